From an optimization exercise on the open Yosys and OpenROAD flow, aimed at small area, a short achievable clock period and few clock cycles; shortcuts taken in it are not production practice.
At most, simulation tests tie the RTL to the original design; equivalence was not proved.
Runs are listed by start time; runs that overlapped did not see each other's results, and the first one shown may already differ from the original design.
Some runs may be left out. An edit can pass the tests and still lose a function that they never use.
For runs 2 to 7 and 9, only the layout was checked, not whether the RTL still works.

$ cat flow/constraint.sdc
create_clock -name core_clock -period 11.0 [get_ports {clock}]
set_input_delay 2.2000 -clock core_clock [delete_from_list [all_inputs] [get_ports {clock}]]
set_output_delay 2.2000 -clock core_clock [all_outputs]
set_load 0.01 [all_outputs]
$ cat flow/run.sh
#!/bin/bash
# synth_recipe.tcl (not shown) runs the flow's synth.tcl, then flattens the netlist and writes it again
# the make line also repeats each setting of config.mk as NAME=value (left out here)
make -C /OpenROAD-flow-scripts/flow DESIGN_CONFIG=/design/flow/config.mk WORK_HOME=/design/flow/orfs CLKGATE_MAP_FILE= SYNTH_SCRIPT=/design/flow/synth_recipe.tcl finish
$ cat flow/design.v
module dff
#(
	parameter DATA_WIDTH = 32
)
(
    input   						clock,
	input   	[DATA_WIDTH - 1:0] 	d	 ,
	output reg  [DATA_WIDTH - 1:0] 	q
);
always@(posedge clock) begin                      
	q <= d;
end
endmodule
module dff_ar
#(
	parameter DATA_WIDTH = 32, 
	parameter RESET_VALUE = 'b0
)
(
    input   						clock,
    input   						reset,
	input   	[DATA_WIDTH - 1:0] 	d	 ,
	output reg 	[DATA_WIDTH - 1:0] 	q
);
always@(posedge clock or posedge reset) begin
	if(reset) begin
		q <= RESET_VALUE;
	end
	else begin                                   
		q <= d;
	end
end
endmodule
module dff_en
#(
	parameter DATA_WIDTH = 32
)
(
    input   						clock,
    input   						en	 ,	
	input   	[DATA_WIDTH - 1:0] 	d	 ,
	output reg 	[DATA_WIDTH - 1:0] 	q
);
always@(posedge clock) begin
	if(en) begin
		q <= d;
	end
	else begin                                   
		q <= q;
	end
end
endmodule
module lzd_2bits(
    input	[1	:0]	src,
	output			p  ,
	output			v
);
assign	p = ~src[1:1];
assign	v = src[0:0] | src[1:1];
endmodule
module lzdu_2bits
#(
	parameter DATA_WIDTH = 2
)
(
    input	[DATA_WIDTH - 2:0]	p0,
	input   [DATA_WIDTH - 2:0]	p1,
	input 						v0,
	input 						v1,
	output  [DATA_WIDTH - 1:0]  p ,
	output						v
);
assign p[DATA_WIDTH - 1:DATA_WIDTH - 1] = ~v1;
assign p[DATA_WIDTH - 2:0] = v1 ? p1 : p0;
assign v = v0 | v1;
endmodule
module lzd_4bits(
    input	[3	:0]	src,
	output	[1	:0]	p  ,
	output			v
);
wire p0, p1;
wire v0, v1;
lzd_2bits u0_lzd_2bits(
    .src(src[1:0]	),
	.p  (p0			),
	.v  (v0			)
);
lzd_2bits u1_lzd_2bits(
    .src(src[3:2]	),
	.p  (p1			),
	.v  (v1			)
);
lzdu_2bits #(2) u_lzdu_2bits(
    .p0(p0	),
	.p1(p1	),
	.v0(v0	),
	.v1(v1	),
	.p (p	),
	.v (v	)
);
endmodule
module lzd_8bits(
    input   [7	:0]	src,
	output  [2	:0]	p  ,
	output			v
);
wire	[1	:0]	p0, p1;
wire			v0, v1;
lzd_4bits u0_lzd_4bits(
    .src(src[3:0]	),
	.p  (p0			),
	.v  (v0			)
);
lzd_4bits u1_lzd_4bits(
    .src(src[7:4]	),
	.p  (p1			),
	.v  (v1			)
);
lzdu_2bits #(3) u_lzdu_2bits(
    .p0(p0	),
	.p1(p1	),
	.v0(v0	),
	.v1(v1	),
	.p (p	),
	.v (v	)
);
endmodule
module lzd_16bits(
    input   [15	:0]	src,
	output  [3 	:0]	p  ,
	output			v
);
wire	[2	:0]	p0, p1;
wire			v0, v1;
lzd_8bits u0_lzd_8bits(
    .src(src[7:0]	),
	.p  (p0			),
	.v  (v0			)
);
lzd_8bits u1_lzd_8bits(
    .src(src[15:8]	),
	.p  (p1			),
	.v  (v1			)
);
lzdu_2bits #(4) u_lzdu_2bits(
    .p0(p0	),
	.p1(p1	),
	.v0(v0	),
	.v1(v1	),
	.p (p	),
	.v (v	)
);
endmodule
module lzd_32bits(
    input	[31	:0]	src,
	output  [4	:0]	p  ,
	output  	    v
);
wire	[3	:0]	p0, p1;
wire			v0, v1;
lzd_16bits u0_lzd_16bits(
    .src(src[15:0]	),
	.p  (p0			),
	.v  (v0			)
);
lzd_16bits u1_lzd_16bits(
    .src(src[31:16]	),
	.p  (p1			),
	.v  (v1			)
);
lzdu_2bits #(5) u_lzdu_2bits(
    .p0(p0	),
	.p1(p1	),
	.v0(v0	),
	.v1(v1	),
	.p (p	),
	.v (v	)
);
endmodule
module lzd_64bits(
    input	[63	:0]	src,
	output  [5	:0]	p  ,
	output			v
);
wire	[4	:0] p0, p1;
wire			v0, v1;
lzd_32bits u0_lzd_32bits(
    .src(src[31:0]	),
	.p  (p0			),
	.v  (v0			)
);
lzd_32bits u1_lzd_32bits(
    .src(src[63:32]	),
	.p  (p1			),
	.v  (v1			)
);
lzdu_2bits #(6) u_lzdu_2bits(
    .p0(p0	),
	.p1(p1	),
	.v0(v0	),
	.v1(v1	),
	.p (p	),
	.v (v	)
);
endmodule
module div_int
#(
	parameter DATA_WIDTH = 32,
	localparam DATA_WIDTH_SUB = DATA_WIDTH - 1,
	localparam DATA_WIDTH_ADD = DATA_WIDTH + 1
)
(
    input						clock       ,
	input		    			reset       ,					 
    input		    			en    		,
    input    					opcode      ,
    input   [DATA_WIDTH_SUB:0]	dividend    ,
    input   [DATA_WIDTH_SUB:0]	divisor     ,		    
    output  					valid_out   ,
	output  					almost_valid,
    output  [DATA_WIDTH_SUB:0]  quotient	,
    output  [DATA_WIDTH_SUB:0]  remainder
);
localparam CYCLE_WIDTH = $clog2(DATA_WIDTH) + 1;
localparam CYCLE_WIDTH_SUB = CYCLE_WIDTH - 1;
localparam FINISH_CYCLE = DATA_WIDTH_ADD;
localparam IDEL = 1'b0;
localparam RUN = 1'b1;
wire						state;
reg							state_next;
wire	[CYCLE_WIDTH_SUB:0] cycle;
reg		[CYCLE_WIDTH_SUB:0] cycle_next;
always@(*) begin
	case(state)
		IDEL: begin
			state_next = en ? RUN : IDEL;
			cycle_next = en ? cycle + 'b1 : 'b0;
		end
		RUN: begin
			state_next = cycle == FINISH_CYCLE ? IDEL : RUN;
			cycle_next = cycle == FINISH_CYCLE ? 'b0 : cycle + 'b1;
		end
	endcase
end
dff_ar #(1			) state_dff(.clock(clock), .reset(reset), .d(state_next), .q(state));
dff_ar #(CYCLE_WIDTH) cycle_dff(.clock(clock), .reset(reset), .d(cycle_next), .q(cycle));
localparam REG_WIDTH = DATA_WIDTH * 2 + 1;
localparam REG_WIDTH_SUB = REG_WIDTH - 1;
wire	[REG_WIDTH_SUB	:0]	dividend_true;
wire	[DATA_WIDTH		:0]	divisor_true;
wire	[DATA_WIDTH		:0]	divisor_negative;
assign dividend_true = opcode ? {{DATA_WIDTH_ADD{dividend[31:31]}}, dividend} : {{DATA_WIDTH_ADD{1'b0}}, dividend};
assign divisor_true = opcode ? {divisor[DATA_WIDTH_SUB:DATA_WIDTH_SUB], divisor} : {1'b0, divisor};
assign divisor_negative = ~divisor_true + 'b1;
wire	[REG_WIDTH_SUB	:0]	result;
wire	[REG_WIDTH_SUB	:0]	result_shifted;
wire	[REG_WIDTH_SUB	:0]	result_next;
wire	[DATA_WIDTH		:0]	r_adder_src0;
wire	[DATA_WIDTH		:0]	r_adder_src1;
wire	[DATA_WIDTH		:0]	r_adder_result;
wire						q;
assign result_shifted = {result[REG_WIDTH_SUB - 1:0], 1'b0};
assign r_adder_src0 = result_shifted[REG_WIDTH_SUB:DATA_WIDTH];
assign r_adder_src1 = result[REG_WIDTH_SUB:REG_WIDTH_SUB] == divisor_true[DATA_WIDTH:DATA_WIDTH] ? divisor_negative : divisor_true;
assign r_adder_result = r_adder_src0 + r_adder_src1;
assign q = result[REG_WIDTH_SUB:REG_WIDTH_SUB] == divisor_true[DATA_WIDTH:DATA_WIDTH] ? 'b1 : 'b0;
assign result_next = state == IDEL ? dividend_true : {r_adder_result, result_shifted[DATA_WIDTH_SUB:1], q};
dff #(REG_WIDTH) result_dff(.clock(clock), .d(result_next), .q(result));
wire	almost_valid_next;
assign almost_valid_next = cycle == DATA_WIDTH;
dff_ar #(1) almost_valid_dff(.clock(clock), .reset(reset), .d(almost_valid_next), .q(almost_valid));
wire						correction_en;
wire	[DATA_WIDTH_SUB	:0]	quotient_correction;
wire	[DATA_WIDTH		:0]	remainder_correction;
assign correction_en = cycle == DATA_WIDTH;
dff_en #(DATA_WIDTH		) quotient_correction_dff_en(.clock(clock), .en(correction_en), .d(result_next[DATA_WIDTH_SUB:0]		), .q(quotient_correction	));
dff_en #(DATA_WIDTH_ADD) remainder_correction_dff_en(.clock(clock), .en(correction_en), .d(result_next[REG_WIDTH_SUB:DATA_WIDTH]), .q(remainder_correction	));
wire						valid_out_next;
wire						need_correct;
wire						add_correct;
wire	[DATA_WIDTH_SUB:0]	quotient_complement;
wire	[DATA_WIDTH_SUB:0]	quotient_addend;
wire	[DATA_WIDTH_SUB:0]	quotient_corrected;
wire	[DATA_WIDTH_SUB:0]	remainder_addend;
wire	[DATA_WIDTH_SUB:0]	remainder_corrected;
assign valid_out_next = cycle == FINISH_CYCLE;
assign need_correct = remainder_correction[DATA_WIDTH:DATA_WIDTH] != dividend_true[REG_WIDTH - 1:REG_WIDTH - 1];
assign add_correct = remainder_correction[DATA_WIDTH:DATA_WIDTH] != divisor_true[DATA_WIDTH:DATA_WIDTH];
assign quotient_addend = add_correct ? -'b1 : 'b1;
assign quotient_complement = {quotient_correction[DATA_WIDTH_SUB - 1:0], 1'b1};
assign quotient_corrected = need_correct ? quotient_complement + quotient_addend : quotient_complement;
assign remainder_addend = add_correct ? divisor_true[DATA_WIDTH_SUB:0] : divisor_negative[DATA_WIDTH_SUB:0];
assign remainder_corrected = need_correct ? remainder_correction[DATA_WIDTH_SUB:0] + remainder_addend : remainder_correction[DATA_WIDTH_SUB:0];
dff_ar #(1) valid_out_dff_ar(.clock(clock), .reset(reset), .d(valid_out_next), .q(valid_out));
dff #(DATA_WIDTH) quotient_dff	(.clock(clock), .d(quotient_corrected	), .q(quotient	));
dff #(DATA_WIDTH) remainder_dff	(.clock(clock), .d(remainder_corrected	), .q(remainder	));
endmodule
module div_fp64(
	input  		    clock    ,
	input  		    reset    ,
	input   	    valid_in ,
	input	[2 	:0]	rm       ,
	input   [63	:0]	dividend ,
	input   [63	:0]	divisor  ,
	output  		valid_out,
	output  [63	:0]	quotient ,
	output			nv	     ,
	output			dz	     ,
	output			of		 ,
	output			uf	     ,
	output			nx		 
);
wire			dividend_sign;
wire			divisor_sign;
wire	[10	:0]	dividend_exp;
wire	[10	:0] divisor_exp;
wire	[51	:0] dividend_man;
wire	[51	:0] divisor_man;
assign dividend_sign = dividend[63:63];
assign divisor_sign = divisor[63:63];
assign dividend_exp = dividend[62:52];
assign divisor_exp = divisor[62:52];
assign dividend_man = dividend[51:0];
assign divisor_man = divisor[51:0];
wire dividend_normal;
wire divisor_normal;
wire dividend_subnormal;
wire divisor_subnormal;
wire dividend_zero;	
wire divisor_zero;	
wire dividend_infinity;
wire divisor_infinity;
wire dividend_snan;
wire divisor_snan;
wire dividend_qnan;
wire divisor_qnan;	
assign dividend_normal = dividend_exp != 11'b0 && dividend_exp != 11'b111_1111_1111;
assign divisor_normal = divisor_exp != 11'b0 && divisor_exp != 11'b111_1111_1111;
assign dividend_subnormal = dividend_exp == 11'b0 && dividend_man != 52'b0;
assign divisor_subnormal = divisor_exp == 11'b0 && divisor_man != 52'b0;
assign dividend_zero = dividend_exp == 11'b0 && dividend_man == 52'b0;
assign divisor_zero = divisor_exp == 11'b0 && divisor_man == 52'b0;
assign dividend_infinity = dividend_exp == 11'b111_1111_1111 && dividend_man == 52'b0;
assign divisor_infinity = divisor_exp == 11'b111_1111_1111 && divisor_man == 52'b0;
assign dividend_snan = dividend_exp == 11'b111_1111_1111 && !dividend_man[51:51] && dividend_man[50:0] != 51'b0;
assign divisor_snan = divisor_exp == 11'b111_1111_1111 && !divisor_man[51:51] && divisor_man[50:0] != 51'b0;
assign dividend_qnan = dividend_exp == 11'b111_1111_1111 && dividend_man[51:51];
assign divisor_qnan = divisor_exp == 11'b111_1111_1111 && divisor_man[51:51];
wire 			zero;	
wire 			infinity;
wire 			snan;
wire 			qnan;
wire	[50	:0]	nan_load;
wire 			nv_d0;
wire 			dz_d0;
assign zero = dividend_zero && (divisor_normal || divisor_subnormal || divisor_infinity) || 
			  (dividend_normal || dividend_subnormal) && divisor_infinity;
assign infinity = dividend_infinity && (divisor_normal || divisor_subnormal || divisor_zero);
assign snan = dividend_snan || divisor_snan;
assign qnan = dividend_qnan || divisor_qnan || dividend_zero && divisor_zero || dividend_infinity && divisor_infinity;
assign nan_load = dividend_snan || dividend_qnan ? dividend_man[50:0] : 
				  divisor_snan || divisor_qnan ? divisor_man[50:0] : 51'b1;
assign nv_d0 = dividend_zero && divisor_zero || dividend_infinity && divisor_infinity || 
			   dividend_snan || divisor_snan || dividend_qnan || divisor_qnan;
assign dz_d0 = (dividend_normal || dividend_subnormal) && divisor_zero;
wire sign;
assign sign = dividend_sign ^ divisor_sign;
wire	[11	:0]	dividend_exp_true;
wire	[11	:0]	divisor_exp_true;
wire	[11	:0]	divisor_exp_negative;
wire	[11	:0]	exp_temp;
wire	[12	:0]	exp_temp_wide;
wire	[5	:0]	dividend_lz;
wire			dividend_lz_v;
wire	[5	:0]	divisor_lz;
wire			divisor_lz_v;
assign dividend_exp_true = dividend_normal ? {1'b0, dividend_exp} + 12'b1100_0000_0001 : 12'b1100_0000_0010;
assign divisor_exp_true = divisor_normal ? {1'b0, divisor_exp} + 12'b1100_0000_0001 : 12'b1100_0000_0010;
assign divisor_exp_negative = ~divisor_exp_true + 'b1;
assign exp_temp_wide = {dividend_exp_true[11:11], dividend_exp_true} - {7'b0, dividend_lz} + 
					   {divisor_exp_negative[11:11], divisor_exp_negative} + {7'b0, divisor_lz};
assign exp_temp = $signed(exp_temp_wide) < $signed(-13'sd2045) ? 12'h803 : 
				  $signed(exp_temp_wide) > $signed(13'sd2045) ? 12'h7fd : exp_temp_wide[11:0];
wire	[52	:0]	dividend_man_true;
wire	[52	:0]	divisor_man_true;
assign dividend_man_true = {dividend_normal, dividend_man} << dividend_lz;
assign divisor_man_true = {divisor_normal, divisor_man} << divisor_lz;
lzd_64bits u0_lzd_64bits(
    .src({dividend_normal, dividend_man, 11'b0}),
	.p  (dividend_lz							),
	.v  (dividend_lz_v							)
);
lzd_64bits u3_lzd_64bits(
    .src({divisor_normal, divisor_man, 11'b0}	),
	.p  (divisor_lz								),
	.v  (divisor_lz_v							)
);
wire 			man_div_finish;
wire 			almost_valid;
wire	[107:0]	man_temp_d1;
wire	[107:0]	man_rem_d1;
div_int #(108) u_div_int(
    .clock    	 (clock								),
	.reset    	 (reset								),					 
    .en       	 (valid_in							),
    .opcode   	 (1'b0								),
    .dividend 	 ({1'b0, dividend_man_true, 54'b0}	),
    .divisor  	 ({55'b0, divisor_man_true}			),		    
    .valid_out	 (man_div_finish					),
	.almost_valid(almost_valid						),
    .quotient 	 (man_temp_d1						),
    .remainder	 (man_rem_d1						)
);
wire			zero_d1;
wire			infinity_d1;
wire			snan_d1;
wire			qnan_d1;
wire	[50	:0] nan_load_d1;
wire			nv_d1;
wire			dz_d1;
wire			sign_d1;
wire	[11	:0] exp_temp_d1;
wire	[2	:0] rm_d1;
dff_en #(1	) zero_dff_en_d1	(.clock(clock), .en(almost_valid), .d(zero		), .q(zero_d1		));
dff_en #(1	) infinity_dff_en_d1(.clock(clock), .en(almost_valid), .d(infinity	), .q(infinity_d1	));
dff_en #(1	) snan_dff_en_d1	(.clock(clock), .en(almost_valid), .d(snan		), .q(snan_d1		));
dff_en #(1	) qnan_dff_en_d1	(.clock(clock), .en(almost_valid), .d(qnan		), .q(qnan_d1		));
dff_en #(1	) nv_dff_en_d1		(.clock(clock), .en(almost_valid), .d(nv_d0		), .q(nv_d1			));
dff_en #(1	) dz_dff_en_d1		(.clock(clock), .en(almost_valid), .d(dz_d0		), .q(dz_d1			));
dff_en #(1	) sign_dff_en_d1	(.clock(clock), .en(almost_valid), .d(sign		), .q(sign_d1		));
dff_en #(12	) exp_temp_dff_en_d1(.clock(clock), .en(almost_valid), .d(exp_temp	), .q(exp_temp_d1	));
dff_en #(3	) rm_dff_en_d1		(.clock(clock), .en(almost_valid), .d(rm		), .q(rm_d1			));
dff_en #(51	) nan_load_dff_en_d1(.clock(clock), .en(almost_valid), .d(nan_load	), .q(nan_load_d1	));
wire	[5	:0]	p1_d1;
wire			v1_d1;
lzd_64bits u1_lzd_64bits(
    .src({man_temp_d1[107:55], 11'b0}	),
	.p  (p1_d1							),
	.v  (v1_d1							)
);
wire	[5	:0]	p2_d1;
wire			v2_d1;
lzd_64bits u2_lzd_64bits(
    .src({man_temp_d1[54:0], 9'b0}	),
	.p  (p2_d1						),
	.v  (v2_d1						)
);
wire	[12	:0] lshift_max_d1;
wire	[12	:0] rshift_min_d1;
wire			shift_direction_d1;  
wire	[6	:0] lshift_bits_d1;
wire	[6	:0] lshift_true_d1;
wire	[9	:0] rshift_bits_d1;
wire	[9	:0] rshift_true_d1;
assign lshift_max_d1 = {exp_temp_d1[11:11], exp_temp_d1} + 'd1022;
assign rshift_min_d1 = $signed(-'d1021) + ~{exp_temp_d1[11:11], exp_temp_d1};	 
assign shift_direction_d1 = $signed(rshift_min_d1) > $signed('b0) || v1_d1;
assign lshift_bits_d1 = p2_d1;
assign rshift_bits_d1 = v1_d1 ? 'd53 - p1_d1 : 'b0;
assign lshift_true_d1 = $signed(lshift_bits_d1) < $signed(lshift_max_d1) ? lshift_bits_d1 : 
						lshift_max_d1[12:12] ? 'b0 : lshift_max_d1[6:0];
assign rshift_true_d1 = $signed(rshift_bits_d1) > $signed(rshift_min_d1) ? rshift_bits_d1 : 
						rshift_min_d1[12:12] ? 'b0 : rshift_min_d1[9:0];
wire	[107:0]	man_lshifted_d1;
wire	[107:0]	man_rshifted_d1;
wire	[54	:0]	man_normalized_d1;
wire	[107:0]	dis_bits_d1;
wire	[11	:0]	exp_lshifted_d1;
wire	[11	:0]	exp_rshifted_d1;
wire	[11	:0]	exp_normalized_d1;
assign man_lshifted_d1 = man_temp_d1 << lshift_true_d1;
assign {man_rshifted_d1, dis_bits_d1} = rshift_true_d1 < 'd108 ? {man_temp_d1, 108'b0} >> rshift_true_d1 : {108'b0, man_temp_d1};
assign man_normalized_d1[54:1] = shift_direction_d1 ? man_rshifted_d1[54:1] : man_lshifted_d1[54:1];
assign man_normalized_d1[0:0] = (shift_direction_d1 ? |{man_rshifted_d1[0:0], dis_bits_d1} : |man_lshifted_d1[0:0]) | (|man_rem_d1);
assign exp_lshifted_d1 = exp_temp_d1 + ~{5'b0, lshift_true_d1} + 'b1;
assign exp_rshifted_d1 = exp_temp_d1 + {2'b0, rshift_true_d1};
assign exp_normalized_d1 = shift_direction_d1 ? exp_rshifted_d1 : exp_lshifted_d1;
wire			zero_d2;
wire			infinity_d2;
wire			snan_d2;
wire			qnan_d2;
wire			nv_d2;
wire			dz_d2;
wire			sign_d2;
wire	[11	:0] exp_temp_d2;
wire	[54	:0] man_temp_d2;
wire	[2	:0] rm_d2;
wire	[50	:0] nan_load_d2;
wire			valid_out_d2;
dff #(1	) zero_dff_d2		(.clock(clock), .d(zero_d1			), .q(zero_d2		));
dff #(1	) infinity_dff_d2	(.clock(clock), .d(infinity_d1		), .q(infinity_d2	));
dff #(1	) snan_dff_d2		(.clock(clock), .d(snan_d1			), .q(snan_d2		));
dff #(1	) qnan_dff_d2		(.clock(clock), .d(qnan_d1			), .q(qnan_d2		));
dff #(1	) nv_dff_d2			(.clock(clock), .d(nv_d1			), .q(nv_d2			));
dff #(1	) dz_dff_d2			(.clock(clock), .d(dz_d1			), .q(dz_d2			));
dff #(1	) sign_dff_d2		(.clock(clock), .d(sign_d1			), .q(sign_d2		));
dff #(12) exp_temp_dff_d2	(.clock(clock), .d(exp_normalized_d1), .q(exp_temp_d2	));
dff #(55) man_temp_dff_d2	(.clock(clock), .d(man_normalized_d1), .q(man_temp_d2	));
dff #(3	) rm_dff_d2			(.clock(clock), .d(rm_d1			), .q(rm_d2			));
dff #(51) nan_load_dff_d2	(.clock(clock), .d(nan_load_d1		), .q(nan_load_d2	));
dff_ar #(1) valid_out_dff_ar_d2(.clock(clock), .reset(reset), .d(man_div_finish), .q(valid_out_d2));
wire	[52	:0] man_round1_d2;
wire	[52	:0]	man_round0_d2;
reg		[52	:0]	man_rounded_d2;
assign man_round1_d2 = man_temp_d2[54:2] + 'b1;
assign man_round0_d2 = man_temp_d2[54:2];
always@(*) begin
	case(rm_d2)
		3'b000: begin
			case(man_temp_d2[1:0])
				2'b00: begin
					man_rounded_d2 = man_round0_d2;
				end
				2'b01: begin
					man_rounded_d2 = man_round0_d2;
				end
				2'b10: begin
					man_rounded_d2 = man_temp_d2[2:2] ? man_round1_d2 : man_round0_d2;
				end
				2'b11: begin
					man_rounded_d2 = man_round1_d2;
				end
			endcase
		end
		3'b001: begin
			man_rounded_d2 = man_round0_d2;
		end
		3'b010: begin
			man_rounded_d2 = sign_d2 ? (|man_temp_d2[1:0] ? man_round1_d2 : man_round0_d2) : man_round0_d2;
		end
		3'b011: begin
			man_rounded_d2 = sign_d2 ? man_round0_d2 : (|man_temp_d2[1:0] ? man_round1_d2 : man_round0_d2);
		end
		3'b100: begin
			man_rounded_d2 = man_temp_d2[1:1] ? man_round1_d2 : man_round0_d2;
		end
		default: begin
			man_rounded_d2 = 'b0;
		end
	endcase
end
wire	[11	:0]	exp_bias_d2;
assign exp_bias_d2 = man_rounded_d2[52:52] ? exp_temp_d2 + 'd1023 : 'b0;
wire			special;
wire			of_d2;
wire			uf_d2;
wire			nx_d2;
wire	[10	:0]	exp_d2;
wire	[51	:0]	man_d2;
assign special = zero_d2 || infinity_d2 || snan_d2 || qnan_d2 || dz_d2;
assign of_d2 = ~special && $signed(exp_temp_d2) > $signed('d1023);
assign uf_d2 = ~special && exp_bias_d2 == 'b0 && |man_temp_d2[1:0];
assign nx_d2 = of_d2 || ~special && |man_temp_d2[1:0];
assign exp_d2 = zero_d2 ? 'b0 : 
				infinity_d2 || snan_d2 || qnan_d2 || of_d2 || dz_d2 ? 'b111_1111_1111 : exp_bias_d2[10:0];
assign man_d2 = zero_d2 ? 'b0 :  
				infinity_d2 ? 'b0 :
				snan_d2 ? {1'b0, nan_load_d2} :
				qnan_d2 ? {1'b1, nan_load_d2} :
				of_d2 || dz_d2 ? 'b0 : man_rounded_d2[51:0];
dff_ar #(1) valid_out_dff_ar_d3(.clock(clock), .reset(reset), .d(valid_out_d2), .q(valid_out));
dff #(64) result_dff_d3	(.clock(clock), .d({sign_d2, exp_d2, man_d2}), .q(quotient	));
dff #(1	) nv_dff_d3		(.clock(clock), .d(nv_d2					), .q(nv		));
dff #(1	) dz_dff_d3		(.clock(clock), .d(dz_d2					), .q(dz		));
dff #(1	) of_dff_d3		(.clock(clock), .d(of_d2					), .q(of		));
dff #(1	) uf_dff_d3		(.clock(clock), .d(uf_d2					), .q(uf		));
dff #(1	) nx_dff_d3		(.clock(clock), .d(nx_d2					), .q(nx		));
endmodule
$ cat flow/config.mk
export PLATFORM = sky130hd
export DESIGN_NAME = div_fp64
export DESIGN_NICKNAME = div_fp64
export VERILOG_FILES = /design/flow/design.v
export SDC_FILE = /design/flow/constraint.sdc
export NUM_CORES = 8
export LEC_CHECK = 0
export CAP_MARGIN = 20
export CORE_MARGIN = 2
export CORE_UTILIZATION = 40
export SETUP_SLACK_MARGIN = 0.2
export SLEW_MARGIN = 20
==> impl_metrics.tcl, run 1 <==
set metrics [dict create \
    status "no timing/DRC/antenna violations" \
    slowest_stage "or4_1" \
    clock_skew_ps 54.89 \
    synth_xor_area_share_pct 5.461 \
    grt_max_degree 197 \
    clockBufferDepth 3 \
    cp-start-kind "primary input" \
    timing.final.ws_setup_ps 501.4 \
    clk_pin_slew_ps 60 \
    synth_async_sr_flop_share_pct 1.395 \
    routed_wl_microns 336000 \
    fp.dieArea_sq_mm 0.1956 \
    cp-end-kind "flop" \
    grtUsageTotal_pct 32.66 \
    htreeDepth 3 \
    pre_cts_ws_ps -1156 \
    port_buffers 203 \
    slew_viol_final 0 \
    post-route-period-util_pct 95.44 \
    drc 0 \
    die_h_microns 442.2 \
    via_per_inst 6.074 \
    synth_edf_count 289 \
    drt_pass1_iterations 6 \
    ys_ff_latch 932 \
    whs_ps 328.6 \
    wl_per_cell_microns 25.86 \
    yosysSeqAreaShare_pct 28.14 \
    area_delta_synth_final_pct 21.99 \
    gp_congestion 1.058 \
    post-place-cells 12760 \
    multi_input_area_sq_mm 0.05251 \
    drtAntennaViolNets 0 \
    ys_warn_count 18 \
    grt_pass1_wl_microns 489100 \
    vias 78920 \
    synthMuxAreaShare_pct 11.55 \
    synthSimpleGateAreaFrac_pct 17.82 \
    synth_ff_type "dfxtp_1" \
    crit_path_frequent_cell "buf_4" \
    synth-compound-area-share_pct 25.21 \
    stdcell_count 12990 \
    clock_latency_ps 770 \
    cts_hold_buf 0 \
    worstMarginPinSlew_ps 1180 \
    synth_top_family_by_area "compound AO/OA/AOI/OAI gates" \
    finalHoldViolCount 0 \
    synth-adder-area-share_pct 7.062 \
    ios 204 \
    fin_nets 10920 \
    post-route-min-period_ps 10500 \
    reg2reg_depth 32 \
    root_buffer "clkbuf_16" \
    core_area_sq_mm 0.1906 \
    fillers 18520 \
    avgSynthCellArea_sq_um 8.148 \
    place_hpwl_microns 267400 \
    tritoncts "yes" \
    cp_data_required_time_ps 11470 \
    seqCellArea_sq_mm 0.02163 \
    syn_inst 9428 \
    synth_area_leaders "dfxtp_1 16%, edfxtp_1 11%, mux2i_1 7.4%, ha_1 6.6%, a21oi_1 5.5%" \
    rsz0062_at_grt "yes" \
    cp_max_fo 7 \
    max-slew-margin-rel_pct 20.53 \
    max_stage_delay_ps 530 \
    hp-class "reg -> reg" \
    hold_path_depth 0 \
    dr.first_iter.drc_count 8026 \
    yosys.area.top_type_share_pct 16.42 \
    worstPathArrival_ps 10970 \
    initial_utilization_pct 40.31 \
    setup_viol 0 \
    die_w_microns 442.2 \
    fmax_mhz 95.25 \
    numClockSinks 932 \
    drive_gt1_share_pct 19.05 \
    synth_top_cell_by_area "dfxtp_1" \
    netlist_area_sq_mm 0.07682 \
    cts_buffers 104 \
    cap_viol_max_count 0 \
    num_rows 160 \
    overflow 0 \
    antenna_found_initial 25 \
    synthDistinctLibCells 114 \
    setup.worst_path.class "in -> reg" \
    grt_pass1_vias 75140 \
]
[worst max-delay path, delay by kind of cell]
family | cells | cell delay [ps]
AOI/OAI and AO/OA | 20 | 3680
xor gates and xnor gates | 2 | 320
adders and majority gates | 1 | 280
buffers and inverters | 10 | 2040
muxes | 2 | 420
and+or+nand+nor | 8 | 1990
[placed cells by master (no fill, tap or decap), drive strengths merged, types with 122 or more instances in the layout]
cell type,instances
inv,245
o22ai,157
xor2,166
dfxtp,630
ha,404
nor2,824
mux2,267
nand3,241
o21ai,553
edfxtp,289
xnor2,313
nor3,178
a21oi,856
buf,1272
mux2i,572
a211oi,164
and2,193
clkdlybuf4s50,200
nand4,122
clkbuf,141
a21o,323
nand2,806
[kinds of logic (layout without fill, tap and decap cells)]
logic type / count (synthesis) / in the layout
buf+inv: 885 / 1910
xor+xnor: 479 / 479
mux: 845 / 845
other cells: 2 / 31
fa+ha+maj: 424 / 424
compound gates: 2981 / 2981
simple gates: 2880 / 2880
flops: 932 / 932
[final timing paths]
check	startpoint	slack [ps]	to
setup reg to reg	u_div_int.quotient_dff.q[80]$_DFF_P_	1230	man_temp_dff_d2.q[0]$_DFF_P_
hold / removal	nv_dff_d2.q$_DFF_P_	330	nv_dff_d3.q$_DFF_P_
hold reg to reg	nv_dff_d2.q$_DFF_P_	330	nv_dff_d3.q$_DFF_P_
min in group asynchronous	reset	1870	u_div_int.cycle_dff.q[5]$_DFF_PP0_
setup / recovery	divisor[27]	500	u_div_int.remainder_correction_dff_en.q[108]$_DFFE_PP_
max in group asynchronous	reset	8630	u_div_int.almost_valid_dff.q$_DFF_PP0_
[registers in the layout, indices dropped and copies added, names as in the netlist, 8 cells and up]
name,flops
u_div_int.result_dff.q,217
u_div_int.remainder_correction_dff_en.q,109
u_div_int.quotient_dff.q,108
u_div_int.remainder_dff.q,108
u_div_int.quotient_correction_dff_en.q,107
result_dff_d3.q,64
man_temp_dff_d2.q,55
nan_load_dff_d2.q,51
nan_load_dff_en_d1.q,51
exp_temp_dff_d2.q,12
exp_temp_dff_en_d1.q,12
u_div_int.cycle_dff.q,8
[stage by stage]
| stage | util, % | instance area [sq um] | TNS [ps] |
|---|---|---|---|
| floorplan | - | 76920 | 0 |
| global placement | 46.79 | 89170 | -44640 |
| detailed placement | 46.79 | 89170 | -41910 |
| CTS | 48.74 | 92880 | 0 |
| global route | 49.17 | 93700 | 0 |
| finish | 49.17 | 93710 | 0 |
[layout make-up]
| cell class | instances | area share, % |
|---|---|---|
| Antenna cell | 23 | 0.06142 |
| Clock buffer | 138 | 3.156 |
| Clock inverter | 58 | 0.6329 |
| Inverter | 236 | 0.9519 |
| Multi-Input combinational cell | 7617 | 56.03 |
| Sequential cell | 932 | 23.08 |
| Tap cell | 2511 | 3.353 |
| Timing Repair Buffer | 1478 | 12.73 |
[per-layer routing]
metal  up-vias  global-route usage [%]  share of wire, %
met5         -                       0             0.010
li1      36880                       -                 -
met4         6                   16.42               5.5
met1     38120                   43.69                43
met2      3296                   51.61                45
met3       619                   4.231               6.7
[synth_stat cells, types with 96 or more instances]
cell type,n
and2_1,189
o22ai_1,157
ha_1,404
and3_1,96
mux2i_1,571
dfxtp_1,630
inv_1,223
clkbuf_1,478
xnor2_1,313
a31oi_1,121
a211oi_1,156
o21bai_1,96
a21oi_1,849
o21ai_0,534
xor2_1,166
a21o_1,323
nand2_1,806
nor2_1,823
nor3_1,177
edfxtp_1,289
mux2_2,266
nand4_1,122
nand3_1,239
nor4_1,107
[repair_timing]
item	4_1_cts	5_1_grt
buffers inserted	3	12
pin swaps	3	35
gates cloned	0	3
gates resized for setup	33	127
setup endpoints to repair	34	78
Testbench counts, summed over its fixed seeds: cycles 1,344,008.
Power of run 1 is not shown: the default activity estimate is doubtful for this run.
==> inputs of run 2 (changes only) <==
==> flow/design.v (replaced) <==
module div_fp64(
	input         clock,
	input         reset,
	input         valid_in,
	input  [2:0]  rm,
	input  [63:0] dividend,
	input  [63:0] divisor,
	output        valid_out,
	output [63:0] quotient,
	output        nv,
	output        dz,
	output        of,
	output        uf,
	output        nx
);
localparam S_IDLE  = 3'd0;
localparam S_NORM  = 3'd1;
localparam S_ITER  = 3'd2;
localparam S_SHIFT = 3'd3;
localparam S_FINAL = 3'd4;
wire [10:0] ea = dividend[62:52];
wire [10:0] eb = divisor[62:52];
wire [51:0] fa = dividend[51:0];
wire [51:0] fb = divisor[51:0];
wire a_ez = ~|ea;
wire b_ez = ~|eb;
wire a_eo = &ea;
wire b_eo = &eb;
wire a_fz = ~|fa;
wire b_fz = ~|fb;
wire a_zero = a_ez & a_fz;
wire b_zero = b_ez & b_fz;
wire a_inf  = a_eo & a_fz;
wire b_inf  = b_eo & b_fz;
wire a_nan  = a_eo & ~a_fz;
wire b_nan  = b_eo & ~b_fz;
wire a_snan = a_nan & ~fa[51];
wire b_snan = b_nan & ~fb[51];
wire zero_res = (a_zero & ~b_zero & ~b_nan) | (~a_eo & b_inf);
wire inf_res  = (a_inf & ~b_eo) | (~a_eo & ~a_zero & b_zero);
wire nan_res  = a_nan | b_nan | (a_zero & b_zero) | (a_inf & b_inf);
wire special  = zero_res | inf_res | nan_res;
wire sign     = dividend[63] ^ divisor[63];
wire [52:0] xa = {~a_ez, fa};
wire [52:0] xb = {~b_ez, fb};
wire [12:0] e0 = {2'b0, ea[10:1], ea[0] | a_ez} - {2'b0, eb[10:1], eb[0] | b_ez} + 13'd1077;
reg  [2:0]  state;
reg         vout;
reg  [54:0] R;       
reg  [52:0] D;       
reg  [63:0] Q;       
reg  [12:0] E;       
reg         zf;      
reg         st;      
reg         after_iter;
reg         nv_r, dz_r, of_r, uf_r, nx_r;
wire        c1 = R[54];                          
wire [53:0] s1 = R[53:0] + (c1 ? {1'b0, D} : ~{1'b0, D}) + {53'b0, ~c1};
wire        c2 = s1[53];
wire [53:0] a2 = {s1[52:0], 1'b0};
wire [53:0] s2 = a2 + (c2 ? {1'b0, D} : ~{1'b0, D}) + {53'b0, ~c2};
wire        b1 = ~s1[53];
wire        b2 = ~s2[53];
wire [55:0] q_it  = {Q[53:0], b1, b2};
wire        stop  = Q[52] | Q[51];
wire [12:0] e_m2  = E - 13'd2;
wire [12:0] e_p1  = E + 13'd1;
wire        r_zero = ~|R;
wire        s1_zero = ~|s1;
wire        rb   = Q[0];
wire        lsb  = Q[1];
wire        exact = zf | (after_iter & r_zero);
wire        stk  = st | ~exact;
wire        inx  = rb | stk;
reg         up;
always @(*) begin
	case (rm)
		3'd0: up = rb & (stk | lsb);
		3'd1: up = 1'b0;
		3'd2: up = sign & inx;
		3'd3: up = ~sign & inx;
		3'd4: up = rb;
		default: up = 1'b0;
	endcase
end
wire [10:0] ef   = Q[53] ? E[10:0] : 11'd0;
wire [62:0] sum  = {ef, Q[52:1]} + {62'b0, up};
wire        ovf  = (~E[12] & (E[11] | (&E[10:0]))) | (&sum[62:52]);
wire        unf  = ~|sum[62:52];
wire [50:0] payload = a_nan ? fa[50:0] : (b_nan ? fb[50:0] : 51'd1);
wire [63:0] res_special = {sign, (zero_res ? 11'd0 : 11'h7ff),
                           (nan_res ? {~(a_snan | b_snan), payload} : 52'd0)};
wire [63:0] res_normal  = ovf ? {sign, 11'h7ff, 52'd0} : {sign, sum};
wire        spec_now = zero_res | inf_res | nan_res;
always @(posedge clock or posedge reset) begin
	if (reset) begin
		state <= S_IDLE;
		vout  <= 1'b0;
	end else begin
		vout <= (state == S_FINAL);
		case (state)
			S_IDLE:  if (valid_in) state <= special ? S_FINAL : (xb[52] ? S_ITER : S_NORM);
			S_NORM:  if (D[51]) state <= S_ITER;
			S_ITER:  if (stop) state <= (Q[52] | $signed(e_m2) < 1) ? S_SHIFT : S_FINAL;
			S_SHIFT: if (!($signed(e_p1) < 1) || $signed(E) < -64) state <= S_FINAL;
			default: state <= S_IDLE;
		endcase
	end
end
always @(posedge clock) begin
	after_iter <= (state == S_ITER);
	R <= (state == S_ITER) ? {s2, 1'b0} : {2'b0, xa};
	case (state)
		S_IDLE: begin
			D  <= xb;
			Q  <= 64'd0;
			E  <= e0;
			zf <= 1'b0;
			st <= 1'b0;
		end
		S_NORM: begin
			D <= {D[51:0], 1'b0};
			E <= e_p1;
		end
		S_ITER: begin
			Q[55:0] <= q_it;
			E  <= e_m2;
			zf <= zf | s1_zero | r_zero;
		end
		S_SHIFT: begin
			zf <= exact;
			if ($signed(E) < -64) begin
				Q  <= 64'd0;
				E  <= 13'd1;
				st <= 1'b1;
			end else begin
				Q[55:0] <= {1'b0, Q[55:1]};
				E  <= e_p1;
				st <= st | Q[0];
			end
		end
		S_FINAL: begin
			Q    <= spec_now ? res_special : res_normal;
			nv_r <= nan_res;
			dz_r <= ~a_eo & ~a_zero & b_zero;
			of_r <= ~spec_now & ovf;
			uf_r <= ~spec_now & ~ovf & unf & inx;
			nx_r <= ~spec_now & (ovf | inx);
		end
		default: ;
	endcase
end
assign valid_out = vout;
assign quotient  = Q;
assign nv = nv_r;
assign dz = dz_r;
assign of = of_r;
assign uf = uf_r;
assign nx = nx_r;
endmodule
==> run 2 against run 1 <==
  * Non-clock buffer count decreased by 1259
  * Clock-buffer cell count decreased by 118
  * Sequential share of layout area increased by 1.0 points
  * Still clean on timing, DRC and antenna
  * Synthesized cell count decreased by 75%
  * Final area decreased by 76%
  * Via count decreased by 76%
  * Setup slack improved by 2700 ps
  * Highest routed layer unchanged
  * Final cell count decreased by 76%
  * First-iteration DRC count decreased by 73%
  * Global-route usage decreased by 3.4 points
==> impl_metrics.tcl, run 2 <==
set metrics [dict create \
    pre_cts_ws_ps 2939 \
    finalHoldViolCount 0 \
    max-slew-margin-rel_pct 29.25 \
    top_register "Q" \
    largest_reg_flops 64 \
    post-cts-setup-buffer-count 0 \
    grt_pass1_vias 18370 \
    clock_latency_ps 480 \
    cap_viol_max_count 0 \
    cp-end-kind "flop" \
    min_to "Q[54]$_DFFE_PP_" \
    overflow 0 \
    tritoncts "yes" \
    final.setup.tns_ps 0 \
    worstPathArrival_ps 8140 \
    grtUsageTotal_pct 29.29 \
    root_buffer "clkbuf_16" \
    post-place-cells 3033 \
    busiest_layer "met2" \
    grtUsageMet3_pct 3.187 \
    setup_viol 0 \
    fp.dieArea_sq_mm 0.04951 \
    numClockSinks 197 \
    synth_common_cells "208 x nand2_1, 190 x xnor2_1, 189 x a21oi_1" \
    dr.first_iter.drc_count 2162 \
    syn_inst 2326 \
    cts_buffers 17 \
    wl_per_cell_microns 24.29 \
    fmax_mhz 127.5 \
    synth_async_sr_flop_share_pct 2.030 \
    layout_commonest_cell "nand2_1" \
    ios 204 \
    fin_nets 2697 \
    top_regs "Q: 64 flops, R: 55 flops, D: 53 flops" \
    netlist_area_sq_mm 0.01910 \
    die_h_microns 222.5 \
    r2r_slack_ps 3160 \
    hp-class "reg -> reg" \
    clock_skew_ps 15.83 \
    worstMarginPinSlew_ps 1045 \
    cp_data_required_time_ps 11300 \
    routed_wl_microns 74440 \
    cp-start-kind "flop" \
    synth_area_leaders "edfxtp_1 22%, xnor2_1 8.7%, ha_1 8.1%, dfxtp_1 5.9%, a21oi_1 5.0%" \
    grt_max_degree 84 \
    rsz0062_at_grt "no" \
    ys_ff_latch 197 \
    place_hpwl_microns 58600 \
    avgSynthCellArea_sq_um 8.210 \
    post-route-min-period_ps 7844 \
    fillers 4679 \
    synth_ff_type "edfxtp_1" \
    htreeDepth 4 \
    drt_pass1_iterations 6 \
    core_area_sq_mm 0.04745 \
    die_w_microns 222.5 \
    cp_max_fo 55 \
    setup.worst_path.class "reg -> reg" \
    synth_edf_count 137 \
    r2r_end "zf$_DFFE_PP_" \
    yosys.area.top_type_share_pct 21.54 \
    reg2reg_depth 25 \
    final_cell_mix "206 x nand2_1, 203 x clkdlybuf4s50_1, 190 x xnor2_1" \
    vias 19310 \
    r2r_start "R[54]$_SDFF_PN0_" \
    cts-resized-gates 0 \
    initial_utilization_pct 40.25 \
    port_buffers 203 \
    grt_pass1_wl_microns 112300 \
    yosysMostFrequentCell "nand2_1" \
    synth_top_cell_by_area "edfxtp_1" \
    min_from "Q[55]$_DFFE_PP_" \
    n_antenna_cell 0 \
    post-route-period-util_pct 71.31 \
    grt.met1_usage_pct 40.69 \
    clockBufferDepth 2 \
    status "no timing/DRC/antenna violations" \
    drc 0 \
    clk_pin_slew_ps 80 \
    cts_hold_buf 0 \
    use_met2_pct 47.97 \
    yosysSeqAreaShare_pct 27.94 \
    synthDistinctLibCells 85 \
    slew_viol_final 0 \
    area_delta_synth_final_pct 16.12 \
    drive_gt1_share_pct 5.429 \
    hold_path_depth 1 \
    via_per_inst 6.299 \
    antenna_found_initial 2 \
    drtAntennaViolNets 0 \
    ys_warn_count 1 \
    num_rows 80 \
    gp_congestion 0.9509 \
    timing.final.ws_setup_ps 3156 \
    stdcell_count 3065 \
]
run 2: changes by cell type after synthesis, moves of 281 or more:
cell and delta:
a21oi_1 -660, nor2_1 -641, nand2_1 -598, dfxtp_1 -574
mux2i_1 -566, o21ai_0 -376, clkbuf_1 -368, ha_1 -281
run 2: cell families (layout without fill, tap and decap cells):
kind of cell             after synthesis  count (layout)  synth area share, %
AND/OR/NAND/NOR                      784             784                20.41
multiplexers                          57              57                3.328
flip-flops                           197             197                27.94
AO/OA/AOI/OAI                        703             703                23.87
buffers and inverters                192             316                3.839
adder cells (fa/ha/maj)              126             126                8.373
XOR/XNOR                             267             267                12.25
run 2: critical path, stage by stage (launching register included):
cell and delay, ps:
dfxtp_4 990, and2b_4 300, nor2_1 50, fa_1 430
a21oi_2 180, o22ai_1 170, o211ai_1 390, a311oi_1 250
a21oi_1 360, o31a_1 250, o21ai_0 170, a21o_1 210
a21o_1 200, a21o_1 170, a21oi_1 180, xor2_1 210
ha_1 210, nand4b_1 130, or4_1 420, or4_1 400
or4_1 420, or4_1 500, nor4_2 160, nand4_1 200
or4_1 480, o41ai_2 210
run 2: final cells by class:
class / count / area, sq um / area share (%)
multi-input cells: 1937 / 13100 / 59.08
inverters: 65 / 244.0 / 1.100
clock buffers: 20 / 456.7 / 2.059
flip-flops and latches: 197 / 5339 / 24.08
well taps: 615 / 769.5 / 3.470
repair buffers: 219 / 2172 / 9.795
clock inverters: 12 / 93.84 / 0.4232
run 2: layer usage:
layer	part of all wire, %	vias up
met4	2.7	4
met2	47	830
met5	0.030	-
met3	6.5	99
li1	-	8974
met1	44	9398
run 2: worst max path at each step:
stage                       to  cells past startpoint             start  slack, ps
2_1_floorplan     zf$_DFFE_PP_                     27  R[54]$_SDFF_PN0_       4490
3_3_place_gp   Q[29]$_DFFE_PP_                     19      dividend[63]       2970
3_5_place_dp   Q[29]$_DFFE_PP_                     20      dividend[63]       2940
4_1_cts           zf$_DFFE_PP_                     25  R[54]$_SDFF_PN0_       3260
5_1_grt         Q[0]$_DFFE_PP_                     24  R[54]$_SDFF_PN0_       2810
6_report          zf$_DFFE_PP_                     25  R[54]$_SDFF_PN0_       3160
run 2: metrics by stage:
step                      cell area [sq um]  hold WS, ps  utilization (%)
final                                 22180        617.2            46.74
after global routing                  22180        652.2            46.74
after CTS                             22180        617.3            46.74
after detailed placement              21620        587.4            45.58
after global placement                21600        585.5            45.52
after floorplan                       19100        534.1                -
Power of run 2 is left out: the tool's default activity adds up to more than one toggle a clock period on the data nets, which glitch-free logic cannot reach.
==> inputs of run 3 (changes only) <==
--- a/flow/config.mk
+++ b/flow/config.mk
@@ -8,5 +8,5 @@
 export CAP_MARGIN = 20
 export CORE_MARGIN = 2
 export CORE_UTILIZATION = 40
-export SETUP_SLACK_MARGIN = 0.2
+export SETUP_SLACK_MARGIN = 5
 export SLEW_MARGIN = 20
==> run 3 against run 2 <==
  * Still clean
  * Critical path depth rose by 1
  * Final area rose by 8.6%
  * Non-clock buffer count grew 91
  * Synthesized cell count is the same
  * First-iteration DRC count increased by 11%
  * Sequential share of layout area is 1.9 points lower
  * Global-route usage grew 0.93 points
  * Die area stayed put
  * Core utilization rose by 4.0 points
  * Worst hold slack improved by 5.8 ps
  * Synthesized area is the same
  * Wire length up 5.6%
==> impl_metrics.tcl, run 3 <==
set metrics [dict create \
    place_hpwl_microns 58640 \
    die_w_microns 222.5 \
    root_buffer "clkbuf_16" \
    min_to "Q[53]$_DFFE_PP_" \
    max-slew-margin-rel_pct 29.46 \
    max_stage_delay_ps 540 \
    area_delta_synth_final_pct 26.15 \
    fp.dieArea_sq_mm 0.04951 \
    synthDistinctLibCells 85 \
    whs_ps 623.0 \
    top_register "Q" \
    cp_data_required_time_ps 11310 \
    grtUsageTotal_pct 30.22 \
    layout_commonest_cell "nand2_1" \
    reg2reg_depth 26 \
    core_area_sq_mm 0.04745 \
    top_regs "Q: 64 flops, R: 55 flops, D: 53 flops" \
    final.setup.tns_ps 0 \
    post-route-period-util_pct 60.34 \
    antenna_found_initial 3 \
    synth_edf_count 137 \
    post-route-min-period_ps 6637 \
    cp-startpoint "R[54]$_SDFF_PN0_" \
    tritoncts "yes" \
    rsz0062_at_grt "yes" \
    hp-class "reg -> reg" \
    via_per_inst 6.339 \
    numClockSinks 197 \
    synth_ff_type "edfxtp_1" \
    cp-start-kind "flop" \
    clockBufferDepth 2 \
    port_buffers 203 \
    routed_wl_microns 78620 \
    grt_pass1_wl_microns 115300 \
    synth_async_sr_flop_share_pct 2.030 \
    cts_buffers 17 \
    syn_inst 2326 \
    final_cell_mix "200 x nand2_1, 197 x clkdlybuf4s50_1, 182 x xnor2_1" \
    ys_warn_count 1 \
    hold_path_depth 1 \
    worstPathArrival_ps 6940 \
    overflow 0 \
    clk_pin_slew_ps 90 \
    synth_area_leaders "edfxtp_1 22%, xnor2_1 8.7%, ha_1 8.1%, dfxtp_1 5.9%, a21oi_1 5.0%" \
    yosysSeqAreaShare_pct 27.94 \
    netlist_area_sq_mm 0.01910 \
    gp_congestion 0.9728 \
    status "no timing/DRC/antenna violations" \
    initial_utilization_pct 40.25 \
    clock_latency_ps 490 \
    cp_max_fo 13 \
    slew_viol_final 0 \
    cap_viol_max_count 0 \
    drc 0 \
    r2r_end "zf$_DFFE_PP_" \
    worstMarginPinSlew_ps 1058 \
    fin_nets 2791 \
    ios 204 \
    slowest_stage "or4_4" \
    avgSynthCellArea_sq_um 8.210 \
    clock_skew_ps 21.82 \
    vias 20040 \
    num_rows 80 \
    setup.worst_path.class "reg -> reg" \
    ys_ff_latch 197 \
    min_from "Q[54]$_DFFE_PP_" \
    synth_top_cell_by_area "edfxtp_1" \
    setup_viol 0 \
    largest_reg_flops 64 \
    drive_gt1_share_pct 14.66 \
    yosysMostFrequentCell "nand2_1" \
    r2r_start "R[54]$_SDFF_PN0_" \
    dr.first_iter.drc_count 2390 \
    grt_max_degree 105 \
    drt_pass1_iterations 6 \
    cts_hold_buf 0 \
    yosys.area.top_type_share_pct 21.54 \
    grt_pass1_vias 19020 \
    synth_common_cells "208 x nand2_1, 190 x xnor2_1, 189 x a21oi_1" \
    die_h_microns 222.5 \
    cp-end-kind "flop" \
    htreeDepth 4 \
    finalHoldViolCount 0 \
    fillers 4493 \
    fmax_mhz 150.7 \
    wl_per_cell_microns 24.87 \
    r2r_slack_ps 4360 \
    drtAntennaViolNets 0 \
]
[run 3: cell counts after synthesis]
Identical to the previous run, type by type.
[run 3: worst max-delay path, delay by kind of cell (launching register included)]
| family | cells | cell delay [ps] |
|---|---|---|
| adders and majority gates | 2 | 610 |
| and+or+nand+nor | 10 | 3110 |
| buffers and inverters | 2 | 330 |
| AOI/OAI and AO/OA | 10 | 1710 |
| DFF | 1 | 360 |
| xor gates and xnor gates | 2 | 310 |
[run 3: how the worst max path moves through the flow]
stage,depth (start not counted),endpoint
after detailed placement,20,Q[44]$_DFFE_PP_
after CTS,28,zf$_DFFE_PP_
after global placement,20,Q[44]$_DFFE_PP_
final,26,zf$_DFFE_PP_
after global routing,26,zf$_DFFE_PP_
after floorplan,27,zf$_DFFE_PP_
[run 3: area by class of cell]
cell class	instances	area [sq um]	area share [%]
tap	615	769.5	3.194
inverter	65	244.0	1.013
sequential	197	5339	22.16
clock inverter	15	186.4	0.7738
clock buffer	17	425.4	1.766
timing repair buffer	310	3048	12.65
antenna	2	5.005	0.02077
multi-input combinational	1940	14070	58.42
[run 3: what timing repair did]
action,4_1_cts,5_1_grt
buffers inserted,54,33
pin swaps,41,46
setup endpoints to repair,114,93
gates resized for setup,123,131
cloned,3,5
[run 3: cells by family (layout without fill, tap and decap cells)]
kind of cell             after synthesis  in the layout  share of synthesized area, %
AO/OA/AOI/OAI                        703            703                         23.87
XOR/XNOR                             267            267                         12.25
adder cells (fa/ha/maj)              126            126                         8.373
buffers and inverters                192            407                         3.839
flip-flops                           197            197                         27.94
multiplexers                          57             57                         3.328
other                                  0              2                             0
AND/OR/NAND/NOR                      784            787                         20.41
[run 3: metal layers]
metal | routed length (microns) | vias up | global-route usage [%]
met1 | 33090 | 9736 | 40.52
met2 | 36300 | 974 | 48.55
met5 | 12 | - | 0
met3 | 5864 | 178 | 4.509
li1 | - | 9146 | -
met4 | 3352 | 2 | 12.71
[run 3: stage by stage]
step | area [sq um] | instances | setup WS (ps) | util, %
final | 24090 | 3161 | 4363 | 50.78
after global routing | 24090 | 3159 | 4148 | 50.77
after CTS | 23250 | 3121 | 4486 | 49.01
after detailed placement | 21600 | 3032 | 2795 | 45.53
after global placement | 21600 | 3032 | 2808 | 45.53
after floorplan | 19130 | 2326 | 4968 | -
Power of run 3 is left out for the same reason.
==> inputs of run 4 (changes only) <==
==> flow/design.v (replaced) <==
module div_fp64(
	input         clock,
	input         reset,
	input         valid_in,
	input  [2:0]  rm,
	input  [63:0] dividend,
	input  [63:0] divisor,
	output        valid_out,
	output [63:0] quotient,
	output        nv,
	output        dz,
	output        of,
	output        uf,
	output        nx
);
localparam S_IDLE  = 3'd0;
localparam S_NORM  = 3'd1;
localparam S_ITER  = 3'd2;
localparam S_POST  = 3'd3;
localparam S_SHIFT = 3'd4;
localparam S_FINAL = 3'd5;
wire [10:0] ea = dividend[62:52];
wire [10:0] eb = divisor[62:52];
wire [51:0] fa = dividend[51:0];
wire [51:0] fb = divisor[51:0];
wire a_ez = ~|ea;
wire b_ez = ~|eb;
wire a_eo = &ea;
wire b_eo = &eb;
wire a_fz = ~|fa;
wire b_fz = ~|fb;
wire a_zero = a_ez & a_fz;
wire b_zero = b_ez & b_fz;
wire a_inf  = a_eo & a_fz;
wire b_inf  = b_eo & b_fz;
wire a_nan  = a_eo & ~a_fz;
wire b_nan  = b_eo & ~b_fz;
wire a_snan = a_nan & ~fa[51];
wire b_snan = b_nan & ~fb[51];
wire zero_res = (a_zero & ~b_zero & ~b_nan) | (~a_eo & b_inf);
wire inf_res  = (a_inf & ~b_eo) | (~a_eo & ~a_zero & b_zero);
wire nan_res  = a_nan | b_nan | (a_zero & b_zero) | (a_inf & b_inf);
wire special  = zero_res | inf_res | nan_res;
wire sign     = dividend[63] ^ divisor[63];
wire [52:0] xa = {~a_ez, fa};
wire [52:0] xb = {~b_ez, fb};
wire [10:0] ea1 = {ea[10:1], ea[0] | a_ez};
wire [10:0] eb1 = {eb[10:1], eb[0] | b_ez};
reg  [2:0]  state;
reg         vout;
reg  [56:0] WS, WC;   
reg  [52:0] D;        
reg  [63:0] Q;        
reg  [12:0] E;
reg  [10:0] EB;
reg  [5:0]  cnt;
reg         st;       
reg         ng;       
reg         spec;
reg         r_near, r_away, r_up;
reg         nv_r, dz_r, of_r, uf_r, nx_r;
wire [6:0] y = WS[55:49] + WC[55:49];
reg  [2:0] qs;    
always @(*) begin : qsel
	reg signed [7:0] m2, m1, m0, mm1;
	reg signed [7:0] yy;
	yy = {y[6], y};
	case (D[51:49])
		3'd0: begin m2 = 12; m1 = 4; m0 = -4; mm1 = -13; end
		3'd1: begin m2 = 14; m1 = 4; m0 = -5; mm1 = -15; end
		3'd2: begin m2 = 15; m1 = 4; m0 = -5; mm1 = -16; end
		3'd3: begin m2 = 16; m1 = 4; m0 = -6; mm1 = -18; end
		3'd4: begin m2 = 18; m1 = 6; m0 = -6; mm1 = -20; end
		3'd5: begin m2 = 20; m1 = 6; m0 = -6; mm1 = -20; end
		3'd6: begin m2 = 20; m1 = 6; m0 = -6; mm1 = -22; end
		default: begin m2 = 24; m1 = 8; m0 = -8; mm1 = -24; end
	endcase
	if (yy >= m2)       qs = 3'b010;
	else if (yy >= m1)  qs = 3'b001;
	else if (yy >= m0)  qs = 3'b000;
	else if (yy >= mm1) qs = 3'b101;
	else                qs = 3'b110;
end
wire qneg = qs[2];
wire q2   = qs[1];
wire q1   = qs[0];
wire qpos = ~qneg & (q1 | q2);
wire [57:0] d4 = {3'b0, D, 2'b0};
wire [57:0] d8 = {2'b0, D, 3'b0};
wire [57:0] mop = (({58{q1}} & d4) | ({58{q2}} & d8)) ^ {58{qpos}};
wire [57:0] wa = {WS[55:0], 2'b0};
wire [57:0] wb = {WC[55:0], 2'b0};
wire [57:0] ws_n = wa ^ wb ^ mop;
wire [57:0] wc_n = {((wa & wb) | (wa & mop) | (wb & mop)), qpos};
wire [53:0] qdec = Q[53:0] - 54'd1;
wire [1:0]  qd   = {q2 | (q1 & qneg), q1};
wire [55:0] q_it = {(qneg ? qdec : Q[53:0]), qd};
wire        stop = ((cnt == 6'd27) & ~a_ez) | q_it[55] | q_it[54];
wire [56:0] wsum  = WS + WC;
wire        wneg  = wsum[56];
wire        wzero = ~|wsum;
wire        first = (cnt == 6'd0);
wire [12:0] e_b   = (state == S_ITER) ? (first ? {2'b11, ~EB} : 13'h1ffe) : 13'd0;
wire [12:0] e_n   = E + e_b + {12'd0, (state != S_ITER) | first};
wire        e_lo  = $signed(E) < -13'sd1075;      
wire        e_lo1 = $signed(E) < -13'sd1076;      
wire        deep  = $signed(E) < -13'sd1140;      
wire        shift_post = Q[55] | Q[54] | e_lo;
wire        borrow = ng & ~Q[0];
wire        rb   = Q[0] ^ ng;
wire        lsb  = Q[1] ^ borrow;
wire        stk  = st | ng;
wire        inx  = rb | stk;
wire        up   = r_near ? (rb & (stk | lsb | r_away)) : (r_up & inx);
wire        inc  = up & ~borrow;
wire        dec  = ~up & borrow;
wire [10:0] ebias = E[10:0] + 11'd1076;
wire [10:0] ef   = Q[53] ? ebias : 11'd0;
wire [62:0] pk   = {ef, Q[52:1]};
reg  [62:0] ones, zeros;    
integer k;
always @(*) begin
	ones[0] = 1'b1;
	zeros[0] = 1'b1;
	for (k = 1; k < 63; k = k + 1) begin
		ones[k]  = ones[k-1] & pk[k-1];
		zeros[k] = zeros[k-1] & ~pk[k-1];
	end
end
wire [62:0] sum  = pk ^ ({63{inc}} & ones) ^ ({63{dec}} & zeros);
wire        e_ovf = $signed(E) > 13'sd970;
wire        ovf  = e_ovf | (inc & ones[52] & (ef == 11'h7fe));
wire        unf  = ((ef == 11'd0) & ~(inc & ones[52])) | ((ef == 11'd1) & dec & zeros[52]);
wire [50:0] payload = a_nan ? fa[50:0] : (b_nan ? fb[50:0] : 51'd1);
wire [63:0] res_special = {sign, (zero_res ? 11'd0 : 11'h7ff),
                           (nan_res ? {~(a_snan | b_snan), payload} : 52'd0)};
wire [63:0] res_normal  = ovf ? {sign, 11'h7ff, 52'd0} : {sign, sum};
always @(posedge clock or posedge reset) begin
	if (reset) begin
		state <= S_IDLE;
		vout  <= 1'b0;
	end else begin
		vout <= (state == S_FINAL);
		case (state)
			S_IDLE:  if (valid_in) state <= special ? S_FINAL : (xb[52] ? S_ITER : S_NORM);
			S_NORM:  if (D[51]) state <= S_ITER;
			S_ITER:  if (stop) state <= S_POST;
			S_POST:  state <= ((shift_post & (Q[55] | e_lo1)) | (~shift_post & e_lo)) ? S_SHIFT : S_FINAL;
			S_SHIFT: if (deep || !e_lo1 && !Q[55]) state <= S_FINAL;
			default: state <= S_IDLE;
		endcase
	end
end
always @(posedge clock) begin
	if (state == S_ITER) begin
		WS <= ws_n[56:0];
		WC <= wc_n[56:0];
	end else begin
		WS <= {4'b0, xa};
		WC <= 57'd0;
	end
	EB <= eb1;
	if (state == S_IDLE || state == S_NORM)
		D <= (state == S_IDLE) ? xb : {D[51:0], 1'b0};
	case (state)
		S_IDLE: begin
			Q      <= 64'd0;
			E      <= {2'b0, ea1};
			cnt    <= 6'd0;
			spec   <= special;
			r_near <= (rm == 3'd0) | (rm == 3'd4);
			r_away <= rm[2];
			r_up   <= ((rm == 3'd3) & ~sign) | ((rm == 3'd2) & sign);
		end
		S_NORM: begin
			E <= e_n;
		end
		S_ITER: begin
			Q[55:0] <= q_it;
			E   <= e_n;
			cnt <= cnt + 6'd1;
		end
		S_POST: begin
			if (shift_post) begin
				Q[55:0] <= {1'b0, Q[55:1]};
				E  <= e_n;
				st <= ~wzero | Q[0];
				ng <= wneg & ~Q[0];
			end else begin
				st <= ~wzero;
				ng <= wneg;
			end
		end
		S_SHIFT: begin
			if (deep) begin
				Q  <= 64'd0;
				E  <= -13'sd1075;
				st <= 1'b1;
				ng <= 1'b0;
			end else begin
				Q[55:0] <= {1'b0, Q[55:1]};
				E  <= e_n;
				st <= st | Q[0];
				ng <= ng & ~Q[0];
			end
		end
		S_FINAL: begin
			Q    <= spec ? res_special : res_normal;
			nv_r <= nan_res;
			dz_r <= ~a_eo & ~a_zero & b_zero;
			of_r <= ~spec & ovf;
			uf_r <= ~spec & ~ovf & unf & inx;
			nx_r <= ~spec & (ovf | inx);
		end
		default: ;
	endcase
end
assign valid_out = vout;
assign quotient  = Q;
assign nv = nv_r;
assign dz = dz_r;
assign of = of_r;
assign uf = uf_r;
assign nx = nx_r;
endmodule
--- a/flow/config.mk
+++ b/flow/config.mk
@@ -8,5 +8,5 @@
 export CAP_MARGIN = 20
 export CORE_MARGIN = 2
 export CORE_UTILIZATION = 40
-export SETUP_SLACK_MARGIN = 5
+export SETUP_SLACK_MARGIN = 0.2
 export SLEW_MARGIN = 20
==> run 4 against run 3 <==
  * Worst hold slack got worse by 15 ps
  * Highest routed layer is now met4
  * Final cell count rose by 7.2%
  * Flip-flop and latch count rose by 77
  * Final area rose by 5.3%
  * Non-clock buffer count fell by 81
  * First-iteration DRC count rose by 2.1%
  * Clock-buffer cell count rose by 39
  * Setup slack improved by 680 ps
  * Clock skew rose by 3.5 ps
  * Synthesized cell count rose by 9.7%
  * Still clean
==> impl_metrics.tcl, run 4 <==
set metrics [dict create \
    yosysMostFrequentCell "nand2_1" \
    cap_viol_max_count 0 \
    finalHoldViolCount 0 \
    max-slew-margin-rel_pct 24.55 \
    via_per_inst 6.175 \
    overflow 0 \
    synth_async_sr_flop_share_pct 1.460 \
    antenna_found_initial 10 \
    post-cts-setup-buffer-count 0 \
    drtAntennaViolNets 0 \
    syn_inst 2552 \
    cts_buffers 36 \
    grt_pass1_vias 19790 \
    drt_pass1_iterations 8 \
    post-route-period-util_pct 54.20 \
    final.setup.tns_ps 0 \
    dr.first_iter.drc_count 2439 \
    num_rows 85 \
    gp_congestion 1.015 \
    synth_area_leaders "edfxtp_1 20%, dfxtp_1 11%, ha_1 5.2%, fa_1 5.1%, a22oi_1 4.8%" \
    layout_commonest_cell "nand2_1" \
    max_stage_delay_ps 810 \
    synth_top_cell_by_area "edfxtp_1" \
    numClockSinks 274 \
    rsz0062_at_grt "no" \
    area_delta_synth_final_pct 16.73 \
    yosys.area.top_type_share_pct 20.31 \
    cp-start-kind "primary input" \
    grt.met1_usage_pct 42.29 \
    cts_hold_buf 0 \
    clk_pin_slew_ps 60 \
    grt_max_degree 100 \
    top_register "Q" \
    fmax_mhz 167.7 \
    grtUsageTotal_pct 29.49 \
    port_buffers 203 \
    use_met2_pct 44.93 \
    grtUsageMet3_pct 4.348 \
    cp-end-kind "flop" \
    worstMarginPinSlew_ps 1103 \
    clock_latency_ps 570 \
    die_h_microns 237.1 \
    die_w_microns 237.1 \
    ys_warn_count 1 \
    hp-class "reg -> reg" \
    avgSynthCellArea_sq_um 8.515 \
    netlist_area_sq_mm 0.02173 \
    busiest_layer "met2" \
    drive_gt1_share_pct 6.376 \
    fp.dieArea_sq_mm 0.05621 \
    cp_cell_sequence "clkdlybuf4s50_1, nor4_1, nand4_1, nor4_1, nor2_4, buf_4, nor2_4, buf_4, inv_1, o22ai_1, o22ai_1, a22oi_1, nand2_1" \
    synth_common_cells "219 x nand2_1, 210 x nor2_1, 177 x o21ai_0" \
    top_regs "Q: 64 flops, WS: 57 flops, WC: 55 flops" \
    tritoncts "yes" \
    wl_per_cell_microns 25.10 \
    routed_wl_microns 85030 \
    vias 20920 \
    htreeDepth 2 \
    cts-resized-gates 0 \
    final_cell_mix "217 x nand2_1, 207 x nor2_1, 203 x clkdlybuf4s50_1" \
    post-route-min-period_ps 5962 \
    cp_max_fo 52 \
    initial_utilization_pct 40.38 \
    slowest_stage "nor4_1" \
    worstPathArrival_ps 6280 \
    drc 0 \
    synthDistinctLibCells 98 \
    clock_skew_ps 25.36 \
    place_hpwl_microns 64970 \
    synth_ff_type "edfxtp_1" \
    largest_reg_flops 64 \
    fin_nets 2934 \
    post-route-util_pct 47.14 \
    setup.worst_path.class "in -> reg" \
    yosysSeqAreaShare_pct 32.11 \
    ys_ff_latch 274 \
    grt_pass1_wl_microns 126600 \
    cp_data_required_time_ps 11320 \
    ios 204 \
    clockBufferDepth 3 \
    setup_viol 0 \
    slew_viol_final 0 \
    root_buffer "clkbuf_16" \
    status "no timing/DRC/antenna violations" \
    core_area_sq_mm 0.05381 \
    synth_edf_count 147 \
]
run 4: cell count changes after synthesis, moves of 19 or more:
cell	change
dfxtp_1	+67
ha_1	-33
a21o_1	-38
fa_1	+52
xor2_1	+32
inv_1	+102
o21ai_0	+19
xnor2_1	-84
o22ai_1	+43
a22oi_1	+64
a21oi_1	-59
nand3_1	-19
nor2_1	+28
clkbuf_1	+24
run 4: path summary, 6_finish.rpt:
| kind | startpoint | endpoint | slack (ps) | depth (start not counted) |
|---|---|---|---|---|
| worst max-delay path | dividend[1] | Q[0]$_DFFE_PP_ | 5040 | 13 |
| worst min-delay path | D[34]$_DFFE_PP_ | D[35]$_DFFE_PP_ | 610 | 1 |
| worst max register to register | WS[49]$_DFF_P_ | WS[19]$_DFF_P_ | 5420 | 14 |
| worst min register to register | D[34]$_DFFE_PP_ | D[35]$_DFFE_PP_ | 610 | 1 |
| max in group asynchronous | reset | state[2]$_DFFE_PP0P_ | 8940 | 2 |
| min in group asynchronous | reset | vout$_DFF_PP0_ | 1870 | 2 |
run 4: per-stage QoR:
step           area, sq um  cells  worst slack (ps)  hold WS [ps]
3_5_place_dp         24240   3313              4493         603.4
6_report             25370   3388              5038         607.8
3_3_place_gp         24240   3313              4489         595.2
2_1_floorplan        21730   2552              5658         577.3
4_1_cts              25330   3378              5071         610.7
5_1_grt              25360   3387              4805         620.9
run 4: metal layers:
layer / share of wire, % / routed length (microns)
met2: 43 / 36980
met5: 0 / 0
met4: 3.8 / 3248
met1: 45 / 37940
met3: 8.1 / 6864
run 4: cell families (layout without fill, tap and decap cells):
kind of cell / count (synthesis) / count (layout) / synth area share [%]
AND/OR/NAND/NOR: 813 / 813 / 18.76
AO/OA/AOI/OAI: 712 / 712 / 21.14
buffers and inverters: 332 / 462 / 5.965
flip-flops: 274 / 274 / 32.11
XOR/XNOR: 215 / 215 / 8.665
adder cells (fa/ha/maj): 145 / 145 / 10.25
multiplexers: 61 / 61 / 3.115
other: 0 / 10 / 0
run 4: final cells by class:
class / instances / area, sq um
fill: 5249 / 28450
timing repair buffer: 229 / 2227
tap: 696 / 870.8
clock buffer: 56 / 1017
multi-input combinational: 1946 / 13550
antenna: 10 / 25.02
inverter: 168 / 630.6
sequential: 274 / 6977
clock inverter: 9 / 68.82
run 4: critical path, delay by kind of cell:
family | cells | cell delay [ps]
buffers and inverters | 4 | 1410
AOI/OAI and AO/OA | 3 | 520
and+or+nand+nor | 6 | 2110
Power of run 4 is not shown: the default activity estimate is doubtful for this run.
==> inputs of run 5 (changes only) <==
--- a/flow/config.mk
+++ b/flow/config.mk
@@ -8,5 +8,5 @@
 export CAP_MARGIN = 20
 export CORE_MARGIN = 2
 export CORE_UTILIZATION = 40
-export SETUP_SLACK_MARGIN = 0.2
+export SETUP_SLACK_MARGIN = 5
 export SLEW_MARGIN = 20
==> run 5 against run 4 <==
  * Via count increased by 0.18%
  * Final cell count unchanged
  * Critical endpoint is now Q[7]$_DFFE_PP_
  * Die area unchanged
  * Worst hold slack about the same
  * Largest cell class unchanged
  * Still clean on timing, DRC and antenna
  * Setup slack improved by 150 ps
  * Sequential share of layout area about the same
==> impl_metrics.tcl, run 5 <==
set metrics [dict create \
    status "no timing/DRC/antenna violations" \
    core_area_sq_mm 0.05381 \
    cts_buffers 36 \
    drt_pass1_iterations 6 \
    clock_skew_ps 25.80 \
    fillers 5248 \
    ios 204 \
    vias 20960 \
    met1_length_microns 37970 \
    stdcell_count 3388 \
    hp-class "reg -> reg" \
    yosysMostFrequentCell "nand2_1" \
    setup_viol 0 \
    cp_cell_sequence "clkdlybuf4s50_1, nor4_1, nand4_1, nor4_1, nor2_1, or3_1, nand2_1, buf_4, o22ai_1, a22oi_1, o21ai_0" \
    clock_latency_ps 570 \
    die_h_microns 237.1 \
    syn_inst 2552 \
    cp_max_fo 39 \
    port_buffers 203 \
    largest_reg_flops 64 \
    die_w_microns 237.1 \
    grt_pass1_vias 19790 \
    post-route-period-util_pct 52.84 \
    yosys.area.top_type_share_pct 20.31 \
    place_hpwl_microns 64970 \
    num_rows 85 \
    cap_viol_max_count 0 \
    grt_max_degree 100 \
    wl_met2_microns 37010 \
    antenna_found_initial 10 \
    numClockSinks 274 \
    layout_commonest_cell "nand2_1" \
    root_buffer "clkbuf_16" \
    worstPathArrival_ps 6090 \
    grt_pass1_wl_microns 126600 \
    top_regs "Q: 64 flops, WS: 57 flops, WC: 55 flops" \
    path_delay_family "simple AND/OR/NAND/NOR gates" \
    overflow 0 \
    max-slew-margin-rel_pct 24.50 \
    cp-end-kind "flop" \
    dr.first_iter.drc_count 2388 \
    ys_ff_latch 274 \
    post-place-cells 3313 \
    cp-start-kind "primary input" \
    max_stage_delay_ps 790 \
    fmax_mhz 172.0 \
    finalHoldViolCount 0 \
    final.setup.tns_ps 0 \
    synth_edf_count 147 \
    crit_path_frequent_cell "nor4_1" \
    clk_pin_slew_ps 60 \
    routed_wl_microns 85090 \
    initial_utilization_pct 40.38 \
    synthDistinctLibCells 98 \
    slowest_stage "nor4_1" \
    avgSynthCellArea_sq_um 8.515 \
    clockBufferDepth 3 \
    synth_ff_type "edfxtp_1" \
    htreeDepth 2 \
    drc 0 \
    final_cell_mix "217 x nand2_1, 207 x nor2_1, 203 x clkdlybuf4s50_1" \
    gp_congestion 1.015 \
    synth_async_sr_flop_share_pct 1.460 \
    yosysSeqAreaShare_pct 32.11 \
    netlist_area_sq_mm 0.02173 \
    fp.dieArea_sq_mm 0.05621 \
    path_buf_inv 2 \
    synth_top_cell_by_area "edfxtp_1" \
    top_register "Q" \
    tritoncts "yes" \
    ys_warn_count 1 \
    top_layer "met4" \
    drive_gt1_share_pct 6.413 \
    drtAntennaViolNets 0 \
    fin_nets 2934 \
    setup.worst_path.class "in -> reg" \
    post-route-min-period_ps 5812 \
    via_per_inst 6.186 \
    worstMarginPinSlew_ps 1104 \
    synth_area_leaders "edfxtp_1 20%, dfxtp_1 11%, ha_1 5.2%, fa_1 5.1%, a22oi_1 4.8%" \
    grtUsageTotal_pct 29.49 \
    slew_viol_final 0 \
    cp_data_required_time_ps 11280 \
    wl_per_cell_microns 25.12 \
    area_delta_synth_final_pct 16.76 \
    dr_wl_met3_microns 6853 \
    rsz0062_at_grt "no" \
    synth_common_cells "219 x nand2_1, 210 x nor2_1, 177 x o21ai_0" \
]
==> run 5: cells by family after synthesis <==
family / after synthesis / share of synthesized area (%)
simple gates: 813 / 18.76
compound gates: 712 / 21.14
buf+inv: 332 / 5.965
flops: 274 / 32.11
xor+xnor: 215 / 8.665
fa+ha+maj: 145 / 10.25
mux: 61 / 3.115
==> run 5: repair_timing <==
| item | 4_1_cts | 5_1_grt |
|---|---|---|
| setup buffers | 0 | 0 |
| setup endpoints to repair | 0 | 9 |
| hold buffers | 0 | 0 |
| gates resized for setup | 0 | 1 |
==> run 5: cell type report <==
cell class,instances,area [sq um],area share (%)
Timing Repair Buffer,229,2227,8.778
Clock inverter,9,68.82,0.2712
Multi-Input combinational cell,1946,13560,53.43
Sequential cell,274,6977,27.50
Tap cell,696,870.8,3.432
Clock buffer,56,1017,4.009
Antenna cell,10,25.02,0.09862
Inverter,168,630.6,2.485
==> run 5: worst paths after layout <==
kind                                  from              endpoint  slack [ps]  cells past startpoint
setup / recovery               divisor[17]        Q[7]$_DFFE_PP_        5190                     11
hold / removal             D[34]$_DFFE_PP_       D[35]$_DFFE_PP_         610                      1
setup reg to reg            WS[49]$_DFF_P_        WS[19]$_DFF_P_        5440                     14
hold reg to reg            D[34]$_DFFE_PP_       D[35]$_DFFE_PP_         610                      1
max in group asynchronous            reset  state[2]$_DFFE_PP0P_        8950                      2
min in group asynchronous            reset  state[1]$_DFFE_PP0P_        1870                      2
==> run 5: per-layer routing <==
layer	global-route usage, %	vias up
met3	4.348	173
met5	0	-
met2	44.93	1048
li1	-	9560
met4	10.92	0
met1	42.29	10180
==> run 5: worst reg2reg max path, stage by stage (launching register included) <==
cell      delay (ps)
dfxtp_1          320
ha_1             270
fa_1             480
a21o_1           190
a21oi_1          160
xnor2_1          330
ha_1             340
nor2b_1          130
o31ai_1          840
a21boi_4         730
buf_4            520
a22oi_1          210
xor2_1           190
fa_1             450
o21ai_0          290
==> run 5: per-stage QoR <==
stage,cell area [sq um],setup WS (ps),hold WS (ps),utilization [%]
5_1_grt,25370,5003,620.9,47.14
3_5_place_dp,24240,4493,603.4,45.05
6_report,25370,5188,607.3,47.15
2_1_floorplan,21730,5658,577.3,-
3_3_place_gp,24240,4489,595.2,45.05
4_1_cts,25330,5071,610.7,47.07
Power of run 5 is not shown: the default activity estimate is doubtful for this run.
==> inputs of run 6 (changes only) <==
==> flow/config.mk (replaced) <==
export PLATFORM = sky130hd
export DESIGN_NAME = div_fp64
export DESIGN_NICKNAME = div_fp64
export VERILOG_FILES = /design/flow/design.v
export SDC_FILE = /design/flow/constraint.sdc
export NUM_CORES = 8
export LEC_CHECK = 0
export CAP_MARGIN = 60
export CORE_MARGIN = 2
export CORE_UTILIZATION = 40
export SETUP_SLACK_MARGIN = 0.2
export SLEW_MARGIN = 60
==> run 6 against run 5 <==
  * Sequential share of layout area fell by 0.48 points
  * Core utilization increased by 0.85 points
  * Still clean on timing, DRC and antenna
  * Global-route usage is 0.17 points higher
  * Critical path type unchanged
  * Via count hardly changed
  * Register-to-register slack better by 640 ps
  * Non-clock buffer count rose by 11
  * Flip-flop and latch count stayed put
  * Wire length is 0.24% higher
  * Critical endpoint is now Q[19]$_DFFE_PP_
  * Synthesized area is the same
  * Worst hold slack better by 3.2 ps
==> impl_metrics.tcl, run 6 <==
set metrics [dict create \
    final.setup.tns_ps 0 \
    largest_reg_flops 64 \
    placed_cell_area_sq_mm 0.02452 \
    layout_commonest_cell "nand2_1" \
    grtUsageTotal_pct 29.66 \
    clock_latency_ps 560 \
    die_h_microns 237.1 \
    grt_max_degree 100 \
    place_hpwl_microns 65120 \
    cp-start-kind "primary input" \
    hold_path_depth 1 \
    slew_viol_final 0 \
    wl_per_cell_microns 25.11 \
    numClockSinks 274 \
    cp_data_required_time_ps 11280 \
    hp-class "reg -> reg" \
    vias 20970 \
    htreeDepth 2 \
    ios 204 \
    synth_edf_count 147 \
    core_area_sq_mm 0.05381 \
    final_cell_mix "217 x nand2_1, 203 x nor2_1, 203 x clkdlybuf4s50_1" \
    worstPathArrival_ps 5900 \
    synth_common_cells "219 x nand2_1, 210 x nor2_1, 177 x o21ai_0" \
    min_from "D[34]$_DFFE_PP_" \
    yosysMostFrequentCell "nand2_1" \
    overflow 0 \
    die_w_microns 237.1 \
    netlist_area_sq_mm 0.02173 \
    fp.dieArea_sq_mm 0.05621 \
    cp_max_fo 39 \
    worstMarginPinSlew_ps 628.3 \
    yosys.area.top_type_share_pct 20.31 \
    reg2reg_depth 18 \
    cts_buffers 36 \
    max-slew-margin-rel_pct 57.67 \
    drt_pass1_iterations 6 \
    cp-end-kind "flop" \
    initial_utilization_pct 40.38 \
    setup.worst_path.class "in -> reg" \
    fin_nets 2945 \
    top_regs "Q: 64 flops, WS: 57 flops, WC: 55 flops" \
    synth_top_cell_by_area "edfxtp_1" \
    ys_warn_count 1 \
    top_register "Q" \
    yosysSeqAreaShare_pct 32.11 \
    grt_pass1_wl_microns 127400 \
    whs_ps 610.5 \
    status "no timing/DRC/antenna violations" \
    r2r_start "state[0]$_DFFE_PP0P_" \
    fmax_mhz 178.1 \
    syn_inst 2552 \
    grt_pass1_vias 20060 \
    drc 0 \
    setup_viol 0 \
    drtAntennaViolNets 0 \
    synthDistinctLibCells 98 \
    post-route-min-period_ps 5616 \
    area_delta_synth_final_pct 18.87 \
    synth_ff_type "edfxtp_1" \
    synth_area_leaders "edfxtp_1 20%, dfxtp_1 11%, ha_1 5.2%, fa_1 5.1%, a22oi_1 4.8%" \
    clockBufferDepth 3 \
    avgSynthCellArea_sq_um 8.515 \
    via_per_inst 6.173 \
    num_rows 85 \
    post-cts-setup-buffer-count 0 \
    gp_congestion 1.015 \
    r2r_end "E[12]$_DFFE_PP_" \
    post-route-period-util_pct 51.05 \
    port_buffers 203 \
    min_to "D[35]$_DFFE_PP_" \
    drive_gt1_share_pct 8.315 \
    r2r_slack_ps 6080 \
    clk_pin_slew_ps 60 \
    routed_wl_microns 85300 \
    synth_async_sr_flop_share_pct 1.460 \
    cts_hold_buf 0 \
    ys_ff_latch 274 \
    fin_area_sq_mm 0.02583 \
    root_buffer "clkbuf_16" \
    tritoncts "yes" \
    clock_skew_ps 18.36 \
    antenna_found_initial 9 \
    rsz0062_at_grt "no" \
    dr.first_iter.drc_count 2739 \
    finalHoldViolCount 0 \
    cts-resized-gates 0 \
    cap_viol_max_count 0 \
]
[run 6: changes by cell type in the layout (fill, tap and decap cells not counted), moves of 4 or more]
| cell | before | now |
|---|---|---|
| nor2_2 | 1 | 5 |
| buf_6 | 0 | 5 |
| xnor2_2 | 1 | 5 |
| nor4_2 | 3 | 12 |
| nor2_1 | 207 | 203 |
| xnor2_1 | 105 | 101 |
| nor4_1 | 65 | 55 |
| clkbuf_1 | 17 | 8 |
| buf_4 | 26 | 21 |
[run 6: critical path, stage by stage]
cell and delay, ps:
clkdlybuf4s50_1 500, nor4_2 600, nand4_1 310, nor4_2 620, a21oi_1 140, or3_1 450
nand2_1 120, buf_4 460, o22ai_1 180, a22oi_1 150, o21ai_0 120
[run 6: worst max-delay path by stage]
stage | slack [ps] | cells past startpoint | startpoint | end
6_report | 5380 | 11 | dividend[1] | Q[19]$_DFFE_PP_
5_1_grt | 5350 | 11 | dividend[1] | Q[7]$_DFFE_PP_
4_1_cts | 5560 | 11 | divisor[39] | Q[19]$_DFFE_PP_
3_5_place_dp | 4980 | 11 | divisor[39] | Q[19]$_DFFE_PP_
3_3_place_gp | 4490 | 13 | dividend[1] | Q[0]$_DFFE_PP_
2_1_floorplan | 5660 | 3 | state[2]$_DFFE_PP0P_ | Q[0]$_DFFE_PP_
[run 6: final cells by class]
cell class	instances	area [sq um]
fill	5185	27980
multi-input combinational	1946	13780
sequential	274	6978
timing repair buffer	240	2391
clock buffer	50	1047
tap	696	870.8
inverter	168	630.6
clock inverter	16	121.4
antenna	7	17.52
[run 6: logic make-up (layout without fill, tap and decap cells)]
logic type,Yosys count,after routing,synth area share [%]
buf+inv,332,474,5.965
xor+xnor,215,215,8.665
compound gates,712,712,21.14
flops,274,274,32.11
simple gates,813,813,18.76
fa+ha+maj,145,145,10.25
mux,61,61,3.115
other cells,0,7,0
[run 6: per-layer routing]
metal / vias to the layer above / part of all wire (%) / global-route usage [%]
met2: 1047 / 44 / 44.89
met3: 161 / 8.7 / 4.756
met4: 0 / 3.7 / 11.51
li1: 9586 / - / -
met1: 10180 / 44 / 42.34
met5: - / 0 / 0
[run 6: through the flow]
step	worst slack [ps]	instances	util [%]
2_1_floorplan	5658	2552	-
3_3_place_gp	4489	3313	45.05
3_5_place_dp	4980	3319	45.57
4_1_cts	5563	3385	47.74
5_1_grt	5350	3397	48.00
6_report	5384	3397	48.00
Power of run 6 is not shown: the default activity estimate is doubtful for this run.
==> inputs of run 7 (changes only) <==
==> flow/design.v (replaced) <==
module div_fp64(
	input         clock,
	input         reset,
	input         valid_in,
	input  [2:0]  rm,
	input  [63:0] dividend,
	input  [63:0] divisor,
	output        valid_out,
	output [63:0] quotient,
	output        nv,
	output        dz,
	output        of,
	output        uf,
	output        nx
);
wire [10:0] ea = dividend[62:52];
wire [10:0] eb = divisor[62:52];
wire [51:0] fa = dividend[51:0];
wire [51:0] fb = divisor[51:0];
wire a_ez = ~|ea;
wire b_ez = ~|eb;
wire sign = dividend[63] ^ divisor[63];
wire [52:0] xa  = {~a_ez, fa};
wire [52:0] xb  = {~b_ez, fb};
wire [10:0] ea1 = {ea[10:1], ea[0] | a_ez};
wire [10:0] eb1 = {eb[10:1], eb[0] | b_ez};
reg  [3:0]  a_fnz, b_fnz;
reg         a_ezr, b_ezr, a_eor, b_eor, a_f51, b_f51;
always @(posedge clock) begin
	a_fnz <= {|fa[51:39], |fa[38:26], |fa[25:13], |fa[12:0]};
	b_fnz <= {|fb[51:39], |fb[38:26], |fb[25:13], |fb[12:0]};
	a_ezr <= a_ez;
	b_ezr <= b_ez;
	a_eor <= &ea;
	b_eor <= &eb;
	a_f51 <= fa[51];
	b_f51 <= fb[51];
end
wire a_fz   = ~|a_fnz;
wire b_fz   = ~|b_fnz;
wire a_zero = a_ezr & a_fz;
wire b_zero = b_ezr & b_fz;
wire a_inf  = a_eor & a_fz;
wire b_inf  = b_eor & b_fz;
wire a_nan  = a_eor & ~a_fz;
wire b_nan  = b_eor & ~b_fz;
wire a_snan = a_nan & ~a_f51;
wire b_snan = b_nan & ~b_f51;
wire zero_res = (a_zero & ~b_zero & ~b_nan) | (~a_eor & b_inf);
wire inf_res  = (a_inf & ~b_eor) | (~a_eor & ~a_zero & b_zero);
wire nan_res  = a_nan | b_nan | (a_zero & b_zero) | (a_inf & b_inf);
reg         c_spec, c_zero, c_nan, c_qb, c_pa, c_pb, c_dz, c_an;
reg         r_near, r_away, r_up;
always @(posedge clock) begin
	c_spec <= zero_res | inf_res | nan_res;
	c_zero <= zero_res;
	c_nan  <= nan_res;
	c_qb   <= ~(a_snan | b_snan);
	c_pa   <= a_nan;
	c_pb   <= ~a_nan & b_nan;
	c_dz   <= ~a_eor & ~a_zero & b_zero;
	c_an   <= ~a_ez;
	r_near <= (rm == 3'd0) | (rm == 3'd4);
	r_away <= rm[2];
	r_up   <= ((rm == 3'd3) & ~sign) | ((rm == 3'd2) & sign);
end
reg         s_idle, s_norm, s_iter, s_post, s_shift, s_final;
reg         vout;
reg         v2;       
reg  [56:0] WS, WC;   
reg  [6:0]  Y;        
reg  [52:0] D;        
reg  [7:0]  DS;       
reg  [55:0] Q;        
reg  [12:0] E;        
reg  [10:0] EB1;
reg  [12:0] EBK;
reg  [5:0]  cnt;
reg         first, second;
reg         st;       
reg  [7:0]  rz;       
reg         ng;       
reg         nv_r, dz_r, of_r, uf_r, nx_r;
wire abort = c_spec & v2;
reg [3:0] qt0;
always @(*) begin
	case (Y)
		7'd0: qt0 = 4'b0000;
		7'd1: qt0 = 4'b0000;
		7'd2: qt0 = 4'b0000;
		7'd3: qt0 = 4'b0000;
		7'd4: qt0 = 4'b0100;
		7'd5: qt0 = 4'b0100;
		7'd6: qt0 = 4'b0100;
		7'd7: qt0 = 4'b0100;
		7'd8: qt0 = 4'b0100;
		7'd9: qt0 = 4'b0100;
		7'd10: qt0 = 4'b0100;
		7'd11: qt0 = 4'b0100;
		7'd12: qt0 = 4'b1000;
		7'd13: qt0 = 4'b1000;
		7'd14: qt0 = 4'b1000;
		7'd15: qt0 = 4'b1000;
		7'd16: qt0 = 4'b1000;
		7'd17: qt0 = 4'b1000;
		7'd18: qt0 = 4'b1000;
		7'd19: qt0 = 4'b1000;
		7'd20: qt0 = 4'b1000;
		7'd21: qt0 = 4'b1000;
		7'd22: qt0 = 4'b1000;
		7'd23: qt0 = 4'b1000;
		7'd24: qt0 = 4'b1000;
		7'd25: qt0 = 4'b1000;
		7'd26: qt0 = 4'b1000;
		7'd27: qt0 = 4'b1000;
		7'd28: qt0 = 4'b1000;
		7'd29: qt0 = 4'b1000;
		7'd30: qt0 = 4'b1000;
		7'd31: qt0 = 4'b1000;
		7'd32: qt0 = 4'b1000;
		7'd33: qt0 = 4'b1000;
		7'd34: qt0 = 4'b1000;
		7'd35: qt0 = 4'b1000;
		7'd36: qt0 = 4'b1000;
		7'd37: qt0 = 4'b1000;
		7'd38: qt0 = 4'b1000;
		7'd39: qt0 = 4'b1000;
		7'd40: qt0 = 4'b1000;
		7'd41: qt0 = 4'b1000;
		7'd42: qt0 = 4'b1000;
		7'd43: qt0 = 4'b1000;
		7'd44: qt0 = 4'b1000;
		7'd45: qt0 = 4'b1000;
		7'd46: qt0 = 4'b1000;
		7'd47: qt0 = 4'b1000;
		7'd48: qt0 = 4'b1000;
		7'd49: qt0 = 4'b1000;
		7'd50: qt0 = 4'b1000;
		7'd51: qt0 = 4'b1000;
		7'd52: qt0 = 4'b1000;
		7'd53: qt0 = 4'b1000;
		7'd54: qt0 = 4'b1000;
		7'd55: qt0 = 4'b1000;
		7'd56: qt0 = 4'b1000;
		7'd57: qt0 = 4'b1000;
		7'd58: qt0 = 4'b1000;
		7'd59: qt0 = 4'b1000;
		7'd60: qt0 = 4'b1000;
		7'd61: qt0 = 4'b1000;
		7'd62: qt0 = 4'b1000;
		7'd63: qt0 = 4'b1000;
		7'd64: qt0 = 4'b0001;
		7'd65: qt0 = 4'b0001;
		7'd66: qt0 = 4'b0001;
		7'd67: qt0 = 4'b0001;
		7'd68: qt0 = 4'b0001;
		7'd69: qt0 = 4'b0001;
		7'd70: qt0 = 4'b0001;
		7'd71: qt0 = 4'b0001;
		7'd72: qt0 = 4'b0001;
		7'd73: qt0 = 4'b0001;
		7'd74: qt0 = 4'b0001;
		7'd75: qt0 = 4'b0001;
		7'd76: qt0 = 4'b0001;
		7'd77: qt0 = 4'b0001;
		7'd78: qt0 = 4'b0001;
		7'd79: qt0 = 4'b0001;
		7'd80: qt0 = 4'b0001;
		7'd81: qt0 = 4'b0001;
		7'd82: qt0 = 4'b0001;
		7'd83: qt0 = 4'b0001;
		7'd84: qt0 = 4'b0001;
		7'd85: qt0 = 4'b0001;
		7'd86: qt0 = 4'b0001;
		7'd87: qt0 = 4'b0001;
		7'd88: qt0 = 4'b0001;
		7'd89: qt0 = 4'b0001;
		7'd90: qt0 = 4'b0001;
		7'd91: qt0 = 4'b0001;
		7'd92: qt0 = 4'b0001;
		7'd93: qt0 = 4'b0001;
		7'd94: qt0 = 4'b0001;
		7'd95: qt0 = 4'b0001;
		7'd96: qt0 = 4'b0001;
		7'd97: qt0 = 4'b0001;
		7'd98: qt0 = 4'b0001;
		7'd99: qt0 = 4'b0001;
		7'd100: qt0 = 4'b0001;
		7'd101: qt0 = 4'b0001;
		7'd102: qt0 = 4'b0001;
		7'd103: qt0 = 4'b0001;
		7'd104: qt0 = 4'b0001;
		7'd105: qt0 = 4'b0001;
		7'd106: qt0 = 4'b0001;
		7'd107: qt0 = 4'b0001;
		7'd108: qt0 = 4'b0001;
		7'd109: qt0 = 4'b0001;
		7'd110: qt0 = 4'b0001;
		7'd111: qt0 = 4'b0001;
		7'd112: qt0 = 4'b0001;
		7'd113: qt0 = 4'b0001;
		7'd114: qt0 = 4'b0001;
		7'd115: qt0 = 4'b0010;
		7'd116: qt0 = 4'b0010;
		7'd117: qt0 = 4'b0010;
		7'd118: qt0 = 4'b0010;
		7'd119: qt0 = 4'b0010;
		7'd120: qt0 = 4'b0010;
		7'd121: qt0 = 4'b0010;
		7'd122: qt0 = 4'b0010;
		7'd123: qt0 = 4'b0010;
		7'd124: qt0 = 4'b0000;
		7'd125: qt0 = 4'b0000;
		7'd126: qt0 = 4'b0000;
		7'd127: qt0 = 4'b0000;
		default: qt0 = 4'b0000;
	endcase
end
reg [3:0] qt1;
always @(*) begin
	case (Y)
		7'd0: qt1 = 4'b0000;
		7'd1: qt1 = 4'b0000;
		7'd2: qt1 = 4'b0000;
		7'd3: qt1 = 4'b0000;
		7'd4: qt1 = 4'b0100;
		7'd5: qt1 = 4'b0100;
		7'd6: qt1 = 4'b0100;
		7'd7: qt1 = 4'b0100;
		7'd8: qt1 = 4'b0100;
		7'd9: qt1 = 4'b0100;
		7'd10: qt1 = 4'b0100;
		7'd11: qt1 = 4'b0100;
		7'd12: qt1 = 4'b0100;
		7'd13: qt1 = 4'b0100;
		7'd14: qt1 = 4'b1000;
		7'd15: qt1 = 4'b1000;
		7'd16: qt1 = 4'b1000;
		7'd17: qt1 = 4'b1000;
		7'd18: qt1 = 4'b1000;
		7'd19: qt1 = 4'b1000;
		7'd20: qt1 = 4'b1000;
		7'd21: qt1 = 4'b1000;
		7'd22: qt1 = 4'b1000;
		7'd23: qt1 = 4'b1000;
		7'd24: qt1 = 4'b1000;
		7'd25: qt1 = 4'b1000;
		7'd26: qt1 = 4'b1000;
		7'd27: qt1 = 4'b1000;
		7'd28: qt1 = 4'b1000;
		7'd29: qt1 = 4'b1000;
		7'd30: qt1 = 4'b1000;
		7'd31: qt1 = 4'b1000;
		7'd32: qt1 = 4'b1000;
		7'd33: qt1 = 4'b1000;
		7'd34: qt1 = 4'b1000;
		7'd35: qt1 = 4'b1000;
		7'd36: qt1 = 4'b1000;
		7'd37: qt1 = 4'b1000;
		7'd38: qt1 = 4'b1000;
		7'd39: qt1 = 4'b1000;
		7'd40: qt1 = 4'b1000;
		7'd41: qt1 = 4'b1000;
		7'd42: qt1 = 4'b1000;
		7'd43: qt1 = 4'b1000;
		7'd44: qt1 = 4'b1000;
		7'd45: qt1 = 4'b1000;
		7'd46: qt1 = 4'b1000;
		7'd47: qt1 = 4'b1000;
		7'd48: qt1 = 4'b1000;
		7'd49: qt1 = 4'b1000;
		7'd50: qt1 = 4'b1000;
		7'd51: qt1 = 4'b1000;
		7'd52: qt1 = 4'b1000;
		7'd53: qt1 = 4'b1000;
		7'd54: qt1 = 4'b1000;
		7'd55: qt1 = 4'b1000;
		7'd56: qt1 = 4'b1000;
		7'd57: qt1 = 4'b1000;
		7'd58: qt1 = 4'b1000;
		7'd59: qt1 = 4'b1000;
		7'd60: qt1 = 4'b1000;
		7'd61: qt1 = 4'b1000;
		7'd62: qt1 = 4'b1000;
		7'd63: qt1 = 4'b1000;
		7'd64: qt1 = 4'b0001;
		7'd65: qt1 = 4'b0001;
		7'd66: qt1 = 4'b0001;
		7'd67: qt1 = 4'b0001;
		7'd68: qt1 = 4'b0001;
		7'd69: qt1 = 4'b0001;
		7'd70: qt1 = 4'b0001;
		7'd71: qt1 = 4'b0001;
		7'd72: qt1 = 4'b0001;
		7'd73: qt1 = 4'b0001;
		7'd74: qt1 = 4'b0001;
		7'd75: qt1 = 4'b0001;
		7'd76: qt1 = 4'b0001;
		7'd77: qt1 = 4'b0001;
		7'd78: qt1 = 4'b0001;
		7'd79: qt1 = 4'b0001;
		7'd80: qt1 = 4'b0001;
		7'd81: qt1 = 4'b0001;
		7'd82: qt1 = 4'b0001;
		7'd83: qt1 = 4'b0001;
		7'd84: qt1 = 4'b0001;
		7'd85: qt1 = 4'b0001;
		7'd86: qt1 = 4'b0001;
		7'd87: qt1 = 4'b0001;
		7'd88: qt1 = 4'b0001;
		7'd89: qt1 = 4'b0001;
		7'd90: qt1 = 4'b0001;
		7'd91: qt1 = 4'b0001;
		7'd92: qt1 = 4'b0001;
		7'd93: qt1 = 4'b0001;
		7'd94: qt1 = 4'b0001;
		7'd95: qt1 = 4'b0001;
		7'd96: qt1 = 4'b0001;
		7'd97: qt1 = 4'b0001;
		7'd98: qt1 = 4'b0001;
		7'd99: qt1 = 4'b0001;
		7'd100: qt1 = 4'b0001;
		7'd101: qt1 = 4'b0001;
		7'd102: qt1 = 4'b0001;
		7'd103: qt1 = 4'b0001;
		7'd104: qt1 = 4'b0001;
		7'd105: qt1 = 4'b0001;
		7'd106: qt1 = 4'b0001;
		7'd107: qt1 = 4'b0001;
		7'd108: qt1 = 4'b0001;
		7'd109: qt1 = 4'b0001;
		7'd110: qt1 = 4'b0001;
		7'd111: qt1 = 4'b0001;
		7'd112: qt1 = 4'b0001;
		7'd113: qt1 = 4'b0010;
		7'd114: qt1 = 4'b0010;
		7'd115: qt1 = 4'b0010;
		7'd116: qt1 = 4'b0010;
		7'd117: qt1 = 4'b0010;
		7'd118: qt1 = 4'b0010;
		7'd119: qt1 = 4'b0010;
		7'd120: qt1 = 4'b0010;
		7'd121: qt1 = 4'b0010;
		7'd122: qt1 = 4'b0010;
		7'd123: qt1 = 4'b0000;
		7'd124: qt1 = 4'b0000;
		7'd125: qt1 = 4'b0000;
		7'd126: qt1 = 4'b0000;
		7'd127: qt1 = 4'b0000;
		default: qt1 = 4'b0000;
	endcase
end
reg [3:0] qt2;
always @(*) begin
	case (Y)
		7'd0: qt2 = 4'b0000;
		7'd1: qt2 = 4'b0000;
		7'd2: qt2 = 4'b0000;
		7'd3: qt2 = 4'b0000;
		7'd4: qt2 = 4'b0100;
		7'd5: qt2 = 4'b0100;
		7'd6: qt2 = 4'b0100;
		7'd7: qt2 = 4'b0100;
		7'd8: qt2 = 4'b0100;
		7'd9: qt2 = 4'b0100;
		7'd10: qt2 = 4'b0100;
		7'd11: qt2 = 4'b0100;
		7'd12: qt2 = 4'b0100;
		7'd13: qt2 = 4'b0100;
		7'd14: qt2 = 4'b0100;
		7'd15: qt2 = 4'b1000;
		7'd16: qt2 = 4'b1000;
		7'd17: qt2 = 4'b1000;
		7'd18: qt2 = 4'b1000;
		7'd19: qt2 = 4'b1000;
		7'd20: qt2 = 4'b1000;
		7'd21: qt2 = 4'b1000;
		7'd22: qt2 = 4'b1000;
		7'd23: qt2 = 4'b1000;
		7'd24: qt2 = 4'b1000;
		7'd25: qt2 = 4'b1000;
		7'd26: qt2 = 4'b1000;
		7'd27: qt2 = 4'b1000;
		7'd28: qt2 = 4'b1000;
		7'd29: qt2 = 4'b1000;
		7'd30: qt2 = 4'b1000;
		7'd31: qt2 = 4'b1000;
		7'd32: qt2 = 4'b1000;
		7'd33: qt2 = 4'b1000;
		7'd34: qt2 = 4'b1000;
		7'd35: qt2 = 4'b1000;
		7'd36: qt2 = 4'b1000;
		7'd37: qt2 = 4'b1000;
		7'd38: qt2 = 4'b1000;
		7'd39: qt2 = 4'b1000;
		7'd40: qt2 = 4'b1000;
		7'd41: qt2 = 4'b1000;
		7'd42: qt2 = 4'b1000;
		7'd43: qt2 = 4'b1000;
		7'd44: qt2 = 4'b1000;
		7'd45: qt2 = 4'b1000;
		7'd46: qt2 = 4'b1000;
		7'd47: qt2 = 4'b1000;
		7'd48: qt2 = 4'b1000;
		7'd49: qt2 = 4'b1000;
		7'd50: qt2 = 4'b1000;
		7'd51: qt2 = 4'b1000;
		7'd52: qt2 = 4'b1000;
		7'd53: qt2 = 4'b1000;
		7'd54: qt2 = 4'b1000;
		7'd55: qt2 = 4'b1000;
		7'd56: qt2 = 4'b1000;
		7'd57: qt2 = 4'b1000;
		7'd58: qt2 = 4'b1000;
		7'd59: qt2 = 4'b1000;
		7'd60: qt2 = 4'b1000;
		7'd61: qt2 = 4'b1000;
		7'd62: qt2 = 4'b1000;
		7'd63: qt2 = 4'b1000;
		7'd64: qt2 = 4'b0001;
		7'd65: qt2 = 4'b0001;
		7'd66: qt2 = 4'b0001;
		7'd67: qt2 = 4'b0001;
		7'd68: qt2 = 4'b0001;
		7'd69: qt2 = 4'b0001;
		7'd70: qt2 = 4'b0001;
		7'd71: qt2 = 4'b0001;
		7'd72: qt2 = 4'b0001;
		7'd73: qt2 = 4'b0001;
		7'd74: qt2 = 4'b0001;
		7'd75: qt2 = 4'b0001;
		7'd76: qt2 = 4'b0001;
		7'd77: qt2 = 4'b0001;
		7'd78: qt2 = 4'b0001;
		7'd79: qt2 = 4'b0001;
		7'd80: qt2 = 4'b0001;
		7'd81: qt2 = 4'b0001;
		7'd82: qt2 = 4'b0001;
		7'd83: qt2 = 4'b0001;
		7'd84: qt2 = 4'b0001;
		7'd85: qt2 = 4'b0001;
		7'd86: qt2 = 4'b0001;
		7'd87: qt2 = 4'b0001;
		7'd88: qt2 = 4'b0001;
		7'd89: qt2 = 4'b0001;
		7'd90: qt2 = 4'b0001;
		7'd91: qt2 = 4'b0001;
		7'd92: qt2 = 4'b0001;
		7'd93: qt2 = 4'b0001;
		7'd94: qt2 = 4'b0001;
		7'd95: qt2 = 4'b0001;
		7'd96: qt2 = 4'b0001;
		7'd97: qt2 = 4'b0001;
		7'd98: qt2 = 4'b0001;
		7'd99: qt2 = 4'b0001;
		7'd100: qt2 = 4'b0001;
		7'd101: qt2 = 4'b0001;
		7'd102: qt2 = 4'b0001;
		7'd103: qt2 = 4'b0001;
		7'd104: qt2 = 4'b0001;
		7'd105: qt2 = 4'b0001;
		7'd106: qt2 = 4'b0001;
		7'd107: qt2 = 4'b0001;
		7'd108: qt2 = 4'b0001;
		7'd109: qt2 = 4'b0001;
		7'd110: qt2 = 4'b0001;
		7'd111: qt2 = 4'b0001;
		7'd112: qt2 = 4'b0010;
		7'd113: qt2 = 4'b0010;
		7'd114: qt2 = 4'b0010;
		7'd115: qt2 = 4'b0010;
		7'd116: qt2 = 4'b0010;
		7'd117: qt2 = 4'b0010;
		7'd118: qt2 = 4'b0010;
		7'd119: qt2 = 4'b0010;
		7'd120: qt2 = 4'b0010;
		7'd121: qt2 = 4'b0010;
		7'd122: qt2 = 4'b0010;
		7'd123: qt2 = 4'b0000;
		7'd124: qt2 = 4'b0000;
		7'd125: qt2 = 4'b0000;
		7'd126: qt2 = 4'b0000;
		7'd127: qt2 = 4'b0000;
		default: qt2 = 4'b0000;
	endcase
end
reg [3:0] qt3;
always @(*) begin
	case (Y)
		7'd0: qt3 = 4'b0000;
		7'd1: qt3 = 4'b0000;
		7'd2: qt3 = 4'b0000;
		7'd3: qt3 = 4'b0000;
		7'd4: qt3 = 4'b0100;
		7'd5: qt3 = 4'b0100;
		7'd6: qt3 = 4'b0100;
		7'd7: qt3 = 4'b0100;
		7'd8: qt3 = 4'b0100;
		7'd9: qt3 = 4'b0100;
		7'd10: qt3 = 4'b0100;
		7'd11: qt3 = 4'b0100;
		7'd12: qt3 = 4'b0100;
		7'd13: qt3 = 4'b0100;
		7'd14: qt3 = 4'b0100;
		7'd15: qt3 = 4'b0100;
		7'd16: qt3 = 4'b1000;
		7'd17: qt3 = 4'b1000;
		7'd18: qt3 = 4'b1000;
		7'd19: qt3 = 4'b1000;
		7'd20: qt3 = 4'b1000;
		7'd21: qt3 = 4'b1000;
		7'd22: qt3 = 4'b1000;
		7'd23: qt3 = 4'b1000;
		7'd24: qt3 = 4'b1000;
		7'd25: qt3 = 4'b1000;
		7'd26: qt3 = 4'b1000;
		7'd27: qt3 = 4'b1000;
		7'd28: qt3 = 4'b1000;
		7'd29: qt3 = 4'b1000;
		7'd30: qt3 = 4'b1000;
		7'd31: qt3 = 4'b1000;
		7'd32: qt3 = 4'b1000;
		7'd33: qt3 = 4'b1000;
		7'd34: qt3 = 4'b1000;
		7'd35: qt3 = 4'b1000;
		7'd36: qt3 = 4'b1000;
		7'd37: qt3 = 4'b1000;
		7'd38: qt3 = 4'b1000;
		7'd39: qt3 = 4'b1000;
		7'd40: qt3 = 4'b1000;
		7'd41: qt3 = 4'b1000;
		7'd42: qt3 = 4'b1000;
		7'd43: qt3 = 4'b1000;
		7'd44: qt3 = 4'b1000;
		7'd45: qt3 = 4'b1000;
		7'd46: qt3 = 4'b1000;
		7'd47: qt3 = 4'b1000;
		7'd48: qt3 = 4'b1000;
		7'd49: qt3 = 4'b1000;
		7'd50: qt3 = 4'b1000;
		7'd51: qt3 = 4'b1000;
		7'd52: qt3 = 4'b1000;
		7'd53: qt3 = 4'b1000;
		7'd54: qt3 = 4'b1000;
		7'd55: qt3 = 4'b1000;
		7'd56: qt3 = 4'b1000;
		7'd57: qt3 = 4'b1000;
		7'd58: qt3 = 4'b1000;
		7'd59: qt3 = 4'b1000;
		7'd60: qt3 = 4'b1000;
		7'd61: qt3 = 4'b1000;
		7'd62: qt3 = 4'b1000;
		7'd63: qt3 = 4'b1000;
		7'd64: qt3 = 4'b0001;
		7'd65: qt3 = 4'b0001;
		7'd66: qt3 = 4'b0001;
		7'd67: qt3 = 4'b0001;
		7'd68: qt3 = 4'b0001;
		7'd69: qt3 = 4'b0001;
		7'd70: qt3 = 4'b0001;
		7'd71: qt3 = 4'b0001;
		7'd72: qt3 = 4'b0001;
		7'd73: qt3 = 4'b0001;
		7'd74: qt3 = 4'b0001;
		7'd75: qt3 = 4'b0001;
		7'd76: qt3 = 4'b0001;
		7'd77: qt3 = 4'b0001;
		7'd78: qt3 = 4'b0001;
		7'd79: qt3 = 4'b0001;
		7'd80: qt3 = 4'b0001;
		7'd81: qt3 = 4'b0001;
		7'd82: qt3 = 4'b0001;
		7'd83: qt3 = 4'b0001;
		7'd84: qt3 = 4'b0001;
		7'd85: qt3 = 4'b0001;
		7'd86: qt3 = 4'b0001;
		7'd87: qt3 = 4'b0001;
		7'd88: qt3 = 4'b0001;
		7'd89: qt3 = 4'b0001;
		7'd90: qt3 = 4'b0001;
		7'd91: qt3 = 4'b0001;
		7'd92: qt3 = 4'b0001;
		7'd93: qt3 = 4'b0001;
		7'd94: qt3 = 4'b0001;
		7'd95: qt3 = 4'b0001;
		7'd96: qt3 = 4'b0001;
		7'd97: qt3 = 4'b0001;
		7'd98: qt3 = 4'b0001;
		7'd99: qt3 = 4'b0001;
		7'd100: qt3 = 4'b0001;
		7'd101: qt3 = 4'b0001;
		7'd102: qt3 = 4'b0001;
		7'd103: qt3 = 4'b0001;
		7'd104: qt3 = 4'b0001;
		7'd105: qt3 = 4'b0001;
		7'd106: qt3 = 4'b0001;
		7'd107: qt3 = 4'b0001;
		7'd108: qt3 = 4'b0001;
		7'd109: qt3 = 4'b0001;
		7'd110: qt3 = 4'b0010;
		7'd111: qt3 = 4'b0010;
		7'd112: qt3 = 4'b0010;
		7'd113: qt3 = 4'b0010;
		7'd114: qt3 = 4'b0010;
		7'd115: qt3 = 4'b0010;
		7'd116: qt3 = 4'b0010;
		7'd117: qt3 = 4'b0010;
		7'd118: qt3 = 4'b0010;
		7'd119: qt3 = 4'b0010;
		7'd120: qt3 = 4'b0010;
		7'd121: qt3 = 4'b0010;
		7'd122: qt3 = 4'b0000;
		7'd123: qt3 = 4'b0000;
		7'd124: qt3 = 4'b0000;
		7'd125: qt3 = 4'b0000;
		7'd126: qt3 = 4'b0000;
		7'd127: qt3 = 4'b0000;
		default: qt3 = 4'b0000;
	endcase
end
reg [3:0] qt4;
always @(*) begin
	case (Y)
		7'd0: qt4 = 4'b0000;
		7'd1: qt4 = 4'b0000;
		7'd2: qt4 = 4'b0000;
		7'd3: qt4 = 4'b0000;
		7'd4: qt4 = 4'b0000;
		7'd5: qt4 = 4'b0000;
		7'd6: qt4 = 4'b0100;
		7'd7: qt4 = 4'b0100;
		7'd8: qt4 = 4'b0100;
		7'd9: qt4 = 4'b0100;
		7'd10: qt4 = 4'b0100;
		7'd11: qt4 = 4'b0100;
		7'd12: qt4 = 4'b0100;
		7'd13: qt4 = 4'b0100;
		7'd14: qt4 = 4'b0100;
		7'd15: qt4 = 4'b0100;
		7'd16: qt4 = 4'b0100;
		7'd17: qt4 = 4'b0100;
		7'd18: qt4 = 4'b1000;
		7'd19: qt4 = 4'b1000;
		7'd20: qt4 = 4'b1000;
		7'd21: qt4 = 4'b1000;
		7'd22: qt4 = 4'b1000;
		7'd23: qt4 = 4'b1000;
		7'd24: qt4 = 4'b1000;
		7'd25: qt4 = 4'b1000;
		7'd26: qt4 = 4'b1000;
		7'd27: qt4 = 4'b1000;
		7'd28: qt4 = 4'b1000;
		7'd29: qt4 = 4'b1000;
		7'd30: qt4 = 4'b1000;
		7'd31: qt4 = 4'b1000;
		7'd32: qt4 = 4'b1000;
		7'd33: qt4 = 4'b1000;
		7'd34: qt4 = 4'b1000;
		7'd35: qt4 = 4'b1000;
		7'd36: qt4 = 4'b1000;
		7'd37: qt4 = 4'b1000;
		7'd38: qt4 = 4'b1000;
		7'd39: qt4 = 4'b1000;
		7'd40: qt4 = 4'b1000;
		7'd41: qt4 = 4'b1000;
		7'd42: qt4 = 4'b1000;
		7'd43: qt4 = 4'b1000;
		7'd44: qt4 = 4'b1000;
		7'd45: qt4 = 4'b1000;
		7'd46: qt4 = 4'b1000;
		7'd47: qt4 = 4'b1000;
		7'd48: qt4 = 4'b1000;
		7'd49: qt4 = 4'b1000;
		7'd50: qt4 = 4'b1000;
		7'd51: qt4 = 4'b1000;
		7'd52: qt4 = 4'b1000;
		7'd53: qt4 = 4'b1000;
		7'd54: qt4 = 4'b1000;
		7'd55: qt4 = 4'b1000;
		7'd56: qt4 = 4'b1000;
		7'd57: qt4 = 4'b1000;
		7'd58: qt4 = 4'b1000;
		7'd59: qt4 = 4'b1000;
		7'd60: qt4 = 4'b1000;
		7'd61: qt4 = 4'b1000;
		7'd62: qt4 = 4'b1000;
		7'd63: qt4 = 4'b1000;
		7'd64: qt4 = 4'b0001;
		7'd65: qt4 = 4'b0001;
		7'd66: qt4 = 4'b0001;
		7'd67: qt4 = 4'b0001;
		7'd68: qt4 = 4'b0001;
		7'd69: qt4 = 4'b0001;
		7'd70: qt4 = 4'b0001;
		7'd71: qt4 = 4'b0001;
		7'd72: qt4 = 4'b0001;
		7'd73: qt4 = 4'b0001;
		7'd74: qt4 = 4'b0001;
		7'd75: qt4 = 4'b0001;
		7'd76: qt4 = 4'b0001;
		7'd77: qt4 = 4'b0001;
		7'd78: qt4 = 4'b0001;
		7'd79: qt4 = 4'b0001;
		7'd80: qt4 = 4'b0001;
		7'd81: qt4 = 4'b0001;
		7'd82: qt4 = 4'b0001;
		7'd83: qt4 = 4'b0001;
		7'd84: qt4 = 4'b0001;
		7'd85: qt4 = 4'b0001;
		7'd86: qt4 = 4'b0001;
		7'd87: qt4 = 4'b0001;
		7'd88: qt4 = 4'b0001;
		7'd89: qt4 = 4'b0001;
		7'd90: qt4 = 4'b0001;
		7'd91: qt4 = 4'b0001;
		7'd92: qt4 = 4'b0001;
		7'd93: qt4 = 4'b0001;
		7'd94: qt4 = 4'b0001;
		7'd95: qt4 = 4'b0001;
		7'd96: qt4 = 4'b0001;
		7'd97: qt4 = 4'b0001;
		7'd98: qt4 = 4'b0001;
		7'd99: qt4 = 4'b0001;
		7'd100: qt4 = 4'b0001;
		7'd101: qt4 = 4'b0001;
		7'd102: qt4 = 4'b0001;
		7'd103: qt4 = 4'b0001;
		7'd104: qt4 = 4'b0001;
		7'd105: qt4 = 4'b0001;
		7'd106: qt4 = 4'b0001;
		7'd107: qt4 = 4'b0001;
		7'd108: qt4 = 4'b0010;
		7'd109: qt4 = 4'b0010;
		7'd110: qt4 = 4'b0010;
		7'd111: qt4 = 4'b0010;
		7'd112: qt4 = 4'b0010;
		7'd113: qt4 = 4'b0010;
		7'd114: qt4 = 4'b0010;
		7'd115: qt4 = 4'b0010;
		7'd116: qt4 = 4'b0010;
		7'd117: qt4 = 4'b0010;
		7'd118: qt4 = 4'b0010;
		7'd119: qt4 = 4'b0010;
		7'd120: qt4 = 4'b0010;
		7'd121: qt4 = 4'b0010;
		7'd122: qt4 = 4'b0000;
		7'd123: qt4 = 4'b0000;
		7'd124: qt4 = 4'b0000;
		7'd125: qt4 = 4'b0000;
		7'd126: qt4 = 4'b0000;
		7'd127: qt4 = 4'b0000;
		default: qt4 = 4'b0000;
	endcase
end
reg [3:0] qt5;
always @(*) begin
	case (Y)
		7'd0: qt5 = 4'b0000;
		7'd1: qt5 = 4'b0000;
		7'd2: qt5 = 4'b0000;
		7'd3: qt5 = 4'b0000;
		7'd4: qt5 = 4'b0000;
		7'd5: qt5 = 4'b0000;
		7'd6: qt5 = 4'b0100;
		7'd7: qt5 = 4'b0100;
		7'd8: qt5 = 4'b0100;
		7'd9: qt5 = 4'b0100;
		7'd10: qt5 = 4'b0100;
		7'd11: qt5 = 4'b0100;
		7'd12: qt5 = 4'b0100;
		7'd13: qt5 = 4'b0100;
		7'd14: qt5 = 4'b0100;
		7'd15: qt5 = 4'b0100;
		7'd16: qt5 = 4'b0100;
		7'd17: qt5 = 4'b0100;
		7'd18: qt5 = 4'b0100;
		7'd19: qt5 = 4'b0100;
		7'd20: qt5 = 4'b1000;
		7'd21: qt5 = 4'b1000;
		7'd22: qt5 = 4'b1000;
		7'd23: qt5 = 4'b1000;
		7'd24: qt5 = 4'b1000;
		7'd25: qt5 = 4'b1000;
		7'd26: qt5 = 4'b1000;
		7'd27: qt5 = 4'b1000;
		7'd28: qt5 = 4'b1000;
		7'd29: qt5 = 4'b1000;
		7'd30: qt5 = 4'b1000;
		7'd31: qt5 = 4'b1000;
		7'd32: qt5 = 4'b1000;
		7'd33: qt5 = 4'b1000;
		7'd34: qt5 = 4'b1000;
		7'd35: qt5 = 4'b1000;
		7'd36: qt5 = 4'b1000;
		7'd37: qt5 = 4'b1000;
		7'd38: qt5 = 4'b1000;
		7'd39: qt5 = 4'b1000;
		7'd40: qt5 = 4'b1000;
		7'd41: qt5 = 4'b1000;
		7'd42: qt5 = 4'b1000;
		7'd43: qt5 = 4'b1000;
		7'd44: qt5 = 4'b1000;
		7'd45: qt5 = 4'b1000;
		7'd46: qt5 = 4'b1000;
		7'd47: qt5 = 4'b1000;
		7'd48: qt5 = 4'b1000;
		7'd49: qt5 = 4'b1000;
		7'd50: qt5 = 4'b1000;
		7'd51: qt5 = 4'b1000;
		7'd52: qt5 = 4'b1000;
		7'd53: qt5 = 4'b1000;
		7'd54: qt5 = 4'b1000;
		7'd55: qt5 = 4'b1000;
		7'd56: qt5 = 4'b1000;
		7'd57: qt5 = 4'b1000;
		7'd58: qt5 = 4'b1000;
		7'd59: qt5 = 4'b1000;
		7'd60: qt5 = 4'b1000;
		7'd61: qt5 = 4'b1000;
		7'd62: qt5 = 4'b1000;
		7'd63: qt5 = 4'b1000;
		7'd64: qt5 = 4'b0001;
		7'd65: qt5 = 4'b0001;
		7'd66: qt5 = 4'b0001;
		7'd67: qt5 = 4'b0001;
		7'd68: qt5 = 4'b0001;
		7'd69: qt5 = 4'b0001;
		7'd70: qt5 = 4'b0001;
		7'd71: qt5 = 4'b0001;
		7'd72: qt5 = 4'b0001;
		7'd73: qt5 = 4'b0001;
		7'd74: qt5 = 4'b0001;
		7'd75: qt5 = 4'b0001;
		7'd76: qt5 = 4'b0001;
		7'd77: qt5 = 4'b0001;
		7'd78: qt5 = 4'b0001;
		7'd79: qt5 = 4'b0001;
		7'd80: qt5 = 4'b0001;
		7'd81: qt5 = 4'b0001;
		7'd82: qt5 = 4'b0001;
		7'd83: qt5 = 4'b0001;
		7'd84: qt5 = 4'b0001;
		7'd85: qt5 = 4'b0001;
		7'd86: qt5 = 4'b0001;
		7'd87: qt5 = 4'b0001;
		7'd88: qt5 = 4'b0001;
		7'd89: qt5 = 4'b0001;
		7'd90: qt5 = 4'b0001;
		7'd91: qt5 = 4'b0001;
		7'd92: qt5 = 4'b0001;
		7'd93: qt5 = 4'b0001;
		7'd94: qt5 = 4'b0001;
		7'd95: qt5 = 4'b0001;
		7'd96: qt5 = 4'b0001;
		7'd97: qt5 = 4'b0001;
		7'd98: qt5 = 4'b0001;
		7'd99: qt5 = 4'b0001;
		7'd100: qt5 = 4'b0001;
		7'd101: qt5 = 4'b0001;
		7'd102: qt5 = 4'b0001;
		7'd103: qt5 = 4'b0001;
		7'd104: qt5 = 4'b0001;
		7'd105: qt5 = 4'b0001;
		7'd106: qt5 = 4'b0001;
		7'd107: qt5 = 4'b0001;
		7'd108: qt5 = 4'b0010;
		7'd109: qt5 = 4'b0010;
		7'd110: qt5 = 4'b0010;
		7'd111: qt5 = 4'b0010;
		7'd112: qt5 = 4'b0010;
		7'd113: qt5 = 4'b0010;
		7'd114: qt5 = 4'b0010;
		7'd115: qt5 = 4'b0010;
		7'd116: qt5 = 4'b0010;
		7'd117: qt5 = 4'b0010;
		7'd118: qt5 = 4'b0010;
		7'd119: qt5 = 4'b0010;
		7'd120: qt5 = 4'b0010;
		7'd121: qt5 = 4'b0010;
		7'd122: qt5 = 4'b0000;
		7'd123: qt5 = 4'b0000;
		7'd124: qt5 = 4'b0000;
		7'd125: qt5 = 4'b0000;
		7'd126: qt5 = 4'b0000;
		7'd127: qt5 = 4'b0000;
		default: qt5 = 4'b0000;
	endcase
end
reg [3:0] qt6;
always @(*) begin
	case (Y)
		7'd0: qt6 = 4'b0000;
		7'd1: qt6 = 4'b0000;
		7'd2: qt6 = 4'b0000;
		7'd3: qt6 = 4'b0000;
		7'd4: qt6 = 4'b0000;
		7'd5: qt6 = 4'b0000;
		7'd6: qt6 = 4'b0100;
		7'd7: qt6 = 4'b0100;
		7'd8: qt6 = 4'b0100;
		7'd9: qt6 = 4'b0100;
		7'd10: qt6 = 4'b0100;
		7'd11: qt6 = 4'b0100;
		7'd12: qt6 = 4'b0100;
		7'd13: qt6 = 4'b0100;
		7'd14: qt6 = 4'b0100;
		7'd15: qt6 = 4'b0100;
		7'd16: qt6 = 4'b0100;
		7'd17: qt6 = 4'b0100;
		7'd18: qt6 = 4'b0100;
		7'd19: qt6 = 4'b0100;
		7'd20: qt6 = 4'b1000;
		7'd21: qt6 = 4'b1000;
		7'd22: qt6 = 4'b1000;
		7'd23: qt6 = 4'b1000;
		7'd24: qt6 = 4'b1000;
		7'd25: qt6 = 4'b1000;
		7'd26: qt6 = 4'b1000;
		7'd27: qt6 = 4'b1000;
		7'd28: qt6 = 4'b1000;
		7'd29: qt6 = 4'b1000;
		7'd30: qt6 = 4'b1000;
		7'd31: qt6 = 4'b1000;
		7'd32: qt6 = 4'b1000;
		7'd33: qt6 = 4'b1000;
		7'd34: qt6 = 4'b1000;
		7'd35: qt6 = 4'b1000;
		7'd36: qt6 = 4'b1000;
		7'd37: qt6 = 4'b1000;
		7'd38: qt6 = 4'b1000;
		7'd39: qt6 = 4'b1000;
		7'd40: qt6 = 4'b1000;
		7'd41: qt6 = 4'b1000;
		7'd42: qt6 = 4'b1000;
		7'd43: qt6 = 4'b1000;
		7'd44: qt6 = 4'b1000;
		7'd45: qt6 = 4'b1000;
		7'd46: qt6 = 4'b1000;
		7'd47: qt6 = 4'b1000;
		7'd48: qt6 = 4'b1000;
		7'd49: qt6 = 4'b1000;
		7'd50: qt6 = 4'b1000;
		7'd51: qt6 = 4'b1000;
		7'd52: qt6 = 4'b1000;
		7'd53: qt6 = 4'b1000;
		7'd54: qt6 = 4'b1000;
		7'd55: qt6 = 4'b1000;
		7'd56: qt6 = 4'b1000;
		7'd57: qt6 = 4'b1000;
		7'd58: qt6 = 4'b1000;
		7'd59: qt6 = 4'b1000;
		7'd60: qt6 = 4'b1000;
		7'd61: qt6 = 4'b1000;
		7'd62: qt6 = 4'b1000;
		7'd63: qt6 = 4'b1000;
		7'd64: qt6 = 4'b0001;
		7'd65: qt6 = 4'b0001;
		7'd66: qt6 = 4'b0001;
		7'd67: qt6 = 4'b0001;
		7'd68: qt6 = 4'b0001;
		7'd69: qt6 = 4'b0001;
		7'd70: qt6 = 4'b0001;
		7'd71: qt6 = 4'b0001;
		7'd72: qt6 = 4'b0001;
		7'd73: qt6 = 4'b0001;
		7'd74: qt6 = 4'b0001;
		7'd75: qt6 = 4'b0001;
		7'd76: qt6 = 4'b0001;
		7'd77: qt6 = 4'b0001;
		7'd78: qt6 = 4'b0001;
		7'd79: qt6 = 4'b0001;
		7'd80: qt6 = 4'b0001;
		7'd81: qt6 = 4'b0001;
		7'd82: qt6 = 4'b0001;
		7'd83: qt6 = 4'b0001;
		7'd84: qt6 = 4'b0001;
		7'd85: qt6 = 4'b0001;
		7'd86: qt6 = 4'b0001;
		7'd87: qt6 = 4'b0001;
		7'd88: qt6 = 4'b0001;
		7'd89: qt6 = 4'b0001;
		7'd90: qt6 = 4'b0001;
		7'd91: qt6 = 4'b0001;
		7'd92: qt6 = 4'b0001;
		7'd93: qt6 = 4'b0001;
		7'd94: qt6 = 4'b0001;
		7'd95: qt6 = 4'b0001;
		7'd96: qt6 = 4'b0001;
		7'd97: qt6 = 4'b0001;
		7'd98: qt6 = 4'b0001;
		7'd99: qt6 = 4'b0001;
		7'd100: qt6 = 4'b0001;
		7'd101: qt6 = 4'b0001;
		7'd102: qt6 = 4'b0001;
		7'd103: qt6 = 4'b0001;
		7'd104: qt6 = 4'b0001;
		7'd105: qt6 = 4'b0001;
		7'd106: qt6 = 4'b0010;
		7'd107: qt6 = 4'b0010;
		7'd108: qt6 = 4'b0010;
		7'd109: qt6 = 4'b0010;
		7'd110: qt6 = 4'b0010;
		7'd111: qt6 = 4'b0010;
		7'd112: qt6 = 4'b0010;
		7'd113: qt6 = 4'b0010;
		7'd114: qt6 = 4'b0010;
		7'd115: qt6 = 4'b0010;
		7'd116: qt6 = 4'b0010;
		7'd117: qt6 = 4'b0010;
		7'd118: qt6 = 4'b0010;
		7'd119: qt6 = 4'b0010;
		7'd120: qt6 = 4'b0010;
		7'd121: qt6 = 4'b0010;
		7'd122: qt6 = 4'b0000;
		7'd123: qt6 = 4'b0000;
		7'd124: qt6 = 4'b0000;
		7'd125: qt6 = 4'b0000;
		7'd126: qt6 = 4'b0000;
		7'd127: qt6 = 4'b0000;
		default: qt6 = 4'b0000;
	endcase
end
reg [3:0] qt7;
always @(*) begin
	case (Y)
		7'd0: qt7 = 4'b0000;
		7'd1: qt7 = 4'b0000;
		7'd2: qt7 = 4'b0000;
		7'd3: qt7 = 4'b0000;
		7'd4: qt7 = 4'b0000;
		7'd5: qt7 = 4'b0000;
		7'd6: qt7 = 4'b0000;
		7'd7: qt7 = 4'b0000;
		7'd8: qt7 = 4'b0100;
		7'd9: qt7 = 4'b0100;
		7'd10: qt7 = 4'b0100;
		7'd11: qt7 = 4'b0100;
		7'd12: qt7 = 4'b0100;
		7'd13: qt7 = 4'b0100;
		7'd14: qt7 = 4'b0100;
		7'd15: qt7 = 4'b0100;
		7'd16: qt7 = 4'b0100;
		7'd17: qt7 = 4'b0100;
		7'd18: qt7 = 4'b0100;
		7'd19: qt7 = 4'b0100;
		7'd20: qt7 = 4'b0100;
		7'd21: qt7 = 4'b0100;
		7'd22: qt7 = 4'b0100;
		7'd23: qt7 = 4'b0100;
		7'd24: qt7 = 4'b1000;
		7'd25: qt7 = 4'b1000;
		7'd26: qt7 = 4'b1000;
		7'd27: qt7 = 4'b1000;
		7'd28: qt7 = 4'b1000;
		7'd29: qt7 = 4'b1000;
		7'd30: qt7 = 4'b1000;
		7'd31: qt7 = 4'b1000;
		7'd32: qt7 = 4'b1000;
		7'd33: qt7 = 4'b1000;
		7'd34: qt7 = 4'b1000;
		7'd35: qt7 = 4'b1000;
		7'd36: qt7 = 4'b1000;
		7'd37: qt7 = 4'b1000;
		7'd38: qt7 = 4'b1000;
		7'd39: qt7 = 4'b1000;
		7'd40: qt7 = 4'b1000;
		7'd41: qt7 = 4'b1000;
		7'd42: qt7 = 4'b1000;
		7'd43: qt7 = 4'b1000;
		7'd44: qt7 = 4'b1000;
		7'd45: qt7 = 4'b1000;
		7'd46: qt7 = 4'b1000;
		7'd47: qt7 = 4'b1000;
		7'd48: qt7 = 4'b1000;
		7'd49: qt7 = 4'b1000;
		7'd50: qt7 = 4'b1000;
		7'd51: qt7 = 4'b1000;
		7'd52: qt7 = 4'b1000;
		7'd53: qt7 = 4'b1000;
		7'd54: qt7 = 4'b1000;
		7'd55: qt7 = 4'b1000;
		7'd56: qt7 = 4'b1000;
		7'd57: qt7 = 4'b1000;
		7'd58: qt7 = 4'b1000;
		7'd59: qt7 = 4'b1000;
		7'd60: qt7 = 4'b1000;
		7'd61: qt7 = 4'b1000;
		7'd62: qt7 = 4'b1000;
		7'd63: qt7 = 4'b1000;
		7'd64: qt7 = 4'b0001;
		7'd65: qt7 = 4'b0001;
		7'd66: qt7 = 4'b0001;
		7'd67: qt7 = 4'b0001;
		7'd68: qt7 = 4'b0001;
		7'd69: qt7 = 4'b0001;
		7'd70: qt7 = 4'b0001;
		7'd71: qt7 = 4'b0001;
		7'd72: qt7 = 4'b0001;
		7'd73: qt7 = 4'b0001;
		7'd74: qt7 = 4'b0001;
		7'd75: qt7 = 4'b0001;
		7'd76: qt7 = 4'b0001;
		7'd77: qt7 = 4'b0001;
		7'd78: qt7 = 4'b0001;
		7'd79: qt7 = 4'b0001;
		7'd80: qt7 = 4'b0001;
		7'd81: qt7 = 4'b0001;
		7'd82: qt7 = 4'b0001;
		7'd83: qt7 = 4'b0001;
		7'd84: qt7 = 4'b0001;
		7'd85: qt7 = 4'b0001;
		7'd86: qt7 = 4'b0001;
		7'd87: qt7 = 4'b0001;
		7'd88: qt7 = 4'b0001;
		7'd89: qt7 = 4'b0001;
		7'd90: qt7 = 4'b0001;
		7'd91: qt7 = 4'b0001;
		7'd92: qt7 = 4'b0001;
		7'd93: qt7 = 4'b0001;
		7'd94: qt7 = 4'b0001;
		7'd95: qt7 = 4'b0001;
		7'd96: qt7 = 4'b0001;
		7'd97: qt7 = 4'b0001;
		7'd98: qt7 = 4'b0001;
		7'd99: qt7 = 4'b0001;
		7'd100: qt7 = 4'b0001;
		7'd101: qt7 = 4'b0001;
		7'd102: qt7 = 4'b0001;
		7'd103: qt7 = 4'b0001;
		7'd104: qt7 = 4'b0010;
		7'd105: qt7 = 4'b0010;
		7'd106: qt7 = 4'b0010;
		7'd107: qt7 = 4'b0010;
		7'd108: qt7 = 4'b0010;
		7'd109: qt7 = 4'b0010;
		7'd110: qt7 = 4'b0010;
		7'd111: qt7 = 4'b0010;
		7'd112: qt7 = 4'b0010;
		7'd113: qt7 = 4'b0010;
		7'd114: qt7 = 4'b0010;
		7'd115: qt7 = 4'b0010;
		7'd116: qt7 = 4'b0010;
		7'd117: qt7 = 4'b0010;
		7'd118: qt7 = 4'b0010;
		7'd119: qt7 = 4'b0010;
		7'd120: qt7 = 4'b0000;
		7'd121: qt7 = 4'b0000;
		7'd122: qt7 = 4'b0000;
		7'd123: qt7 = 4'b0000;
		7'd124: qt7 = 4'b0000;
		7'd125: qt7 = 4'b0000;
		7'd126: qt7 = 4'b0000;
		7'd127: qt7 = 4'b0000;
		default: qt7 = 4'b0000;
	endcase
end
wire [3:0] qs = ({4{DS[0]}} & qt0) | ({4{DS[1]}} & qt1) | ({4{DS[2]}} & qt2) | ({4{DS[3]}} & qt3) |
                ({4{DS[4]}} & qt4) | ({4{DS[5]}} & qt5) | ({4{DS[6]}} & qt6) | ({4{DS[7]}} & qt7);
wire qp2 = qs[3];    
wire qp1 = qs[2];
wire qn1 = qs[1];
wire qn2 = qs[0];
wire qpos = qp2 | qp1;
wire qneg = qn1 | qn2;
wire [57:0] d4 = {3'b0, D, 2'b0};
wire [57:0] d8 = {2'b0, D, 3'b0};
wire [57:0] mop = ({58{qp1}} & ~d4) | ({58{qp2}} & ~d8) | ({58{qn1}} & d4) | ({58{qn2}} & d8);
wire [57:0] wa = {WS[55:0], 2'b0};
wire [57:0] wb = {WC[55:0], 2'b0};
wire [57:0] ws_n = wa ^ wb ^ mop;
wire [57:0] wc_n = {((wa & wb) | (wa & mop) | (wb & mop)), qpos};
function [6:0] est;
	input [7:0] a, b, m;    
	reg   [6:0] s, c;
	begin
		s   = a[7:1] ^ b[7:1] ^ m[7:1];
		c   = (a[6:0] & b[6:0]) | (a[6:0] & m[6:0]) | (b[6:0] & m[6:0]);
		est = s + c;
	end
endfunction
wire [7:0] ea8 = wa[55:48];
wire [7:0] eb8 = wb[55:48];
wire [6:0] y_p2 = est(ea8, eb8, ~d8[55:48]);
wire [6:0] y_p1 = est(ea8, eb8, ~d4[55:48]);
wire [6:0] y_z  = est(ea8, eb8, 8'd0);
wire [6:0] y_m1 = est(ea8, eb8, d4[55:48]);
wire [6:0] y_m2 = est(ea8, eb8, d8[55:48]);
wire [6:0] y_n  = ({7{qp2}} & y_p2) | ({7{qp1}} & y_p1) | ({7{~qpos & ~qneg}} & y_z) |
                  ({7{qn1}} & y_m1) | ({7{qn2}} & y_m2);
wire [53:0] qdec = Q[53:0] - 54'd1;
wire [1:0]  qd   = {qp2 | qn2 | qn1, qp1 | qn1};
wire [55:0] q_it = {(qneg ? qdec : Q[53:0]), qd};
wire        stop = ((cnt == 6'd27) & c_an) | Q[53] | Q[52];
wire [56:0] wsum  = WS + WC;
wire        wneg  = wsum[56];
wire [7:0]  wnz   = {|wsum[56:50], |wsum[49:43], |wsum[42:36], |wsum[35:29],
                     |wsum[28:22], |wsum[21:15], |wsum[14:8], |wsum[7:0]};
wire        e_lo   = E[12] | (E == 13'd0);           
wire        e_lo1  = E[12];                          
wire        e_deep = E[12] & ~&E[11:6];              
wire        e_ovf  = ~E[12] & (E[11] | &E[10:0]);    
wire        shift_post = Q[55] | Q[54] | e_lo;
wire        sh_more    = s_post ? (shift_post & (Q[55] | e_lo1)) : (~e_deep & (e_lo1 | Q[55]));
reg  [12:0] e_inc, e_dec;
integer j;
always @(*) begin
	for (j = 0; j < 13; j = j + 1) begin
		e_inc[j] = E[j] ^ (&(E | ~((13'd1 << j) - 13'd1)));
		e_dec[j] = (j == 0) ? E[0] : (E[j] ^ ~|(E & ((13'd1 << j) - 13'd2)));
	end
end
wire [12:0] e_add = E + EBK;
reg  [12:0] e_nx;
always @(*) begin
	if (s_idle)
		e_nx = {2'b0, ea1};
	else if (s_iter)
		e_nx = second ? e_add : e_dec;
	else if (s_norm | (s_post & shift_post) | (s_shift & ~e_deep))
		e_nx = e_inc;
	else if (s_shift)
		e_nx = 13'd1;
	else
		e_nx = E;
end
wire        borrow = ng & ~Q[0];
wire        rb   = Q[0] ^ ng;
wire        lsb  = Q[1] ^ borrow;
wire        stk  = st | (|rz) | ng;
wire        inx  = rb | stk;
wire        up   = r_near ? (rb & (stk | lsb | r_away)) : (r_up & inx);
wire        inc  = up & ~borrow;
wire        dec  = ~up & borrow;
wire [10:0] ef   = Q[53] ? E[10:0] : 11'd0;
wire [62:0] pk   = {ef, Q[52:1]};
reg  [62:0] ones, zeros;    
integer k;
always @(*) begin
	ones[0] = 1'b1;
	zeros[0] = 1'b1;
	for (k = 1; k < 63; k = k + 1) begin
		ones[k]  = ones[k-1] & pk[k-1];
		zeros[k] = zeros[k-1] & ~pk[k-1];
	end
end
wire [62:0] sum  = pk ^ (({63{inc}} & ones) | ({63{dec}} & zeros));
wire        ovf  = e_ovf | (inc & ones[52] & (ef == 11'h7fe));
wire        unf  = ((ef == 11'd0) & ~(inc & ones[52])) | ((ef == 11'd1) & dec & zeros[52]);
wire [50:0] payload = ({51{c_pa}} & fa[50:0]) | ({51{c_pb}} & fb[50:0]) | {50'd0, ~c_pa & ~c_pb};
wire [63:0] res_special = {sign, {11{~c_zero}}, (c_nan ? {c_qb, payload} : 52'd0)};
wire [63:0] res_normal  = ovf ? {sign, 11'h7ff, 52'd0} : {sign, sum};
wire [63:0] res = c_spec ? res_special : res_normal;
always @(posedge clock or posedge reset) begin
	if (reset) begin
		s_idle  <= 1'b1;
		s_norm  <= 1'b0;
		s_iter  <= 1'b0;
		s_post  <= 1'b0;
		s_shift <= 1'b0;
		s_final <= 1'b0;
		vout    <= 1'b0;
	end else begin
		vout    <= s_final;
		s_idle  <= (s_idle & ~valid_in) | s_final;
		s_norm  <= (s_idle & valid_in & ~xb[52]) | (s_norm & ~abort & ~D[51]);
		s_iter  <= (s_idle & valid_in & xb[52]) | (s_norm & ~abort & D[51]) | (s_iter & ~abort & ~stop);
		s_post  <= s_iter & ~abort & stop;
		s_shift <= (s_post | s_shift) & sh_more;
		s_final <= ((s_norm | s_iter) & abort) | ((s_post | s_shift) & ~sh_more);
	end
end
always @(posedge clock) begin
	v2     <= ~s_idle;
	first  <= s_idle | s_norm;
	second <= s_iter & first;
	EB1    <= eb1;
	EBK    <= 13'd1076 - {2'b0, EB1};
	E      <= e_nx;
	nv_r   <= c_nan;
	dz_r   <= c_dz;
	of_r   <= ~c_spec & ovf;
	uf_r   <= ~c_spec & ~ovf & unf & inx;
	nx_r   <= ~c_spec & (ovf | inx);
	if (s_iter) begin
		WS <= ws_n[56:0];
		WC <= wc_n[56:0];
		Y  <= y_n;
	end else if (s_final) begin
		WS <= res[56:0];
		WC <= {50'd0, res[63:57]};
		Y  <= {3'b0, xa[52:49]};
	end else begin
		WS <= {4'b0, xa};
		WC <= 57'd0;
		Y  <= {3'b0, xa[52:49]};
	end
	if (s_idle) begin
		D  <= xb;
		DS <= 8'd1 << xb[51:49];
	end else if (s_norm) begin
		D  <= {D[51:0], 1'b0};
		DS <= 8'd1 << D[50:48];
	end
	if (s_idle) begin
		Q   <= 56'd0;
		cnt <= 6'd0;
	end
	if (s_iter) begin
		Q   <= q_it;
		cnt <= cnt + 6'd1;
	end
	if (s_post) begin
		rz <= wnz;
		if (shift_post) begin
			Q  <= {1'b0, Q[55:1]};
			st <= Q[0];
			ng <= wneg & ~Q[0];
		end else begin
			st <= 1'b0;
			ng <= wneg;
		end
	end
	if (s_shift) begin
		if (e_deep) begin
			Q  <= 56'd0;
			st <= 1'b1;
			ng <= 1'b0;
		end else begin
			Q  <= {1'b0, Q[55:1]};
			st <= st | Q[0];
			ng <= ng & ~Q[0];
		end
	end
end
assign valid_out = vout;
assign quotient  = {WC[6:0], WS};
assign nv = nv_r;
assign dz = dz_r;
assign of = of_r;
assign uf = uf_r;
assign nx = nx_r;
endmodule
--- a/flow/config.mk
+++ b/flow/config.mk
@@ -5,8 +5,8 @@
 export SDC_FILE = /design/flow/constraint.sdc
 export NUM_CORES = 8
 export LEC_CHECK = 0
-export CAP_MARGIN = 60
+export CAP_MARGIN = 20
 export CORE_MARGIN = 2
 export CORE_UTILIZATION = 40
 export SETUP_SLACK_MARGIN = 0.2
-export SLEW_MARGIN = 60
+export SLEW_MARGIN = 20
==> run 7 against run 6 <==
  * Flip-flop and latch count is 56 higher
  * Critical path depth is 3 higher
  * Final area is 16% higher
  * Die area is 19% higher
  * Worst hold slack worse by 280 ps
  * Still clean on timing, DRC and antenna
  * Final cell count is 22% higher
  * Core utilization is 1.6 points lower
  * Setup slack better by 1000 ps
==> impl_metrics.tcl, run 7 <==
set metrics [dict create \
    status "no timing/DRC/antenna violations" \
    final_cell_mix "322 x nor2_1, 256 x o21ai_0, 251 x nand2_1" \
    top_regs "WC: 57 flops, WS: 57 flops, Q: 56 flops" \
    reg2reg_depth 14 \
    wl_per_cell_microns 22.93 \
    grtUsageTotal_pct 27.58 \
    layout_commonest_cell "nor2_1" \
    die_h_microns 258.7 \
    finalHoldViolCount 0 \
    drc 0 \
    post-route-util_pct 46.38 \
    via_per_inst 6.025 \
    yosys.area.top_type_share_pct 18.13 \
    ios 204 \
    n_antenna_cell 0 \
    worstMarginPinSlew_ps 1216 \
    cts_hold_buf 0 \
    setup_viol 0 \
    r2r_slack_ps 6420 \
    setup.worst_path.class "reg -> reg" \
    synth_area_leaders "dfxtp_1 18%, edfxtp_1 10%, fa_1 7.1%, ha_1 5.7%, o21ai_0 5.0%" \
    htreeDepth 2 \
    min_to "dz_r$_DFF_P_" \
    clock_skew_ps 21.56 \
    synth_top_cell_by_area "dfxtp_1" \
    netlist_area_sq_mm 0.02595 \
    clock_latency_ps 590 \
    timing.final.ws_setup_ps 6425 \
    yosysSeqAreaShare_pct 28.99 \
    synth_edf_count 88 \
    synthDistinctLibCells 93 \
    cp-end-kind "flop" \
    pre_cts_ws_ps 6521 \
    post-route-period-util_pct 41.60 \
    drt_pass1_iterations 6 \
    max-slew-margin-rel_pct 18.19 \
    hp-class "reg -> reg" \
    gp_congestion 0.9793 \
    syn_inst 3206 \
    fin_nets 3603 \
    cts-resized-gates 0 \
    cp_data_required_time_ps 11460 \
    dr.first_iter.drc_count 2901 \
    slew_viol_final 0 \
    die_w_microns 258.7 \
    cts_buffers 41 \
    ys_warn_count 1 \
    seqCellArea_sq_mm 0.007536 \
    drtAntennaViolNets 0 \
    post-cts-setup-buffer-count 0 \
    cp_max_fo 7 \
    r2r_start "rz[5]$_DFFE_PP_" \
    numClockSinks 330 \
    synth_common_cells "323 x nor2_1, 257 x o21ai_0, 252 x nand2_1" \
    fmax_mhz 218.6 \
    place_hpwl_microns 70840 \
    min_from "c_dz$_DFF_P_" \
    initial_utilization_pct 40.33 \
    antenna_found_initial 2 \
    drive_gt1_share_pct 6.409 \
    hold_path_depth 0 \
    fillers 6266 \
    fp.dieArea_sq_mm 0.06693 \
    grt_pass1_vias 23790 \
    core_area_sq_mm 0.06435 \
    synth_async_sr_flop_share_pct 2.121 \
    overflow 0 \
    area_delta_synth_final_pct 14.99 \
    vias 24990 \
    grt_max_degree 85 \
    clockBufferDepth 3 \
    yosysMostFrequentCell "nor2_1" \
    port_buffers 203 \
    r2r_end "WC[0]$_DFF_P_" \
    root_buffer "clkbuf_16" \
    final.setup.tns_ps 0 \
    num_rows 93 \
    clk_pin_slew_ps 60 \
    rsz0062_at_grt "no" \
    ys_ff_latch 330 \
    avgSynthCellArea_sq_um 8.095 \
    grt_pass1_wl_microns 144500 \
    tritoncts "yes" \
    cp-start-kind "flop" \
    cap_viol_max_count 0 \
    routed_wl_microns 95100 \
    worstPathArrival_ps 5040 \
    post-route-min-period_ps 4575 \
    cp-startpoint "rz[5]$_DFFE_PP_" \
    multi_input_area_sq_mm 0.01668 \
    synth_ff_type "dfxtp_1" \
]
[run 7: cell count changes after synthesis, sizes merged, moves of 37 or more]
cell,delta
nor2,+113
dfxtp,+112
inv,+74
a22oi,-73
a211oi,+71
a21oi,+65
o21ai,+62
edfxtp,-59
clkbuf,+55
a221oi,+38
fa,+37
[run 7: metrics by stage]
stage / area, sq um / hold slack [ps] / cells
after floorplan: 25950 / 309.6 / 3206
after global placement: 28460 / 309.7 / 4071
after detailed placement: 28470 / 312.1 / 4071
after CTS: 29840 / 326.3 / 4147
after global routing: 29840 / 336.5 / 4147
final: 29840 / 326.6 / 4147
[run 7: layer usage]
metal | track usage [%] | part of all wire (%) | vias to the layer above | wire [microns]
met1 | 38.65 | 45 | 12140 | 42500
met4 | 8.237 | 3.0 | 2 | 2874
met2 | 43.84 | 45 | 1091 | 42790
met5 | 0 | 0.014 | - | 13
li1 | - | - | 11580 | -
met3 | 4.186 | 7.3 | 166 | 6924
[run 7: how the worst max path moves through the flow]
| stage | end | slack, ps | depth (start not counted) |
|---|---|---|---|
| after floorplan | WS[29]$_DFF_P_ | 7550 | 15 |
| after global placement | WS[33]$_DFF_P_ | 6580 | 15 |
| after detailed placement | WS[33]$_DFF_P_ | 6520 | 14 |
| after CTS | WS[33]$_DFF_P_ | 6520 | 14 |
| after global routing | WS[33]$_DFF_P_ | 6260 | 14 |
| final | WC[0]$_DFF_P_ | 6420 | 14 |
[run 7: logic make-up (layout without fill, tap and decap cells)]
family                   Yosys count  after routing  share of synthesized area (%)
flip-flops                       330            330                          28.99
multiplexers                      60             60                          2.550
AND/OR/NAND/NOR                 1004           1004                          18.58
adder cells (fa/ha/maj)          210            210                          12.79
AO/OA/AOI/OAI                    935            935                          23.35
XOR/XNOR                         201            201                          6.783
buffers and inverters            466            552                          6.957
[run 7: area by class of cell]
class	count	share of cell area (%)
flip-flops and latches	330	25.25
clock inverters	18	0.5241
multi-input cells	2410	55.90
well taps	855	3.585
clock buffers	58	4.075
repair buffers	236	7.639
inverters	240	3.027
[run 7: worst max-delay path, cell delays in order, from the launching register on]
cell and delay, ps:
edfxtp_1 350, or4_1 580, nor4_1 520, nand4b_1 170, o211a_1 180, inv_1 60, ha_1 180, nor3b_1 600
nand4_1 260, nor4_4 460, nand4b_1 410, nand2_1 160, mux2i_1 90, a221oi_1 340, o21ai_0 110
Power of run 7 is not shown: the default activity estimate is doubtful for this run.
==> inputs of run 8 (changes only) <==
==> flow/design.v (replaced) <==
module div_fp64(
	input         clock,
	input         reset,
	input         valid_in,
	input  [2:0]  rm,
	input  [63:0] dividend,
	input  [63:0] divisor,
	output        valid_out,
	output [63:0] quotient,
	output        nv,
	output        dz,
	output        of,
	output        uf,
	output        nx
);
wire [10:0] ea = dividend[62:52];
wire [10:0] eb = divisor[62:52];
wire [51:0] fa = dividend[51:0];
wire [51:0] fb = divisor[51:0];
wire a_ez = ~|ea;
wire b_ez = ~|eb;
wire a_eo = &ea;
wire b_eo = &eb;
wire a_fz = ~|fa;
wire b_fz = ~|fb;
wire a_zero = a_ez & a_fz;
wire b_zero = b_ez & b_fz;
wire a_inf  = a_eo & a_fz;
wire b_inf  = b_eo & b_fz;
wire a_nan  = a_eo & ~a_fz;
wire b_nan  = b_eo & ~b_fz;
wire a_snan = a_nan & ~fa[51];
wire b_snan = b_nan & ~fb[51];
wire zero_res = (a_zero & ~b_zero & ~b_nan) | (~a_eo & b_inf);
wire inf_res  = (a_inf & ~b_eo) | (~a_eo & ~a_zero & b_zero);
wire nan_res  = a_nan | b_nan | (a_zero & b_zero) | (a_inf & b_inf);
wire special  = zero_res | inf_res | nan_res;
wire sign     = dividend[63] ^ divisor[63];
wire [52:0] xa  = {~a_ez, fa};
wire [52:0] xb  = {~b_ez, fb};
wire [10:0] ea1 = {ea[10:1], ea[0] | a_ez};
wire [10:0] eb1 = {eb[10:1], eb[0] | b_ez};
reg         s_idle, s_norm, s_iter, s_post, s_shift, s_final;
reg         vout;
reg  [56:0] WS, WC;   
reg  [6:0]  Y;        
reg  [52:0] D;        
reg  [55:0] Q;        
reg  [12:0] E;        
reg         e_lo, e_lo1, e_deep, e_ovf;
reg  [10:0] EB;
reg  [5:0]  cnt;
reg         first;
reg         st;       
reg  [3:0]  rz;       
reg         ng;       
reg         c_spec, c_zero, c_nan, c_qb, c_pa, c_pb, c_nv, c_dz, c_an;
reg         r_near, r_away, r_up;
reg         nv_r, dz_r, of_r, uf_r, nx_r;
reg  [3:0] qs;    
always @(*) begin
	case ({D[51:49], Y})
		10'd0: qs = 4'b0000;
		10'd1: qs = 4'b0000;
		10'd2: qs = 4'b0000;
		10'd3: qs = 4'b0000;
		10'd4: qs = 4'b0100;
		10'd5: qs = 4'b0100;
		10'd6: qs = 4'b0100;
		10'd7: qs = 4'b0100;
		10'd8: qs = 4'b0100;
		10'd9: qs = 4'b0100;
		10'd10: qs = 4'b0100;
		10'd11: qs = 4'b0100;
		10'd12: qs = 4'b1000;
		10'd13: qs = 4'b1000;
		10'd14: qs = 4'b1000;
		10'd15: qs = 4'b1000;
		10'd16: qs = 4'b1000;
		10'd17: qs = 4'b1000;
		10'd18: qs = 4'b1000;
		10'd19: qs = 4'b1000;
		10'd20: qs = 4'b1000;
		10'd21: qs = 4'b1000;
		10'd22: qs = 4'b1000;
		10'd23: qs = 4'b1000;
		10'd24: qs = 4'b1000;
		10'd25: qs = 4'b1000;
		10'd26: qs = 4'b1000;
		10'd27: qs = 4'b1000;
		10'd28: qs = 4'b1000;
		10'd29: qs = 4'b1000;
		10'd30: qs = 4'b1000;
		10'd31: qs = 4'b1000;
		10'd32: qs = 4'b1000;
		10'd33: qs = 4'b1000;
		10'd34: qs = 4'b1000;
		10'd35: qs = 4'b1000;
		10'd36: qs = 4'b1000;
		10'd37: qs = 4'b1000;
		10'd38: qs = 4'b1000;
		10'd39: qs = 4'b1000;
		10'd40: qs = 4'b1000;
		10'd41: qs = 4'b1000;
		10'd42: qs = 4'b1000;
		10'd43: qs = 4'b1000;
		10'd44: qs = 4'b1000;
		10'd45: qs = 4'b1000;
		10'd46: qs = 4'b1000;
		10'd47: qs = 4'b1000;
		10'd48: qs = 4'b1000;
		10'd49: qs = 4'b1000;
		10'd50: qs = 4'b1000;
		10'd51: qs = 4'b1000;
		10'd52: qs = 4'b1000;
		10'd53: qs = 4'b1000;
		10'd54: qs = 4'b1000;
		10'd55: qs = 4'b1000;
		10'd56: qs = 4'b1000;
		10'd57: qs = 4'b1000;
		10'd58: qs = 4'b1000;
		10'd59: qs = 4'b1000;
		10'd60: qs = 4'b1000;
		10'd61: qs = 4'b1000;
		10'd62: qs = 4'b1000;
		10'd63: qs = 4'b1000;
		10'd64: qs = 4'b0001;
		10'd65: qs = 4'b0001;
		10'd66: qs = 4'b0001;
		10'd67: qs = 4'b0001;
		10'd68: qs = 4'b0001;
		10'd69: qs = 4'b0001;
		10'd70: qs = 4'b0001;
		10'd71: qs = 4'b0001;
		10'd72: qs = 4'b0001;
		10'd73: qs = 4'b0001;
		10'd74: qs = 4'b0001;
		10'd75: qs = 4'b0001;
		10'd76: qs = 4'b0001;
		10'd77: qs = 4'b0001;
		10'd78: qs = 4'b0001;
		10'd79: qs = 4'b0001;
		10'd80: qs = 4'b0001;
		10'd81: qs = 4'b0001;
		10'd82: qs = 4'b0001;
		10'd83: qs = 4'b0001;
		10'd84: qs = 4'b0001;
		10'd85: qs = 4'b0001;
		10'd86: qs = 4'b0001;
		10'd87: qs = 4'b0001;
		10'd88: qs = 4'b0001;
		10'd89: qs = 4'b0001;
		10'd90: qs = 4'b0001;
		10'd91: qs = 4'b0001;
		10'd92: qs = 4'b0001;
		10'd93: qs = 4'b0001;
		10'd94: qs = 4'b0001;
		10'd95: qs = 4'b0001;
		10'd96: qs = 4'b0001;
		10'd97: qs = 4'b0001;
		10'd98: qs = 4'b0001;
		10'd99: qs = 4'b0001;
		10'd100: qs = 4'b0001;
		10'd101: qs = 4'b0001;
		10'd102: qs = 4'b0001;
		10'd103: qs = 4'b0001;
		10'd104: qs = 4'b0001;
		10'd105: qs = 4'b0001;
		10'd106: qs = 4'b0001;
		10'd107: qs = 4'b0001;
		10'd108: qs = 4'b0001;
		10'd109: qs = 4'b0001;
		10'd110: qs = 4'b0001;
		10'd111: qs = 4'b0001;
		10'd112: qs = 4'b0001;
		10'd113: qs = 4'b0001;
		10'd114: qs = 4'b0001;
		10'd115: qs = 4'b0010;
		10'd116: qs = 4'b0010;
		10'd117: qs = 4'b0010;
		10'd118: qs = 4'b0010;
		10'd119: qs = 4'b0010;
		10'd120: qs = 4'b0010;
		10'd121: qs = 4'b0010;
		10'd122: qs = 4'b0010;
		10'd123: qs = 4'b0010;
		10'd124: qs = 4'b0000;
		10'd125: qs = 4'b0000;
		10'd126: qs = 4'b0000;
		10'd127: qs = 4'b0000;
		10'd128: qs = 4'b0000;
		10'd129: qs = 4'b0000;
		10'd130: qs = 4'b0000;
		10'd131: qs = 4'b0000;
		10'd132: qs = 4'b0100;
		10'd133: qs = 4'b0100;
		10'd134: qs = 4'b0100;
		10'd135: qs = 4'b0100;
		10'd136: qs = 4'b0100;
		10'd137: qs = 4'b0100;
		10'd138: qs = 4'b0100;
		10'd139: qs = 4'b0100;
		10'd140: qs = 4'b0100;
		10'd141: qs = 4'b0100;
		10'd142: qs = 4'b1000;
		10'd143: qs = 4'b1000;
		10'd144: qs = 4'b1000;
		10'd145: qs = 4'b1000;
		10'd146: qs = 4'b1000;
		10'd147: qs = 4'b1000;
		10'd148: qs = 4'b1000;
		10'd149: qs = 4'b1000;
		10'd150: qs = 4'b1000;
		10'd151: qs = 4'b1000;
		10'd152: qs = 4'b1000;
		10'd153: qs = 4'b1000;
		10'd154: qs = 4'b1000;
		10'd155: qs = 4'b1000;
		10'd156: qs = 4'b1000;
		10'd157: qs = 4'b1000;
		10'd158: qs = 4'b1000;
		10'd159: qs = 4'b1000;
		10'd160: qs = 4'b1000;
		10'd161: qs = 4'b1000;
		10'd162: qs = 4'b1000;
		10'd163: qs = 4'b1000;
		10'd164: qs = 4'b1000;
		10'd165: qs = 4'b1000;
		10'd166: qs = 4'b1000;
		10'd167: qs = 4'b1000;
		10'd168: qs = 4'b1000;
		10'd169: qs = 4'b1000;
		10'd170: qs = 4'b1000;
		10'd171: qs = 4'b1000;
		10'd172: qs = 4'b1000;
		10'd173: qs = 4'b1000;
		10'd174: qs = 4'b1000;
		10'd175: qs = 4'b1000;
		10'd176: qs = 4'b1000;
		10'd177: qs = 4'b1000;
		10'd178: qs = 4'b1000;
		10'd179: qs = 4'b1000;
		10'd180: qs = 4'b1000;
		10'd181: qs = 4'b1000;
		10'd182: qs = 4'b1000;
		10'd183: qs = 4'b1000;
		10'd184: qs = 4'b1000;
		10'd185: qs = 4'b1000;
		10'd186: qs = 4'b1000;
		10'd187: qs = 4'b1000;
		10'd188: qs = 4'b1000;
		10'd189: qs = 4'b1000;
		10'd190: qs = 4'b1000;
		10'd191: qs = 4'b1000;
		10'd192: qs = 4'b0001;
		10'd193: qs = 4'b0001;
		10'd194: qs = 4'b0001;
		10'd195: qs = 4'b0001;
		10'd196: qs = 4'b0001;
		10'd197: qs = 4'b0001;
		10'd198: qs = 4'b0001;
		10'd199: qs = 4'b0001;
		10'd200: qs = 4'b0001;
		10'd201: qs = 4'b0001;
		10'd202: qs = 4'b0001;
		10'd203: qs = 4'b0001;
		10'd204: qs = 4'b0001;
		10'd205: qs = 4'b0001;
		10'd206: qs = 4'b0001;
		10'd207: qs = 4'b0001;
		10'd208: qs = 4'b0001;
		10'd209: qs = 4'b0001;
		10'd210: qs = 4'b0001;
		10'd211: qs = 4'b0001;
		10'd212: qs = 4'b0001;
		10'd213: qs = 4'b0001;
		10'd214: qs = 4'b0001;
		10'd215: qs = 4'b0001;
		10'd216: qs = 4'b0001;
		10'd217: qs = 4'b0001;
		10'd218: qs = 4'b0001;
		10'd219: qs = 4'b0001;
		10'd220: qs = 4'b0001;
		10'd221: qs = 4'b0001;
		10'd222: qs = 4'b0001;
		10'd223: qs = 4'b0001;
		10'd224: qs = 4'b0001;
		10'd225: qs = 4'b0001;
		10'd226: qs = 4'b0001;
		10'd227: qs = 4'b0001;
		10'd228: qs = 4'b0001;
		10'd229: qs = 4'b0001;
		10'd230: qs = 4'b0001;
		10'd231: qs = 4'b0001;
		10'd232: qs = 4'b0001;
		10'd233: qs = 4'b0001;
		10'd234: qs = 4'b0001;
		10'd235: qs = 4'b0001;
		10'd236: qs = 4'b0001;
		10'd237: qs = 4'b0001;
		10'd238: qs = 4'b0001;
		10'd239: qs = 4'b0001;
		10'd240: qs = 4'b0001;
		10'd241: qs = 4'b0010;
		10'd242: qs = 4'b0010;
		10'd243: qs = 4'b0010;
		10'd244: qs = 4'b0010;
		10'd245: qs = 4'b0010;
		10'd246: qs = 4'b0010;
		10'd247: qs = 4'b0010;
		10'd248: qs = 4'b0010;
		10'd249: qs = 4'b0010;
		10'd250: qs = 4'b0010;
		10'd251: qs = 4'b0000;
		10'd252: qs = 4'b0000;
		10'd253: qs = 4'b0000;
		10'd254: qs = 4'b0000;
		10'd255: qs = 4'b0000;
		10'd256: qs = 4'b0000;
		10'd257: qs = 4'b0000;
		10'd258: qs = 4'b0000;
		10'd259: qs = 4'b0000;
		10'd260: qs = 4'b0100;
		10'd261: qs = 4'b0100;
		10'd262: qs = 4'b0100;
		10'd263: qs = 4'b0100;
		10'd264: qs = 4'b0100;
		10'd265: qs = 4'b0100;
		10'd266: qs = 4'b0100;
		10'd267: qs = 4'b0100;
		10'd268: qs = 4'b0100;
		10'd269: qs = 4'b0100;
		10'd270: qs = 4'b0100;
		10'd271: qs = 4'b1000;
		10'd272: qs = 4'b1000;
		10'd273: qs = 4'b1000;
		10'd274: qs = 4'b1000;
		10'd275: qs = 4'b1000;
		10'd276: qs = 4'b1000;
		10'd277: qs = 4'b1000;
		10'd278: qs = 4'b1000;
		10'd279: qs = 4'b1000;
		10'd280: qs = 4'b1000;
		10'd281: qs = 4'b1000;
		10'd282: qs = 4'b1000;
		10'd283: qs = 4'b1000;
		10'd284: qs = 4'b1000;
		10'd285: qs = 4'b1000;
		10'd286: qs = 4'b1000;
		10'd287: qs = 4'b1000;
		10'd288: qs = 4'b1000;
		10'd289: qs = 4'b1000;
		10'd290: qs = 4'b1000;
		10'd291: qs = 4'b1000;
		10'd292: qs = 4'b1000;
		10'd293: qs = 4'b1000;
		10'd294: qs = 4'b1000;
		10'd295: qs = 4'b1000;
		10'd296: qs = 4'b1000;
		10'd297: qs = 4'b1000;
		10'd298: qs = 4'b1000;
		10'd299: qs = 4'b1000;
		10'd300: qs = 4'b1000;
		10'd301: qs = 4'b1000;
		10'd302: qs = 4'b1000;
		10'd303: qs = 4'b1000;
		10'd304: qs = 4'b1000;
		10'd305: qs = 4'b1000;
		10'd306: qs = 4'b1000;
		10'd307: qs = 4'b1000;
		10'd308: qs = 4'b1000;
		10'd309: qs = 4'b1000;
		10'd310: qs = 4'b1000;
		10'd311: qs = 4'b1000;
		10'd312: qs = 4'b1000;
		10'd313: qs = 4'b1000;
		10'd314: qs = 4'b1000;
		10'd315: qs = 4'b1000;
		10'd316: qs = 4'b1000;
		10'd317: qs = 4'b1000;
		10'd318: qs = 4'b1000;
		10'd319: qs = 4'b1000;
		10'd320: qs = 4'b0001;
		10'd321: qs = 4'b0001;
		10'd322: qs = 4'b0001;
		10'd323: qs = 4'b0001;
		10'd324: qs = 4'b0001;
		10'd325: qs = 4'b0001;
		10'd326: qs = 4'b0001;
		10'd327: qs = 4'b0001;
		10'd328: qs = 4'b0001;
		10'd329: qs = 4'b0001;
		10'd330: qs = 4'b0001;
		10'd331: qs = 4'b0001;
		10'd332: qs = 4'b0001;
		10'd333: qs = 4'b0001;
		10'd334: qs = 4'b0001;
		10'd335: qs = 4'b0001;
		10'd336: qs = 4'b0001;
		10'd337: qs = 4'b0001;
		10'd338: qs = 4'b0001;
		10'd339: qs = 4'b0001;
		10'd340: qs = 4'b0001;
		10'd341: qs = 4'b0001;
		10'd342: qs = 4'b0001;
		10'd343: qs = 4'b0001;
		10'd344: qs = 4'b0001;
		10'd345: qs = 4'b0001;
		10'd346: qs = 4'b0001;
		10'd347: qs = 4'b0001;
		10'd348: qs = 4'b0001;
		10'd349: qs = 4'b0001;
		10'd350: qs = 4'b0001;
		10'd351: qs = 4'b0001;
		10'd352: qs = 4'b0001;
		10'd353: qs = 4'b0001;
		10'd354: qs = 4'b0001;
		10'd355: qs = 4'b0001;
		10'd356: qs = 4'b0001;
		10'd357: qs = 4'b0001;
		10'd358: qs = 4'b0001;
		10'd359: qs = 4'b0001;
		10'd360: qs = 4'b0001;
		10'd361: qs = 4'b0001;
		10'd362: qs = 4'b0001;
		10'd363: qs = 4'b0001;
		10'd364: qs = 4'b0001;
		10'd365: qs = 4'b0001;
		10'd366: qs = 4'b0001;
		10'd367: qs = 4'b0001;
		10'd368: qs = 4'b0010;
		10'd369: qs = 4'b0010;
		10'd370: qs = 4'b0010;
		10'd371: qs = 4'b0010;
		10'd372: qs = 4'b0010;
		10'd373: qs = 4'b0010;
		10'd374: qs = 4'b0010;
		10'd375: qs = 4'b0010;
		10'd376: qs = 4'b0010;
		10'd377: qs = 4'b0010;
		10'd378: qs = 4'b0010;
		10'd379: qs = 4'b0000;
		10'd380: qs = 4'b0000;
		10'd381: qs = 4'b0000;
		10'd382: qs = 4'b0000;
		10'd383: qs = 4'b0000;
		10'd384: qs = 4'b0000;
		10'd385: qs = 4'b0000;
		10'd386: qs = 4'b0000;
		10'd387: qs = 4'b0000;
		10'd388: qs = 4'b0100;
		10'd389: qs = 4'b0100;
		10'd390: qs = 4'b0100;
		10'd391: qs = 4'b0100;
		10'd392: qs = 4'b0100;
		10'd393: qs = 4'b0100;
		10'd394: qs = 4'b0100;
		10'd395: qs = 4'b0100;
		10'd396: qs = 4'b0100;
		10'd397: qs = 4'b0100;
		10'd398: qs = 4'b0100;
		10'd399: qs = 4'b0100;
		10'd400: qs = 4'b1000;
		10'd401: qs = 4'b1000;
		10'd402: qs = 4'b1000;
		10'd403: qs = 4'b1000;
		10'd404: qs = 4'b1000;
		10'd405: qs = 4'b1000;
		10'd406: qs = 4'b1000;
		10'd407: qs = 4'b1000;
		10'd408: qs = 4'b1000;
		10'd409: qs = 4'b1000;
		10'd410: qs = 4'b1000;
		10'd411: qs = 4'b1000;
		10'd412: qs = 4'b1000;
		10'd413: qs = 4'b1000;
		10'd414: qs = 4'b1000;
		10'd415: qs = 4'b1000;
		10'd416: qs = 4'b1000;
		10'd417: qs = 4'b1000;
		10'd418: qs = 4'b1000;
		10'd419: qs = 4'b1000;
		10'd420: qs = 4'b1000;
		10'd421: qs = 4'b1000;
		10'd422: qs = 4'b1000;
		10'd423: qs = 4'b1000;
		10'd424: qs = 4'b1000;
		10'd425: qs = 4'b1000;
		10'd426: qs = 4'b1000;
		10'd427: qs = 4'b1000;
		10'd428: qs = 4'b1000;
		10'd429: qs = 4'b1000;
		10'd430: qs = 4'b1000;
		10'd431: qs = 4'b1000;
		10'd432: qs = 4'b1000;
		10'd433: qs = 4'b1000;
		10'd434: qs = 4'b1000;
		10'd435: qs = 4'b1000;
		10'd436: qs = 4'b1000;
		10'd437: qs = 4'b1000;
		10'd438: qs = 4'b1000;
		10'd439: qs = 4'b1000;
		10'd440: qs = 4'b1000;
		10'd441: qs = 4'b1000;
		10'd442: qs = 4'b1000;
		10'd443: qs = 4'b1000;
		10'd444: qs = 4'b1000;
		10'd445: qs = 4'b1000;
		10'd446: qs = 4'b1000;
		10'd447: qs = 4'b1000;
		10'd448: qs = 4'b0001;
		10'd449: qs = 4'b0001;
		10'd450: qs = 4'b0001;
		10'd451: qs = 4'b0001;
		10'd452: qs = 4'b0001;
		10'd453: qs = 4'b0001;
		10'd454: qs = 4'b0001;
		10'd455: qs = 4'b0001;
		10'd456: qs = 4'b0001;
		10'd457: qs = 4'b0001;
		10'd458: qs = 4'b0001;
		10'd459: qs = 4'b0001;
		10'd460: qs = 4'b0001;
		10'd461: qs = 4'b0001;
		10'd462: qs = 4'b0001;
		10'd463: qs = 4'b0001;
		10'd464: qs = 4'b0001;
		10'd465: qs = 4'b0001;
		10'd466: qs = 4'b0001;
		10'd467: qs = 4'b0001;
		10'd468: qs = 4'b0001;
		10'd469: qs = 4'b0001;
		10'd470: qs = 4'b0001;
		10'd471: qs = 4'b0001;
		10'd472: qs = 4'b0001;
		10'd473: qs = 4'b0001;
		10'd474: qs = 4'b0001;
		10'd475: qs = 4'b0001;
		10'd476: qs = 4'b0001;
		10'd477: qs = 4'b0001;
		10'd478: qs = 4'b0001;
		10'd479: qs = 4'b0001;
		10'd480: qs = 4'b0001;
		10'd481: qs = 4'b0001;
		10'd482: qs = 4'b0001;
		10'd483: qs = 4'b0001;
		10'd484: qs = 4'b0001;
		10'd485: qs = 4'b0001;
		10'd486: qs = 4'b0001;
		10'd487: qs = 4'b0001;
		10'd488: qs = 4'b0001;
		10'd489: qs = 4'b0001;
		10'd490: qs = 4'b0001;
		10'd491: qs = 4'b0001;
		10'd492: qs = 4'b0001;
		10'd493: qs = 4'b0001;
		10'd494: qs = 4'b0010;
		10'd495: qs = 4'b0010;
		10'd496: qs = 4'b0010;
		10'd497: qs = 4'b0010;
		10'd498: qs = 4'b0010;
		10'd499: qs = 4'b0010;
		10'd500: qs = 4'b0010;
		10'd501: qs = 4'b0010;
		10'd502: qs = 4'b0010;
		10'd503: qs = 4'b0010;
		10'd504: qs = 4'b0010;
		10'd505: qs = 4'b0010;
		10'd506: qs = 4'b0000;
		10'd507: qs = 4'b0000;
		10'd508: qs = 4'b0000;
		10'd509: qs = 4'b0000;
		10'd510: qs = 4'b0000;
		10'd511: qs = 4'b0000;
		10'd512: qs = 4'b0000;
		10'd513: qs = 4'b0000;
		10'd514: qs = 4'b0000;
		10'd515: qs = 4'b0000;
		10'd516: qs = 4'b0000;
		10'd517: qs = 4'b0000;
		10'd518: qs = 4'b0100;
		10'd519: qs = 4'b0100;
		10'd520: qs = 4'b0100;
		10'd521: qs = 4'b0100;
		10'd522: qs = 4'b0100;
		10'd523: qs = 4'b0100;
		10'd524: qs = 4'b0100;
		10'd525: qs = 4'b0100;
		10'd526: qs = 4'b0100;
		10'd527: qs = 4'b0100;
		10'd528: qs = 4'b0100;
		10'd529: qs = 4'b0100;
		10'd530: qs = 4'b1000;
		10'd531: qs = 4'b1000;
		10'd532: qs = 4'b1000;
		10'd533: qs = 4'b1000;
		10'd534: qs = 4'b1000;
		10'd535: qs = 4'b1000;
		10'd536: qs = 4'b1000;
		10'd537: qs = 4'b1000;
		10'd538: qs = 4'b1000;
		10'd539: qs = 4'b1000;
		10'd540: qs = 4'b1000;
		10'd541: qs = 4'b1000;
		10'd542: qs = 4'b1000;
		10'd543: qs = 4'b1000;
		10'd544: qs = 4'b1000;
		10'd545: qs = 4'b1000;
		10'd546: qs = 4'b1000;
		10'd547: qs = 4'b1000;
		10'd548: qs = 4'b1000;
		10'd549: qs = 4'b1000;
		10'd550: qs = 4'b1000;
		10'd551: qs = 4'b1000;
		10'd552: qs = 4'b1000;
		10'd553: qs = 4'b1000;
		10'd554: qs = 4'b1000;
		10'd555: qs = 4'b1000;
		10'd556: qs = 4'b1000;
		10'd557: qs = 4'b1000;
		10'd558: qs = 4'b1000;
		10'd559: qs = 4'b1000;
		10'd560: qs = 4'b1000;
		10'd561: qs = 4'b1000;
		10'd562: qs = 4'b1000;
		10'd563: qs = 4'b1000;
		10'd564: qs = 4'b1000;
		10'd565: qs = 4'b1000;
		10'd566: qs = 4'b1000;
		10'd567: qs = 4'b1000;
		10'd568: qs = 4'b1000;
		10'd569: qs = 4'b1000;
		10'd570: qs = 4'b1000;
		10'd571: qs = 4'b1000;
		10'd572: qs = 4'b1000;
		10'd573: qs = 4'b1000;
		10'd574: qs = 4'b1000;
		10'd575: qs = 4'b1000;
		10'd576: qs = 4'b0001;
		10'd577: qs = 4'b0001;
		10'd578: qs = 4'b0001;
		10'd579: qs = 4'b0001;
		10'd580: qs = 4'b0001;
		10'd581: qs = 4'b0001;
		10'd582: qs = 4'b0001;
		10'd583: qs = 4'b0001;
		10'd584: qs = 4'b0001;
		10'd585: qs = 4'b0001;
		10'd586: qs = 4'b0001;
		10'd587: qs = 4'b0001;
		10'd588: qs = 4'b0001;
		10'd589: qs = 4'b0001;
		10'd590: qs = 4'b0001;
		10'd591: qs = 4'b0001;
		10'd592: qs = 4'b0001;
		10'd593: qs = 4'b0001;
		10'd594: qs = 4'b0001;
		10'd595: qs = 4'b0001;
		10'd596: qs = 4'b0001;
		10'd597: qs = 4'b0001;
		10'd598: qs = 4'b0001;
		10'd599: qs = 4'b0001;
		10'd600: qs = 4'b0001;
		10'd601: qs = 4'b0001;
		10'd602: qs = 4'b0001;
		10'd603: qs = 4'b0001;
		10'd604: qs = 4'b0001;
		10'd605: qs = 4'b0001;
		10'd606: qs = 4'b0001;
		10'd607: qs = 4'b0001;
		10'd608: qs = 4'b0001;
		10'd609: qs = 4'b0001;
		10'd610: qs = 4'b0001;
		10'd611: qs = 4'b0001;
		10'd612: qs = 4'b0001;
		10'd613: qs = 4'b0001;
		10'd614: qs = 4'b0001;
		10'd615: qs = 4'b0001;
		10'd616: qs = 4'b0001;
		10'd617: qs = 4'b0001;
		10'd618: qs = 4'b0001;
		10'd619: qs = 4'b0001;
		10'd620: qs = 4'b0010;
		10'd621: qs = 4'b0010;
		10'd622: qs = 4'b0010;
		10'd623: qs = 4'b0010;
		10'd624: qs = 4'b0010;
		10'd625: qs = 4'b0010;
		10'd626: qs = 4'b0010;
		10'd627: qs = 4'b0010;
		10'd628: qs = 4'b0010;
		10'd629: qs = 4'b0010;
		10'd630: qs = 4'b0010;
		10'd631: qs = 4'b0010;
		10'd632: qs = 4'b0010;
		10'd633: qs = 4'b0010;
		10'd634: qs = 4'b0000;
		10'd635: qs = 4'b0000;
		10'd636: qs = 4'b0000;
		10'd637: qs = 4'b0000;
		10'd638: qs = 4'b0000;
		10'd639: qs = 4'b0000;
		10'd640: qs = 4'b0000;
		10'd641: qs = 4'b0000;
		10'd642: qs = 4'b0000;
		10'd643: qs = 4'b0000;
		10'd644: qs = 4'b0000;
		10'd645: qs = 4'b0000;
		10'd646: qs = 4'b0100;
		10'd647: qs = 4'b0100;
		10'd648: qs = 4'b0100;
		10'd649: qs = 4'b0100;
		10'd650: qs = 4'b0100;
		10'd651: qs = 4'b0100;
		10'd652: qs = 4'b0100;
		10'd653: qs = 4'b0100;
		10'd654: qs = 4'b0100;
		10'd655: qs = 4'b0100;
		10'd656: qs = 4'b0100;
		10'd657: qs = 4'b0100;
		10'd658: qs = 4'b0100;
		10'd659: qs = 4'b0100;
		10'd660: qs = 4'b1000;
		10'd661: qs = 4'b1000;
		10'd662: qs = 4'b1000;
		10'd663: qs = 4'b1000;
		10'd664: qs = 4'b1000;
		10'd665: qs = 4'b1000;
		10'd666: qs = 4'b1000;
		10'd667: qs = 4'b1000;
		10'd668: qs = 4'b1000;
		10'd669: qs = 4'b1000;
		10'd670: qs = 4'b1000;
		10'd671: qs = 4'b1000;
		10'd672: qs = 4'b1000;
		10'd673: qs = 4'b1000;
		10'd674: qs = 4'b1000;
		10'd675: qs = 4'b1000;
		10'd676: qs = 4'b1000;
		10'd677: qs = 4'b1000;
		10'd678: qs = 4'b1000;
		10'd679: qs = 4'b1000;
		10'd680: qs = 4'b1000;
		10'd681: qs = 4'b1000;
		10'd682: qs = 4'b1000;
		10'd683: qs = 4'b1000;
		10'd684: qs = 4'b1000;
		10'd685: qs = 4'b1000;
		10'd686: qs = 4'b1000;
		10'd687: qs = 4'b1000;
		10'd688: qs = 4'b1000;
		10'd689: qs = 4'b1000;
		10'd690: qs = 4'b1000;
		10'd691: qs = 4'b1000;
		10'd692: qs = 4'b1000;
		10'd693: qs = 4'b1000;
		10'd694: qs = 4'b1000;
		10'd695: qs = 4'b1000;
		10'd696: qs = 4'b1000;
		10'd697: qs = 4'b1000;
		10'd698: qs = 4'b1000;
		10'd699: qs = 4'b1000;
		10'd700: qs = 4'b1000;
		10'd701: qs = 4'b1000;
		10'd702: qs = 4'b1000;
		10'd703: qs = 4'b1000;
		10'd704: qs = 4'b0001;
		10'd705: qs = 4'b0001;
		10'd706: qs = 4'b0001;
		10'd707: qs = 4'b0001;
		10'd708: qs = 4'b0001;
		10'd709: qs = 4'b0001;
		10'd710: qs = 4'b0001;
		10'd711: qs = 4'b0001;
		10'd712: qs = 4'b0001;
		10'd713: qs = 4'b0001;
		10'd714: qs = 4'b0001;
		10'd715: qs = 4'b0001;
		10'd716: qs = 4'b0001;
		10'd717: qs = 4'b0001;
		10'd718: qs = 4'b0001;
		10'd719: qs = 4'b0001;
		10'd720: qs = 4'b0001;
		10'd721: qs = 4'b0001;
		10'd722: qs = 4'b0001;
		10'd723: qs = 4'b0001;
		10'd724: qs = 4'b0001;
		10'd725: qs = 4'b0001;
		10'd726: qs = 4'b0001;
		10'd727: qs = 4'b0001;
		10'd728: qs = 4'b0001;
		10'd729: qs = 4'b0001;
		10'd730: qs = 4'b0001;
		10'd731: qs = 4'b0001;
		10'd732: qs = 4'b0001;
		10'd733: qs = 4'b0001;
		10'd734: qs = 4'b0001;
		10'd735: qs = 4'b0001;
		10'd736: qs = 4'b0001;
		10'd737: qs = 4'b0001;
		10'd738: qs = 4'b0001;
		10'd739: qs = 4'b0001;
		10'd740: qs = 4'b0001;
		10'd741: qs = 4'b0001;
		10'd742: qs = 4'b0001;
		10'd743: qs = 4'b0001;
		10'd744: qs = 4'b0001;
		10'd745: qs = 4'b0001;
		10'd746: qs = 4'b0001;
		10'd747: qs = 4'b0001;
		10'd748: qs = 4'b0010;
		10'd749: qs = 4'b0010;
		10'd750: qs = 4'b0010;
		10'd751: qs = 4'b0010;
		10'd752: qs = 4'b0010;
		10'd753: qs = 4'b0010;
		10'd754: qs = 4'b0010;
		10'd755: qs = 4'b0010;
		10'd756: qs = 4'b0010;
		10'd757: qs = 4'b0010;
		10'd758: qs = 4'b0010;
		10'd759: qs = 4'b0010;
		10'd760: qs = 4'b0010;
		10'd761: qs = 4'b0010;
		10'd762: qs = 4'b0000;
		10'd763: qs = 4'b0000;
		10'd764: qs = 4'b0000;
		10'd765: qs = 4'b0000;
		10'd766: qs = 4'b0000;
		10'd767: qs = 4'b0000;
		10'd768: qs = 4'b0000;
		10'd769: qs = 4'b0000;
		10'd770: qs = 4'b0000;
		10'd771: qs = 4'b0000;
		10'd772: qs = 4'b0000;
		10'd773: qs = 4'b0000;
		10'd774: qs = 4'b0100;
		10'd775: qs = 4'b0100;
		10'd776: qs = 4'b0100;
		10'd777: qs = 4'b0100;
		10'd778: qs = 4'b0100;
		10'd779: qs = 4'b0100;
		10'd780: qs = 4'b0100;
		10'd781: qs = 4'b0100;
		10'd782: qs = 4'b0100;
		10'd783: qs = 4'b0100;
		10'd784: qs = 4'b0100;
		10'd785: qs = 4'b0100;
		10'd786: qs = 4'b0100;
		10'd787: qs = 4'b0100;
		10'd788: qs = 4'b1000;
		10'd789: qs = 4'b1000;
		10'd790: qs = 4'b1000;
		10'd791: qs = 4'b1000;
		10'd792: qs = 4'b1000;
		10'd793: qs = 4'b1000;
		10'd794: qs = 4'b1000;
		10'd795: qs = 4'b1000;
		10'd796: qs = 4'b1000;
		10'd797: qs = 4'b1000;
		10'd798: qs = 4'b1000;
		10'd799: qs = 4'b1000;
		10'd800: qs = 4'b1000;
		10'd801: qs = 4'b1000;
		10'd802: qs = 4'b1000;
		10'd803: qs = 4'b1000;
		10'd804: qs = 4'b1000;
		10'd805: qs = 4'b1000;
		10'd806: qs = 4'b1000;
		10'd807: qs = 4'b1000;
		10'd808: qs = 4'b1000;
		10'd809: qs = 4'b1000;
		10'd810: qs = 4'b1000;
		10'd811: qs = 4'b1000;
		10'd812: qs = 4'b1000;
		10'd813: qs = 4'b1000;
		10'd814: qs = 4'b1000;
		10'd815: qs = 4'b1000;
		10'd816: qs = 4'b1000;
		10'd817: qs = 4'b1000;
		10'd818: qs = 4'b1000;
		10'd819: qs = 4'b1000;
		10'd820: qs = 4'b1000;
		10'd821: qs = 4'b1000;
		10'd822: qs = 4'b1000;
		10'd823: qs = 4'b1000;
		10'd824: qs = 4'b1000;
		10'd825: qs = 4'b1000;
		10'd826: qs = 4'b1000;
		10'd827: qs = 4'b1000;
		10'd828: qs = 4'b1000;
		10'd829: qs = 4'b1000;
		10'd830: qs = 4'b1000;
		10'd831: qs = 4'b1000;
		10'd832: qs = 4'b0001;
		10'd833: qs = 4'b0001;
		10'd834: qs = 4'b0001;
		10'd835: qs = 4'b0001;
		10'd836: qs = 4'b0001;
		10'd837: qs = 4'b0001;
		10'd838: qs = 4'b0001;
		10'd839: qs = 4'b0001;
		10'd840: qs = 4'b0001;
		10'd841: qs = 4'b0001;
		10'd842: qs = 4'b0001;
		10'd843: qs = 4'b0001;
		10'd844: qs = 4'b0001;
		10'd845: qs = 4'b0001;
		10'd846: qs = 4'b0001;
		10'd847: qs = 4'b0001;
		10'd848: qs = 4'b0001;
		10'd849: qs = 4'b0001;
		10'd850: qs = 4'b0001;
		10'd851: qs = 4'b0001;
		10'd852: qs = 4'b0001;
		10'd853: qs = 4'b0001;
		10'd854: qs = 4'b0001;
		10'd855: qs = 4'b0001;
		10'd856: qs = 4'b0001;
		10'd857: qs = 4'b0001;
		10'd858: qs = 4'b0001;
		10'd859: qs = 4'b0001;
		10'd860: qs = 4'b0001;
		10'd861: qs = 4'b0001;
		10'd862: qs = 4'b0001;
		10'd863: qs = 4'b0001;
		10'd864: qs = 4'b0001;
		10'd865: qs = 4'b0001;
		10'd866: qs = 4'b0001;
		10'd867: qs = 4'b0001;
		10'd868: qs = 4'b0001;
		10'd869: qs = 4'b0001;
		10'd870: qs = 4'b0001;
		10'd871: qs = 4'b0001;
		10'd872: qs = 4'b0001;
		10'd873: qs = 4'b0001;
		10'd874: qs = 4'b0010;
		10'd875: qs = 4'b0010;
		10'd876: qs = 4'b0010;
		10'd877: qs = 4'b0010;
		10'd878: qs = 4'b0010;
		10'd879: qs = 4'b0010;
		10'd880: qs = 4'b0010;
		10'd881: qs = 4'b0010;
		10'd882: qs = 4'b0010;
		10'd883: qs = 4'b0010;
		10'd884: qs = 4'b0010;
		10'd885: qs = 4'b0010;
		10'd886: qs = 4'b0010;
		10'd887: qs = 4'b0010;
		10'd888: qs = 4'b0010;
		10'd889: qs = 4'b0010;
		10'd890: qs = 4'b0000;
		10'd891: qs = 4'b0000;
		10'd892: qs = 4'b0000;
		10'd893: qs = 4'b0000;
		10'd894: qs = 4'b0000;
		10'd895: qs = 4'b0000;
		10'd896: qs = 4'b0000;
		10'd897: qs = 4'b0000;
		10'd898: qs = 4'b0000;
		10'd899: qs = 4'b0000;
		10'd900: qs = 4'b0000;
		10'd901: qs = 4'b0000;
		10'd902: qs = 4'b0000;
		10'd903: qs = 4'b0000;
		10'd904: qs = 4'b0100;
		10'd905: qs = 4'b0100;
		10'd906: qs = 4'b0100;
		10'd907: qs = 4'b0100;
		10'd908: qs = 4'b0100;
		10'd909: qs = 4'b0100;
		10'd910: qs = 4'b0100;
		10'd911: qs = 4'b0100;
		10'd912: qs = 4'b0100;
		10'd913: qs = 4'b0100;
		10'd914: qs = 4'b0100;
		10'd915: qs = 4'b0100;
		10'd916: qs = 4'b0100;
		10'd917: qs = 4'b0100;
		10'd918: qs = 4'b0100;
		10'd919: qs = 4'b0100;
		10'd920: qs = 4'b1000;
		10'd921: qs = 4'b1000;
		10'd922: qs = 4'b1000;
		10'd923: qs = 4'b1000;
		10'd924: qs = 4'b1000;
		10'd925: qs = 4'b1000;
		10'd926: qs = 4'b1000;
		10'd927: qs = 4'b1000;
		10'd928: qs = 4'b1000;
		10'd929: qs = 4'b1000;
		10'd930: qs = 4'b1000;
		10'd931: qs = 4'b1000;
		10'd932: qs = 4'b1000;
		10'd933: qs = 4'b1000;
		10'd934: qs = 4'b1000;
		10'd935: qs = 4'b1000;
		10'd936: qs = 4'b1000;
		10'd937: qs = 4'b1000;
		10'd938: qs = 4'b1000;
		10'd939: qs = 4'b1000;
		10'd940: qs = 4'b1000;
		10'd941: qs = 4'b1000;
		10'd942: qs = 4'b1000;
		10'd943: qs = 4'b1000;
		10'd944: qs = 4'b1000;
		10'd945: qs = 4'b1000;
		10'd946: qs = 4'b1000;
		10'd947: qs = 4'b1000;
		10'd948: qs = 4'b1000;
		10'd949: qs = 4'b1000;
		10'd950: qs = 4'b1000;
		10'd951: qs = 4'b1000;
		10'd952: qs = 4'b1000;
		10'd953: qs = 4'b1000;
		10'd954: qs = 4'b1000;
		10'd955: qs = 4'b1000;
		10'd956: qs = 4'b1000;
		10'd957: qs = 4'b1000;
		10'd958: qs = 4'b1000;
		10'd959: qs = 4'b1000;
		10'd960: qs = 4'b0001;
		10'd961: qs = 4'b0001;
		10'd962: qs = 4'b0001;
		10'd963: qs = 4'b0001;
		10'd964: qs = 4'b0001;
		10'd965: qs = 4'b0001;
		10'd966: qs = 4'b0001;
		10'd967: qs = 4'b0001;
		10'd968: qs = 4'b0001;
		10'd969: qs = 4'b0001;
		10'd970: qs = 4'b0001;
		10'd971: qs = 4'b0001;
		10'd972: qs = 4'b0001;
		10'd973: qs = 4'b0001;
		10'd974: qs = 4'b0001;
		10'd975: qs = 4'b0001;
		10'd976: qs = 4'b0001;
		10'd977: qs = 4'b0001;
		10'd978: qs = 4'b0001;
		10'd979: qs = 4'b0001;
		10'd980: qs = 4'b0001;
		10'd981: qs = 4'b0001;
		10'd982: qs = 4'b0001;
		10'd983: qs = 4'b0001;
		10'd984: qs = 4'b0001;
		10'd985: qs = 4'b0001;
		10'd986: qs = 4'b0001;
		10'd987: qs = 4'b0001;
		10'd988: qs = 4'b0001;
		10'd989: qs = 4'b0001;
		10'd990: qs = 4'b0001;
		10'd991: qs = 4'b0001;
		10'd992: qs = 4'b0001;
		10'd993: qs = 4'b0001;
		10'd994: qs = 4'b0001;
		10'd995: qs = 4'b0001;
		10'd996: qs = 4'b0001;
		10'd997: qs = 4'b0001;
		10'd998: qs = 4'b0001;
		10'd999: qs = 4'b0001;
		10'd1000: qs = 4'b0010;
		10'd1001: qs = 4'b0010;
		10'd1002: qs = 4'b0010;
		10'd1003: qs = 4'b0010;
		10'd1004: qs = 4'b0010;
		10'd1005: qs = 4'b0010;
		10'd1006: qs = 4'b0010;
		10'd1007: qs = 4'b0010;
		10'd1008: qs = 4'b0010;
		10'd1009: qs = 4'b0010;
		10'd1010: qs = 4'b0010;
		10'd1011: qs = 4'b0010;
		10'd1012: qs = 4'b0010;
		10'd1013: qs = 4'b0010;
		10'd1014: qs = 4'b0010;
		10'd1015: qs = 4'b0010;
		10'd1016: qs = 4'b0000;
		10'd1017: qs = 4'b0000;
		10'd1018: qs = 4'b0000;
		10'd1019: qs = 4'b0000;
		10'd1020: qs = 4'b0000;
		10'd1021: qs = 4'b0000;
		10'd1022: qs = 4'b0000;
		10'd1023: qs = 4'b0000;
		default: qs = 4'b0000;
	endcase
end
wire qp2 = qs[3];
wire qp1 = qs[2];
wire qn1 = qs[1];
wire qn2 = qs[0];
wire qpos = qp2 | qp1;
wire qneg = qn1 | qn2;
wire [57:0] d4 = {3'b0, D, 2'b0};
wire [57:0] d8 = {2'b0, D, 3'b0};
wire [57:0] mop = ({58{qp1}} & ~d4) | ({58{qp2}} & ~d8) | ({58{qn1}} & d4) | ({58{qn2}} & d8);
wire [57:0] wa = {WS[55:0], 2'b0};
wire [57:0] wb = {WC[55:0], 2'b0};
wire [57:0] ws_n = wa ^ wb ^ mop;
wire [57:0] wc_n = {((wa & wb) | (wa & mop) | (wb & mop)), qpos};
function [6:0] est;
	input [7:0] a, b, m;    
	reg   [6:0] s, c;
	begin
		s   = a[7:1] ^ b[7:1] ^ m[7:1];
		c   = (a[6:0] & b[6:0]) | (a[6:0] & m[6:0]) | (b[6:0] & m[6:0]);
		est = s + c;
	end
endfunction
wire [7:0] ea8 = wa[55:48];
wire [7:0] eb8 = wb[55:48];
wire [6:0] y_p2 = est(ea8, eb8, ~d8[55:48]);
wire [6:0] y_p1 = est(ea8, eb8, ~d4[55:48]);
wire [6:0] y_z  = est(ea8, eb8, 8'd0);
wire [6:0] y_m1 = est(ea8, eb8, d4[55:48]);
wire [6:0] y_m2 = est(ea8, eb8, d8[55:48]);
wire [6:0] y_n  = ({7{qp2}} & y_p2) | ({7{qp1}} & y_p1) | ({7{~qpos & ~qneg}} & y_z) |
                  ({7{qn1}} & y_m1) | ({7{qn2}} & y_m2);
wire [53:0] qdec = Q[53:0] - 54'd1;
wire [1:0]  qd   = {qp2 | qn2 | qn1, qp1 | qn1};
wire [55:0] q_it = {(qneg ? qdec : Q[53:0]), qd};
wire        stop = ((cnt == 6'd27) & c_an) | q_it[55] | q_it[54];
wire [56:0] wsum  = WS + WC;
wire        wneg  = wsum[56];
wire [3:0]  wnz   = {|wsum[56:43], |wsum[42:29], |wsum[28:15], |wsum[14:0]};
function lt_c;
	input [12:0] e;
	input [12:0] c;
	integer i;
	reg lt, eq;
	reg [12:0] u, v;
	begin
		u = e ^ 13'h1000;
		v = c ^ 13'h1000;
		lt = 1'b0;
		eq = 1'b1;
		for (i = 12; i >= 0; i = i - 1) begin
			lt = lt | (eq & ~u[i] & v[i]);
			eq = eq & (u[i] == v[i]);
		end
		lt_c = lt;
	end
endfunction
wire        shift_post = Q[55] | Q[54] | e_lo;
wire        sh_more    = s_post ? (shift_post & (Q[55] | e_lo1)) : (~e_deep & (e_lo1 | Q[55]));
reg         m_sub, m_dec;    
reg  [12:0] e_inc, e_dec;
integer j;
always @(*) begin
	for (j = 0; j < 13; j = j + 1) begin
		e_inc[j] = E[j] ^ (&(E | ~((13'd1 << j) - 13'd1)));
		e_dec[j] = (j == 0) ? E[0] : (E[j] ^ ~|(E & ((13'd1 << j) - 13'd2)));
	end
end
wire [12:0] e_sub = E - {2'b0, EB};
wire        m_inc = s_norm | (s_post & shift_post) | (s_shift & ~e_deep);
reg  [12:0] e_nx;      
always @(*) begin
	if (m_sub)
		e_nx = e_sub;
	else if (m_dec)
		e_nx = e_dec;
	else if (m_inc)
		e_nx = e_inc;
	else if (s_shift)
		e_nx = -13'sd1075;
	else
		e_nx = E;
end
wire        borrow = ng & ~Q[0];
wire        rb   = Q[0] ^ ng;
wire        lsb  = Q[1] ^ borrow;
wire        stk  = st | (|rz) | ng;
wire        inx  = rb | stk;
wire        up   = r_near ? (rb & (stk | lsb | r_away)) : (r_up & inx);
wire        inc  = up & ~borrow;
wire        dec  = ~up & borrow;
wire [10:0] ebias = E[10:0] + 11'd1076;
wire [10:0] ef   = Q[53] ? ebias : 11'd0;
wire [62:0] pk   = {ef, Q[52:1]};
reg  [62:0] ones, zeros;    
integer k;
always @(*) begin
	ones[0] = 1'b1;
	zeros[0] = 1'b1;
	for (k = 1; k < 63; k = k + 1) begin
		ones[k]  = ones[k-1] & pk[k-1];
		zeros[k] = zeros[k-1] & ~pk[k-1];
	end
end
wire [62:0] sum  = pk ^ ({63{inc}} & ones) ^ ({63{dec}} & zeros);
wire        ovf  = e_ovf | (inc & ones[52] & (ef == 11'h7fe));
wire        unf  = ((ef == 11'd0) & ~(inc & ones[52])) | ((ef == 11'd1) & dec & zeros[52]);
wire [50:0] payload = ({51{c_pa}} & fa[50:0]) | ({51{c_pb}} & fb[50:0]) | {50'd0, ~c_pa & ~c_pb};
wire [63:0] res_special = {sign, {11{~c_zero}}, (c_nan ? {c_qb, payload} : 52'd0)};
wire [63:0] res_normal  = ovf ? {sign, 11'h7ff, 52'd0} : {sign, sum};
wire [63:0] res = c_spec ? res_special : res_normal;
always @(posedge clock or posedge reset) begin
	if (reset) begin
		s_idle  <= 1'b1;
		s_norm  <= 1'b0;
		s_iter  <= 1'b0;
		s_post  <= 1'b0;
		s_shift <= 1'b0;
		s_final <= 1'b0;
		vout    <= 1'b0;
	end else begin
		vout    <= s_final;
		s_idle  <= (s_idle & ~valid_in) | s_final;
		s_norm  <= (s_idle & valid_in & ~xb[52]) | (s_norm & ~c_spec & ~D[51]);
		s_iter  <= (s_idle & valid_in & xb[52]) | (s_norm & ~c_spec & D[51]) | (s_iter & ~c_spec & ~stop);
		s_post  <= s_iter & ~c_spec & stop;
		s_shift <= (s_post | s_shift) & sh_more;
		s_final <= (s_norm & c_spec) | (s_iter & c_spec) | ((s_post | s_shift) & ~sh_more);
	end
end
always @(posedge clock) begin
	c_spec <= special;
	c_an   <= ~a_ez;
	c_zero <= zero_res;
	c_nan  <= nan_res;
	c_qb   <= ~(a_snan | b_snan);
	c_pa   <= a_nan;
	c_pb   <= ~a_nan & b_nan;
	c_nv   <= nan_res;
	c_dz   <= ~a_eo & ~a_zero & b_zero;
	r_near <= (rm == 3'd0) | (rm == 3'd4);
	r_away <= rm[2];
	r_up   <= ((rm == 3'd3) & ~sign) | ((rm == 3'd2) & sign);
	EB     <= eb1;
	first  <= s_idle | s_norm;
	m_sub  <= (s_idle & valid_in & xb[52]) | (s_norm & D[51]);
	m_dec  <= s_iter & ~stop;
	nv_r   <= c_nv;
	dz_r   <= c_dz;
	of_r   <= ~c_spec & ovf;
	uf_r   <= ~c_spec & ~ovf & unf & inx;
	nx_r   <= ~c_spec & (ovf | inx);
	E      <= s_idle ? {2'b0, ea1} : e_nx;
	e_lo   <= lt_c(e_nx, -13'sd1075);      
	e_lo1  <= lt_c(e_nx, -13'sd1076);      
	e_deep <= lt_c(e_nx, -13'sd1140);      
	e_ovf  <= ~lt_c(e_nx, 13'sd971);       
	if (s_iter) begin
		WS <= ws_n[56:0];
		WC <= wc_n[56:0];
		Y  <= y_n;
	end else if (s_final) begin
		WS <= res[56:0];
		WC <= {50'd0, res[63:57]};
		Y  <= {3'b0, xa[52:49]};
	end else begin
		WS <= {4'b0, xa};
		WC <= 57'd0;
		Y  <= {3'b0, xa[52:49]};
	end
	if (s_idle)
		D <= xb;
	else if (s_norm)
		D <= {D[51:0], 1'b0};
	if (s_idle) begin
		Q   <= 56'd0;
		cnt <= 6'd0;
	end
	if (s_iter) begin
		Q   <= q_it;
		cnt <= cnt + 6'd1;
	end
	if (s_post) begin
		rz <= wnz;
		if (shift_post) begin
			Q  <= {1'b0, Q[55:1]};
			st <= Q[0];
			ng <= wneg & ~Q[0];
		end else begin
			st <= 1'b0;
			ng <= wneg;
		end
	end
	if (s_shift) begin
		if (e_deep) begin
			Q  <= 56'd0;
			st <= 1'b1;
			ng <= 1'b0;
		end else begin
			Q  <= {1'b0, Q[55:1]};
			st <= st | Q[0];
			ng <= ng & ~Q[0];
		end
	end
end
assign valid_out = vout;
assign quotient  = {WC[6:0], WS};
assign nv = nv_r;
assign dz = dz_r;
assign of = of_r;
assign uf = uf_r;
assign nx = nx_r;
endmodule
==> run 8 against run 7 <==
  * Setup slack got worse by 110 ps
  * Clock skew grew 2.0 ps
  * Final area is 5.0% lower
  * Final cell count shrank 3.1%
  * Global-route usage increased by 1.4 points
  * Synthesized cell count shrank 2.0%
  * Flip-flop and latch count decreased by 35
  * Critical endpoint is now c_zero$_DFF_P_
  * Highest routed layer is now met4
==> impl_metrics.tcl, run 8 <==
set metrics [dict create \
    status "no timing/DRC/antenna violations" \
    stdcell_count 4018 \
    area_delta_synth_final_pct 14.27 \
    synth-compound-area-share_pct 24.17 \
    fmax_mhz 213.4 \
    drtAntennaViolNets 0 \
    rsz0062_at_grt "no" \
    setup.worst_path.class "in -> reg" \
    slew_viol_final 0 \
    yosysSeqAreaShare_pct 26.56 \
    top_regs "WC: 57 flops, WS: 57 flops, Q: 56 flops" \
    clockBufferDepth 3 \
    port_buffers 203 \
    grtUsageTotal_pct 28.96 \
    pre_cts_ws_ps 5712 \
    overflow 0 \
    tritoncts "yes" \
    post-route-period-util_pct 42.61 \
    timing.final.ws_setup_ps 6313 \
    vias 24300 \
    max-slew-margin-rel_pct 26.38 \
    cts_buffers 38 \
    clock_latency_ps 570 \
    synth_top_family_by_area "compound AO/OA/AOI/OAI gates" \
    synthSimpleGateAreaFrac_pct 19.00 \
    root_buffer "clkbuf_16" \
    worstMarginPinSlew_ps 1102 \
    grt_pass1_vias 23650 \
    post-place-cells 3948 \
    post-route-min-period_ps 4687 \
    initial_utilization_pct 40.37 \
    synth_xor_area_share_pct 7.023 \
    drt_pass1_iterations 7 \
    synth_area_leaders "dfxtp_1 18%, edfxtp_1 7.9%, fa_1 7.4%, nor2_1 6.0%, ha_1 5.7%" \
    dr.first_iter.drc_count 2295 \
    finalHoldViolCount 0 \
    fp.dieArea_sq_mm 0.06405 \
    cap_viol_max_count 0 \
    synth_common_cells "397 x nor2_1, 260 x a21oi_1, 234 x inv_1" \
    die_h_microns 253.1 \
    setup_viol 0 \
    max_stage_delay_ps 960 \
    num_rows 91 \
    cp_max_fo 4 \
    die_w_microns 253.1 \
    fin_nets 3538 \
    cp-start-kind "primary input" \
    syn_inst 3141 \
    synth_async_sr_flop_share_pct 2.373 \
    wl_per_cell_microns 23.59 \
    drc 0 \
    netlist_area_sq_mm 0.02482 \
    grt_pass1_wl_microns 143200 \
    yosys.area.top_type_share_pct 17.99 \
    cp-end-kind "flop" \
    r2r_slack_ps 6600 \
    final_cell_mix "395 x nor2_1, 260 x a21oi_1, 233 x inv_1" \
    slowest_stage "nor4_1" \
    htreeDepth 2 \
    clock_skew_ps 23.55 \
    synth_top_cell_by_area "dfxtp_1" \
    antenna_found_initial 1 \
    clk_pin_slew_ps 60 \
    grt_max_degree 61 \
    synth_ff_type "dfxtp_1" \
    cts_hold_buf 0 \
    avgSynthCellArea_sq_um 7.902 \
    ys_warn_count 1 \
    place_hpwl_microns 71330 \
    ios 204 \
    hp-class "reg -> reg" \
    routed_wl_microns 94770 \
    cp_cell_sequence "clkdlybuf4s50_1, nor4_1, buf_4, nand4_1, nor4_1, and2_1, a21oi_1, mux2i_1" \
    numClockSinks 295 \
    synth-adder-area-share_pct 13.21 \
    core_area_sq_mm 0.06148 \
    crit_path_frequent_cell "nor4_1" \
    final.setup.tns_ps 0 \
    via_per_inst 6.047 \
    layout_commonest_cell "nor2_1" \
    path_buf_inv 2 \
    synthMuxAreaShare_pct 2.828 \
    synthDistinctLibCells 89 \
    drive_gt1_share_pct 5.454 \
    ys_ff_latch 295 \
    cp_data_required_time_ps 11490 \
    synth_edf_count 65 \
    post-cts-setup-buffer-count 0 \
    worstPathArrival_ps 5180 \
    path_delay_family "simple AND/OR/NAND/NOR gates" \
    yosysMostFrequentCell "nor2_1" \
    gp_congestion 0.9751 \
    cts-resized-gates 0 \
]
==> run 8: changes by cell type in the layout (fill, tap and decap cells not counted), sizes merged, moves of 23 or more <==
cell	before	now
xor2	80	57
nor2	324	397
o22ai	47	14
nand2	254	163
edfxtp	88	65
a21oi	195	260
o21ai	258	215
a211oi	88	116
==> run 8: cells by family after synthesis <==
group                    Yosys count
flip-flops                       295
XOR/XNOR                         199
adder cells (fa/ha/maj)          207
multiplexers                      64
AO/OA/AOI/OAI                    940
AND/OR/NAND/NOR                  987
buffers and inverters            449
==> run 8: per-stage QoR <==
| stage | utilization (%) | area [sq um] | hold WS [ps] |
|---|---|---|---|
| 2_1_floorplan | - | 24820 | 309.6 |
| 3_5_place_dp | 44.26 | 27210 | 326.9 |
| 6_report | 46.13 | 28360 | 337.3 |
| 5_1_grt | 46.13 | 28360 | 352.9 |
| 4_1_cts | 46.12 | 28360 | 341.1 |
| 3_3_place_gp | 44.20 | 27180 | 319.5 |
==> run 8: worst register-to-register path: cells and delay by family (launching register included) <==
| family | cells | cell delay [ps] |
|---|---|---|
| compound gates | 5 | 1450 |
| fa+ha+maj | 1 | 520 |
| buf+inv | 2 | 1130 |
| flops | 1 | 810 |
| simple gates | 2 | 410 |
==> run 8: path summary, 6_finish.rpt <==
kind / start / to / cells after the start
max: dividend[6] / c_zero$_DFF_P_ / 8
min: c_dz$_DFF_P_ / dz_r$_DFF_P_ / 0
max reg2reg: D[49]$_DFFE_PP_ / WS[9]$_DFF_P_ / 10
min reg2reg: c_dz$_DFF_P_ / dz_r$_DFF_P_ / 0
max in group asynchronous: reset / s_iter$_DFF_PP0_ / 2
min in group asynchronous: reset / s_norm$_DFF_PP0_ / 2
==> run 8: layout make-up <==
| type | count | area, sq um |
|---|---|---|
| diodes | 1 | 2.502 |
| clock buffers | 51 | 1061 |
| clock inverters | 18 | 87.58 |
| fillers | 6080 | 33120 |
| inverters | 237 | 889.6 |
| multi-input cells | 2397 | 16480 |
| flip-flops and latches | 295 | 6603 |
| well taps | 790 | 988.4 |
| repair buffers | 229 | 2247 |
==> run 8: metal layers <==
layer / wire (microns) / GRT usage (%) / share of wire, % / vias to the layer above
met5: 0 / 0 / 0 / -
li1: - / - / - / 11330
met1: 39930 / 37.72 / 42 / 11840
met4: 3552 / 10.53 / 3.7 / 0
met3: 5983 / 3.670 / 6.3 / 163
met2: 45300 / 49.10 / 48 / 963
Testbench counts for the RTL of run 8, summed over its fixed seeds: cycles 379,545.
Power of run 8 is not shown: the default activity estimate is doubtful for this run.
==> inputs of run 9 (changes only) <==
--- a/flow/design.v
+++ b/flow/design.v
@@ -19,47 +19,71 @@
 wire [51:0] fb = divisor[51:0];
 wire a_ez = ~|ea;
 wire b_ez = ~|eb;
-wire a_eo = &ea;
-wire b_eo = &eb;
-wire a_fz = ~|fa;
-wire b_fz = ~|fb;
-wire a_zero = a_ez & a_fz;
-wire b_zero = b_ez & b_fz;
-wire a_inf  = a_eo & a_fz;
-wire b_inf  = b_eo & b_fz;
-wire a_nan  = a_eo & ~a_fz;
-wire b_nan  = b_eo & ~b_fz;
-wire a_snan = a_nan & ~fa[51];
-wire b_snan = b_nan & ~fb[51];
-wire zero_res = (a_zero & ~b_zero & ~b_nan) | (~a_eo & b_inf);
-wire inf_res  = (a_inf & ~b_eo) | (~a_eo & ~a_zero & b_zero);
-wire nan_res  = a_nan | b_nan | (a_zero & b_zero) | (a_inf & b_inf);
-wire special  = zero_res | inf_res | nan_res;
-wire sign     = dividend[63] ^ divisor[63];
+wire sign = dividend[63] ^ divisor[63];
 wire [52:0] xa  = {~a_ez, fa};
 wire [52:0] xb  = {~b_ez, fb};
 wire [10:0] ea1 = {ea[10:1], ea[0] | a_ez};
 wire [10:0] eb1 = {eb[10:1], eb[0] | b_ez};
+reg  [3:0]  a_fnz, b_fnz;
+reg         a_ezr, b_ezr, a_eor, b_eor, a_f51, b_f51;
+always @(posedge clock) begin
+	a_fnz <= {|fa[51:39], |fa[38:26], |fa[25:13], |fa[12:0]};
+	b_fnz <= {|fb[51:39], |fb[38:26], |fb[25:13], |fb[12:0]};
+	a_ezr <= a_ez;
+	b_ezr <= b_ez;
+	a_eor <= &ea;
+	b_eor <= &eb;
+	a_f51 <= fa[51];
+	b_f51 <= fb[51];
+end
+wire a_fz   = ~|a_fnz;
+wire b_fz   = ~|b_fnz;
+wire a_zero = a_ezr & a_fz;
+wire b_zero = b_ezr & b_fz;
+wire a_inf  = a_eor & a_fz;
+wire b_inf  = b_eor & b_fz;
+wire a_nan  = a_eor & ~a_fz;
+wire b_nan  = b_eor & ~b_fz;
+wire a_snan = a_nan & ~a_f51;
+wire b_snan = b_nan & ~b_f51;
+wire zero_res = (a_zero & ~b_zero & ~b_nan) | (~a_eor & b_inf);
+wire inf_res  = (a_inf & ~b_eor) | (~a_eor & ~a_zero & b_zero);
+wire nan_res  = a_nan | b_nan | (a_zero & b_zero) | (a_inf & b_inf);
+reg         c_spec, c_zero, c_nan, c_qb, c_pa, c_pb, c_dz, c_an;
+reg         r_near, r_away, r_up;
+always @(posedge clock) begin
+	c_spec <= zero_res | inf_res | nan_res;
+	c_zero <= zero_res;
+	c_nan  <= nan_res;
+	c_qb   <= ~(a_snan | b_snan);
+	c_pa   <= a_nan;
+	c_pb   <= ~a_nan & b_nan;
+	c_dz   <= ~a_eor & ~a_zero & b_zero;
+	c_an   <= ~a_ez;
+	r_near <= (rm == 3'd0) | (rm == 3'd4);
+	r_away <= rm[2];
+	r_up   <= ((rm == 3'd3) & ~sign) | ((rm == 3'd2) & sign);
+end
 reg         s_idle, s_norm, s_iter, s_post, s_shift, s_final;
 reg         vout;
+reg         v2;       
 reg  [56:0] WS, WC;   
 reg  [6:0]  Y;        
 reg  [52:0] D;        
-reg  [55:0] Q;        
+reg  [2:0]  DT;       
+reg  [56:0] Q;        
 reg  [12:0] E;        
-reg         e_lo, e_lo1, e_deep, e_ovf;
-reg  [10:0] EB;
+reg  [10:0] EB1;
+reg  [12:0] EBK;
 reg  [5:0]  cnt;
-reg         first;
+reg         first, second;
 reg         st;       
-reg  [3:0]  rz;       
-reg         ng;       
-reg         c_spec, c_zero, c_nan, c_qb, c_pa, c_pb, c_nv, c_dz, c_an;
-reg         r_near, r_away, r_up;
+reg  [7:0]  rz;       
 reg         nv_r, dz_r, of_r, uf_r, nx_r;
+wire abort = c_spec & v2;
 reg  [3:0] qs;    
 always @(*) begin
-	case ({D[51:49], Y})
+	case ({~DT, Y})
 		10'd0: qs = 4'b0000;
 		10'd1: qs = 4'b0000;
 		10'd2: qs = 4'b0000;
@@ -1087,7 +1111,7 @@
 		default: qs = 4'b0000;
 	endcase
 end
-wire qp2 = qs[3];
+wire qp2 = qs[3];    
 wire qp1 = qs[2];
 wire qn1 = qs[1];
 wire qn2 = qs[0];
@@ -1118,34 +1142,20 @@
 wire [6:0] y_m2 = est(ea8, eb8, d8[55:48]);
 wire [6:0] y_n  = ({7{qp2}} & y_p2) | ({7{qp1}} & y_p1) | ({7{~qpos & ~qneg}} & y_z) |
                   ({7{qn1}} & y_m1) | ({7{qn2}} & y_m2);
-wire [53:0] qdec = Q[53:0] - 54'd1;
+wire [56:0] qdec = Q - 57'd2;
 wire [1:0]  qd   = {qp2 | qn2 | qn1, qp1 | qn1};
-wire [55:0] q_it = {(qneg ? qdec : Q[53:0]), qd};
-wire        stop = ((cnt == 6'd27) & c_an) | q_it[55] | q_it[54];
+wire [56:0] q_it = {(qneg ? qdec[54:1] : Q[54:1]), qd, 1'b0};
+wire        stop = ((cnt == 6'd27) & c_an) | Q[54] | Q[53];
 wire [56:0] wsum  = WS + WC;
 wire        wneg  = wsum[56];
-wire [3:0]  wnz   = {|wsum[56:43], |wsum[42:29], |wsum[28:15], |wsum[14:0]};
-function lt_c;
-	input [12:0] e;
-	input [12:0] c;
-	integer i;
-	reg lt, eq;
-	reg [12:0] u, v;
-	begin
-		u = e ^ 13'h1000;
-		v = c ^ 13'h1000;
-		lt = 1'b0;
-		eq = 1'b1;
-		for (i = 12; i >= 0; i = i - 1) begin
-			lt = lt | (eq & ~u[i] & v[i]);
-			eq = eq & (u[i] == v[i]);
-		end
-		lt_c = lt;
-	end
-endfunction
-wire        shift_post = Q[55] | Q[54] | e_lo;
-wire        sh_more    = s_post ? (shift_post & (Q[55] | e_lo1)) : (~e_deep & (e_lo1 | Q[55]));
-reg         m_sub, m_dec;    
+wire [7:0]  wnz   = {|wsum[56:50], |wsum[49:43], |wsum[42:36], |wsum[35:29],
+                     |wsum[28:22], |wsum[21:15], |wsum[14:8], |wsum[7:0]};
+wire        e_lo   = E[12] | (E == 13'd0);           
+wire        e_lo1  = E[12];                          
+wire        e_deep = E[12] & ~&E[11:6];              
+wire        e_ovf  = ~E[12] & (E[11] | &E[10:0]);    
+wire        shift_post = Q[56] | Q[55] | e_lo;    
+wire        sh_more    = s_post ? (shift_post & (Q[56] | e_lo1)) : (~e_deep & (e_lo1 | Q[55]));
 reg  [12:0] e_inc, e_dec;
 integer j;
 always @(*) begin
@@ -1154,48 +1164,39 @@
 		e_dec[j] = (j == 0) ? E[0] : (E[j] ^ ~|(E & ((13'd1 << j) - 13'd2)));
 	end
 end
-wire [12:0] e_sub = E - {2'b0, EB};
-wire        m_inc = s_norm | (s_post & shift_post) | (s_shift & ~e_deep);
-reg  [12:0] e_nx;      
+wire [12:0] e_add = E + EBK;
+reg  [12:0] e_nx;
 always @(*) begin
-	if (m_sub)
-		e_nx = e_sub;
-	else if (m_dec)
-		e_nx = e_dec;
-	else if (m_inc)
+	if (s_idle)
+		e_nx = {2'b0, ea1};
+	else if (s_iter)
+		e_nx = second ? e_add : e_dec;
+	else if (s_norm | (s_post & shift_post) | (s_shift & ~e_deep))
 		e_nx = e_inc;
 	else if (s_shift)
-		e_nx = -13'sd1075;
+		e_nx = 13'd1;
 	else
 		e_nx = E;
 end
-wire        borrow = ng & ~Q[0];
-wire        rb   = Q[0] ^ ng;
-wire        lsb  = Q[1] ^ borrow;
-wire        stk  = st | (|rz) | ng;
+wire        rb   = Q[0];
+wire        lsb  = Q[1];
+wire        stk  = st | (|rz);
 wire        inx  = rb | stk;
-wire        up   = r_near ? (rb & (stk | lsb | r_away)) : (r_up & inx);
-wire        inc  = up & ~borrow;
-wire        dec  = ~up & borrow;
-wire [10:0] ebias = E[10:0] + 11'd1076;
-wire [10:0] ef   = Q[53] ? ebias : 11'd0;
+wire        inc  = r_near ? (rb & (stk | lsb | r_away)) : (r_up & inx);
+wire [10:0] ef   = Q[53] ? E[10:0] : 11'd0;
 wire [62:0] pk   = {ef, Q[52:1]};
-reg  [62:0] ones, zeros;    
+reg  [62:0] ones;    
 integer k;
 always @(*) begin
-	ones[0] = 1'b1;
-	zeros[0] = 1'b1;
-	for (k = 1; k < 63; k = k + 1) begin
-		ones[k]  = ones[k-1] & pk[k-1];
-		zeros[k] = zeros[k-1] & ~pk[k-1];
-	end
+	for (k = 0; k < 63; k = k + 1)
+		ones[k] = &(pk | ~((63'd1 << k) - 63'd1));
 end
-wire [62:0] sum  = pk ^ ({63{inc}} & ones) ^ ({63{dec}} & zeros);
+wire [62:0] sum  = inc ? (pk ^ ones) : pk;
 wire        ovf  = e_ovf | (inc & ones[52] & (ef == 11'h7fe));
-wire        unf  = ((ef == 11'd0) & ~(inc & ones[52])) | ((ef == 11'd1) & dec & zeros[52]);
+wire        unf  = (ef == 11'd0) & ~(inc & ones[52]);
 wire [50:0] payload = ({51{c_pa}} & fa[50:0]) | ({51{c_pb}} & fb[50:0]) | {50'd0, ~c_pa & ~c_pb};
 wire [63:0] res_special = {sign, {11{~c_zero}}, (c_nan ? {c_qb, payload} : 52'd0)};
-wire [63:0] res_normal  = ovf ? {sign, 11'h7ff, 52'd0} : {sign, sum};
+wire [63:0] res_normal  = e_ovf ? {sign, 11'h7ff, 52'd0} : {sign, sum};
 wire [63:0] res = c_spec ? res_special : res_normal;
 always @(posedge clock or posedge reset) begin
 	if (reset) begin
@@ -1209,40 +1210,25 @@
 	end else begin
 		vout    <= s_final;
 		s_idle  <= (s_idle & ~valid_in) | s_final;
-		s_norm  <= (s_idle & valid_in & ~xb[52]) | (s_norm & ~c_spec & ~D[51]);
-		s_iter  <= (s_idle & valid_in & xb[52]) | (s_norm & ~c_spec & D[51]) | (s_iter & ~c_spec & ~stop);
-		s_post  <= s_iter & ~c_spec & stop;
+		s_norm  <= (s_idle & valid_in & ~xb[52]) | (s_norm & ~abort & ~D[51]);
+		s_iter  <= (s_idle & valid_in & xb[52]) | (s_norm & ~abort & D[51]) | (s_iter & ~abort & ~stop);
+		s_post  <= s_iter & ~abort & stop;
 		s_shift <= (s_post | s_shift) & sh_more;
-		s_final <= (s_norm & c_spec) | (s_iter & c_spec) | ((s_post | s_shift) & ~sh_more);
+		s_final <= ((s_norm | s_iter) & abort) | ((s_post | s_shift) & ~sh_more);
 	end
 end
 always @(posedge clock) begin
-	c_spec <= special;
-	c_an   <= ~a_ez;
-	c_zero <= zero_res;
-	c_nan  <= nan_res;
-	c_qb   <= ~(a_snan | b_snan);
-	c_pa   <= a_nan;
-	c_pb   <= ~a_nan & b_nan;
-	c_nv   <= nan_res;
-	c_dz   <= ~a_eo & ~a_zero & b_zero;
-	r_near <= (rm == 3'd0) | (rm == 3'd4);
-	r_away <= rm[2];
-	r_up   <= ((rm == 3'd3) & ~sign) | ((rm == 3'd2) & sign);
-	EB     <= eb1;
+	v2     <= ~s_idle;
 	first  <= s_idle | s_norm;
-	m_sub  <= (s_idle & valid_in & xb[52]) | (s_norm & D[51]);
-	m_dec  <= s_iter & ~stop;
-	nv_r   <= c_nv;
+	second <= s_iter & first;
+	EB1    <= eb1;
+	EBK    <= 13'd1076 - {2'b0, EB1};
+	E      <= e_nx;
+	nv_r   <= c_nan;
 	dz_r   <= c_dz;
 	of_r   <= ~c_spec & ovf;
 	uf_r   <= ~c_spec & ~ovf & unf & inx;
 	nx_r   <= ~c_spec & (ovf | inx);
-	E      <= s_idle ? {2'b0, ea1} : e_nx;
-	e_lo   <= lt_c(e_nx, -13'sd1075);      
-	e_lo1  <= lt_c(e_nx, -13'sd1076);      
-	e_deep <= lt_c(e_nx, -13'sd1140);      
-	e_ovf  <= ~lt_c(e_nx, 13'sd971);       
 	if (s_iter) begin
 		WS <= ws_n[56:0];
 		WC <= wc_n[56:0];
@@ -1256,12 +1242,15 @@
 		WC <= 57'd0;
 		Y  <= {3'b0, xa[52:49]};
 	end
-	if (s_idle)
-		D <= xb;
-	else if (s_norm)
-		D <= {D[51:0], 1'b0};
 	if (s_idle) begin
-		Q   <= 56'd0;
+		D  <= xb;
+		DT <= ~xb[51:49];
+	end else if (s_norm) begin
+		D  <= {D[51:0], 1'b0};
+		DT <= ~D[50:48];
+	end
+	if (s_idle) begin
+		Q   <= 57'd0;
 		cnt <= 6'd0;
 	end
 	if (s_iter) begin
@@ -1271,23 +1260,20 @@
 	if (s_post) begin
 		rz <= wnz;
 		if (shift_post) begin
-			Q  <= {1'b0, Q[55:1]};
-			st <= Q[0];
-			ng <= wneg & ~Q[0];
+			Q  <= wneg ? {2'b0, qdec[56:2]} : {2'b0, Q[56:2]};
+			st <= wneg ? qdec[1] : Q[1];
 		end else begin
+			Q  <= wneg ? {1'b0, qdec[56:1]} : {1'b0, Q[56:1]};
 			st <= 1'b0;
-			ng <= wneg;
 		end
 	end
 	if (s_shift) begin
 		if (e_deep) begin
-			Q  <= 56'd0;
+			Q  <= 57'd0;
 			st <= 1'b1;
-			ng <= 1'b0;
 		end else begin
-			Q  <= {1'b0, Q[55:1]};
+			Q  <= {1'b0, Q[56:1]};
 			st <= st | Q[0];
-			ng <= ng & ~Q[0];
 		end
 	end
 end
==> run 9 against run 8 <==
  * Global-route usage is 0.15 points lower
  * Clock skew increased by 11 ps
  * Still clean
  * Wire length is 8.2% higher
  * Critical endpoint is now Q[13]$_DFFE_PP_
  * Clock-buffer cell count up 9
==> impl_metrics.tcl, run 9 <==
set metrics [dict create \
    area_delta_synth_final_pct 14.95 \
    reg2reg_depth 12 \
    clock_skew_ps 34.83 \
    num_rows 94 \
    path_buf_inv 2 \
    rsz0062_at_grt "no" \
    r2r_start "WS[46]$_DFF_P_" \
    cp.depth 12 \
    initial_utilization_pct 40.51 \
    antenna_found_initial 2 \
    dr.first_iter.drc_count 3171 \
    die_h_microns 262.5 \
    overflow 0 \
    cts_buffers 42 \
    clock_latency_ps 610 \
    tritoncts "yes" \
    post-route-period-util_pct 48.00 \
    clk_pin_slew_ps 60 \
    htreeDepth 2 \
    status "no timing/DRC/antenna violations" \
    cap_viol_max_count 0 \
    cp_cell_sequence "ha_1, inv_1, fa_1, o21ai_0, a221oi_1, o21ai_0, nor3_1, xor2_4, buf_4, or3_1, o221ai_1, o21bai_1" \
    fmax_mhz 189.4 \
    drtAntennaViolNets 0 \
    cp-startpoint "WS[46]$_DFF_P_" \
    r2r_slack_ps 5720 \
    synth_area_leaders "edfxtp_1 16%, dfxtp_1 13%, fa_1 6.9%, ha_1 5.8%, xnor2_1 4.9%" \
    syn_inst 3166 \
    drive_gt1_share_pct 6.013 \
    worstMarginPinSlew_ps 1142 \
    min_from "c_dz$_DFF_P_" \
    synth_edf_count 139 \
    yosys.area.top_type_share_pct 15.61 \
    place_hpwl_microns 76080 \
    synth_ff_type "dfxtp_1" \
    via_per_inst 6.238 \
    routed_wl_microns 102600 \
    clockBufferDepth 3 \
    ios 204 \
    layout_commonest_cell "nor2_1" \
    top_regs "Q: 57 flops, WC: 57 flops, WS: 57 flops" \
    grt_pass1_vias 24880 \
    ys_ff_latch 325 \
    yosysMostFrequentCell "nor2_1" \
    drc 0 \
    cp-endpoint "Q[13]$_DFFE_PP_" \
    finalHoldViolCount 0 \
    max-slew-margin-rel_pct 23.71 \
    setup_viol 0 \
    cp_max_fo 61 \
    grtUsageTotal_pct 28.81 \
    fp.dieArea_sq_mm 0.06891 \
    slowest_stage "nor3_1" \
    root_buffer "clkbuf_16" \
    synth_async_sr_flop_share_pct 2.154 \
    path_delay_family "simple AND/OR/NAND/NOR gates" \
    core_area_sq_mm 0.06598 \
    hp-class "reg -> reg" \
    setup.worst_path.class "reg -> reg" \
    fin_nets 3558 \
    yosysSeqAreaShare_pct 29.68 \
    drt_pass1_iterations 8 \
    synth_common_cells "264 x nor2_1, 243 x nand2_1, 224 x inv_1" \
    cp-end-kind "flop" \
    final_cell_mix "262 x nor2_1, 240 x nand2_1, 223 x inv_1" \
    ys_warn_count 1 \
    max_stage_delay_ps 960 \
    cts-resized-gates 0 \
    worstPathArrival_ps 5590 \
    cp_data_required_time_ps 11310 \
    port_buffers 203 \
    synthDistinctLibCells 82 \
    die_w_microns 262.5 \
    crit_path_frequent_cell "o21ai_0" \
    slew_viol_final 0 \
    post-cts-setup-buffer-count 0 \
    r2r_end "Q[13]$_DFFE_PP_" \
    post-route-min-period_ps 5280 \
    wl_per_cell_microns 24.96 \
    vias 25630 \
    avgSynthCellArea_sq_um 8.443 \
    cts_hold_buf 0 \
    cp-start-kind "flop" \
    numClockSinks 325 \
    grt_max_degree 65 \
    netlist_area_sq_mm 0.02673 \
    synth_top_cell_by_area "edfxtp_1" \
    final.setup.tns_ps 0 \
    grt_pass1_wl_microns 155200 \
    gp_congestion 0.9555 \
]
-- run 9: cell types whose count changed after synthesis, sizes merged, moves of 28 or more --
cell,delta
nor2,-133
a211oi,-99
o221ai,+97
nand2,+80
edfxtp,+74
xor2,+57
a21oi,-46
dfxtp,-44
clkbuf,+35
mux2i,+28
-- run 9: area by class of cell --
type | instances | area (sq um)
diodes | 2 | 5.005
clock buffers | 60 | 1211
clock inverters | 18 | 239.0
fillers | 6462 | 35250
inverters | 224 | 843.3
multi-input cells | 2382 | 17140
flip-flops and latches | 325 | 7941
well taps | 864 | 1081
repair buffers | 234 | 2265
-- run 9: layer usage --
metal / vias up / routed length [microns] / global-route usage, %
met5: - / 0 / 0
met4: 0 / 3917 / 10.16
met3: 237 / 9437 / 4.882
met2: 1438 / 47220 / 47.27
met1: 12370 / 42010 / 38.25
li1: 11590 / - / -
-- run 9: cell families (layout without fill, tap and decap cells) --
kind of cell	count (synthesis)	count (layout)	share of synthesized area [%]
AO/OA/AOI/OAI	884	884	21.98
XOR/XNOR	265	265	8.682
flip-flops	325	325	29.68
AND/OR/NAND/NOR	927	927	16.74
buffers and inverters	459	536	6.642
adder cells (fa/ha/maj)	215	215	12.65
other	0	2	0
multiplexers	91	91	3.632
-- run 9: worst reg2reg max path: stages, from the launching register on --
cell	delay (ps)
dfxtp_1	350
ha_1	230
inv_1	170
fa_1	370
o21ai_0	260
a221oi_1	380
o21ai_0	390
nor3_1	960
xor2_4	160
buf_4	620
or3_1	690
o221ai_1	220
o21bai_1	210
-- run 9: how the worst min path moves through the flow --
stage	endpoint	slack, ps	cells past startpoint
5_1_grt	dz_r$_DFF_P_	340	0
3_5_place_dp	dz_r$_DFF_P_	320	0
2_1_floorplan	dz_r$_DFF_P_	310	0
4_1_cts	dz_r$_DFF_P_	340	0
3_3_place_gp	dz_r$_DFF_P_	320	0
6_report	dz_r$_DFF_P_	330	0
-- run 9: stage by stage --
step	util (%)	setup WS (ps)	hold WS [ps]	std cells	instance area (sq um)
final	46.57	5720	333.6	4109	30730
after floorplan	-	7320	309.6	3166	26730
after global placement	44.34	5913	324.2	4029	29260
after detailed placement	44.36	5831	324.0	4029	29270
after CTS	46.56	5800	336.0	4107	30720
after global routing	46.57	5444	343.5	4108	30720
Power of run 9 is not shown: the default activity estimate is doubtful for this run.
==> inputs of run 10 (changes only) <==
==> flow/design.v: back to that of run 8 <==
==> flow/flow/run.sh (new file) <==
#!/bin/bash
set -euo pipefail
cd "$(dirname "$0")/.."
bash standard.sh synth > flow_synth.log 2>&1
bash standard.sh finish 'BUFFER_PORTS_ARGS=-buffer_cell sky130_fd_sc_hd__buf_1' SETUP_SLACK_MARGIN=7 > flow_layout.log 2>&1
==> flow/standard.sh (new file) <==
#!/bin/bash
# synth_recipe.tcl (not shown) runs the flow's synth.tcl, then flattens the netlist and writes it again
# the make line also repeats each setting of config.mk as NAME=value (left out here)
make -C /OpenROAD-flow-scripts/flow DESIGN_CONFIG=/design/flow/config.mk WORK_HOME=/design/flow/orfs CLKGATE_MAP_FILE= SYNTH_SCRIPT=/design/flow/synth_recipe.tcl "${@:-finish}"
removed: flow/run.sh
==> run 10 against run 9 <==
  * Core utilization shrank 1.9 points
  * Non-clock buffer count increased by 3
  * Critical path type unchanged
  * Wire length fell by 12%
  * Final cell count down 1.9%
  * Global-route usage shrank 1.1 points
  * Critical path depth is 2 lower
  * Clock skew shrank 1.6 ps
  * Flip-flop and latch count fell by 30
==> impl_metrics.tcl, run 10 <==
set metrics [dict create \
    slew_viol_final 0 \
    grt_pass1_wl_microns 137600 \
    grtUsageTotal_pct 27.71 \
    max_stage_delay_ps 640 \
    ys_warn_count 1 \
    place_hpwl_microns 66240 \
    routed_wl_microns 90090 \
    grt_pass1_vias 22620 \
    clock_latency_ps 590 \
    num_rows 91 \
    slowest_stage "or4_1" \
    area_delta_synth_final_pct 10.67 \
    synth_async_sr_flop_share_pct 2.373 \
    die_h_microns 253.1 \
    worstPathArrival_ps 4330 \
    wl_per_cell_microns 22.35 \
    worstMarginPinSlew_ps 1093 \
    fin_area_sq_mm 0.02747 \
    path_delay_family "simple AND/OR/NAND/NOR gates" \
    die_w_microns 253.1 \
    cts_buffers 40 \
    post-place-cells 3949 \
    gp_congestion 0.9321 \
    cp_data_required_time_ps 11450 \
    post-route-period-util_pct 35.34 \
    vias 24060 \
    synth_area_leaders "dfxtp_1 18%, edfxtp_1 7.9%, fa_1 7.4%, nor2_1 6.0%, ha_1 5.7%" \
    ios 204 \
    clockBufferDepth 3 \
    fmax_mhz 257.2 \
    yosys.area.top_type_share_pct 17.99 \
    drc 0 \
    yosysSeqAreaShare_pct 26.56 \
    initial_utilization_pct 40.37 \
    drt_pass1_iterations 6 \
    top_regs "WC: 57 flops, WS: 57 flops, Q: 56 flops" \
    avgSynthCellArea_sq_um 7.902 \
    synth_top_cell_by_area "dfxtp_1" \
    cap_viol_max_count 0 \
    status "no timing/DRC/antenna violations" \
    core_area_sq_mm 0.06148 \
    synth_ff_type "dfxtp_1" \
    cp_cell_sequence "or4_1, o32a_1, nor2_1, or4b_4, or2_1, o31ai_4, a22oi_1, xor2_1, o21ai_1, nand2_1" \
    netlist_area_sq_mm 0.02482 \
    ys_ff_latch 295 \
    root_buffer "clkbuf_16" \
    final.setup.tns_ps 0 \
    htreeDepth 2 \
    finalHoldViolCount 0 \
    placed_cell_area_sq_mm 0.02592 \
    layout_commonest_cell "nor2_1" \
    hp-class "reg -> reg" \
    setup.worst_path.class "reg -> reg" \
    cp-start-kind "flop" \
    setup_viol 0 \
    via_per_inst 5.970 \
    numClockSinks 295 \
    grt_max_degree 65 \
    n_antenna_cell 0 \
    syn_inst 3141 \
    synth_common_cells "397 x nor2_1, 260 x a21oi_1, 234 x inv_1" \
    cp_max_fo 8 \
    drtAntennaViolNets 0 \
    tritoncts "yes" \
    fp.dieArea_sq_mm 0.06405 \
    synth_edf_count 65 \
    post-route-min-period_ps 3887 \
    path_buf_inv 0 \
    fin_nets 3548 \
    yosysMostFrequentCell "nor2_1" \
    drive_gt1_share_pct 6.512 \
    final_cell_mix "395 x nor2_1, 259 x a21oi_1, 233 x inv_1" \
    antenna_found_initial 2 \
    port_buffers 203 \
    dr.first_iter.drc_count 2315 \
    clk_pin_slew_ps 60 \
    cp-end-kind "flop" \
    synthDistinctLibCells 89 \
    rsz0062_at_grt "yes" \
    whs_ps 424.7 \
    clock_skew_ps 33.24 \
    stdcell_count 4030 \
    overflow 0 \
    max-slew-margin-rel_pct 27.12 \
]
-- run 10: logic make-up (layout without fill, tap and decap cells) --
family	count (synthesis)	in the layout	synth area share (%)
compound gates	940	940	24.17
simple gates	987	987	19.00
xor+xnor	199	199	7.023
flops	295	295	26.56
buf+inv	449	548	7.209
mux	64	64	2.828
fa+ha+maj	207	207	13.21
-- run 10: final timing paths --
path | cells past startpoint | start | end | slack, ps
worst max register to register | 10 | rz[3]$_DFFE_PP_ | WC[0]$_DFF_P_ | 7110
min in group asynchronous | 2 | reset | vout$_DFF_PP0_ | 1540
worst min register to register | 0 | c_dz$_DFF_P_ | dz_r$_DFF_P_ | 420
worst max-delay path | 10 | rz[3]$_DFFE_PP_ | WC[0]$_DFF_P_ | 7110
worst min-delay path | 0 | c_dz$_DFF_P_ | dz_r$_DFF_P_ | 420
max in group asynchronous | 2 | reset | s_idle$_DFF_PP1_ | 9180
-- run 10: stage by stage --
| stage | util [%] | setup slack (ps) |
|---|---|---|
| detailed placement | 42.16 | 6319 |
| global route | 44.67 | 6990 |
| CTS | 44.41 | 7018 |
| global placement | 42.15 | 6380 |
| finish | 44.67 | 7113 |
| floorplan | - | 7500 |
-- run 10: cell type report --
| cell class | count | area (sq um) |
|---|---|---|
| Clock inverter | 25 | 262.8 |
| Fill cell | 6254 | 34020 |
| Tap cell | 790 | 988.4 |
| Multi-Input combinational cell | 2397 | 16600 |
| Clock buffer | 49 | 1097 |
| Inverter | 237 | 890.9 |
| Timing Repair Buffer | 237 | 1027 |
| Sequential cell | 295 | 6605 |
-- run 10: routing by layer --
layer	part of all wire (%)	routed length, microns	track usage (%)
met2	46	41720	44.85
met3	7.1	6386	4.030
met4	3.4	3027	9.349
met5	0.023	21	0
met1	43	38930	37.78
-- run 10: what timing repair did --
item	4_1_cts	5_1_grt
gates resized for setup	8	21
pin swaps	1	1
buffers inserted	0	7
hold buffers	0	0
endpoints found under the setup margin	19	72
-- run 10: worst reg2reg max path: stages, from the launching register on --
cell and delay (ps):
edfxtp_1 460, or4_1 640, o32a_1 350, nor2_1 310, or4b_4 580, or2_1 400, o31ai_4 210, a22oi_1 120
xor2_1 210, o21ai_1 370, nand2_1 100
Testbench counts for the RTL of run 10, summed over its fixed seeds: cycles 379,545.
Power of run 10 is not shown: the default activity estimate is doubtful for this run.
==> inputs of run 11 (changes only) <==
==> flow/flow/run.sh (replaced) <==
#!/bin/bash
set -euo pipefail
cd "$(dirname "$0")/.."
bash standard.sh synth > flow_synth.log 2>&1
bash standard.sh finish 'BUFFER_PORTS_ARGS=-buffer_cell sky130_fd_sc_hd__buf_1' SETUP_SLACK_MARGIN=7.5 > flow_layout.log 2>&1
==> run 11 against run 10 <==
  * Largest cell class unchanged
  * Fmax is 11% higher
  * Still clean
  * First-iteration DRC count is 4.9% higher
  * Global-route usage is 0.18 points higher
==> impl_metrics.tcl, run 11 <==
set metrics [dict create \
    grt_pass1_vias 22760 \
    cp-end-kind "primary output" \
    dr.first_iter.drc_count 2429 \
    hp-class "reg -> reg" \
    synth_common_cells "397 x nor2_1, 260 x a21oi_1, 234 x inv_1" \
    synth_top_cell_by_area "dfxtp_1" \
    clockBufferDepth 3 \
    worstPathArrival_ps 1290 \
    finalHoldViolCount 0 \
    cp_cell_sequence "buf_2" \
    dr_wl_met3_microns 6902 \
    synth_edf_count 65 \
    drtAntennaViolNets 0 \
    slew_viol_final 0 \
    path_buf_inv 1 \
    via_per_inst 5.972 \
    worstMarginPinSlew_ps 1122 \
    final.setup.tns_ps 0 \
    setup_viol 0 \
    synthDistinctLibCells 89 \
    timing.final.ws_setup_ps 7510 \
    gp_congestion 0.9321 \
    clock_latency_ps 600 \
    yosysSeqAreaShare_pct 26.56 \
    rsz0062_at_grt "yes" \
    initial_utilization_pct 40.37 \
    ys_ff_latch 295 \
    status "no timing/DRC/antenna violations" \
    yosys.area.top_type_share_pct 17.99 \
    syn_inst 3141 \
    place_hpwl_microns 66240 \
    fp.dieArea_sq_mm 0.06405 \
    port_buffers 203 \
    met1_length_microns 39320 \
    overflow 0 \
    grtUsageTotal_pct 27.90 \
    num_rows 91 \
    top_regs "WC: 57 flops, WS: 57 flops, Q: 56 flops" \
    clock_skew_ps 40.84 \
    drc 0 \
    cp_data_required_time_ps 8800 \
    max_stage_delay_ps 420 \
    antenna_found_initial 2 \
    grt_max_degree 65 \
    drive_gt1_share_pct 11.60 \
    top_layer "met5" \
    htreeDepth 2 \
    synth_ff_type "dfxtp_1" \
    cts_buffers 40 \
    area_delta_synth_final_pct 14.48 \
    routed_wl_microns 92010 \
    synth_async_sr_flop_share_pct 2.373 \
    tritoncts "yes" \
    netlist_area_sq_mm 0.02482 \
    cp_max_fo 3 \
    die_h_microns 253.1 \
    ios 204 \
    die_w_microns 253.1 \
    clk_pin_slew_ps 60 \
    grt_pass1_wl_microns 138600 \
    post-route-min-period_ps 3490 \
    wl_met2_microns 42230 \
    max-slew-margin-rel_pct 25.06 \
    root_buffer "clkbuf_16" \
    cap_viol_max_count 0 \
    setup.worst_path.class "reg -> out" \
    drt_pass1_iterations 8 \
    yosysMostFrequentCell "nor2_1" \
    vias 24280 \
    fin_nets 3584 \
    wl_per_cell_microns 22.63 \
    avgSynthCellArea_sq_um 7.902 \
    slowest_stage "dfxtp_1" \
    final_cell_mix "392 x nor2_1, 245 x a21oi_1, 229 x inv_1" \
    cp-start-kind "flop" \
    n_antenna_cell 0 \
    pre_cts_ws_ps 6319 \
    ys_warn_count 1 \
    numClockSinks 295 \
    layout_commonest_cell "nor2_1" \
    path_delay_family "flip-flops" \
    post-route-period-util_pct 31.72 \
    core_area_sq_mm 0.06148 \
    synth_area_leaders "dfxtp_1 18%, edfxtp_1 7.9%, fa_1 7.4%, nor2_1 6.0%, ha_1 5.7%" \
    fmax_mhz 286.6 \
]
run 11: path summary, 6_finish.rpt:
kind	startpoint	endpoint	slack [ps]	cells past startpoint
max in group asynchronous	reset	s_idle$_DFF_PP1_	9180	2
min in group asynchronous	reset	vout$_DFF_PP0_	1540	2
worst min register to register	c_dz$_DFF_P_	dz_r$_DFF_P_	430	0
worst max-delay path	WC[3]$_DFF_P_	quotient[60]	7510	1
worst min-delay path	c_dz$_DFF_P_	dz_r$_DFF_P_	430	0
worst max register to register	WS[0]$_DFF_P_	rz[3]$_DFFE_PP_	7530	12
run 11: worst reg2reg max path, cell delays in order, from the launching register on:
cell and delay [ps]:
dfxtp_2 350, ha_4 170, fa_2 400, a211oi_2 260, o21a_1 200, o21ai_4 90
o211a_1 300, or2_4 270, a21oi_4 210, buf_6 120, a41o_1 170, o2111ai_2 130
or4_1 510
run 11: cell type report:
cell class              instances  area [sq um]
fillers                      6147         33070
clock buffers                  49          1097
clock inverters                25         262.8
well taps                     790         988.4
multi-input cells            2397         17110
inverters                     237         895.9
repair buffers                273          1413
flip-flops and latches        295          6645
run 11: repair_timing:
item,CTS,global route
pin swaps,18,31
cloned,0,2
hold buffers,0,0
setup endpoints to repair,165,126
buffers inserted,19,22
gates resized for setup,81,131
run 11: kinds of logic (layout without fill, tap and decap cells):
group	Yosys count	count (layout)	synth area share, %
AND/OR/NAND/NOR	987	987	19.00
XOR/XNOR	199	199	7.023
AO/OA/AOI/OAI	940	940	24.17
multiplexers	64	64	2.828
flip-flops	295	295	26.56
adder cells (fa/ha/maj)	207	207	13.21
buffers and inverters	449	584	7.209
run 11: per-stage QoR:
step / hold slack (ps) / instances / area [sq um] / util (%)
2_1_floorplan: 309.6 / 3141 / 24820 / -
3_3_place_gp: 412.8 / 3949 / 25920 / 42.15
3_5_place_dp: 414.7 / 3949 / 25920 / 42.16
4_1_cts: 418.6 / 4042 / 27750 / 45.13
5_1_grt: 427.0 / 4066 / 28410 / 46.21
6_report: 427.0 / 4066 / 28410 / 46.21
run 11: per-layer routing:
| metal | GRT usage [%] | up-vias |
|---|---|---|
| li1 | - | 11450 |
| met1 | 38.07 | 11730 |
| met2 | 44.89 | 936 |
| met3 | 3.947 | 166 |
| met4 | 10.06 | 4 |
| met5 | 0 | - |
Power of run 11 is not shown: the default activity estimate is doubtful for this run.
==> inputs of run 12 (changes only) <==
--- a/flow/design.v
+++ b/flow/design.v
@@ -1121,10 +1121,24 @@
 wire [53:0] qdec = Q[53:0] - 54'd1;
 wire [1:0]  qd   = {qp2 | qn2 | qn1, qp1 | qn1};
 wire [55:0] q_it = {(qneg ? qdec : Q[53:0]), qd};
-wire        stop = ((cnt == 6'd27) & c_an) | q_it[55] | q_it[54];
-wire [56:0] wsum  = WS + WC;
-wire        wneg  = wsum[56];
-wire [3:0]  wnz   = {|wsum[56:43], |wsum[42:29], |wsum[28:15], |wsum[14:0]};
+wire        stop = ((cnt == 6'd27) & c_an) | q_it[55] | q_it[54] | (e_le3 & ~first);
+wire [56:0] rp = WS ^ WC;
+wire [56:0] rg = WS & WC;
+wire [56:0] rt = WS | WC;
+wire [56:0] zc = rp ^ {rt[55:0], 1'b0};
+reg  [63:0] tg, tp;
+integer lv, ix;
+always @(*) begin
+	tg = {8'd0, rg[55:0]};
+	tp = {8'hff, rt[55:0]};
+	for (lv = 1; lv < 64; lv = lv * 2)
+		for (ix = 0; ix < 64; ix = ix + 2 * lv) begin
+			tg[ix + 2*lv - 1] = tg[ix + 2*lv - 1] | (tp[ix + 2*lv - 1] & tg[ix + lv - 1]);
+			tp[ix + 2*lv - 1] = tp[ix + 2*lv - 1] & tp[ix + lv - 1];
+		end
+end
+wire        wneg  = rp[56] ^ tg[63];
+wire [3:0]  wnz   = {|zc[56:43], |zc[42:29], |zc[28:15], |zc[14:0]};
 function lt_c;
 	input [12:0] e;
 	input [12:0] c;
@@ -1169,6 +1183,11 @@
 	else
 		e_nx = E;
 end
+wire        eo_ovf = ~lt_c(e_nx, 13'sd1025);      
+wire        eo_unf = lt_c(e_nx, -13'sd1075);      
+wire        i_out  = c_spec | (m_sub & (eo_ovf | eo_unf));
+reg         x_ovf, x_unf;
+reg         e_le3;
 wire        borrow = ng & ~Q[0];
 wire        rb   = Q[0] ^ ng;
 wire        lsb  = Q[1] ^ borrow;
@@ -1196,7 +1215,9 @@
 wire [50:0] payload = ({51{c_pa}} & fa[50:0]) | ({51{c_pb}} & fb[50:0]) | {50'd0, ~c_pa & ~c_pb};
 wire [63:0] res_special = {sign, {11{~c_zero}}, (c_nan ? {c_qb, payload} : 52'd0)};
 wire [63:0] res_normal  = ovf ? {sign, 11'h7ff, 52'd0} : {sign, sum};
-wire [63:0] res = c_spec ? res_special : res_normal;
+wire [63:0] res_ovf = {sign, 11'h7ff, 52'd0};
+wire [63:0] res_unf = {sign, 11'd0, 51'd0, r_up};
+wire [63:0] res = c_spec ? res_special : (x_ovf ? res_ovf : (x_unf ? res_unf : res_normal));
 always @(posedge clock or posedge reset) begin
 	if (reset) begin
 		s_idle  <= 1'b1;
@@ -1210,10 +1231,10 @@
 		vout    <= s_final;
 		s_idle  <= (s_idle & ~valid_in) | s_final;
 		s_norm  <= (s_idle & valid_in & ~xb[52]) | (s_norm & ~c_spec & ~D[51]);
-		s_iter  <= (s_idle & valid_in & xb[52]) | (s_norm & ~c_spec & D[51]) | (s_iter & ~c_spec & ~stop);
-		s_post  <= s_iter & ~c_spec & stop;
+		s_iter  <= (s_idle & valid_in & xb[52]) | (s_norm & ~c_spec & D[51]) | (s_iter & ~i_out & ~stop);
+		s_post  <= s_iter & ~i_out & stop;
 		s_shift <= (s_post | s_shift) & sh_more;
-		s_final <= (s_norm & c_spec) | (s_iter & c_spec) | ((s_post | s_shift) & ~sh_more);
+		s_final <= (s_norm & c_spec) | (s_iter & i_out) | ((s_post | s_shift) & ~sh_more);
 	end
 end
 always @(posedge clock) begin
@@ -1235,11 +1256,14 @@
 	m_dec  <= s_iter & ~stop;
 	nv_r   <= c_nv;
 	dz_r   <= c_dz;
-	of_r   <= ~c_spec & ovf;
-	uf_r   <= ~c_spec & ~ovf & unf & inx;
-	nx_r   <= ~c_spec & (ovf | inx);
+	of_r   <= ~c_spec & (x_ovf | (~x_unf & ovf));
+	uf_r   <= ~c_spec & (x_unf | (~x_ovf & ~ovf & unf & inx));
+	nx_r   <= ~c_spec & (x_ovf | x_unf | ovf | inx);
+	x_ovf  <= s_iter & m_sub & eo_ovf;
+	x_unf  <= s_iter & m_sub & eo_unf;
 	E      <= s_idle ? {2'b0, ea1} : e_nx;
 	e_lo   <= lt_c(e_nx, -13'sd1075);      
+	e_le3  <= lt_c(e_nx, -13'sd1072);      
 	e_lo1  <= lt_c(e_nx, -13'sd1076);      
 	e_deep <= lt_c(e_nx, -13'sd1140);      
 	e_ovf  <= ~lt_c(e_nx, 13'sd971);       
==> run 12 against run 11 <==
  * Flip-flop and latch count grew 4
  * Synthesized area shrank 1.2%
  * Global-route usage grew 0.73 points
  * Register-to-register slack is essentially flat
  * Critical path depth grew 7
  * Sequential share of layout area grew 0.72 points
  * Via count shrank 1.2%
  * Synthesized cell count shrank 5.0%
  * Die area shrank 1.2%
  * Critical path type is now in -> reg
  * Critical endpoint is now c_dz$_DFF_P_
==> impl_metrics.tcl, run 12 <==
set metrics [dict create \
    reg2reg_depth 8 \
    pre_cts_ws_ps 6606 \
    avgSynthCellArea_sq_um 8.214 \
    yosysSeqAreaShare_pct 27.22 \
    cp_data_required_time_ps 11460 \
    timing.final.ws_setup_ps 7473 \
    ios 204 \
    finalHoldViolCount 0 \
    synth_async_sr_flop_share_pct 2.341 \
    clockBufferDepth 3 \
    core_area_sq_mm 0.06047 \
    vias 23990 \
    slew_viol_final 0 \
    fillers 5922 \
    fmax_mhz 283.5 \
    cts_hold_buf 0 \
    path_buf_inv 2 \
    drc 0 \
    synthDistinctLibCells 90 \
    grtUsageTotal_pct 28.63 \
    cp-end-kind "flop" \
    cp_cell_sequence "buf_1, nor4_2, nand4_1, nor4_4, and2_1, inv_1, nand2_1, nor2_1" \
    die_h_microns 251.5 \
    r2r_slack_ps 7530 \
    gp_congestion 0.9777 \
    place_hpwl_microns 68670 \
    min_to "nv_r$_DFF_P_" \
    initial_utilization_pct 40.53 \
    drt_pass1_iterations 6 \
    path_delay_family "simple AND/OR/NAND/NOR gates" \
    slowest_stage "nor4_2" \
    ys_ff_latch 299 \
    worstPathArrival_ps 3980 \
    rsz0062_at_grt "no" \
    max-slew-margin-rel_pct 28.87 \
    tritoncts "yes" \
    final_cell_mix "290 x nor2_1, 240 x inv_1, 205 x dfxtp_1" \
    syn_inst 2984 \
    worstMarginPinSlew_ps 1064 \
    num_rows 90 \
    r2r_start "Y[5]$_SDFF_PN0_" \
    synth_ff_type "dfxtp_1" \
    clock_latency_ps 560 \
    r2r_end "Y[1]$_DFF_P_" \
    synth_edf_count 65 \
    cp_max_fo 4 \
    netlist_area_sq_mm 0.02451 \
    max_stage_delay_ps 580 \
    clock_skew_ps 21.72 \
    dr.first_iter.drc_count 2697 \
    port_buffers 203 \
    area_delta_synth_final_pct 13.74 \
    grt_pass1_vias 22960 \
    cts_buffers 37 \
    post-route-min-period_ps 3527 \
    drtAntennaViolNets 0 \
    drive_gt1_share_pct 10.51 \
    min_from "c_nan$_DFF_P_" \
    synth_top_cell_by_area "dfxtp_1" \
    synth_common_cells "298 x nor2_1, 246 x inv_1, 227 x dfxtp_1" \
    cp-start-kind "primary input" \
    status "no timing/DRC/antenna violations" \
    cp-startpoint "dividend[12]" \
    fin_nets 3501 \
    yosys.area.top_type_share_pct 18.54 \
    hp-class "reg -> reg" \
    die_w_microns 251.5 \
    hold_path_depth 0 \
    grt_max_degree 79 \
    htreeDepth 2 \
    fp.dieArea_sq_mm 0.06327 \
    numClockSinks 299 \
    layout_commonest_cell "nor2_1" \
    synth_area_leaders "dfxtp_1 19%, ha_1 8.6%, edfxtp_1 8.0%, fa_1 7.2%, xnor2_1 5.5%" \
    cap_viol_max_count 0 \
    top_regs "WC: 57 flops, WS: 57 flops, Q: 56 flops" \
    routed_wl_microns 93620 \
    setup_viol 0 \
    wl_per_cell_microns 23.87 \
    grt_pass1_wl_microns 140200 \
    ys_warn_count 1 \
    root_buffer "clkbuf_16" \
    post-route-period-util_pct 32.07 \
    via_per_inst 6.116 \
    overflow 0 \
    setup.worst_path.class "in -> reg" \
    yosysMostFrequentCell "nor2_1" \
    antenna_found_initial 4 \
    final.setup.tns_ps 0 \
    clk_pin_slew_ps 60 \
]
[run 12: cell count changes in the layout (fill, tap and decap cells not counted), moves of 17 or more]
cell      delta
nor2_1     -102
a21oi_1     -82
ha_1        +70
nand2_1     +34
nor4_1      +25
a211oi_1    -22
a21o_1      -20
buf_4       +19
o221ai_1    +17
[run 12: kinds of logic after synthesis]
logic type / after synthesis / share of synthesized area (%)
AOI/OAI and AO/OA: 785 / 21.15
xor gates and xnor gates: 218 / 7.821
adders and majority gates: 257 / 15.82
buffers and inverters: 454 / 7.152
DFF: 299 / 27.22
muxes: 64 / 2.884
and+or+nand+nor: 907 / 17.95
[run 12: layer usage]
metal	vias up	track usage (%)	part of all wire, %
met5	-	0	0.041
met4	6	8.656	3.2
met3	197	5.643	9.7
met2	1252	44.26	44
met1	11650	40.24	43
li1	10890	-	-
[run 12: layout make-up]
cell class | instances | area [sq um] | area share [%]
inverter | 248 | 940.9 | 3.375
clock inverter | 8 | 71.32 | 0.2558
sequential | 299 | 6721 | 24.11
timing repair buffer | 291 | 1473 | 5.283
tap | 782 | 978.4 | 3.510
multi-input combinational | 2233 | 16540 | 59.35
antenna | 1 | 2.502 | 0.008977
clock buffer | 60 | 1145 | 4.107
[run 12: repair_timing]
action,in CTS,in global routing
setup endpoints to repair,159,87
gates cloned,1,1
gates resized for setup,54,62
pin swaps,9,20
setup buffers,23,30
hold endpoints to repair,0,0
[run 12: how the worst max path moves through the flow]
| stage | endpoint | cells past startpoint |
|---|---|---|
| after floorplan | c_dz$_DFF_P_ | 7 |
| after detailed placement | c_qb$_DFF_P_ | 6 |
| after CTS | WS[48]$_DFF_P_ | 9 |
| after global routing | s_iter$_DFF_PP0_ | 14 |
| final | c_dz$_DFF_P_ | 8 |
| after global placement | c_qb$_DFF_P_ | 6 |
[run 12: through the flow]
stage / std cells / hold slack (ps) / area (sq um) / util (%)
floorplan: 2984 / 309.6 / 24510 / -
global placement: 3797 / 472.3 / 25740 / 42.57
detailed placement: 3797 / 464.7 / 25740 / 42.57
CTS: 3889 / 477.2 / 27400 / 45.31
global route: 3921 / 496.4 / 27870 / 46.10
finish: 3922 / 492.3 / 27880 / 46.10
[run 12: worst register-to-register path, stage by stage (launching register included)]
cell	delay [ps]
dfxtp_1	600
a22oi_1	160
o21ai_0	350
a21oi_2	200
o21ai_0	420
o21a_1	610
and3_1	470
nand2b_1	100
a31oi_1	420
Testbench counts for the RTL of run 12, summed over its fixed seeds: cycles 289,191.
Power of run 12 is not shown: the default activity estimate is doubtful for this run.
==> inputs of run 13 (changes only) <==
--- a/flow/design.v
+++ b/flow/design.v
@@ -52,7 +52,6 @@
 reg  [5:0]  cnt;
 reg         first;
 reg         st;       
-reg  [3:0]  rz;       
 reg         ng;       
 reg         c_spec, c_zero, c_nan, c_qb, c_pa, c_pb, c_nv, c_dz, c_an;
 reg         r_near, r_away, r_up;
@@ -1100,45 +1099,37 @@
 wire [57:0] wb = {WC[55:0], 2'b0};
 wire [57:0] ws_n = wa ^ wb ^ mop;
 wire [57:0] wc_n = {((wa & wb) | (wa & mop) | (wb & mop)), qpos};
+wire [7:0] ea8 = wa[55:48];
+wire [7:0] eb8 = wb[55:48];
+wire [6:0] y_ab = ea8[7:1] + eb8[7:1];
 function [6:0] est;
+	input [6:0] s;
 	input [7:0] a, b, m;    
-	reg   [6:0] s, c;
 	begin
-		s   = a[7:1] ^ b[7:1] ^ m[7:1];
-		c   = (a[6:0] & b[6:0]) | (a[6:0] & m[6:0]) | (b[6:0] & m[6:0]);
-		est = s + c;
+		est = s + m[7:1] + {6'd0, (a[0] & b[0]) | (a[0] & m[0]) | (b[0] & m[0])};
 	end
 endfunction
-wire [7:0] ea8 = wa[55:48];
-wire [7:0] eb8 = wb[55:48];
-wire [6:0] y_p2 = est(ea8, eb8, ~d8[55:48]);
-wire [6:0] y_p1 = est(ea8, eb8, ~d4[55:48]);
-wire [6:0] y_z  = est(ea8, eb8, 8'd0);
-wire [6:0] y_m1 = est(ea8, eb8, d4[55:48]);
-wire [6:0] y_m2 = est(ea8, eb8, d8[55:48]);
+wire [6:0] y_p2 = est(y_ab, ea8, eb8, ~d8[55:48]);
+wire [6:0] y_p1 = est(y_ab, ea8, eb8, ~d4[55:48]);
+wire [6:0] y_z  = est(y_ab, ea8, eb8, 8'd0);
+wire [6:0] y_m1 = est(y_ab, ea8, eb8, d4[55:48]);
+wire [6:0] y_m2 = est(y_ab, ea8, eb8, d8[55:48]);
 wire [6:0] y_n  = ({7{qp2}} & y_p2) | ({7{qp1}} & y_p1) | ({7{~qpos & ~qneg}} & y_z) |
                   ({7{qn1}} & y_m1) | ({7{qn2}} & y_m2);
 wire [53:0] qdec = Q[53:0] - 54'd1;
 wire [1:0]  qd   = {qp2 | qn2 | qn1, qp1 | qn1};
 wire [55:0] q_it = {(qneg ? qdec : Q[53:0]), qd};
 wire        stop = ((cnt == 6'd27) & c_an) | q_it[55] | q_it[54] | (e_le3 & ~first);
-wire [56:0] rp = WS ^ WC;
-wire [56:0] rg = WS & WC;
-wire [56:0] rt = WS | WC;
-wire [56:0] zc = rp ^ {rt[55:0], 1'b0};
-reg  [63:0] tg, tp;
-integer lv, ix;
-always @(*) begin
-	tg = {8'd0, rg[55:0]};
-	tp = {8'hff, rt[55:0]};
-	for (lv = 1; lv < 64; lv = lv * 2)
-		for (ix = 0; ix < 64; ix = ix + 2 * lv) begin
-			tg[ix + 2*lv - 1] = tg[ix + 2*lv - 1] | (tp[ix + 2*lv - 1] & tg[ix + lv - 1]);
-			tp[ix + 2*lv - 1] = tp[ix + 2*lv - 1] & tp[ix + lv - 1];
-		end
-end
-wire        wneg  = rp[56] ^ tg[63];
-wire [3:0]  wnz   = {|zc[56:43], |zc[42:29], |zc[28:15], |zc[14:0]};
+function y_clear_f;
+	input [6:0] y;
+	y_clear_f = y[6] ? (y <= 7'h7d) : (y != 7'd0);
+endfunction
+reg         yc;
+wire        y_clear = yc;
+wire        xtra    = s_post & ~y_clear & ~lim;
+reg         lim;      
+wire        rem_nz  = y_clear;
+wire        rem_neg = y_clear & Y[6];
 function lt_c;
 	input [12:0] e;
 	input [12:0] c;
@@ -1169,7 +1160,7 @@
 	end
 end
 wire [12:0] e_sub = E - {2'b0, EB};
-wire        m_inc = s_norm | (s_post & shift_post) | (s_shift & ~e_deep);
+wire        m_inc = s_norm | (s_post & ~xtra & shift_post) | (s_shift & ~e_deep);
 reg  [12:0] e_nx;      
 always @(*) begin
 	if (m_sub)
@@ -1188,10 +1179,12 @@
 wire        i_out  = c_spec | (m_sub & (eo_ovf | eo_unf));
 reg         x_ovf, x_unf;
 reg         e_le3;
-wire        borrow = ng & ~Q[0];
-wire        rb   = Q[0] ^ ng;
+wire        fast = s_post & ~xtra & ~Q[55] & ~Q[54] & ~e_lo;
+wire        ngx  = fast ? rem_neg : ng;
+wire        borrow = ngx & ~Q[0];
+wire        rb   = Q[0] ^ ngx;
 wire        lsb  = Q[1] ^ borrow;
-wire        stk  = st | (|rz) | ng;
+wire        stk  = fast ? rem_nz : (st | ng);
 wire        inx  = rb | stk;
 wire        up   = r_near ? (rb & (stk | lsb | r_away)) : (r_up & inx);
 wire        inc  = up & ~borrow;
@@ -1199,25 +1192,27 @@
 wire [10:0] ebias = E[10:0] + 11'd1076;
 wire [10:0] ef   = Q[53] ? ebias : 11'd0;
 wire [62:0] pk   = {ef, Q[52:1]};
-reg  [62:0] ones, zeros;    
+reg  [62:0] ones;    
 integer k;
 always @(*) begin
 	ones[0] = 1'b1;
-	zeros[0] = 1'b1;
-	for (k = 1; k < 63; k = k + 1) begin
-		ones[k]  = ones[k-1] & pk[k-1];
-		zeros[k] = zeros[k-1] & ~pk[k-1];
-	end
+	for (k = 1; k < 63; k = k + 1)
+		ones[k] = ones[k-1] & pk[k-1];
 end
-wire [62:0] sum  = pk ^ ({63{inc}} & ones) ^ ({63{dec}} & zeros);
+wire        fz   = ~|Q[52:1];
+wire [10:0] ef_d = ef - {10'd0, fz};
+wire [62:0] sum  = dec ? {ef_d, qdec[52:1]} : (pk ^ ({63{inc}} & ones));
 wire        ovf  = e_ovf | (inc & ones[52] & (ef == 11'h7fe));
-wire        unf  = ((ef == 11'd0) & ~(inc & ones[52])) | ((ef == 11'd1) & dec & zeros[52]);
+wire        unf  = ((ef == 11'd0) & ~(inc & ones[52])) | ((ef == 11'd1) & dec & fz);
 wire [50:0] payload = ({51{c_pa}} & fa[50:0]) | ({51{c_pb}} & fb[50:0]) | {50'd0, ~c_pa & ~c_pb};
 wire [63:0] res_special = {sign, {11{~c_zero}}, (c_nan ? {c_qb, payload} : 52'd0)};
 wire [63:0] res_normal  = ovf ? {sign, 11'h7ff, 52'd0} : {sign, sum};
 wire [63:0] res_ovf = {sign, 11'h7ff, 52'd0};
 wire [63:0] res_unf = {sign, 11'd0, 51'd0, r_up};
 wire [63:0] res = c_spec ? res_special : (x_ovf ? res_ovf : (x_unf ? res_unf : res_normal));
+wire       yc_n = (qp2 & y_clear_f(y_p2)) | (qp1 & y_clear_f(y_p1)) | (~qpos & ~qneg & y_clear_f(y_z)) |
+                  (qn1 & y_clear_f(y_m1)) | (qn2 & y_clear_f(y_m2));
+wire [6:0] y_d = (s_iter | xtra) ? y_n : {3'b0, xa[52:49]};
 always @(posedge clock or posedge reset) begin
 	if (reset) begin
 		s_idle  <= 1'b1;
@@ -1228,13 +1223,13 @@
 		s_final <= 1'b0;
 		vout    <= 1'b0;
 	end else begin
-		vout    <= s_final;
-		s_idle  <= (s_idle & ~valid_in) | s_final;
+		vout    <= s_final | fast;
+		s_idle  <= (s_idle & ~valid_in) | s_final | fast;
 		s_norm  <= (s_idle & valid_in & ~xb[52]) | (s_norm & ~c_spec & ~D[51]);
 		s_iter  <= (s_idle & valid_in & xb[52]) | (s_norm & ~c_spec & D[51]) | (s_iter & ~i_out & ~stop);
-		s_post  <= s_iter & ~i_out & stop;
-		s_shift <= (s_post | s_shift) & sh_more;
-		s_final <= (s_norm & c_spec) | (s_iter & i_out) | ((s_post | s_shift) & ~sh_more);
+		s_post  <= (s_iter & ~i_out & stop) | xtra;
+		s_shift <= ((s_post & ~xtra & ~fast) | s_shift) & sh_more;
+		s_final <= (s_norm & c_spec) | (s_iter & i_out) | (((s_post & ~xtra & ~fast) | s_shift) & ~sh_more);
 	end
 end
 always @(posedge clock) begin
@@ -1267,18 +1262,17 @@
 	e_lo1  <= lt_c(e_nx, -13'sd1076);      
 	e_deep <= lt_c(e_nx, -13'sd1140);      
 	e_ovf  <= ~lt_c(e_nx, 13'sd971);       
-	if (s_iter) begin
+	Y  <= y_d;
+	yc <= (s_iter | xtra) ? yc_n : y_clear_f({3'b0, xa[52:49]});
+	if (s_iter | xtra) begin
 		WS <= ws_n[56:0];
 		WC <= wc_n[56:0];
-		Y  <= y_n;
-	end else if (s_final) begin
+	end else if (s_final | fast) begin
 		WS <= res[56:0];
 		WC <= {50'd0, res[63:57]};
-		Y  <= {3'b0, xa[52:49]};
 	end else begin
 		WS <= {4'b0, xa};
 		WC <= 57'd0;
-		Y  <= {3'b0, xa[52:49]};
 	end
 	if (s_idle)
 		D <= xb;
@@ -1290,17 +1284,21 @@
 	end
 	if (s_iter) begin
 		Q   <= q_it;
+		cnt <= stop ? 6'd0 : cnt + 6'd1;
+		lim <= 1'b0;
+	end
+	if (xtra) begin
 		cnt <= cnt + 6'd1;
+		lim <= (cnt == 6'd26);
 	end
-	if (s_post) begin
-		rz <= wnz;
+	if (s_post & ~xtra) begin
 		if (shift_post) begin
 			Q  <= {1'b0, Q[55:1]};
-			st <= Q[0];
-			ng <= wneg & ~Q[0];
+			st <= rem_nz | Q[0];
+			ng <= rem_neg & ~Q[0];
 		end else begin
-			st <= 1'b0;
-			ng <= wneg;
+			st <= rem_nz;
+			ng <= rem_neg;
 		end
 	end
 	if (s_shift) begin
==> flow/flow/run.sh (replaced) <==
#!/bin/bash
set -euo pipefail
cd "$(dirname "$0")/.."
bash standard.sh synth > flow_synth.log 2>&1
bash standard.sh finish 'BUFFER_PORTS_ARGS=-buffer_cell sky130_fd_sc_hd__buf_1' SETUP_SLACK_MARGIN=7.5 \
	CTS_CLUSTER_SIZE=20 CTS_CLUSTER_DIAMETER=100 > flow_layout.log 2>&1
==> run 13 against run 12 <==
  * Still clean
  * Flip-flop and latch count down 4
  * Critical path depth up 5
  * First-iteration DRC count is 22% lower
  * Clock-buffer cell count fell by 28
  * Non-clock buffer count increased by 22
  * Die area down 12%
  * Synthesized cell count decreased by 13%
  * Clock skew barely moved
  * Worst hold slack worse by 130 ps
  * Setup slack worse by 56 ps
==> impl_metrics.tcl, run 13 <==
set metrics [dict create \
    grtUsageMet3_pct 6.085 \
    die_w_microns 236.0 \
    gp_congestion 0.9386 \
    cp_max_fo 5 \
    wl_per_cell_microns 25.39 \
    slew_viol_final 0 \
    fp.dieArea_sq_mm 0.05568 \
    num_rows 85 \
    cp_data_required_time_ps 11420 \
    grtUsageTotal_pct 29.59 \
    cts_buffers 20 \
    setup.worst_path.class "reg -> reg" \
    hp-class "reg -> reg" \
    initial_utilization_pct 40.23 \
    synth_async_sr_flop_share_pct 2.373 \
    worstPathArrival_ps 4000 \
    largest_reg_flops 57 \
    crit_path_frequent_cell "ha_4" \
    fmax_mhz 279.1 \
    syn_inst 2605 \
    yosysSeqAreaShare_pct 30.49 \
    top_regs "WS: 57 flops, Q: 56 flops, WC: 55 flops" \
    post-route-period-util_pct 32.57 \
    die_h_microns 236.0 \
    antenna_found_initial 5 \
    fillers 5193 \
    root_buffer "clkbuf_16" \
    post-route-min-period_ps 3583 \
    dr.first_iter.drc_count 2108 \
    synthDistinctLibCells 95 \
    synth_top_cell_by_area "dfxtp_1" \
    clock_skew_ps 21.69 \
    via_per_inst 6.419 \
    tritoncts "yes" \
    clock_latency_ps 570 \
    setup_viol 0 \
    grt_max_degree 70 \
    worstMarginPinSlew_ps 1198 \
    ys_ff_latch 295 \
    routed_wl_microns 87130 \
    yosys.area.top_type_share_pct 21.02 \
    max-slew-margin-rel_pct 19.50 \
    avgSynthCellArea_sq_um 8.262 \
    port_buffers 203 \
    synth_ff_type "dfxtp_1" \
    grt_pass1_vias 20550 \
    drc 0 \
    overflow 0 \
    final.setup.tns_ps 0 \
    numClockSinks 295 \
    fin_nets 2978 \
    clk_pin_slew_ps 90 \
    synth_common_cells "229 x nor2_1, 226 x dfxtp_1, 195 x inv_1" \
    vias 22020 \
    use_met2_pct 46.16 \
    drt_pass1_iterations 6 \
    cp-end-kind "flop" \
    drive_gt1_share_pct 15.98 \
    top_register "WS" \
    netlist_area_sq_mm 0.02152 \
    cp_cell_sequence "ha_4, fa_2, xor2_4, buf_12, ha_4, buf_4, xor2_1, and3_1, nand3_1, or4_1, a32o_2, a31oi_4, a21oi_4" \
    rsz0062_at_grt "yes" \
    finalHoldViolCount 0 \
    ios 204 \
    busiest_layer "met2" \
    layout_commonest_cell "nor2_1" \
    status "no timing/DRC/antenna violations" \
    cap_viol_max_count 0 \
    path_delay_family "adder cells" \
    synth_edf_count 62 \
    synth_area_leaders "dfxtp_1 21%, edfxtp_1 8.7%, fa_1 5.8%, xnor2_1 5.2%, a221oi_1 4.1%" \
    grt_pass1_wl_microns 128800 \
    drtAntennaViolNets 0 \
    yosysMostFrequentCell "nor2_1" \
    place_hpwl_microns 59830 \
    cts_hold_buf 0 \
    cp-start-kind "flop" \
    max_stage_delay_ps 520 \
    slowest_stage "or4_1" \
    multi_input_area_sq_mm 0.01453 \
    core_area_sq_mm 0.05350 \
    path_buf_inv 2 \
    area_delta_synth_final_pct 17.41 \
    htreeDepth 1 \
    final_cell_mix "218 x nor2_1, 195 x dfxtp_1, 191 x buf_1" \
    grt.met1_usage_pct 41.19 \
    seqCellArea_sq_mm 0.006623 \
    clockBufferDepth 3 \
    ys_warn_count 1 \
]
==> run 13: final cells by class <==
type | instances | area share, %
multi-input combinational | 1894 | 57.50
sequential | 295 | 26.21
timing repair buffer | 313 | 7.358
tap | 696 | 3.446
inverter | 196 | 2.961
clock buffer | 32 | 2.322
clock inverter | 4 | 0.1980
antenna | 1 | 0.009902
==> run 13: final timing paths <==
check,from,end,slack [ps],cells after the start
min in group asynchronous,reset,s_final$_DFF_PP0_,1640,2
worst min-delay path,c_dz$_DFF_P_,dz_r$_DFF_P_,360,0
max in group asynchronous,reset,s_iter$_DFF_PP0_,8980,2
worst min register to register,c_dz$_DFF_P_,dz_r$_DFF_P_,360,0
worst max-delay path,WS[47]$_DFF_P_,yc$_DFF_P_,7420,13
worst max register to register,WS[47]$_DFF_P_,yc$_DFF_P_,7420,13
==> run 13: layer usage <==
| layer | share of wire (%) | routed length (microns) | vias to the layer above |
|---|---|---|---|
| met5 | 0.025 | 22 | - |
| met4 | 3.6 | 3107 | 4 |
| met3 | 10 | 9071 | 182 |
| met2 | 45 | 38850 | 1223 |
| met1 | 41 | 36070 | 10820 |
| li1 | - | - | 9797 |
==> run 13: through the flow <==
stage	cell area, sq um	util (%)	hold WS [ps]	std cells	setup WS [ps]
2_1_floorplan	21550	-	309.6	2605	7485
3_3_place_gp	22580	42.21	349.8	3311	6062
3_5_place_dp	22580	42.21	336.9	3311	6140
4_1_cts	24340	45.49	352.8	3393	7402
5_1_grt	25270	47.23	364.8	3430	7349
6_report	25270	47.24	357.9	3431	7417
==> run 13: repair_timing <==
action / CTS / global route
gates cloned: 4 / 2
resized for setup: 137 / 141
setup endpoints to repair: 143 / 92
buffers inserted: 42 / 35
pin swaps: 38 / 57
==> run 13: kinds of logic (layout without fill, tap and decap cells) <==
kind of cell	after synthesis	after routing	share of synthesized area [%]
adder cells (fa/ha/maj)	125	125	9.417
XOR/XNOR	167	167	6.831
buffers and inverters	418	545	7.580
AO/OA/AOI/OAI	758	759	24.60
flip-flops	295	295	30.49
multiplexers	55	55	2.854
other	0	1	0
AND/OR/NAND/NOR	787	788	18.23
Testbench counts for the RTL of run 13, summed over its fixed seeds: cycles 285,462.
Power of run 13 is not shown: the default activity estimate is doubtful for this run.
==> inputs of run 14 (changes only) <==
--- a/flow/design.v
+++ b/flow/design.v
@@ -1180,15 +1180,24 @@
 reg         x_ovf, x_unf;
 reg         e_le3;
 wire        fast = s_post & ~xtra & ~Q[55] & ~Q[54] & ~e_lo;
-wire        ngx  = fast ? rem_neg : ng;
-wire        borrow = ngx & ~Q[0];
-wire        rb   = Q[0] ^ ngx;
-wire        lsb  = Q[1] ^ borrow;
-wire        stk  = fast ? rem_nz : (st | ng);
-wire        inx  = rb | stk;
-wire        up   = r_near ? (rb & (stk | lsb | r_away)) : (r_up & inx);
-wire        inc  = up & ~borrow;
-wire        dec  = ~up & borrow;
+function [3:0] rnd;       
+	input q0, q1, n, sk;
+	reg b, r, l, k, u;
+	begin
+		b   = n & ~q0;
+		r   = q0 ^ n;
+		l   = q1 ^ b;
+		k   = sk | n;
+		u   = r_near ? (r & (k | l | r_away)) : (r_up & (r | k));
+		rnd = {u & ~b, ~u & b, r | k, b};
+	end
+endfunction
+wire [3:0]  rd_f = rnd(Q[0], Q[1], rem_neg, rem_nz);
+wire [3:0]  rd_n = rnd(Q[0], Q[1], ng, st);
+wire [3:0]  rd   = fast ? rd_f : rd_n;
+wire        inc  = rd[3];
+wire        dec  = rd[2];
+wire        inx  = rd[1];
 wire [10:0] ebias = E[10:0] + 11'd1076;
 wire [10:0] ef   = Q[53] ? ebias : 11'd0;
 wire [62:0] pk   = {ef, Q[52:1]};
==> flow/flow/run.sh (replaced) <==
#!/bin/bash
set -euo pipefail
cd "$(dirname "$0")/.."
bash standard.sh synth > flow_synth.log 2>&1
bash standard.sh finish 'BUFFER_PORTS_ARGS=-buffer_cell sky130_fd_sc_hd__buf_1' SETUP_SLACK_MARGIN=7.5 \
	CTS_CLUSTER_SIZE=20 CTS_CLUSTER_DIAMETER=100 CORE_UTILIZATION=60 > flow_layout.log 2>&1
==> run 14 against run 13 <==
  * Non-clock buffer count shrank 21
  * Synthesized area grew 0.73%
  * Highest routed layer is now met4
  * Synthesized cell count grew 1.8%
  * Setup slack gained 87 ps
  * Fmax grew 2.5%
  * Critical path depth shrank 2
  * Die area shrank 32%
  * Still clean on timing, DRC and antenna
  * Via count grew 3.1%
  * Final area shrank 3.6%
  * First-iteration DRC count grew 50%
==> impl_metrics.tcl, run 14 <==
set metrics [dict create \
    drtAntennaViolNets 0 \
    setup.worst_path.class "reg -> reg" \
    clock_skew_ps 52.10 \
    synth-compound-area-share_pct 25.33 \
    hold_path_depth 0 \
    rsz0062_at_grt "yes" \
    final_cell_mix "234 x nor2_1, 200 x buf_1, 187 x dfxtp_1" \
    yosys.area.top_type_share_pct 20.87 \
    syn_inst 2652 \
    initial_utilization_pct 60.95 \
    synth_edf_count 62 \
    synth_common_cells "244 x nor2_1, 226 x dfxtp_1, 192 x clkbuf_1" \
    cp_max_fo 57 \
    slew_viol_final 0 \
    synth_area_leaders "dfxtp_1 21%, edfxtp_1 8.6%, fa_1 5.7%, nor2_1 4.2%, xnor2_1 4.0%" \
    finalHoldViolCount 0 \
    avgSynthCellArea_sq_um 8.175 \
    reg2reg_depth 11 \
    top_regs "WS: 57 flops, Q: 56 flops, WC: 55 flops" \
    htreeDepth 1 \
    synth_async_sr_flop_share_pct 2.373 \
    ys_ff_latch 295 \
    min_to "nv_r$_DFF_P_" \
    grt_pass1_vias 20900 \
    cp_cell_sequence "inv_1, a31oi_1, o21ai_0, a221oi_4, a31oi_4, buf_12, clkinvlp_4, mux2i_1, nor2_1, fa_1, o22ai_1" \
    path_delay_family "compound AO/OA/AOI/OAI gates" \
    tritoncts "yes" \
    grt_pass1_wl_microns 124100 \
    fillers 3008 \
    yosysSeqAreaShare_pct 30.27 \
    post-route-period-util_pct 31.78 \
    port_buffers 203 \
    min_from "c_nan$_DFF_P_" \
    place_hpwl_microns 56810 \
    worstMarginPinSlew_ps 1157 \
    core_area_sq_mm 0.03557 \
    fp.dieArea_sq_mm 0.03767 \
    drt_pass1_iterations 7 \
    netlist_area_sq_mm 0.02168 \
    drc 0 \
    synth-adder-area-share_pct 9.407 \
    grt_max_degree 80 \
    cp_data_required_time_ps 11400 \
    antenna_found_initial 0 \
    hp-class "reg -> reg" \
    die_h_microns 194.1 \
    cap_viol_max_count 0 \
    max_stage_delay_ps 560 \
    synth_top_family_by_area "compound AO/OA/AOI/OAI gates" \
    ios 204 \
    overflow 0 \
    die_w_microns 194.1 \
    fin_nets 2998 \
    numClockSinks 295 \
    max-slew-margin-rel_pct 22.85 \
    multi_input_area_sq_mm 0.01437 \
    num_rows 69 \
    status "no timing/DRC/antenna violations" \
    yosysMostFrequentCell "nor2_1" \
    clk_pin_slew_ps 100 \
    gp_congestion 0.9739 \
    n_antenna_cell 0 \
    r2r_end "WS[2]$_DFF_P_" \
    routed_wl_microns 82750 \
    root_buffer "clkbuf_16" \
    clock_latency_ps 570 \
    layout_commonest_cell "nor2_1" \
    r2r_start "D[49]$_DFFE_PP_" \
    grtUsageTotal_pct 41.52 \
    path_buf_inv 3 \
    slowest_stage "edfxtp_1" \
    area_delta_synth_final_pct 12.34 \
    seqCellArea_sq_mm 0.006631 \
    wl_per_cell_microns 25.78 \
    r2r_slack_ps 7500 \
    cts_buffers 19 \
    clockBufferDepth 3 \
    largest_reg_flops 57 \
    vias 22710 \
    whs_ps 390.7 \
    post-route-min-period_ps 3496 \
    cp-end-kind "flop" \
    final.setup.tns_ps 0 \
    pre_cts_ws_ps 6137 \
    synthMuxAreaShare_pct 2.966 \
    synth_ff_type "dfxtp_1" \
    cp-start-kind "flop" \
    synth_xor_area_share_pct 6.383 \
    timing.final.ws_setup_ps 7504 \
    synthDistinctLibCells 91 \
    synth_top_cell_by_area "dfxtp_1" \
    drive_gt1_share_pct 12.91 \
    ys_warn_count 1 \
    fmax_mhz 286.1 \
    synthSimpleGateAreaFrac_pct 18.23 \
    via_per_inst 7.074 \
    dr.first_iter.drc_count 3163 \
    setup_viol 0 \
    top_register "WS" \
    worstPathArrival_ps 3890 \
]
-- run 14: cell types whose count changed in the layout (fill, tap and decap cells not counted), moves of 13 or more --
cell	before	now
xnor2_2	23	4
xor2_1	34	58
nor3_1	93	75
nor2_1	218	234
a211oi_1	52	39
and3_1	11	26
o21ai_0	129	158
a21oi_1	103	140
-- run 14: layout make-up --
class	instances	share of cell area, %
inverters	189	2.933
multi-input cells	1942	59.00
well taps	461	2.368
repair buffers	292	6.231
flip-flops and latches	295	27.23
clock inverters	2	0.1336
clock buffers	29	2.106
-- run 14: worst max-delay path by stage --
stage / to / depth (start not counted) / start
2_1_floorplan: yc$_DFF_P_ / 14 / WS[47]$_DFF_P_
6_report: WS[2]$_DFF_P_ / 11 / D[49]$_DFFE_PP_
4_1_cts: s_post$_DFF_PP0_ / 12 / E[2]$_DFF_P_
3_3_place_gp: c_zero$_DFF_P_ / 7 / dividend[51]
5_1_grt: WS[2]$_DFF_P_ / 11 / D[49]$_DFFE_PP_
3_5_place_dp: c_zero$_DFF_P_ / 7 / dividend[51]
-- run 14: cells by family (layout without fill, tap and decap cells) --
logic type	count (synthesis)	after routing
AO/OA/AOI/OAI	810	810
XOR/XNOR	158	158
adder cells (fa/ha/maj)	126	126
buffers and inverters	415	512
flip-flops	295	295
multiplexers	58	58
AND/OR/NAND/NOR	790	790
-- run 14: what timing repair did --
| action | 4_1_cts | 5_1_grt |
|---|---|---|
| pin swaps | 15 | 31 |
| buffers inserted | 25 | 33 |
| resized for setup | 110 | 112 |
| endpoints found under the hold margin | 0 | 0 |
| endpoints found under the setup margin | 186 | 120 |
| hold buffers | 0 | 0 |
-- run 14: routing by layer --
layer / up-vias / share of wire, % / track usage (%)
met5: - / 0 / 0
li1: 9921 / - / -
met1: 10800 / 39 / 57.85
met3: 290 / 13 / 9.062
met2: 1702 / 44 / 63.49
met4: 0 / 4.6 / 14.90
-- run 14: worst register-to-register path, stage by stage (launching register included) --
cell,delay [ps]
edfxtp_1,560
inv_1,360
a31oi_1,170
o21ai_0,340
a221oi_4,180
a31oi_4,220
buf_12,310
clkinvlp_4,300
mux2i_1,190
nor2_1,100
fa_1,530
o22ai_1,80
-- run 14: metrics by stage --
| stage | instance area (sq um) | instances | utilization [%] |
|---|---|---|---|
| 3_5_place_dp | 22440 | 3121 | 63.10 |
| 2_1_floorplan | 21690 | 2652 | - |
| 6_report | 24360 | 3210 | 68.48 |
| 4_1_cts | 23650 | 3177 | 66.48 |
| 5_1_grt | 24360 | 3210 | 68.48 |
| 3_3_place_gp | 22440 | 3121 | 63.09 |
Testbench counts for the RTL of run 14, summed over its fixed seeds: cycles 285,462.
Power of run 14 is not shown: the default activity estimate is doubtful for this run.
==> inputs of run 15 (changes only) <==
--- a/flow/design.v
+++ b/flow/design.v
@@ -1119,7 +1119,7 @@
 wire [53:0] qdec = Q[53:0] - 54'd1;
 wire [1:0]  qd   = {qp2 | qn2 | qn1, qp1 | qn1};
 wire [55:0] q_it = {(qneg ? qdec : Q[53:0]), qd};
-wire        stop = ((cnt == 6'd27) & c_an) | q_it[55] | q_it[54] | (e_le3 & ~first);
+wire        stop = (c_an ? (cnt == 6'd27) : (Q[53] | Q[52])) | (e_le3 & ~first);
 function y_clear_f;
 	input [6:0] y;
 	y_clear_f = y[6] ? (y <= 7'h7d) : (y != 7'd0);
==> run 15 against run 14 <==
  * First-iteration DRC count decreased by 4.3%
  * Synthesized area decreased by 1.3%
  * Via count increased by 2.4%
  * Worst hold slack got worse by 40 ps
  * Still clean
  * Flip-flop and latch count unchanged
  * Setup slack got worse by 53 ps
  * Register-to-register slack got worse by 50 ps
  * Global-route usage increased by 5.0 points
  * Final area increased by 0.97%
  * Sequential share of layout area decreased by 0.23 points
==> impl_metrics.tcl, run 15 <==
set metrics [dict create \
    clk_pin_slew_ps 100 \
    drt_pass1_iterations 7 \
    largest_reg_flops 57 \
    cp-start-kind "flop" \
    timing.final.ws_setup_ps 7451 \
    via_per_inst 7.154 \
    num_rows 69 \
    area_delta_synth_final_pct 14.97 \
    drc 0 \
    yosysSeqAreaShare_pct 30.68 \
    max-slew-margin-rel_pct 27.37 \
    dr.first_iter.drc_count 3027 \
    overflow 0 \
    hp-class "reg -> reg" \
    netlist_area_sq_mm 0.02139 \
    clockBufferDepth 3 \
    synth_area_leaders "dfxtp_1 21%, edfxtp_1 8.7%, fa_1 5.8%, o21ai_0 4.7%, nor2_1 4.5%" \
    syn_inst 2643 \
    setup.worst_path.class "reg -> reg" \
    grtUsageMet3_pct 13.24 \
    synth_xor_area_share_pct 6.879 \
    ios 204 \
    ys_warn_count 1 \
    routed_wl_microns 90820 \
    final.setup.tns_ps 0 \
    fin_nets 3031 \
    layout_commonest_cell "nor2_1" \
    ys_ff_latch 295 \
    htreeDepth 1 \
    slew_viol_final 0 \
    pre_cts_ws_ps 6446 \
    root_buffer "clkbuf_16" \
    seqCellArea_sq_mm 0.006640 \
    wl_per_cell_microns 27.95 \
    drtAntennaViolNets 0 \
    clock_skew_ps 21.41 \
    top_register "WS" \
    initial_utilization_pct 60.58 \
    grt_pass1_wl_microns 130100 \
    tritoncts "yes" \
    synthDistinctLibCells 93 \
    status "no timing/DRC/antenna violations" \
    place_hpwl_microns 61530 \
    whs_ps 350.9 \
    use_met2_pct 70.50 \
    grt.met1_usage_pct 57.92 \
    fillers 2926 \
    core_area_sq_mm 0.03531 \
    vias 23240 \
    worstPathArrival_ps 3940 \
    drive_gt1_share_pct 13.51 \
    synthMuxAreaShare_pct 1.872 \
    grtUsageTotal_pct 46.55 \
    synth_ff_type "dfxtp_1" \
    avgSynthCellArea_sq_um 8.093 \
    busiest_layer "met2" \
    cts_hold_buf 0 \
    rsz0062_at_grt "yes" \
    fmax_mhz 281.8 \
    post-route-min-period_ps 3549 \
    setup_viol 0 \
    synth-adder-area-share_pct 9.488 \
    cp_max_fo 9 \
    finalHoldViolCount 0 \
    yosysMostFrequentCell "nor2_1" \
    cts_buffers 18 \
    top_regs "WS: 57 flops, Q: 56 flops, WC: 55 flops" \
    cp-end-kind "flop" \
    synth-compound-area-share_pct 25.27 \
    yosys.area.top_type_share_pct 21.15 \
    die_w_microns 192.8 \
    grt_pass1_vias 21380 \
    synth_edf_count 62 \
    cap_viol_max_count 0 \
    antenna_found_initial 3 \
    multi_input_area_sq_mm 0.01427 \
    gp_congestion 1.055 \
    synthSimpleGateAreaFrac_pct 18.27 \
    final_cell_mix "245 x nor2_1, 200 x buf_1, 193 x inv_1, 193 x o21ai_0, 191 x dfxtp_1" \
    clock_latency_ps 540 \
    port_buffers 203 \
    synth_top_family_by_area "compound AO/OA/AOI/OAI gates" \
    grt_max_degree 77 \
    fp.dieArea_sq_mm 0.03718 \
    post-route-period-util_pct 32.26 \
    synth_common_cells "254 x nor2_1, 226 x dfxtp_1, 201 x o21ai_0" \
    synth_async_sr_flop_share_pct 2.373 \
    numClockSinks 295 \
    cp_data_required_time_ps 11390 \
    synth_top_cell_by_area "dfxtp_1" \
    worstMarginPinSlew_ps 1085 \
    die_h_microns 192.8 \
]
run 15: layout make-up:
type | count | area share (%)
diodes | 5 | 0.05088
clock buffers | 31 | 2.198
inverters | 204 | 3.159
multi-input cells | 1935 | 58.04
flip-flops and latches | 295 | 27.00
well taps | 461 | 2.345
repair buffers | 318 | 7.204
run 15: critical path, stage by stage, from the launching register on:
cell,delay [ps]
dfxtp_4,390
or4_4,530
nor4bb_4,300
buf_4,180
nand3b_4,100
or4_4,530
nor3_4,220
ha_4,200
ha_4,140
nand2_4,50
a21oi_4,150
nand2_2,90
a22oi_2,200
xor2_1,190
o221ai_1,120
run 15: logic make-up (layout without fill, tap and decap cells):
family,count (synthesis),in the layout
simple gates,806,809
compound gates,797,797
xor+xnor,168,168
other cells,0,5
flops,295,295
mux,36,36
fa+ha+maj,125,125
buf+inv,416,553
run 15: through the flow:
stage / area, sq um / instances / util, %
after floorplan: 21400 / 2643 / -
after global placement: 22230 / 3133 / 62.95
after detailed placement: 22230 / 3133 / 62.96
after CTS: 23600 / 3201 / 66.84
after global routing: 24590 / 3246 / 69.63
final: 24590 / 3249 / 69.65
run 15: what timing repair did:
action	4_1_cts	5_1_grt
gates cloned	3	2
setup endpoints to repair	176	97
gates resized for setup	117	134
setup buffers	34	41
pin swaps	30	47
run 15: path summary, 6_finish.rpt:
path / startpoint / endpoint / slack [ps] / depth (start not counted)
min in group asynchronous: reset / vout$_DFF_PP0_ / 1570 / 2
worst max register to register: Q[21]$_DFF_P_ / WC[5]$_DFF_P_ / 7450 / 14
worst min register to register: c_dz$_DFF_P_ / dz_r$_DFF_P_ / 350 / 0
worst max-delay path: Q[21]$_DFF_P_ / WC[5]$_DFF_P_ / 7450 / 14
max in group asynchronous: reset / s_idle$_DFF_PP1_ / 9150 / 2
worst min-delay path: c_dz$_DFF_P_ / dz_r$_DFF_P_ / 350 / 0
run 15: layer usage:
layer,up-vias,routed length (microns)
met1,10860,31260
li1,9907,-
met3,505,12920
met2,1974,38440
met4,0,8194
met5,-,0
Testbench counts for the RTL of run 15, summed over its fixed seeds: cycles 285,462.
Power of run 15 is not shown: the default activity estimate is doubtful for this run.

static timing again, ports no longer ideal:
How much do the figures lean on ideal ports? The routed layouts below were timed once more, with nothing changed but the port constraints. Step 1 sets driving cells, clkbuf_16 on the clock port and buf_2 on the other inputs (assumed; they add their load-dependent delay and slew). Step 2 times the ports against the registers' clock, not the clock port: input delays grow and output delays shrink by t, the midpoint of the rising clock arrivals with the driver on. a / b / c = ideal / step 1 / step 2; a / b = the first two.
run | shift t [ns] | setup WS [ns] | clock arrival spread, ns
run 1 | 0.829 | 0.501 / 0.553 / -0.276 | 0.057 / 0.057
run 2 | 0.524 | 3.156 / 3.156 / 2.826 | 0.016 / 0.016
run 3 | 0.534 | 4.363 / 4.363 / 4.363 | 0.022 / 0.022
run 4 | 0.603 | 5.038 / 5.064 / 4.461 | 0.030 / 0.030
run 5 | 0.603 | 5.188 / 5.217 / 4.614 | 0.029 / 0.029
run 6 | 0.606 | 5.384 / 5.411 / 4.805 | 0.024 / 0.024
run 7 | 0.649 | 6.425 / 6.425 / 6.425 | 0.022 / 0.022
run 8 | 0.620 | 6.313 / 6.352 / 5.732 | 0.028 / 0.028
run 9 | 0.655 | 5.720 / 5.720 / 5.720 | 0.035 / 0.035
run 10 | 0.637 | 7.113 / 7.113 / 6.542 | 0.033 / 0.033
run 11 | 0.639 | 7.510 / 7.451 / 6.926 | 0.041 / 0.041
run 12 | 0.617 | 7.473 / 7.508 / 6.895 | 0.022 / 0.022
run 13 | 0.613 | 7.417 / 7.417 / 6.849 | 0.022 / 0.022
run 14 | 0.599 | 7.504 / 7.482 / 6.944 | 0.053 / 0.052
run 15 | 0.585 | 7.451 / 7.451 / 6.870 | 0.021 / 0.021
With both steps, setup timing fails in run 1, where it was met with ideal ports. The setup slack of run 1, which loses most, moves by +0.052 ns with the drivers and by -0.777 ns with both steps.
